Background: an optimization exercise with open tools, aiming at small area and a short achievable clock period. Do not read the settings as production practice.
Where RTL was checked, it was by simulation tests only, not by an equivalence proof against the original.
Runs are listed by start time; runs that overlapped did not see each other's results, and the first one shown may already differ from the original design.
The series may have gaps, and a smaller design here may also do less where the tests do not look.
For runs 5 and 6, only the layout was checked, not whether the RTL still works.
No activity file was given, so power comes from the tool's default toggle rates.

==> design/flow/design.v <==
module framer_o(
    input mclk,  
    input wclk, 
    input [23:0] chan1,
    input [23:0] chan2,
    input [23:0] chan3,
    input [23:0] chan4,
    input [23:0] chan5,
    input [23:0] chan6,
    input [23:0] chan7,
    input [23:0] chan8,
    input [3:0] user,
    output reg adat
);
reg out;
reg [8:0] bclk;
reg [10:0] xbit;
reg plr;
always @( posedge mclk ) 
begin
    if (plr != wclk && wclk)
        bclk <= 0;  
    else
        bclk <= bclk + 1;
    plr <= wclk;
end
always @( negedge mclk ) 
begin
    case (bclk) 
8'h00: out <= 1;
8'h01: out <= chan1[0];
8'h02: out <= chan1[1];
8'h03: out <= chan1[2];
8'h04: out <= chan1[3];
8'h05: out <= 1;
8'h06: out <= chan1[4];
8'h07: out <= chan1[5];
8'h08: out <= chan1[6];
8'h09: out <= chan1[7];
8'h0a: out <= 1;
8'h0b: out <= chan1[8];
8'h0c: out <= chan1[9];
8'h0d: out <= chan1[10];
8'h0e: out <= chan1[11];
8'h0f: out <= 1;
8'h10: out <= chan1[12];
8'h11: out <= chan1[13];
8'h12: out <= chan1[14];
8'h13: out <= chan1[15];
8'h14: out <= 1;
8'h15: out <= chan1[16];
8'h16: out <= chan1[17];
8'h17: out <= chan1[18];
8'h18: out <= chan1[19];
8'h19: out <= 1;
8'h1a: out <= chan1[20];
8'h1b: out <= chan1[21];
8'h1c: out <= chan1[22];
8'h1d: out <= chan1[23];
8'h1e: out <= 1;
8'h1f: out <= chan2[0];
8'h20: out <= chan2[1];
8'h21: out <= chan2[2];
8'h22: out <= chan2[3];
8'h23: out <= 1;
8'h24: out <= chan2[4];
8'h25: out <= chan2[5];
8'h26: out <= chan2[6];
8'h27: out <= chan2[7];
8'h28: out <= 1;
8'h29: out <= chan2[8];
8'h2a: out <= chan2[9];
8'h2b: out <= chan2[10];
8'h2c: out <= chan2[11];
8'h2d: out <= 1;
8'h2e: out <= chan2[12];
8'h2f: out <= chan2[13];
8'h30: out <= chan2[14];
8'h31: out <= chan2[15];
8'h32: out <= 1;
8'h33: out <= chan2[16];
8'h34: out <= chan2[17];
8'h35: out <= chan2[18];
8'h36: out <= chan2[19];
8'h37: out <= 1;
8'h38: out <= chan2[20];
8'h39: out <= chan2[21];
8'h3a: out <= chan2[22];
8'h3b: out <= chan2[23];
8'h3c: out <= 1;
8'h3d: out <= chan3[0];
8'h3e: out <= chan3[1];
8'h3f: out <= chan3[2];
8'h40: out <= chan3[3];
8'h41: out <= 1;
8'h42: out <= chan3[4];
8'h43: out <= chan3[5];
8'h44: out <= chan3[6];
8'h45: out <= chan3[7];
8'h46: out <= 1;
8'h47: out <= chan3[8];
8'h48: out <= chan3[9];
8'h49: out <= chan3[10];
8'h4a: out <= chan3[11];
8'h4b: out <= 1;
8'h4c: out <= chan3[12];
8'h4d: out <= chan3[13];
8'h4e: out <= chan3[14];
8'h4f: out <= chan3[15];
8'h50: out <= 1;
8'h51: out <= chan3[16];
8'h52: out <= chan3[17];
8'h53: out <= chan3[18];
8'h54: out <= chan3[19];
8'h55: out <= 1;
8'h56: out <= chan3[20];
8'h57: out <= chan3[21];
8'h58: out <= chan3[22];
8'h59: out <= chan3[23];
8'h5a: out <= 1;
8'h5b: out <= chan4[0];
8'h5c: out <= chan4[1];
8'h5d: out <= chan4[2];
8'h5e: out <= chan4[3];
8'h5f: out <= 1;
8'h60: out <= chan4[4];
8'h61: out <= chan4[5];
8'h62: out <= chan4[6];
8'h63: out <= chan4[7];
8'h64: out <= 1;
8'h65: out <= chan4[8];
8'h66: out <= chan4[9];
8'h67: out <= chan4[10];
8'h68: out <= chan4[11];
8'h69: out <= 1;
8'h6a: out <= chan4[12];
8'h6b: out <= chan4[13];
8'h6c: out <= chan4[14];
8'h6d: out <= chan4[15];
8'h6e: out <= 1;
8'h6f: out <= chan4[16];
8'h70: out <= chan4[17];
8'h71: out <= chan4[18];
8'h72: out <= chan4[19];
8'h73: out <= 1;
8'h74: out <= chan4[20];
8'h75: out <= chan4[21];
8'h76: out <= chan4[22];
8'h77: out <= chan4[23];
8'h78: out <= 1;
8'h79: out <= chan5[0];
8'h7a: out <= chan5[1];
8'h7b: out <= chan5[2];
8'h7c: out <= chan5[3];
8'h7d: out <= 1;
8'h7e: out <= chan5[4];
8'h7f: out <= chan5[5];
8'h80: out <= chan5[6];
8'h81: out <= chan5[7];
8'h82: out <= 1;
8'h83: out <= chan5[8];
8'h84: out <= chan5[9];
8'h85: out <= chan5[10];
8'h86: out <= chan5[11];
8'h87: out <= 1;
8'h88: out <= chan5[12];
8'h89: out <= chan5[13];
8'h8a: out <= chan5[14];
8'h8b: out <= chan5[15];
8'h8c: out <= 1;
8'h8d: out <= chan5[16];
8'h8e: out <= chan5[17];
8'h8f: out <= chan5[18];
8'h90: out <= chan5[19];
8'h91: out <= 1;
8'h92: out <= chan5[20];
8'h93: out <= chan5[21];
8'h94: out <= chan5[22];
8'h95: out <= chan5[23];
8'h96: out <= 1;
8'h97: out <= chan6[0];
8'h98: out <= chan6[1];
8'h99: out <= chan6[2];
8'h9a: out <= chan6[3];
8'h9b: out <= 1;
8'h9c: out <= chan6[4];
8'h9d: out <= chan6[5];
8'h9e: out <= chan6[6];
8'h9f: out <= chan6[7];
8'ha0: out <= 1;
8'ha1: out <= chan6[8];
8'ha2: out <= chan6[9];
8'ha3: out <= chan6[10];
8'ha4: out <= chan6[11];
8'ha5: out <= 1;
8'ha6: out <= chan6[12];
8'ha7: out <= chan6[13];
8'ha8: out <= chan6[14];
8'ha9: out <= chan6[15];
8'haa: out <= 1;
8'hab: out <= chan6[16];
8'hac: out <= chan6[17];
8'had: out <= chan6[18];
8'hae: out <= chan6[19];
8'haf: out <= 1;
8'hb0: out <= chan6[20];
8'hb1: out <= chan6[21];
8'hb2: out <= chan6[22];
8'hb3: out <= chan6[23];
8'hb4: out <= 1;
8'hb5: out <= chan7[0];
8'hb6: out <= chan7[1];
8'hb7: out <= chan7[2];
8'hb8: out <= chan7[3];
8'hb9: out <= 1;
8'hba: out <= chan7[4];
8'hbb: out <= chan7[5];
8'hbc: out <= chan7[6];
8'hbd: out <= chan7[7];
8'hbe: out <= 1;
8'hbf: out <= chan7[8];
8'hc0: out <= chan7[9];
8'hc1: out <= chan7[10];
8'hc2: out <= chan7[11];
8'hc3: out <= 1;
8'hc4: out <= chan7[12];
8'hc5: out <= chan7[13];
8'hc6: out <= chan7[14];
8'hc7: out <= chan7[15];
8'hc8: out <= 1;
8'hc9: out <= chan7[16];
8'hca: out <= chan7[17];
8'hcb: out <= chan7[18];
8'hcc: out <= chan7[19];
8'hcd: out <= 1;
8'hce: out <= chan7[20];
8'hcf: out <= chan7[21];
8'hd0: out <= chan7[22];
8'hd1: out <= chan7[23];
8'hd2: out <= 1;
8'hd3: out <= chan8[0];
8'hd4: out <= chan8[1];
8'hd5: out <= chan8[2];
8'hd6: out <= chan8[3];
8'hd7: out <= 1;
8'hd8: out <= chan8[4];
8'hd9: out <= chan8[5];
8'hda: out <= chan8[6];
8'hdb: out <= chan8[7];
8'hdc: out <= 1;
8'hdd: out <= chan8[8];
8'hde: out <= chan8[9];
8'hdf: out <= chan8[10];
8'he0: out <= chan8[11];
8'he1: out <= 1;
8'he2: out <= chan8[12];
8'he3: out <= chan8[13];
8'he4: out <= chan8[14];
8'he5: out <= chan8[15];
8'he6: out <= 1;
8'he7: out <= chan8[16];
8'he8: out <= chan8[17];
8'he9: out <= chan8[18];
8'hea: out <= chan8[19];
8'heb: out <= 1;
8'hec: out <= chan8[20];
8'hed: out <= chan8[21];
8'hee: out <= chan8[22];
8'hef: out <= chan8[23];
8'hf0: out <= 1;
8'hf1: out <= 0;
8'hf2: out <= 0;
8'hf3: out <= 0;
8'hf4: out <= 0;
8'hf5: out <= 0;
8'hf6: out <= 0;
8'hf7: out <= 0;
8'hf8: out <= 0;
8'hf9: out <= 0;
8'hfa: out <= 0;
8'hfb: out <= 1;
8'hfc: out <= user[0];
8'hfd: out <= user[1];
8'hfe: out <= user[2];
8'hff: out <= user[3];
    endcase
end
always @( posedge mclk )
begin
    if(out)
        adat <= ~adat;
end
endmodule
==> design/flow/run.sh <==
#!/bin/bash
# synth_recipe.tcl (not shown) runs the flow's synth.tcl, then flattens the netlist and writes it again
# the make line also repeats each setting of config.mk as NAME=value (left out here)
make -C /OpenROAD-flow-scripts/flow DESIGN_CONFIG=/design/flow/config.mk WORK_HOME=/design/flow/orfs CLKGATE_MAP_FILE= SYNTH_SCRIPT=/design/flow/synth_recipe.tcl finish
==> design/flow/config.mk <==
export PLATFORM = sky130hd
export DESIGN_NAME = framer_o
export DESIGN_NICKNAME = framer_o
export VERILOG_FILES = /design/flow/design.v
export SDC_FILE = /design/flow/constraint.sdc
export NUM_CORES = 4
export LEC_CHECK = 0
export CAP_MARGIN = 20
export CORE_MARGIN = 2
export CORE_UTILIZATION = 40
export PLACE_DENSITY = 0.6
export SETUP_SLACK_MARGIN = 0.2
export SLEW_MARGIN = 20
==> design/flow/constraint.sdc <==
create_clock -name core_clock -period 6.0 [get_ports {mclk}]
set_input_delay 1.2000 -clock core_clock [delete_from_list [all_inputs] [get_ports {mclk}]]
set_output_delay 1.2000 -clock core_clock [all_outputs]
set_load 0.01 [all_outputs]
==> results by group, run 1 <==
Outcome
  • Status: finished clean

Finish
  • Share of cells above drive strength 1: 18.2%
  • Area grow syn2layout: 73.5%
  • Layout Cells excl Fill: 818
  • Util after Layout: 71.1%
  • # diodes: 0
  • Cell area after layout: 0.00617 mm2
  • Final nets: 914

Yosys
  • Unique masters post-synth: 86
  • Mapped Area: 0.00356 mm2
  • Register area share after synthesis: 7.32%
  • Ys async rst share: 0%
  • Main synth FF type: dfxtp_1
  • Post-Synthesis Cells: 505
  • Syn nets: 708
  • Synth warn: 1
  • Number of synthesized flops with an enable pin: 2
  • Avg Inst Size Synth: 7.04 um2
  • Flops & latches, synth: 12

Critical path
  • CP Buf/Inv Count: 1
  • Worst path required time: 3.05 ns
  • Delay-heaviest family, CP: simple AND/OR/NAND/NOR gates
  • Critical path peak fanout: 1
  • Worst Setup End Kind: flop
  • CP startpoint kind: input pin
  • Worst-path cell chain: clkdlybuf4s50_1 > a22oi_1 > o32ai_1 > nor4_1 > nor4bb_2 > and4bb_2 > a32oi_1
  • Slowest stage delay, CP: 0.40 ns
  • Critical Path Slowest Stage Cell: clkdlybuf4s50_1
  • CP Class: input pin to flop
  • Worst path arrival time: 2.84 ns

Clock network
  • Num CTS Buffers: 3
  • Buffer depth of the longest clock path: 2
  • CTS Root Cell: clkbuf_8
  • Clk sinks: 12
  • Hold buffers post-CTS: 0
  • CTS tree: done
  • Worst-Skew Late Latency: 0.31 ns
  • H-tree levels: 1
  • Clock transition at the registers of the reported paths: 0.07 ns

Detailed routing
  • Via count: 5,871
  • ANT nets after route: 0
  • Starting DRT DRC Count: 768
  • Remaining DRCs: 0
  • Total wire length: 22,800 um
  • Via-to-Cell Ratio: 7.18
  • Total iterations of the first detailed-routing run: 14
  • Avg WL per Cell: 27.9 um

Pwr
  • Maximum VDD drop: 0.315 mV
  • Leakage power: 2.35 nW
  • PD cells: 206 mW/mm2

Timing
  • Fin Hold WS: 0.457 ns
  • # setup viols final: 0
  • Final Skew: 0.0698 ns
  • Final Hold Vio Count: 0
  • Setup ws final: 0.211 ns
  • Slew Limit Fails: 0
  • Worst-Margin Slew: 0.698 ns
  • Worst slew margin relative to its limit: 53.4%
  • Unrepaired setup endpoints after global routing: no

Global routing
  • Global route overflow: 0
  • Initial antenna violation count: 0
  • First-pass GRT wire length: 33,300 um
  • All-Layer GR Usage: 44.3%
  • Vias in the first global route: 5,644
  • Largest net degree at the start of global routing: 51

Worst hold path
  • Class of the worst hold path: flop to flop

Floorplan
  • Die H: 98.3 um
  • Initial Utilization: 41.0%
  • I/O Pins: 199
  • Core area: 0.00868 mm2
  • # rows: 34
  • Die X-Extent: 98.3 um
  • Die area: 0.00966 mm2

Placement
  • Inst Count DP: 812
  • Pre-CTS WS: -0.316 ns
  • Area after DPL: 0.00583 mm2
  • Placer Congestion: 1.09
  • Post-DP HPWL: 17,200 um
  • Port Buffer Count: 198

Job
  • Max-cap check violation count: 0
==> cell families (layout without fill, tap and decap cells) <==
group           Yosys count  after routing  share of synthesized area, %
flops                    12             12                          7.32
compound gates          211            211                          44.8
simple gates            194            194                          31.9
mux                       8              8                          2.32
buf+inv                  68            273                          10.2
xor+xnor                  7              7                          1.72
fa+ha+maj                 5              5                          1.76
==> repair_timing <==
item | 4_1_cts | 5_1_grt
endpoints found under the setup margin | 2 | 2
buffers inserted | 0 | 2
endpoints found under the hold margin | 0 | 0
resized for setup | 28 | 66
pin swaps | 31 | 35
==> where the power goes <==
| group | total, mW | internal (mW) | leakage [nW] | switching [mW] |
|---|---|---|---|---|
| combinational | 1.05 | 0.462 | 2.22 | 0.588 |
| sequential | 0.128 | 0.107 | 0.104 | 0.0213 |
| clock | 0.0911 | 0.0480 | 0.0281 | 0.0431 |
==> registers in the layout, indices dropped and copies added (netlist names) <==
name and flops:
adat 1, out 1, plr 1, bclk 9
==> per-stage QoR <==
step	total power, mW	TNS, ns
floorplan	0.674	0
global placement	1.06	-0.241
detailed placement	1.06	-0.316
CTS	1.17	0
global route	1.31	0
finish	1.27	0
==> placed cells by master, fill, tap and decap left out, types with 4 or more instances in the layout <==
cell | synthesis | routed
a221oi_2 | 0 | 6
a22o_1 | 23 | 23
a32oi_1 | 4 | 4
inv_1 | 11 | 11
nor2b_1 | 9 | 9
o22ai_1 | 9 | 8
nor3_1 | 8 | 8
a222oi_1 | 5 | 5
a211oi_1 | 4 | 4
buf_4 | 6 | 55
nand4_1 | 12 | 12
nor4_1 | 9 | 8
and3b_2 | 0 | 4
a31oi_1 | 6 | 6
nor2_1 | 37 | 36
o211ai_1 | 6 | 6
dlymetal6s2s_1 | 0 | 19
dfxtp_2 | 0 | 5
nor3b_4 | 1 | 4
nand3_1 | 23 | 22
dfxtp_1 | 10 | 4
buf_12 | 0 | 4
o2111ai_1 | 8 | 7
dlygate4sd2_1 | 0 | 12
a21oi_1 | 24 | 24
xor2_1 | 5 | 5
and3_1 | 8 | 5
o21ai_0 | 17 | 16
nand2b_1 | 7 | 7
a22oi_1 | 48 | 40
o221ai_1 | 5 | 5
and3b_1 | 8 | 4
nand2_1 | 38 | 38
a221oi_1 | 10 | 4
ha_1 | 5 | 4
mux2i_1 | 6 | 6
clkdlybuf4s50_1 | 0 | 164
a22oi_2 | 0 | 8
o32ai_1 | 4 | 4
==> synthesized netlist by cell type, types with 9 or more instances <==
cell type / instances / area [um2]
nor2_1: 37 / 139
nor4_1: 9 / 56.3
a22o_1: 23 / 201
o22ai_1: 9 / 56.3
nand3_1: 23 / 115
dfxtp_1: 10 / 200
a22oi_1: 48 / 360
nand2_1: 38 / 143
inv_1: 11 / 41.3
a221oi_1: 10 / 87.6
clkbuf_1: 13 / 48.8
o21ai_0: 17 / 85.1
buf_2: 25 / 125
nor2b_1: 9 / 56.3
nand4_1: 12 / 75.1
a21oi_1: 24 / 120
==> path summary, 6_finish.rpt <==
check,from,endpoint,slack [ns],cells after the start
worst max register to register,bclk[5]$_SDFF_PP0_,out$_DFFE_NP_,0.28,7
worst min register to register,bclk[0]$_SDFF_PP0_,bclk[0]$_SDFF_PP0_,0.46,1
worst max-delay path,chan4[19],out$_DFFE_NP_,0.21,7
worst min-delay path,bclk[0]$_SDFF_PP0_,bclk[0]$_SDFF_PP0_,0.46,1
==> final cells by class <==
| type | instances | area, um2 |
|---|---|---|
| inverter | 11 | 41.3 |
| tap | 108 | 135 |
| timing repair buffer | 257 | 2510 |
| multi-input combinational | 425 | 3170 |
| fill | 705 | 2510 |
| sequential | 12 | 270 |
| clock buffer | 4 | 45.0 |
| clock inverter | 1 | 3.75 |
==> layer usage <==
layer / vias up / global-route usage (%) / share of wire [%]
met5: - / 0 / 0
met4: 0 / 22.2 / 6.1
met3: 137 / 11.1 / 13
met2: 547 / 71.3 / 45
met1: 2741 / 54.8 / 36
li1: 2446 / - / -
==> run 2, diff against run 1 <==
==> design/flow/design.v (replaced) <==
module framer_o(
    input mclk,  
    input wclk,
    input [23:0] chan1,
    input [23:0] chan2,
    input [23:0] chan3,
    input [23:0] chan4,
    input [23:0] chan5,
    input [23:0] chan6,
    input [23:0] chan7,
    input [23:0] chan8,
    input [3:0] user,
    output reg adat
);
reg       t;
reg [2:0] j;
reg [4:0] m;
reg       plr;
reg [7:0] pn;
wire fs = wclk & ~plr;
wire [23:0] a;
wire [7:0]  b;
adat_dec dec (.t(t), .j(j), .m(m), .a(a), .b(b));
wire [23:0] ch [0:7];
assign ch[0] = chan1; assign ch[1] = chan2; assign ch[2] = chan3; assign ch[3] = chan4;
assign ch[4] = chan5; assign ch[5] = chan6; assign ch[6] = chan7; assign ch[7] = chan8;
wire [7:0] pnd;
genvar c;
generate
    for (c = 0; c < 8; c = c + 1) begin : g_ch
        adat_chsel sel (.d(ch[c]), .a(a), .b(b[c]), .yn(pnd[c]));
    end
endgenerate
wire cb;
adat_const cst (.t(t), .j(j), .m(m), .user(user), .y(cb));
wire [8:0] qn;
adat_inc inc (.q({t, j, m}), .qn(qn));
always @(posedge mclk) begin
    plr <= wclk;
    pn <= pnd;
    {t, j, m} <= fs ? 9'd1 : qn;
    if (cb | ~&pn)
        adat <= ~adat;
end
endmodule
module adat_dec (
    input t,
    input [2:0] j,
    input [4:0] m,
    output [23:0] a,
    output [7:0] b
);
genvar i;
generate
    for (i = 0; i < 24; i = i + 1) begin : g_a
        assign a[i] = (m == (i / 4) * 5 + (i % 4) + 1);
    end
    for (i = 0; i < 8; i = i + 1) begin : g_b
        assign b[i] = ~t & (j == i);
    end
endgenerate
endmodule
module adat_chsel (
    input [23:0] d,
    input [23:0] a,
    input b,
    output yn
);
wire [7:0] y;
wire [1:0] o;
genvar i;
generate
    for (i = 0; i < 8; i = i + 1) begin : g_aoi
        adat_aoi222 u (.a0(d[3*i]), .s0(a[3*i]), .a1(d[3*i+1]), .s1(a[3*i+1]),
                       .a2(d[3*i+2]), .s2(a[3*i+2]), .y(y[i]));
    end
endgenerate
adat_nand4 n0 (.a(y[3:0]), .y(o[0]));
adat_nand4 n1 (.a(y[7:4]), .y(o[1]));
adat_oai21 f (.a(o), .b(b), .y(yn));
endmodule
module adat_aoi222 (
    input a0, s0, a1, s1, a2, s2,
    output y
);
assign y = ~((a0 & s0) | (a1 & s1) | (a2 & s2));
endmodule
module adat_nand4 (
    input [3:0] a,
    output y
);
assign y = ~&a;
endmodule
module adat_oai21 (
    input [1:0] a,
    input b,
    output y
);
assign y = ~((a[0] | a[1]) & b);
endmodule
module adat_const (
    input t,
    input [2:0] j,
    input [4:0] m,
    input [3:0] user,
    output reg y
);
always @* begin
    if (t)
        y = user[3];                                    
    else if (m == 5'd0)
        y = (j == 3'd0) ? user[3] : 1'b0;               
    else if (m < 5'd30)
        y = (m == 5'd1) || (m == 5'd6) || (m == 5'd11) ||
            (m == 5'd16) || (m == 5'd21) || (m == 5'd26);  
    else if (m == 5'd30)
        y = (j == 3'd6) ? 1'b1 : (j == 3'd7) ? user[1] : 1'b0;  
    else
        y = (j == 3'd0) ? 1'b1 : (j == 3'd6) ? user[0] :
            (j == 3'd7) ? user[2] : 1'b0;               
end
endmodule
module adat_inc (
    input [8:0] q,
    output reg [8:0] qn
);
wire       t = q[8];
wire [2:0] j = q[7:5];
wire [4:0] m = q[4:0];
always @* begin
    qn = {t, j, m + 5'd1};
    if (t)
        qn = q + 9'd1;
    else if (m == 5'd29)
        qn = {1'b0, j + 3'd1, (j == 3'd7) ? 5'd30 : 5'd0};
    else if (m == 5'd31)
        qn = {j == 3'd7, j + 3'd1, (j == 3'd7) ? 5'd0 : 5'd30};
end
endmodule
--- a/design/flow/config.mk
+++ b/design/flow/config.mk
@@ -11,3 +11,4 @@
 export PLACE_DENSITY = 0.6
 export SETUP_SLACK_MARGIN = 0.2
 export SLEW_MARGIN = 20
+export SYNTH_HIERARCHICAL = 1
==> run 2 against run 1 <==
Against the previous run: still clean on timing, DRC and antenna; design area decreased by 34%; routed wire length decreased by 50%; combinational power decreased by 62%; via count decreased by 43%; core utilization increased by 15 points; first-iteration DRC count decreased by 20%; sequential share of layout area increased by 5.1 points; power decreased by 46%; sequential power increased by 52%; final cell count decreased by 39%; largest cell class is now non-clock buffers; highest routed layer unchanged.
==> results by group, run 2 <==
Placement
  • Post-DP HPWL: 9290 um (-46%)
  • Port Buffer Count: 198 (unchanged)
  • Placer Congestion: 0.939 (-14%)

Clock network
  • Clock transition at the registers of the reported paths: 0.07 ns (about the same)
  • Hold buffers post-CTS: 0 (unchanged)
  • Num CTS Buffers: 3 (unchanged)
  • Clk sinks: 19 (+7)
  • CTS Root Cell: clkbuf_8
  • Buffer depth of the longest clock path: 2 (unchanged)
  • CTS tree: done
  • H-tree levels: 1 (unchanged)
  • Post-CTS setup buffers: 0 (unchanged)
  • PostCTS Resize Cnt: 0 (-100%)
  • Worst-Skew Late Latency: 0.26 ns (-0.05 ns)

Floorplan
  • Die H: 74.6 um (-24%)
  • Core area: 0.00475 mm2 (-45%)
  • # rows: 25 (-26%)
  • Die area: 0.00557 mm2 (-42%)
  • I/O Pins: 199 (unchanged)
  • Initial Utilization: 42.0% (+1.0 points)
  • Die X-Extent: 74.6 um (-24%)

Critical path
  • Worst-path cell chain: clkdlybuf4s50_1 > mux2_1 > a31oi_1 > a211o_1 > a32oi_1 > or4b_1
  • Worst path required time: 6.01 ns (+2.96 ns)
  • Slowest stage delay, CP: 0.54 ns (+0.14 ns)
  • CP startpoint kind: input pin
  • Worst path arrival time: 2.84 ns (about the same)
  • Critical Path Slowest Stage Cell: or4b_1
  • Worst Setup End Kind: flop
  • Critical Path Start: user[0]
  • Critical path peak fanout: 1 (unchanged)
  • Launch point of the worst reg-to-reg path: m[2]$_SDFF_PP0_
  • CP Class: input pin to flop

Finish
  • Most common cell after layout, fill and taps aside: clkdlybuf4s50_1
  • Number of flip-flops under the largest register name: 8 (-1)
  • # diodes: 0 (unchanged)
  • Most frequent cells in the layout: clkdlybuf4s50_1 (198), a222oi_1 (64), nor2_1 (30)
  • Area grow syn2layout: 106%
  • Share of cells above drive strength 1: 3.45% (-15 points)
  • Util after Layout: 86.3% (+15 points)
  • Fill cells: 275 (-61%)
  • Reg with most FFs: pn
  • Final nets: 639 (-30%)

Yosys
  • Register area share after synthesis: 19.6% (+12 points)
  • Ys async rst share: 0% (unchanged)
  • Avg Inst Size Synth: 8.53 um2 (+21%)
  • Largest area contributor in the netlist: a222oi_1
  • Mux cell area share after synthesis: 2.57% (+0.25 points)
  • Post-synth top cells: a222oi_1 (64), nor2_1 (30), nand4_1 (19), dfxtp_1 (18), nand2b_1 (10)
  • Synth warn: 9 (+8)
  • Area fraction in compound gates after synthesis: 39.7% (-5.0 points)
  • Post-Synth XOR/XNOR Area: 2.19% (+0.47 points)
  • Largest family of logic cells by synthesized area: compound AO/OA/AOI/OAI gates
  • Flops & latches, synth: 19 (+7)
  • Unique masters post-synth: 45 (-48%)
  • Adder-Cell Fraction of Synth Area: 3.13% (+1.4 points)
  • Top cells by area, synth: a222oi_1 (32%), dfxtp_1 (18%), nand4_1 (6.0%), nor2_1 (5.6%), ha_1 (3.1%)
  • Number of synthesized flops with an enable pin: 1 (-1)
  • Mapped Area: 0.00200 mm2 (-44%)
  • Synth top area share: 32.1% (+22 points)
  • Syn nets: 437 (-38%)
  • Top-count cell post-synth: a222oi_1
  • Simple-gate area share of the yosys netlist: 32.0% (+0.12 points)
  • Post-Synthesis Cells: 234 (-54%)
  • Main synth FF type: dfxtp_1

Global routing
  • Vias in the first global route: 3,455 (-39%)
  • All-Layer GR Usage: 38.7% (-5.5 points)
  • Largest net degree at the start of global routing: 22 (-57%)
  • Initial antenna violation count: 0 (unchanged)
  • First-pass GRT wire length: 16,200 um (-51%)
  • Global route overflow: 0 (unchanged)

Pwr
  • PD cells: 168 mW/mm2 (-19%)
  • Leakage power: 1.46 nW (-38%)
  • Maximum VDD drop: 0.101 mV (-68%)

Timing
  • Final Skew: 0.000501 ns (-0.0693 ns)
  • Peak Freq: 353 MHz
  • Unrepaired setup endpoints after global routing: no
  • Final min period: 2.83 ns
  • Worst slew margin relative to its limit: 42.0% (-11 points)
  • Final worst-path cycle share: 47.2%
  • Setup TNS: 0 ns (unchanged)
  • Final Hold Vio Count: 0 (unchanged)
  • Worst-Margin Slew: 0.867 ns (+0.169 ns)
  • Slew Limit Fails: 0 (unchanged)
  • # setup viols final: 0 (unchanged)

Detailed routing
  • Avg WL per Cell: 22.7 um (-19%)
  • ANT nets after route: 0 (unchanged)
  • Via-to-Cell Ratio: 6.66 (-7.3%)
  • Total iterations of the first detailed-routing run: 8 (-6)
  • Starting DRT DRC Count: 614 (-20%)
  • Total wire length: 11,400 um (-50%)
  • Remaining DRCs: 0 (unchanged)
  • Via count: 3,341 (-43%)

Worst hold path
  • Min-delay src: adat$_DFFE_PP_
  • Class of the worst hold path: flop to flop

Outcome
  • Status: finished clean

Job
  • Max-cap check violation count: 0 (unchanged)
[run 2: changes by cell type in the layout (fill, tap and decap cells not counted), moves of 12 or more]
cell,before,now
a22oi_1,40,0
buf_4,55,0
nand2_1,38,4
dlygate4sd2_1,12,0
dlymetal6s2s_1,19,0
a22o_1,23,0
clkdlybuf4s50_1,164,198
o21ai_0,16,3
nand3_1,22,5
dfxtp_1,4,18
a222oi_1,5,64
a21oi_1,24,3
[run 2: metrics by stage]
stage / setup WS [ns] / total power, mW / cell area [um2] / hold slack [ns] / instances
detailed placement: 2.91 / 0.584 / 4060 / 0.545 / 498
global route: 3.11 / 0.723 / 4100 / 0.566 / 502
CTS: 3.17 / 0.672 / 4100 / 0.560 / 502
finish: 3.17 / 0.688 / 4100 / 0.563 / 502
global placement: 2.94 / 0.566 / 4060 / 0.531 / 498
floorplan: 3.39 / 0.377 / 2000 / 0.538 / 234
[run 2: per-module statistics from Yosys, one instance, submodules excluded, a selection]
module / copies in the design / cells inside / area, um2 / flip-flops and latches
framer_o: 1 / 33 / 478 / 19
adat_inc: 1 / 44 / 348 / 0
adat_dec: 1 / 49 / 239 / 0
adat_const: 1 / 20 / 150 / 0
adat_aoi222: 64 / 1 / 10.0 / 0
adat_nand4: 16 / 1 / 6.26 / 0
adat_oai21: 8 / 1 / 5.00 / 0
[run 2: critical path: cells and delay by family]
| family | cells | cell delay (ns) |
|---|---|---|
| muxes | 1 | 0.29 |
| buffers and inverters | 1 | 0.41 |
| AOI/OAI and AO/OA | 3 | 0.40 |
| and+or+nand+nor | 1 | 0.54 |
[run 2: cell families (layout without fill, tap and decap cells)]
logic type,Yosys count,in the layout
AO/OA/AOI/OAI,87,87
adder cells (fa/ha/maj),5,5
multiplexers,5,5
flip-flops,19,19
XOR/XNOR,5,5
AND/OR/NAND/NOR,109,109
buffers and inverters,4,205
[run 2: power breakdown]
group / total, mW / internal, mW / switching [mW]
Sequential: 0.195 / 0.147 / 0.0484
Clock: 0.0903 / 0.0472 / 0.0430
Combinational: 0.402 / 0.230 / 0.173
Total: 0.688 / 0.424 / 0.264
[run 2: worst paths after layout]
kind,endpoint,slack (ns),depth (start not counted)
setup reg to reg,pn[2]$_DFF_P_,3.49,5
hold / removal,adat$_DFFE_PP_,0.56,1
hold reg to reg,adat$_DFFE_PP_,0.56,1
setup / recovery,adat$_DFFE_PP_,3.17,6
[run 2: area by class of cell]
| cell class | instances | area, um2 | share of cell area [%] |
|---|---|---|---|
| Tap cell | 67 | 83.8 | 2.04 |
| Multi-Input combinational cell | 211 | 1590 | 38.8 |
| Timing Repair Buffer | 198 | 1980 | 48.3 |
| Inverter | 3 | 11.3 | 0.274 |
| Clock buffer | 4 | 45.0 | 1.10 |
| Sequential cell | 19 | 390 | 9.52 |
[run 2: layer usage]
metal | global-route usage [%] | routed length [um] | vias to the layer above
met3 | 11.5 | 1250 | 63
met4 | 23.2 | 642 | 0
li1 | - | - | 1481
met2 | 71.3 | 5890 | 277
met5 | 0 | 0 | -
met1 | 38.1 | 3610 | 1520
==> run 3, diff against run 2 <==
--- a/design/flow/config.mk
+++ b/design/flow/config.mk
@@ -9,6 +9,6 @@
 export CORE_MARGIN = 2
 export CORE_UTILIZATION = 40
 export PLACE_DENSITY = 0.6
-export SETUP_SLACK_MARGIN = 0.2
+export SETUP_SLACK_MARGIN = 4.0
 export SLEW_MARGIN = 20
 export SYNTH_HIERARCHICAL = 1
==> run 3 against run 2 <==
Against the previous run: area after synthesis stayed put; worst setup slack better by 0.43 ns; hold slack worse by 0.021 ns.
==> results by group, run 3 <==
Detailed routing
  • Total wire length: 12,200 um (+7.1%)
  • Via-to-Cell Ratio: 7.00 (+5.1%)
  • Starting DRT DRC Count: 752 (+22%)
  • Remaining DRCs: 0 (unchanged)
  • ANT nets after route: 0 (unchanged)
  • Via count: 3,526 (+5.5%)
  • Avg WL per Cell: 24.2 um (+6.6%)
  • Total iterations of the first detailed-routing run: 9 (+1)

Pwr
  • Final Power: 693 uW (+0.80%)
  • Maximum VDD drop: 0.116 mV (+15%)
  • Leakage power: 1.72 nW (+18%)
  • PD cells: 173 mW/mm2 (+3.3%)

Timing
  • Setup TNS: 0 ns (unchanged)
  • Final min period: 2.41 ns (-0.425 ns)
  • Final Hold Vio Count: 0 (unchanged)
  • Unrepaired setup endpoints after global routing: yes
  • Fin Hold WS: 0.542 ns (-0.0211 ns)
  • # setup viols final: 0 (unchanged)
  • Final Skew: 0.00407 ns (+0.00357 ns)
  • Worst slew margin relative to its limit: 54.5% (+12 points)
  • Slew Limit Fails: 0 (unchanged)
  • Peak Freq: 415 MHz (+18%)
  • Worst-Margin Slew: 0.680 ns (-0.187 ns)
  • Final worst-path cycle share: 40.1% (-7.1 points)

Global routing
  • First-pass GRT wire length: 16,700 um (+2.8%)
  • Global route overflow: 0 (unchanged)
  • Largest net degree at the start of global routing: 22 (unchanged)
  • Vias in the first global route: 3,431 (-0.69%)
  • All-Layer GR Usage: 39.4% (+0.69 points)
  • Initial antenna violation count: 0 (unchanged)

Yosys
  • Syn nets: 437 (unchanged)
  • Main synth FF type: dfxtp_1
  • Post-Synthesis Cells: 234 (unchanged)
  • Flops & latches, synth: 19 (unchanged)
  • Number of synthesized flops with an enable pin: 1 (unchanged)
  • Synth warn: 9 (unchanged)
  • Synth top area share: 32.1% (unchanged)
  • Register area share after synthesis: 19.6% (unchanged)
  • Top-count cell post-synth: a222oi_1
  • Ys async rst share: 0% (unchanged)
  • Largest area contributor in the netlist: a222oi_1
  • Mapped Area: 0.00200 mm2 (unchanged)
  • Top cells by area, synth: a222oi_1 (32%), dfxtp_1 (18%), nand4_1 (6.0%), nor2_1 (5.6%), ha_1 (3.1%)
  • Unique masters post-synth: 45 (unchanged)
  • Post-synth top cells: a222oi_1 (64), nor2_1 (30), nand4_1 (19), dfxtp_1 (18), nand2b_1 (10)
  • Avg Inst Size Synth: 8.53 um2 (unchanged)

Floorplan
  • Die H: 74.6 um (unchanged)
  • I/O Pins: 199 (unchanged)
  • Initial Utilization: 42.0% (unchanged)
  • Die area: 0.00557 mm2 (unchanged)
  • Core area: 0.00475 mm2 (unchanged)
  • # rows: 25 (unchanged)
  • Die X-Extent: 74.6 um (unchanged)

Clock network
  • Clock transition at the registers of the reported paths: 0.07 ns (about the same)
  • Post-CTS setup buffers: 0 (unchanged)
  • CTS Root Cell: clkbuf_8
  • CTS tree: done
  • H-tree levels: 1 (unchanged)
  • Clk sinks: 19 (unchanged)
  • Worst-Skew Late Latency: 0.26 ns (about the same)
  • Buffer depth of the longest clock path: 2 (unchanged)
  • Num CTS Buffers: 3 (unchanged)

Placement
  • Placer Congestion: 0.905 (-3.7%)
  • Port Buffer Count: 198 (unchanged)
  • Post-DP HPWL: 9030 um (-2.8%)
  • Area after DPL: 0.00406 mm2 (about the same)

Finish
  • Share of cells above drive strength 1: 17.7% (+14 points)
  • Reg with most FFs: pn
  • Most common cell after layout, fill and taps aside: dlygate4sd2_1
  • Most frequent cells in the layout: dlygate4sd2_1 (115), a222oi_1 (64), clkdlybuf4s15_1 (31)
  • Cell area after layout: 0.00400 mm2 (-2.4%)
  • Number of flip-flops under the largest register name: 8 (unchanged)
  • Final nets: 639 (unchanged)
  • Fill cells: 308 (+12%)
  • Util after Layout: 84.2% (-2.1 points)
  • Area grow syn2layout: 101%

Critical path
  • Critical path peak fanout: 1 (unchanged)
  • CP startpoint kind: input pin
  • Worst path arrival time: 2.42 ns (-0.42 ns)
  • Worst path required time: 6.01 ns (about the same)
  • CP Class: input pin to flop
  • Worst Setup End Kind: flop

Outcome
  • Status: finished clean

Job
  • Max-cap check violation count: 0 (unchanged)

Worst hold path
  • Class of the worst hold path: flop to flop
[run 3: changes by cell type in the layout (fill, tap and decap cells not counted), moves of 10 or more]
cell	previous run	this run
nor2_4	0	10
clkdlybuf4s15_1	0	31
clkdlybuf4s50_1	198	15
nor2_1	30	13
clkbuf_2	0	23
dlygate4sd2_1	0	115
[run 3: cell families (layout without fill, tap and decap cells)]
| logic type | count (synthesis) | in the layout | share of synthesized area [%] |
|---|---|---|---|
| AO/OA/AOI/OAI | 87 | 87 | 39.7 |
| XOR/XNOR | 5 | 5 | 2.19 |
| adder cells (fa/ha/maj) | 5 | 5 | 3.13 |
| buffers and inverters | 4 | 205 | 0.752 |
| flip-flops | 19 | 19 | 19.6 |
| multiplexers | 5 | 5 | 2.57 |
| other | 0 | 2 | 0 |
| AND/OR/NAND/NOR | 109 | 109 | 32.0 |
[run 3: timing repair]
action,CTS,global route
gates resized for setup,226,96
hold endpoints to repair,0,0
pin swaps,92,57
hold buffers,0,0
endpoints found under the setup margin,13,16
[run 3: worst paths after layout]
check,start,to,slack (ns),depth (start not counted)
setup / recovery,user[0],adat$_DFFE_PP_,3.59,6
hold / removal,adat$_DFFE_PP_,adat$_DFFE_PP_,0.54,1
setup reg to reg,j[2]$_SDFF_PP0_,adat$_DFFE_PP_,3.95,5
hold reg to reg,adat$_DFFE_PP_,adat$_DFFE_PP_,0.54,1
[run 3: final cells by class]
class / instances / area [um2] / share of cell area, %
Multi-Input combinational cell: 211 / 1730 / 43.2
Timing Repair Buffer: 198 / 1720 / 43.1
Sequential cell: 19 / 404 / 10.1
Tap cell: 67 / 83.8 / 2.09
Clock buffer: 4 / 45.0 / 1.13
Inverter: 3 / 11.3 / 0.281
Antenna cell: 2 / 5.00 / 0.125
[run 3: layer usage]
| layer | vias to the layer above | wire (um) | part of all wire [%] | track usage [%] |
|---|---|---|---|---|
| met5 | - | 0 | 0 | 0 |
| met4 | 0 | 679 | 5.6 | 17.3 |
| met3 | 83 | 1390 | 11 | 8.84 |
| met2 | 348 | 6180 | 51 | 73.0 |
| met1 | 1608 | 3950 | 32 | 42.9 |
| li1 | 1487 | - | - | - |
[run 3: where the power goes]
part           internal, mW  switching, mW  total, mW
registers             0.150         0.0489      0.199
logic                 0.196          0.204      0.400
clock network        0.0474         0.0463     0.0937
total                 0.394          0.300      0.693
[run 3: critical path: stages]
cell	delay, ns
buf_6	0.09
mux2_4	0.27
a31oi_4	0.13
a211o_1	0.15
a32oi_1	0.10
or4b_1	0.48
[run 3: modules after synthesis, one instance, submodules excluded, excerpt]
module | cells inside | copies in the design | flops+latches | area (um2)
adat_aoi222 | 1 | 64 | 0 | 10.0
adat_const | 20 | 1 | 0 | 150
adat_dec | 49 | 1 | 0 | 239
adat_inc | 44 | 1 | 0 | 348
adat_nand4 | 1 | 16 | 0 | 6.26
adat_oai21 | 1 | 8 | 0 | 5.00
framer_o | 33 | 1 | 19 | 478
[run 3: per-stage QoR]
step,setup slack (ns),std cells
3_3_place_gp,3.05,498
3_5_place_dp,3.01,498
4_1_cts,3.55,502
6_report,3.59,504
2_1_floorplan,3.50,234
5_1_grt,3.56,502
==> run 4, diff against run 3 <==
==> design/flow/flow/run.sh (new file) <==
#!/bin/bash
# The standard layout, with plain buf_1 cells as the port buffers
set -euo pipefail
bash standard.sh "BUFFER_PORTS_ARGS=-buffer_cell sky130_fd_sc_hd__buf_1" finish > standard_flow.log 2>&1
==> design/flow/standard.sh (new file) <==
#!/bin/bash
# synth_recipe.tcl (not shown) runs the flow's synth.tcl, then flattens the netlist and writes it again
# the make line also repeats each setting of config.mk as NAME=value (left out here)
make -C /OpenROAD-flow-scripts/flow DESIGN_CONFIG=/design/flow/config.mk WORK_HOME=/design/flow/orfs CLKGATE_MAP_FILE= SYNTH_SCRIPT=/design/flow/synth_recipe.tcl "${@:-finish}"
--- a/design/flow/config.mk
+++ b/design/flow/config.mk
@@ -9,6 +9,6 @@
 export CORE_MARGIN = 2
 export CORE_UTILIZATION = 40
 export PLACE_DENSITY = 0.6
-export SETUP_SLACK_MARGIN = 4.0
+export SETUP_SLACK_MARGIN = 0.2
 export SLEW_MARGIN = 20
 export SYNTH_HIERARCHICAL = 1
removed: design/flow/run.sh
==> run 4 against run 3 <==
Against the previous run: clock skew is 0.0024 ns higher; final cell count shrank 0.40%; synthesized cell count stayed put; combinational power shrank 25%; power fell by 16%; clock-buffer cell count did not move; design area is 28% lower.
==> results by group, run 4 <==
Outcome
  • Status: finished clean

Finish
  • Area grow syn2layout: 43.5%
  • Most common cell after layout, fill and taps aside: buf_1
  • Final nets: 639 (unchanged)
  • Util after Layout: 60.2% (-24 points)
  • Share of cells above drive strength 1: 3.45% (-14 points)
  • Reg with most FFs: pn
  • # diodes: 0 (-2)
  • Most frequent cells in the layout: buf_1 (198), a222oi_1 (64), nor2_1 (30)
  • Number of flip-flops under the largest register name: 8 (unchanged)
  • Layout Cells excl Fill: 502 (-0.40%)
  • Cell area after layout: 0.00286 mm2 (-28%)

Yosys
  • Synth top area share: 32.1% (unchanged)
  • Largest family of logic cells by synthesized area: compound AO/OA/AOI/OAI gates
  • Ys async rst share: 0% (unchanged)
  • Flops & latches, synth: 19 (unchanged)
  • Register area share after synthesis: 19.6% (unchanged)
  • Avg Inst Size Synth: 8.53 um2 (unchanged)
  • Top cells by area, synth: a222oi_1 (32%), dfxtp_1 (18%), nand4_1 (6.0%), nor2_1 (5.6%), ha_1 (3.1%)
  • Mux cell area share after synthesis: 2.57% (unchanged)
  • Number of synthesized flops with an enable pin: 1 (unchanged)
  • Largest area contributor in the netlist: a222oi_1
  • Mapped Area: 0.00200 mm2 (unchanged)
  • Adder-Cell Fraction of Synth Area: 3.13% (unchanged)
  • Syn nets: 437 (unchanged)
  • Simple-gate area share of the yosys netlist: 32.0% (unchanged)
  • Post-Synthesis Cells: 234 (unchanged)
  • Top-count cell post-synth: a222oi_1
  • Post-synth top cells: a222oi_1 (64), nor2_1 (30), nand4_1 (19), dfxtp_1 (18), nand2b_1 (10)
  • Area fraction in compound gates after synthesis: 39.7% (unchanged)
  • Main synth FF type: dfxtp_1
  • Unique masters post-synth: 45 (unchanged)
  • Post-Synth XOR/XNOR Area: 2.19% (unchanged)
  • Synth warn: 9 (unchanged)

Detailed routing
  • Total iterations of the first detailed-routing run: 11 (+2)
  • Via count: 3,192 (-9.5%)
  • Total wire length: 9590 um (-21%)
  • ANT nets after route: 0 (unchanged)
  • Remaining DRCs: 0 (unchanged)
  • Via-to-Cell Ratio: 6.36 (-9.1%)
  • Avg WL per Cell: 19.1 um (-21%)
  • Starting DRT DRC Count: 517 (-31%)

Pwr
  • Leakage power: 0.916 nW (-47%)
  • Comb power frac: 51.5% (-6.2 points)
  • Switching power total: 246 uW (-18%)
  • Maximum VDD drop: 0.128 mV (+11%)
  • Int Pwr: 337 uW (-15%)
  • Sw frac: 42.3% (-0.94 points)
  • Sequential power share: 32.7% (+4.0 points)
  • Final Power: 583 uW (-16%)
  • Clock Power Share: 15.8% (+2.3 points)
  • PD cells: 204 mW/mm2 (+17%)

Clock network
  • Clock transition at the registers of the reported paths: 0.07 ns (about the same)
  • Clk sinks: 19 (unchanged)
  • PostCTS Resize Cnt: 0 (-100%)
  • CTS Root Cell: clkbuf_8
  • Buffer depth of the longest clock path: 2 (unchanged)
  • CTS tree: done
  • H-tree levels: 1 (unchanged)
  • Worst-Skew Late Latency: 0.26 ns (about the same)
  • Hold buffers post-CTS: 0 (unchanged)
  • Post-CTS setup buffers: 0 (unchanged)
  • Num CTS Buffers: 3 (unchanged)

Global routing
  • Initial antenna violation count: 0 (unchanged)
  • All-Layer GR Usage: 32.2% (-7.2 points)
  • Largest net degree at the start of global routing: 22 (unchanged)
  • Global route overflow: 0 (unchanged)
  • Vias in the first global route: 2,762 (-19%)
  • First-pass GRT wire length: 13,600 um (-19%)

Timing
  • Worst-Margin Slew: 0.689 ns (+0.00936 ns)
  • Final Skew: 0.00648 ns (+0.00241 ns)
  • Unrepaired setup endpoints after global routing: no
  • Slew Limit Fails: 0 (unchanged)
  • Final Hold Vio Count: 0 (unchanged)
  • Fin Hold WS: 0.544 ns (+0.00212 ns)
  • Setup ws final: 3.54 ns (-0.0506 ns)
  • Peak Freq: 407 MHz (-2.1%)
  • Setup TNS: 0 ns (unchanged)
  • Final worst-path cycle share: 41.0% (+0.84 points)
  • # setup viols final: 0 (unchanged)
  • Worst slew margin relative to its limit: 53.9% (-0.63 points)
  • Final min period: 2.46 ns (+0.0506 ns)

Job
  • Max-cap check violation count: 0 (unchanged)

Floorplan
  • Die H: 74.6 um (unchanged)
  • # rows: 25 (unchanged)
  • Die area: 0.00557 mm2 (unchanged)
  • Die X-Extent: 74.6 um (unchanged)
  • I/O Pins: 199 (unchanged)
  • Initial Utilization: 42.0% (unchanged)
  • Core area: 0.00475 mm2 (unchanged)

Worst hold path
  • Hold EP: adat$_DFFE_PP_
  • Class of the worst hold path: flop to flop
  • Min-delay src: adat$_DFFE_PP_
  • WHS Path Cells: 1 (unchanged)

Critical path
  • CP startpoint kind: input pin
  • Reg-to-reg slack, setup: 3.65 ns (-0.30 ns)
  • Launch point of the worst reg-to-reg path: m[0]$_SDFF_PP1_
  • RR Endpoint: pn[0]$_DFF_P_
  • Worst path arrival time: 2.47 ns (+0.05 ns)
  • Worst path required time: 6.01 ns (about the same)
  • CP Class: input pin to flop
  • Reg2Reg Depth: 5 (unchanged)
  • Critical path peak fanout: 1 (unchanged)
  • Worst Setup End Kind: flop

Placement
  • Area after DPL: 0.00282 mm2 (-31%)
  • Pre-CTS WS: 3.27 ns (+0.266 ns)
  • Port Buffer Count: 198 (unchanged)
  • Post-DP HPWL: 7820 um (-13%)
  • Placer Congestion: 0.924 (+2.2%)
  • Inst Count DP: 498 (unchanged)
-- run 4: kinds of logic (layout without fill, tap and decap cells) --
family,Yosys count,count (layout)
AND/OR/NAND/NOR,109,109
AO/OA/AOI/OAI,87,87
flip-flops,19,19
adder cells (fa/ha/maj),5,5
XOR/XNOR,5,5
multiplexers,5,5
buffers and inverters,4,205
-- run 4: Yosys stat by module, one instance, submodules excluded, a selection --
module | cell area (um2) | flip-flops and latches | cells inside | times used
framer_o | 478 | 19 | 33 | 1
adat_const | 150 | 0 | 20 | 1
adat_oai21 | 5.00 | 0 | 1 | 8
adat_aoi222 | 10.0 | 0 | 1 | 64
adat_dec | 239 | 0 | 49 | 1
adat_inc | 348 | 0 | 44 | 1
adat_nand4 | 6.26 | 0 | 1 | 16
-- run 4: critical path: stages --
cell and delay, ns:
buf_1 0.07, mux2_1 0.28, a31oi_1 0.17, a211o_1 0.14, a32oi_1 0.08, or4b_1 0.53
-- run 4: worst max-delay path by stage --
| stage | from | endpoint | slack (ns) | cells past startpoint |
|---|---|---|---|---|
| final | user[2] | adat$_DFFE_PP_ | 3.54 | 6 |
| after global routing | user[2] | adat$_DFFE_PP_ | 3.47 | 6 |
| after CTS | user[2] | adat$_DFFE_PP_ | 3.54 | 6 |
| after detailed placement | user[2] | adat$_DFFE_PP_ | 3.27 | 6 |
| after global placement | user[2] | adat$_DFFE_PP_ | 3.28 | 6 |
| after floorplan | user[2] | adat$_DFFE_PP_ | 3.39 | 5 |
-- run 4: final cells by class --
class                   count  area [um2]
clock buffers               4        45.0
flip-flops and latches     19         390
inverters                   3        11.3
repair buffers            198         743
fillers                   496        1890
multi-input cells         211        1590
well taps                  67        83.8
-- run 4: layer usage --
layer  vias up  global-route usage [%]  wire length (um)
met4         0                    14.7               387
met5         -                       0                 0
met2       236                    54.6              4760
met3        32                    2.81               778
li1       1481                       -                 -
met1      1443                    41.6              3670
-- run 4: power groups by stage --
| stage | Clock, mW | Sequential, mW | Combinational, mW |
|---|---|---|---|
| finish | 0.0919 | 0.191 | 0.300 |
| detailed placement | 0 | 0.192 | 0.293 |
| global placement | 0 | 0.191 | 0.290 |
| CTS | 0.0917 | 0.189 | 0.295 |
| floorplan | 0 | 0.181 | 0.196 |
| global route | 0.0978 | 0.197 | 0.328 |
==> run 5, diff against run 4 <==
==> design/flow/design.v (replaced) <==
module framer_o(
    input mclk,  
    input wclk,
    input [23:0] chan1,
    input [23:0] chan2,
    input [23:0] chan3,
    input [23:0] chan4,
    input [23:0] chan5,
    input [23:0] chan6,
    input [23:0] chan7,
    input [23:0] chan8,
    input [3:0] user,
    output reg adat
);
reg [6:0] G;
reg [2:0] r;
reg plr;
reg [5:0] pn;
wire [5:0] pnd;
wire fs = wclk & ~plr;
wire [191:0] data = {chan8, chan7, chan6, chan5, chan4, chan3, chan2, chan1};
wire [31:0] a;    
wire [5:0]  b;    
adat_dec dec (.G(G), .r(r), .a(a), .b(b));
wire y0_0;
adat_aoi222 u0_0 (.a0(data[0]), .s0(a[0]), .a1(data[1]), .s1(a[1]), .a2(data[2]), .s2(a[2]), .y(y0_0));
wire y0_1;
adat_aoi222 u0_1 (.a0(data[3]), .s0(a[3]), .a1(data[4]), .s1(a[4]), .a2(data[5]), .s2(a[5]), .y(y0_1));
wire y0_2;
adat_aoi222 u0_2 (.a0(data[6]), .s0(a[6]), .a1(data[7]), .s1(a[7]), .a2(data[8]), .s2(a[8]), .y(y0_2));
wire y0_3;
adat_aoi222 u0_3 (.a0(data[9]), .s0(a[9]), .a1(data[10]), .s1(a[10]), .a2(data[11]), .s2(a[11]), .y(y0_3));
wire y0_4;
adat_aoi222 u0_4 (.a0(data[12]), .s0(a[12]), .a1(data[13]), .s1(a[13]), .a2(data[14]), .s2(a[14]), .y(y0_4));
wire y0_5;
adat_aoi222 u0_5 (.a0(data[15]), .s0(a[15]), .a1(data[16]), .s1(a[16]), .a2(data[17]), .s2(a[17]), .y(y0_5));
wire y0_6;
adat_aoi222 u0_6 (.a0(data[18]), .s0(a[18]), .a1(data[19]), .s1(a[19]), .a2(data[20]), .s2(a[20]), .y(y0_6));
wire y0_7;
adat_aoi222 u0_7 (.a0(data[21]), .s0(a[21]), .a1(data[22]), .s1(a[22]), .a2(data[23]), .s2(a[23]), .y(y0_7));
wire y0_8;
adat_aoi222 u0_8 (.a0(data[24]), .s0(a[24]), .a1(data[25]), .s1(a[25]), .a2(data[26]), .s2(a[26]), .y(y0_8));
wire y0_9;
adat_aoi222 u0_9 (.a0(data[27]), .s0(a[27]), .a1(data[28]), .s1(a[28]), .a2(data[29]), .s2(a[29]), .y(y0_9));
wire y0_10;
adat_aoi22 u0_10 (.a0(data[30]), .s0(a[30]), .a1(data[31]), .s1(a[31]), .y(y0_10));
wire o0_0;
adat_nand4 n0_0 (.a({y0_0, y0_1, y0_2, y0_3}), .y(o0_0));
wire o0_1;
adat_nand4 n0_1 (.a({y0_4, y0_5, y0_6, y0_7}), .y(o0_1));
wire o0_2;
adat_nand3 n0_2 (.a({y0_8, y0_9, y0_10}), .y(o0_2));
adat_oai31 f0 (.a({o0_0, o0_1, o0_2}), .b(b[0]), .y(pnd[0]));
wire y1_0;
adat_aoi222 u1_0 (.a0(data[32]), .s0(a[0]), .a1(data[33]), .s1(a[1]), .a2(data[34]), .s2(a[2]), .y(y1_0));
wire y1_1;
adat_aoi222 u1_1 (.a0(data[35]), .s0(a[3]), .a1(data[36]), .s1(a[4]), .a2(data[37]), .s2(a[5]), .y(y1_1));
wire y1_2;
adat_aoi222 u1_2 (.a0(data[38]), .s0(a[6]), .a1(data[39]), .s1(a[7]), .a2(data[40]), .s2(a[8]), .y(y1_2));
wire y1_3;
adat_aoi222 u1_3 (.a0(data[41]), .s0(a[9]), .a1(data[42]), .s1(a[10]), .a2(data[43]), .s2(a[11]), .y(y1_3));
wire y1_4;
adat_aoi222 u1_4 (.a0(data[44]), .s0(a[12]), .a1(data[45]), .s1(a[13]), .a2(data[46]), .s2(a[14]), .y(y1_4));
wire y1_5;
adat_aoi222 u1_5 (.a0(data[47]), .s0(a[15]), .a1(data[48]), .s1(a[16]), .a2(data[49]), .s2(a[17]), .y(y1_5));
wire y1_6;
adat_aoi222 u1_6 (.a0(data[50]), .s0(a[18]), .a1(data[51]), .s1(a[19]), .a2(data[52]), .s2(a[20]), .y(y1_6));
wire y1_7;
adat_aoi222 u1_7 (.a0(data[53]), .s0(a[21]), .a1(data[54]), .s1(a[22]), .a2(data[55]), .s2(a[23]), .y(y1_7));
wire y1_8;
adat_aoi222 u1_8 (.a0(data[56]), .s0(a[24]), .a1(data[57]), .s1(a[25]), .a2(data[58]), .s2(a[26]), .y(y1_8));
wire y1_9;
adat_aoi222 u1_9 (.a0(data[59]), .s0(a[27]), .a1(data[60]), .s1(a[28]), .a2(data[61]), .s2(a[29]), .y(y1_9));
wire y1_10;
adat_aoi22 u1_10 (.a0(data[62]), .s0(a[30]), .a1(data[63]), .s1(a[31]), .y(y1_10));
wire o1_0;
adat_nand4 n1_0 (.a({y1_0, y1_1, y1_2, y1_3}), .y(o1_0));
wire o1_1;
adat_nand4 n1_1 (.a({y1_4, y1_5, y1_6, y1_7}), .y(o1_1));
wire o1_2;
adat_nand3 n1_2 (.a({y1_8, y1_9, y1_10}), .y(o1_2));
adat_oai31 f1 (.a({o1_0, o1_1, o1_2}), .b(b[1]), .y(pnd[1]));
wire y2_0;
adat_aoi222 u2_0 (.a0(data[64]), .s0(a[0]), .a1(data[65]), .s1(a[1]), .a2(data[66]), .s2(a[2]), .y(y2_0));
wire y2_1;
adat_aoi222 u2_1 (.a0(data[67]), .s0(a[3]), .a1(data[68]), .s1(a[4]), .a2(data[69]), .s2(a[5]), .y(y2_1));
wire y2_2;
adat_aoi222 u2_2 (.a0(data[70]), .s0(a[6]), .a1(data[71]), .s1(a[7]), .a2(data[72]), .s2(a[8]), .y(y2_2));
wire y2_3;
adat_aoi222 u2_3 (.a0(data[73]), .s0(a[9]), .a1(data[74]), .s1(a[10]), .a2(data[75]), .s2(a[11]), .y(y2_3));
wire y2_4;
adat_aoi222 u2_4 (.a0(data[76]), .s0(a[12]), .a1(data[77]), .s1(a[13]), .a2(data[78]), .s2(a[14]), .y(y2_4));
wire y2_5;
adat_aoi222 u2_5 (.a0(data[79]), .s0(a[15]), .a1(data[80]), .s1(a[16]), .a2(data[81]), .s2(a[17]), .y(y2_5));
wire y2_6;
adat_aoi222 u2_6 (.a0(data[82]), .s0(a[18]), .a1(data[83]), .s1(a[19]), .a2(data[84]), .s2(a[20]), .y(y2_6));
wire y2_7;
adat_aoi222 u2_7 (.a0(data[85]), .s0(a[21]), .a1(data[86]), .s1(a[22]), .a2(data[87]), .s2(a[23]), .y(y2_7));
wire y2_8;
adat_aoi222 u2_8 (.a0(data[88]), .s0(a[24]), .a1(data[89]), .s1(a[25]), .a2(data[90]), .s2(a[26]), .y(y2_8));
wire y2_9;
adat_aoi222 u2_9 (.a0(data[91]), .s0(a[27]), .a1(data[92]), .s1(a[28]), .a2(data[93]), .s2(a[29]), .y(y2_9));
wire y2_10;
adat_aoi22 u2_10 (.a0(data[94]), .s0(a[30]), .a1(data[95]), .s1(a[31]), .y(y2_10));
wire o2_0;
adat_nand4 n2_0 (.a({y2_0, y2_1, y2_2, y2_3}), .y(o2_0));
wire o2_1;
adat_nand4 n2_1 (.a({y2_4, y2_5, y2_6, y2_7}), .y(o2_1));
wire o2_2;
adat_nand3 n2_2 (.a({y2_8, y2_9, y2_10}), .y(o2_2));
adat_oai31 f2 (.a({o2_0, o2_1, o2_2}), .b(b[2]), .y(pnd[2]));
wire y3_0;
adat_aoi222 u3_0 (.a0(data[96]), .s0(a[0]), .a1(data[97]), .s1(a[1]), .a2(data[98]), .s2(a[2]), .y(y3_0));
wire y3_1;
adat_aoi222 u3_1 (.a0(data[99]), .s0(a[3]), .a1(data[100]), .s1(a[4]), .a2(data[101]), .s2(a[5]), .y(y3_1));
wire y3_2;
adat_aoi222 u3_2 (.a0(data[102]), .s0(a[6]), .a1(data[103]), .s1(a[7]), .a2(data[104]), .s2(a[8]), .y(y3_2));
wire y3_3;
adat_aoi222 u3_3 (.a0(data[105]), .s0(a[9]), .a1(data[106]), .s1(a[10]), .a2(data[107]), .s2(a[11]), .y(y3_3));
wire y3_4;
adat_aoi222 u3_4 (.a0(data[108]), .s0(a[12]), .a1(data[109]), .s1(a[13]), .a2(data[110]), .s2(a[14]), .y(y3_4));
wire y3_5;
adat_aoi222 u3_5 (.a0(data[111]), .s0(a[15]), .a1(data[112]), .s1(a[16]), .a2(data[113]), .s2(a[17]), .y(y3_5));
wire y3_6;
adat_aoi222 u3_6 (.a0(data[114]), .s0(a[18]), .a1(data[115]), .s1(a[19]), .a2(data[116]), .s2(a[20]), .y(y3_6));
wire y3_7;
adat_aoi222 u3_7 (.a0(data[117]), .s0(a[21]), .a1(data[118]), .s1(a[22]), .a2(data[119]), .s2(a[23]), .y(y3_7));
wire y3_8;
adat_aoi222 u3_8 (.a0(data[120]), .s0(a[24]), .a1(data[121]), .s1(a[25]), .a2(data[122]), .s2(a[26]), .y(y3_8));
wire y3_9;
adat_aoi222 u3_9 (.a0(data[123]), .s0(a[27]), .a1(data[124]), .s1(a[28]), .a2(data[125]), .s2(a[29]), .y(y3_9));
wire y3_10;
adat_aoi22 u3_10 (.a0(data[126]), .s0(a[30]), .a1(data[127]), .s1(a[31]), .y(y3_10));
wire o3_0;
adat_nand4 n3_0 (.a({y3_0, y3_1, y3_2, y3_3}), .y(o3_0));
wire o3_1;
adat_nand4 n3_1 (.a({y3_4, y3_5, y3_6, y3_7}), .y(o3_1));
wire o3_2;
adat_nand3 n3_2 (.a({y3_8, y3_9, y3_10}), .y(o3_2));
adat_oai31 f3 (.a({o3_0, o3_1, o3_2}), .b(b[3]), .y(pnd[3]));
wire y4_0;
adat_aoi222 u4_0 (.a0(data[128]), .s0(a[0]), .a1(data[129]), .s1(a[1]), .a2(data[130]), .s2(a[2]), .y(y4_0));
wire y4_1;
adat_aoi222 u4_1 (.a0(data[131]), .s0(a[3]), .a1(data[132]), .s1(a[4]), .a2(data[133]), .s2(a[5]), .y(y4_1));
wire y4_2;
adat_aoi222 u4_2 (.a0(data[134]), .s0(a[6]), .a1(data[135]), .s1(a[7]), .a2(data[136]), .s2(a[8]), .y(y4_2));
wire y4_3;
adat_aoi222 u4_3 (.a0(data[137]), .s0(a[9]), .a1(data[138]), .s1(a[10]), .a2(data[139]), .s2(a[11]), .y(y4_3));
wire y4_4;
adat_aoi222 u4_4 (.a0(data[140]), .s0(a[12]), .a1(data[141]), .s1(a[13]), .a2(data[142]), .s2(a[14]), .y(y4_4));
wire y4_5;
adat_aoi222 u4_5 (.a0(data[143]), .s0(a[15]), .a1(data[144]), .s1(a[16]), .a2(data[145]), .s2(a[17]), .y(y4_5));
wire y4_6;
adat_aoi222 u4_6 (.a0(data[146]), .s0(a[18]), .a1(data[147]), .s1(a[19]), .a2(data[148]), .s2(a[20]), .y(y4_6));
wire y4_7;
adat_aoi222 u4_7 (.a0(data[149]), .s0(a[21]), .a1(data[150]), .s1(a[22]), .a2(data[151]), .s2(a[23]), .y(y4_7));
wire y4_8;
adat_aoi222 u4_8 (.a0(data[152]), .s0(a[24]), .a1(data[153]), .s1(a[25]), .a2(data[154]), .s2(a[26]), .y(y4_8));
wire y4_9;
adat_aoi222 u4_9 (.a0(data[155]), .s0(a[27]), .a1(data[156]), .s1(a[28]), .a2(data[157]), .s2(a[29]), .y(y4_9));
wire y4_10;
adat_aoi22 u4_10 (.a0(data[158]), .s0(a[30]), .a1(data[159]), .s1(a[31]), .y(y4_10));
wire o4_0;
adat_nand4 n4_0 (.a({y4_0, y4_1, y4_2, y4_3}), .y(o4_0));
wire o4_1;
adat_nand4 n4_1 (.a({y4_4, y4_5, y4_6, y4_7}), .y(o4_1));
wire o4_2;
adat_nand3 n4_2 (.a({y4_8, y4_9, y4_10}), .y(o4_2));
adat_oai31 f4 (.a({o4_0, o4_1, o4_2}), .b(b[4]), .y(pnd[4]));
wire y5_0;
adat_aoi222 u5_0 (.a0(data[160]), .s0(a[0]), .a1(data[161]), .s1(a[1]), .a2(data[162]), .s2(a[2]), .y(y5_0));
wire y5_1;
adat_aoi222 u5_1 (.a0(data[163]), .s0(a[3]), .a1(data[164]), .s1(a[4]), .a2(data[165]), .s2(a[5]), .y(y5_1));
wire y5_2;
adat_aoi222 u5_2 (.a0(data[166]), .s0(a[6]), .a1(data[167]), .s1(a[7]), .a2(data[168]), .s2(a[8]), .y(y5_2));
wire y5_3;
adat_aoi222 u5_3 (.a0(data[169]), .s0(a[9]), .a1(data[170]), .s1(a[10]), .a2(data[171]), .s2(a[11]), .y(y5_3));
wire y5_4;
adat_aoi222 u5_4 (.a0(data[172]), .s0(a[12]), .a1(data[173]), .s1(a[13]), .a2(data[174]), .s2(a[14]), .y(y5_4));
wire y5_5;
adat_aoi222 u5_5 (.a0(data[175]), .s0(a[15]), .a1(data[176]), .s1(a[16]), .a2(data[177]), .s2(a[17]), .y(y5_5));
wire y5_6;
adat_aoi222 u5_6 (.a0(data[178]), .s0(a[18]), .a1(data[179]), .s1(a[19]), .a2(data[180]), .s2(a[20]), .y(y5_6));
wire y5_7;
adat_aoi222 u5_7 (.a0(data[181]), .s0(a[21]), .a1(data[182]), .s1(a[22]), .a2(data[183]), .s2(a[23]), .y(y5_7));
wire y5_8;
adat_aoi222 u5_8 (.a0(data[184]), .s0(a[24]), .a1(data[185]), .s1(a[25]), .a2(data[186]), .s2(a[26]), .y(y5_8));
wire y5_9;
adat_aoi222 u5_9 (.a0(data[187]), .s0(a[27]), .a1(data[188]), .s1(a[28]), .a2(data[189]), .s2(a[29]), .y(y5_9));
wire y5_10;
adat_aoi22 u5_10 (.a0(data[190]), .s0(a[30]), .a1(data[191]), .s1(a[31]), .y(y5_10));
wire o5_0;
adat_nand4 n5_0 (.a({y5_0, y5_1, y5_2, y5_3}), .y(o5_0));
wire o5_1;
adat_nand4 n5_1 (.a({y5_4, y5_5, y5_6, y5_7}), .y(o5_1));
wire o5_2;
adat_nand3 n5_2 (.a({y5_8, y5_9, y5_10}), .y(o5_2));
adat_oai31 f5 (.a({o5_0, o5_1, o5_2}), .b(b[5]), .y(pnd[5]));
wire cb;
adat_const cst (.G(G), .r(r), .user(user), .y(cb));
wire [6:0] Gn;
wire [2:0] rn;
adat_next nx (.G(G), .r(r), .fs(fs), .Gn(Gn), .rn(rn));
always @(posedge mclk) begin
    plr <= wclk;
    pn <= pnd;
    G <= Gn;
    r <= rn;
    adat <= adat ^ (cb | ~&pn);
end
endmodule
module adat_dec (
    input [6:0] G,
    input [2:0] r,
    output [31:0] a,
    output [5:0] b
);
wire [3:0] rsn;
adat_nand2b d_r1 (.an(r[1]), .b(r[0]), .y(rsn[0]));    
adat_nand2b d_r2 (.an(r[2]), .b(r[1]), .y(rsn[1]));    
adat_nand2 d_r3 (.a(r[2]), .b(r[0]), .y(rsn[2]));      
adat_nand2b d_r4 (.an(r[0]), .b(r[2]), .y(rsn[3]));    
wire [2:0] gi;
adat_inv i_g0 (.a(G[0]), .y(gi[0]));
adat_inv i_g1 (.a(G[1]), .y(gi[1]));
adat_inv i_g2 (.a(G[2]), .y(gi[2]));
wire [7:0] gln;
genvar i;
generate
    for (i = 0; i < 8; i = i + 1) begin : g_gl
        adat_nand3 d_gl (.a({i[2] ? G[2] : gi[2], i[1] ? G[1] : gi[1], i[0] ? G[0] : gi[0]}), .y(gln[i]));
    end
    for (i = 0; i < 32; i = i + 1) begin : g_a
        adat_nor2 d_a (.a(rsn[i % 4]), .b(gln[i / 4]), .y(a[i]));
    end
    for (i = 0; i < 6; i = i + 1) begin : g_b
        assign b[i] = (G[6:3] == i);
    end
endgenerate
endmodule
module adat_inv (input a, output y);
assign y = ~a;
endmodule
module adat_nand2 (input a, b, output y);
assign y = ~(a & b);
endmodule
module adat_nand2b (input an, b, output y);
assign y = ~(~an & b);
endmodule
module adat_nor2 (input a, b, output y);
assign y = ~(a | b);
endmodule
module adat_const (
    input [6:0] G,
    input [2:0] r,
    input [3:0] user,
    output y
);
wire r0 = ~r[2] & ~r[0];
wire r1 = r[0] & ~r[1];
wire r2 = r[1] & ~r[2];
wire r3 = r[2] & r[0];
wire r4 = r[2] & ~r[0];
wire g50 = (G == 7'd50);
wire g51 = (G == 7'd51);
assign y = (r1 & (G <= 7'd48)) | (r2 & g50) | (r3 & g50 & user[0]) |
           (r4 & g50 & user[1]) | (r0 & g51 & user[2]) |
           (user[3] & ((G >= 7'd52) | (g51 & ~r0) | ((G == 7'd0) & r0)));
endmodule
module adat_next (
    input [6:0] G,
    input [2:0] r,
    input fs,
    output [6:0] Gn,
    output [2:0] rn
);
wire wrap = G[6] & G[5] & G[2] & G[1] & r[0] & ~r[1];
wire clr = fs | wrap;
wire e = r[2] & ~r[0];
assign Gn = clr ? 7'd0 : G + {6'd0, e};
assign rn = fs ? 3'b001 : wrap ? 3'b000 : {r[1] & r[0], r[0], ~r[2]};
endmodule
module adat_aoi222 (input a0, s0, a1, s1, a2, s2, output y);
assign y = ~((a0 & s0) | (a1 & s1) | (a2 & s2));
endmodule
module adat_aoi22 (input a0, s0, a1, s1, output y);
assign y = ~((a0 & s0) | (a1 & s1));
endmodule
module adat_nand4 (input [3:0] a, output y);
assign y = ~&a;
endmodule
module adat_nand3 (input [2:0] a, output y);
assign y = ~&a;
endmodule
module adat_oai31 (input [2:0] a, input b, output y);
assign y = ~((|a) & b);
endmodule
--- a/design/flow/config.mk
+++ b/design/flow/config.mk
@@ -9,6 +9,6 @@
 export CORE_MARGIN = 2
 export CORE_UTILIZATION = 40
 export PLACE_DENSITY = 0.6
-export SETUP_SLACK_MARGIN = 0.2
+export SETUP_SLACK_MARGIN = 4.1
 export SLEW_MARGIN = 20
 export SYNTH_HIERARCHICAL = 1
==> run 5 against run 4 <==
Against the previous run: clock-buffer cell count is the same; critical path depth grew 2; non-clock buffer count is the same; register-to-register slack gained 0.43 ns; critical endpoint is now adat$_DFF_P_; design area shrank 6.3%; sequential power shrank about 20%; maximum frequency grew 3.2%; final cell count shrank 6.8%; first-iteration DRC count grew 12%; highest routed layer unchanged; worst setup slack gained 0.075 ns; area after synthesis shrank 9.8%; routed wire length shrank 11%.
==> results by group, run 5 <==
Critical path
  • Worst path arrival time: 2.53 ns (+0.06 ns)
  • CP startpoint kind: input pin
  • RR Endpoint: pn[5]$_DFF_P_
  • Critical Path Start: user[1]
  • CP Class: input pin to flop
  • Worst Setup End Kind: flop
  • Slowest stage delay, CP: 0.35 ns (-0.18 ns)
  • Critical Path Slowest Stage Cell: a221o_1
  • Reg2Reg Depth: 6 (+1)
  • Launch point of the worst reg-to-reg path: G[2]$_DFF_P_
  • Worst path required time: 6.15 ns (+0.14 ns)
  • Reg-to-reg slack, setup: 4.08 ns (+0.43 ns)
  • Worst-path cell chain: buf_1 > mux2_4 > mux2i_1 > nand2_1 > a221o_1 > and4b_1 > nand4_1 > xor2_1
  • Critical path peak fanout: 1 (unchanged)

Finish
  • Reg with most FFs: G
  • Final nets: 617 (-3.4%)
  • Layout Cells excl Fill: 468 (-6.8%)
  • # diodes: 0 (unchanged)
  • Most frequent cells in the layout: buf_1 (197), a222oi_1 (60), nor2_1 (42)
  • Most common cell after layout, fill and taps aside: buf_1
  • Multi-input gate area: 0.00143 mm2 (-10%)
  • Reg area: 367 um2 (-6.1%)
  • Share of cells above drive strength 1: 7.21% (+3.8 points)
  • Number of flip-flops under the largest register name: 7 (-1)
  • Area grow syn2layout: 49.1%
  • Fill cells: 436 (-12%)

Detailed routing
  • Starting DRT DRC Count: 579 (+12%)
  • Remaining DRCs: 0 (unchanged)
  • Via count: 2,981 (-6.6%)
  • Via-to-Cell Ratio: 6.37 (+0.17%)
  • ANT nets after route: 0 (unchanged)
  • Total wire length: 8580 um (-11%)
  • Total iterations of the first detailed-routing run: 8 (-3)
  • Avg WL per Cell: 18.3 um (-4.1%)

Pwr
  • Comb power frac: 41.5% (-10 points)
  • Sw frac: 36.8% (-5.4 points)
  • Switching power total: 159 uW (-36%)
  • Clock Power Share: 22.9% (+7.1 points)
  • Maximum VDD drop: 0.0838 mV (-35%)
  • PD cells: 160 mW/mm2 (-21%)
  • Sequential power share: 35.7% (+3.0 points)
  • Leakage power: 0.817 nW (-11%)
  • Int Pwr: 272 uW (-19%)

Clock network
  • CTS Root Cell: clkbuf_8
  • CTS tree: done
  • Clock transition at the registers of the reported paths: 0.07 ns (about the same)
  • Num CTS Buffers: 3 (unchanged)
  • Clk sinks: 18 (-1)
  • Buffer depth of the longest clock path: 2 (unchanged)
  • H-tree levels: 1 (unchanged)
  • Post-CTS setup buffers: 0 (unchanged)
  • Worst-Skew Late Latency: 0.25 ns (about the same)

Yosys
  • Avg Inst Size Synth: 8.41 um2 (-1.4%)
  • Unique masters post-synth: 33 (-27%)
  • Post-synth top cells: a222oi_1 (60), nor2_1 (42), dfxtp_1 (18), nand3_1 (16), nand4_1 (13)
  • Ys async rst share: 0% (unchanged)
  • Post-Synthesis Cells: 214 (-8.5%)
  • Mapped Area: 0.00180 mm2 (-9.8%)
  • Top cells by area, synth: a222oi_1 (33%), dfxtp_1 (20%), nor2_1 (8.8%), nand4_1 (4.5%), nand3_1 (4.5%)
  • Flops & latches, synth: 18 (-1)
  • Synth top area share: 33.4% (+1.3 points)
  • Main synth FF type: dfxtp_1
  • Synth warn: 7 (-2)
  • Syn nets: 414 (-5.3%)
  • Top-count cell post-synth: a222oi_1
  • Number of synthesized flops with an enable pin: 0 (-1)
  • Largest area contributor in the netlist: a222oi_1
  • Register area share after synthesis: 20.0% (+0.47 points)

Timing
  • Setup TNS: 0 ns (unchanged)
  • # setup viols final: 0 (unchanged)
  • Worst slew margin relative to its limit: 64.0% (+10 points)
  • Final Hold Vio Count: 0 (unchanged)
  • Peak Freq: 420 MHz (+3.2%)
  • Worst-Margin Slew: 0.538 ns (-0.151 ns)
  • Final Skew: 0.00554 ns (-0.000942 ns)
  • Final worst-path cycle share: 39.7% (-1.3 points)
  • Slew Limit Fails: 0 (unchanged)
  • Setup ws final: 3.62 ns (+0.0752 ns)
  • Final min period: 2.38 ns (-0.0752 ns)
  • Unrepaired setup endpoints after global routing: yes

Worst hold path
  • WHS Path Cells: 1 (unchanged)
  • Class of the worst hold path: flop to flop
  • Min-delay src: adat$_DFF_P_
  • Hold EP: adat$_DFF_P_

Placement
  • Port Buffer Count: 198 (unchanged)
  • Placer Congestion: 0.913 (-1.3%)
  • Post-DP HPWL: 7100 um (-9.3%)
  • Pre-CTS WS: 3.33 ns (+0.0541 ns)
  • Inst Count DP: 464 (-6.8%)

Floorplan
  • I/O Pins: 199 (unchanged)
  • Die X-Extent: 71.1 um (-4.8%)
  • # rows: 24 (-4.0%)
  • Die area: 0.00505 mm2 (-9.3%)
  • Core area: 0.00435 mm2 (-8.4%)
  • Initial Utilization: 41.3% (-0.65 points)
  • Die H: 71.1 um (-4.8%)

Global routing
  • First-pass GRT wire length: 12,900 um (-5.3%)
  • Vias in the first global route: 2,700 (-2.2%)
  • Initial antenna violation count: 0 (unchanged)
  • Largest net degree at the start of global routing: 13 (-41%)
  • Global route overflow: 0 (unchanged)
  • All-Layer GR Usage: 31.8% (-0.42 points)

Outcome
  • Status: finished clean

Job
  • Max-cap check violation count: 0 (unchanged)
-- run 5: final cells by class --
type / instances / area share, %
inverters: 7 / 0.979
flip-flops and latches: 18 / 13.7
clock buffers: 4 / 2.05
repair buffers: 198 / 27.8
well taps: 52 / 2.43
multi-input cells: 189 / 53.1
-- run 5: worst max path at each step --
stage,endpoint,cells after the start
2_1_floorplan,adat$_DFF_P_,7
3_5_place_dp,adat$_DFF_P_,8
3_3_place_gp,adat$_DFF_P_,8
4_1_cts,adat$_DFF_P_,8
6_report,adat$_DFF_P_,8
5_1_grt,adat$_DFF_P_,8
-- run 5: critical path, delay by kind of cell --
family	cells	cell delay [ns]
compound gates	1	0.35
xor+xnor	1	0.15
buf+inv	1	0.07
mux	2	0.38
simple gates	3	0.39
-- run 5: logic make-up (layout without fill, tap and decap cells) --
kind of cell | after synthesis | after routing | synth area share, %
and+or+nand+nor | 99 | 99 | 28.2
AOI/OAI and AO/OA | 82 | 82 | 45.8
DFF | 18 | 18 | 20.0
buffers and inverters | 7 | 209 | 1.46
xor gates and xnor gates | 4 | 4 | 1.95
adders and majority gates | 2 | 2 | 1.39
muxes | 2 | 2 | 1.18
-- run 5: repair_timing --
| item | 4_1_cts | 5_1_grt |
|---|---|---|
| pin swaps | 0 | 20 |
| hold buffers | 0 | 0 |
| setup endpoints to repair | 8 | 9 |
| gates resized for setup | 3 | 8 |
-- run 5: power groups by stage --
stage               Clock [mW]  Combinational, mW  Sequential, mW
global placement             0              0.171           0.154
detailed placement           0              0.173           0.154
finish                  0.0986              0.178           0.153
CTS                     0.0994              0.174           0.152
floorplan                    0             0.0920           0.150
global route             0.105              0.196           0.156
-- run 5: metal layers --
layer,vias to the layer above,routed length [um],global-route usage [%]
li1,1395,-,-
met3,18,657,3.42
met2,177,4220,52.4
met1,1391,3540,44.0
met4,0,163,8.81
met5,-,0,0
-- run 5: modules after synthesis, one instance, submodules excluded, excerpt --
module / flops+latches / times used / area, um2 / cells inside
adat_const: 0 / 1 / 115 / 17
adat_nor2: 0 / 32 / 3.75 / 1
adat_next: 0 / 1 / 185 / 32
adat_dec: 0 / 1 / 57.6 / 6
adat_nand2b: 0 / 3 / 6.26 / 1
adat_inv: 0 / 3 / 3.75 / 1
adat_nand2: 0 / 1 / 3.75 / 1
adat_aoi22: 0 / 6 / 12.5 / 1
adat_oai31: 0 / 6 / 12.5 / 1
adat_nand4: 0 / 12 / 6.26 / 1
adat_aoi222: 0 / 60 / 10.0 / 1
framer_o: 18 / 1 / 392 / 22
-- run 5: metrics by stage --
step	hold slack (ns)	total power, mW	instance area, um2	util [%]
after floorplan	0.468	0.242	1800	-
after global placement	0.474	0.325	2610	59.9
after detailed placement	0.479	0.326	2610	59.9
after CTS	0.490	0.425	2670	61.2
after global routing	0.520	0.457	2680	61.6
final	0.477	0.431	2680	61.6
==> run 6, diff against run 5 <==
--- a/design/flow/config.mk
+++ b/design/flow/config.mk
@@ -9,6 +9,6 @@
 export CORE_MARGIN = 2
 export CORE_UTILIZATION = 40
 export PLACE_DENSITY = 0.6
-export SETUP_SLACK_MARGIN = 4.1
+export SETUP_SLACK_MARGIN = 3.8
 export SLEW_MARGIN = 20
 export SYNTH_HIERARCHICAL = 1
==> run 6 against run 5 <==
Against the previous run: global-route usage grew 0.57 points; power decreased by 0.66%; largest power group unchanged; largest cell class unchanged; still clean on timing, DRC and antenna; combinational power is essentially flat.
==> results by group, run 6 <==
Outcome
  • Status: finished clean

Detailed routing
  • Total wire length: 8550 um (-0.29%)
  • Starting DRT DRC Count: 545 (-5.9%)
  • Avg WL per Cell: 18.3 um (-0.29%)
  • Total iterations of the first detailed-routing run: 11 (+3)
  • Via-to-Cell Ratio: 6.33 (-0.57%)
  • Via count: 2,964 (-0.57%)
  • Remaining DRCs: 0 (unchanged)
  • ANT nets after route: 0 (unchanged)

Yosys
  • Flops & latches, synth: 18 (unchanged)
  • Avg Inst Size Synth: 8.41 um2 (unchanged)
  • Top-count cell post-synth: a222oi_1
  • Main synth FF type: dfxtp_1
  • Post-synth top cells: a222oi_1 (60), nor2_1 (42), dfxtp_1 (18), nand3_1 (16), nand4_1 (13)
  • Syn nets: 414 (unchanged)
  • Ys async rst share: 0% (unchanged)
  • Synth warn: 7 (unchanged)
  • Unique masters post-synth: 33 (unchanged)
  • Synth top area share: 33.4% (unchanged)
  • Post-Synthesis Cells: 214 (unchanged)
  • Largest area contributor in the netlist: a222oi_1
  • Register area share after synthesis: 20.0% (unchanged)
  • Top cells by area, synth: a222oi_1 (33%), dfxtp_1 (20%), nor2_1 (8.8%), nand4_1 (4.5%), nand3_1 (4.5%)
  • Number of synthesized flops with an enable pin: 0 (unchanged)
  • Mapped Area: 0.00180 mm2 (unchanged)

Finish
  • Most frequent cells in the layout: buf_1 (198), a222oi_1 (60), nor2_1 (42)
  • Final nets: 617 (unchanged)
  • Reg with most FFs: G
  • Area grow syn2layout: 48.4%
  • Share of cells above drive strength 1: 5.29% (-1.9 points)
  • Most common cell after layout, fill and taps aside: buf_1
  • Number of flip-flops under the largest register name: 7 (unchanged)
  • # diodes: 0 (unchanged)
  • Layout Cells excl Fill: 468 (unchanged)

Job
  • Max-cap check violation count: 0 (unchanged)

Critical path
  • CP startpoint kind: input pin
  • Worst Setup End Kind: flop
  • Worst path required time: 6.14 ns (about the same)
  • CP Class: input pin to flop
  • Worst path arrival time: 2.57 ns (+0.04 ns)
  • Critical path peak fanout: 1 (unchanged)

Timing
  • Final min period: 2.43 ns (+0.0482 ns)
  • Final worst-path cycle share: 40.5% (+0.80 points)
  • Final Skew: 0.00489 ns (-0.000654 ns)
  • Unrepaired setup endpoints after global routing: yes
  • Slew Limit Fails: 0 (unchanged)
  • Worst slew margin relative to its limit: 61.0% (-3.0 points)
  • Final Hold Vio Count: 0 (unchanged)
  • # setup viols final: 0 (unchanged)
  • Setup TNS: 0 ns (unchanged)
  • Peak Freq: 411 MHz (-2.0%)
  • Worst-Margin Slew: 0.583 ns (+0.0453 ns)

Global routing
  • All-Layer GR Usage: 32.4% (+0.57 points)
  • Largest net degree at the start of global routing: 13 (unchanged)
  • Initial antenna violation count: 0 (unchanged)
  • Vias in the first global route: 2,783 (+3.1%)
  • Global route overflow: 0 (unchanged)
  • First-pass GRT wire length: 13,100 um (+1.5%)

Pwr
  • Leakage power: 0.812 nW (-0.67%)
  • Comb power frac: 41.4% (about the same)
  • Int Pwr: 268 uW (-1.3%)
  • Sequential power share: 35.8% (about the same)
  • Switching power total: 159 uW (+0.48%)
  • PD cells: 160 mW/mm2 (-0.19%)
  • Maximum VDD drop: 0.0942 mV (+12%)
  • Sw frac: 37.2% (+0.42 points)
  • Clock Power Share: 22.8% (about the same)

Clock network
  • Num CTS Buffers: 3 (unchanged)
  • Hold buffers post-CTS: 0 (unchanged)
  • CTS tree: done
  • H-tree levels: 1 (unchanged)
  • Worst-Skew Late Latency: 0.25 ns (about the same)
  • Clk sinks: 18 (unchanged)
  • Clock transition at the registers of the reported paths: 0.06 ns (about the same)
  • CTS Root Cell: clkbuf_8
  • Buffer depth of the longest clock path: 2 (unchanged)

Floorplan
  • Die X-Extent: 71.1 um (unchanged)
  • Die H: 71.1 um (unchanged)
  • Core area: 0.00435 mm2 (unchanged)
  • # rows: 24 (unchanged)
  • Initial Utilization: 41.3% (unchanged)
  • Die area: 0.00505 mm2 (unchanged)
  • I/O Pins: 199 (unchanged)

Placement
  • Post-DP HPWL: 7070 um (-0.34%)
  • Placer Congestion: 0.894 (-2.0%)
  • Inst Count DP: 464 (unchanged)
  • Port Buffer Count: 198 (unchanged)

Worst hold path
  • Class of the worst hold path: flop to flop
[run 6: cell count changes in the layout (fill, tap and decap cells not counted), moves of 3 or more]
cell / previous run / this run
dfxtp_1: 13 / 17
nand2b_1: 1 / 4
nand2b_2: 3 / 0
dfxtp_2: 5 / 1
[run 6: critical path, stage by stage]
cell     delay (ns)
buf_1          0.07
mux2_1         0.28
mux2i_1        0.12
nand2_1        0.06
a221o_1        0.33
and4b_1        0.25
nand4_1        0.10
xor2_1         0.16
[run 6: path summary, 6_finish.rpt]
| kind | to | slack [ns] | depth (start not counted) | start |
|---|---|---|---|---|
| setup / recovery | adat$_DFF_P_ | 3.57 | 8 | user[0] |
| hold / removal | adat$_DFF_P_ | 0.49 | 1 | adat$_DFF_P_ |
| setup reg to reg | pn[0]$_DFF_P_ | 3.91 | 5 | r[0]$_DFF_P_ |
| hold reg to reg | adat$_DFF_P_ | 0.49 | 1 | adat$_DFF_P_ |
[run 6: area by class of cell]
type,instances,area (um2)
sequential,18,362
inverter,7,26.3
timing repair buffer,198,743
multi-input combinational,189,1420
clock buffer,4,55.1
fill,421,1680
tap,52,65.1
[run 6: cell families (layout without fill, tap and decap cells)]
kind of cell             count (synthesis)  after routing  share of synthesized area [%]
adder cells (fa/ha/maj)                  2              2                           1.39
buffers and inverters                    7            209                           1.46
flip-flops                              18             18                           20.0
AND/OR/NAND/NOR                         99             99                           28.2
XOR/XNOR                                 4              4                           1.95
multiplexers                             2              2                           1.18
AO/OA/AOI/OAI                           82             82                           45.8
[run 6: per-stage QoR]
| step | area, um2 | hold slack, ns | utilization (%) | setup slack, ns | total power [mW] |
|---|---|---|---|---|---|
| 5_1_grt | 2670 | 0.511 | 61.3 | 3.45 | 0.455 |
| 3_3_place_gp | 2610 | 0.477 | 59.9 | 3.35 | 0.325 |
| 2_1_floorplan | 1800 | 0.468 | - | 3.48 | 0.240 |
| 3_5_place_dp | 2610 | 0.484 | 59.9 | 3.32 | 0.327 |
| 4_1_cts | 2660 | 0.501 | 61.1 | 3.57 | 0.425 |
| 6_report | 2670 | 0.487 | 61.3 | 3.57 | 0.428 |
[run 6: metal layers]
metal | GRT usage (%) | vias to the layer above | wire length, um
met2 | 53.9 | 189 | 4190
met5 | 0 | - | 0
li1 | - | 1394 | -
met1 | 42.6 | 1366 | 3320
met3 | 5.84 | 15 | 911
met4 | 9.64 | 0 | 129
[run 6: repair_timing]
action / in CTS / in global routing
buffers inserted: 0 / 0
setup endpoints to repair: 1 / 5
gates resized for setup: 0 / 3
[run 6: power by group through the flow]
stage | clock (mW) | sequential [mW] | combinational (mW)
6_report | 0.0976 | 0.153 | 0.177
5_1_grt | 0.105 | 0.155 | 0.194
4_1_cts | 0.0992 | 0.152 | 0.174
3_5_place_dp | 0 | 0.155 | 0.172
3_3_place_gp | 0 | 0.155 | 0.170
2_1_floorplan | 0 | 0.150 | 0.0902
[run 6: modules after synthesis, one instance, submodules excluded, a selection]
module       cells  times used  flip-flops and latches
adat_aoi22       1           6                       0
adat_aoi222      1          60                       0
adat_const      17           1                       0
adat_dec         6           1                       0
adat_inv         1           3                       0
adat_nand2       1           1                       0
adat_nand2b      1           3                       0
adat_nand3       1          14                       0
adat_nand4       1          12                       0
adat_next       32           1                       0
adat_nor2        1          32                       0
adat_oai31       1           6                       0
==> run 7, diff against run 6 <==
--- a/design/flow/design.v
+++ b/design/flow/design.v
@@ -196,8 +196,15 @@
 wire o5_2;
 adat_nand3 n5_2 (.a({y5_8, y5_9, y5_10}), .y(o5_2));
 adat_oai31 f5 (.a({o5_0, o5_1, o5_2}), .b(b[5]), .y(pnd[5]));
-wire cb;
-adat_const cst (.G(G), .r(r), .user(user), .y(cb));
+wire [3:0] us;
+wire k;
+adat_const cst (.G(G), .r(r), .us(us), .k(k));
+wire yu, yk, p1, p2, cur;
+adat_aoi222 c_u (.a0(user[0]), .s0(us[0]), .a1(user[1]), .s1(us[1]), .a2(user[2]), .s2(us[2]), .y(yu));
+adat_aoi21 c_k (.a0(user[3]), .s0(us[3]), .b(k), .y(yk));
+adat_and4 c_p1 (.a(pn[3:0]), .y(p1));
+adat_and3 c_p2 (.a({yk, pn[5:4]}), .y(p2));
+adat_nand3 c_b (.a({yu, p1, p2}), .y(cur));
 wire [6:0] Gn;
 wire [2:0] rn;
 adat_next nx (.G(G), .r(r), .fs(fs), .Gn(Gn), .rn(rn));
@@ -206,7 +213,7 @@
     pn <= pnd;
     G <= Gn;
     r <= rn;
-    adat <= adat ^ (cb | ~&pn);
+    adat <= adat ^ cur;
 end
 endmodule
 module adat_dec (
@@ -253,8 +260,8 @@
 module adat_const (
     input [6:0] G,
     input [2:0] r,
-    input [3:0] user,
-    output y
+    output [3:0] us,
+    output k
 );
 wire r0 = ~r[2] & ~r[0];
 wire r1 = r[0] & ~r[1];
@@ -263,9 +270,20 @@
 wire r4 = r[2] & ~r[0];
 wire g50 = (G == 7'd50);
 wire g51 = (G == 7'd51);
-assign y = (r1 & (G <= 7'd48)) | (r2 & g50) | (r3 & g50 & user[0]) |
-           (r4 & g50 & user[1]) | (r0 & g51 & user[2]) |
-           (user[3] & ((G >= 7'd52) | (g51 & ~r0) | ((G == 7'd0) & r0)));
+assign k = (r1 & (G <= 7'd48)) | (r2 & g50);
+assign us[0] = r3 & g50;
+assign us[1] = r4 & g50;
+assign us[2] = r0 & g51;
+assign us[3] = (G >= 7'd52) | (g51 & ~r0) | ((G == 7'd0) & r0);
+endmodule
+module adat_aoi21 (input a0, s0, b, output y);
+assign y = ~((a0 & s0) | b);
+endmodule
+module adat_and4 (input [3:0] a, output y);
+assign y = &a;
+endmodule
+module adat_and3 (input [2:0] a, output y);
+assign y = &a;
 endmodule
 module adat_next (
     input [6:0] G,
--- a/design/flow/config.mk
+++ b/design/flow/config.mk
@@ -9,6 +9,6 @@
 export CORE_MARGIN = 2
 export CORE_UTILIZATION = 40
 export PLACE_DENSITY = 0.6
-export SETUP_SLACK_MARGIN = 3.8
+export SETUP_SLACK_MARGIN = 4.1
 export SLEW_MARGIN = 20
 export SYNTH_HIERARCHICAL = 1
==> run 7 against run 6 <==
Against the previous run: still clean on timing, DRC and antenna; area after synthesis increased by 2.3%; power up 4.5%; sequential power about the same; maximum frequency grew 19%; first-iteration DRC count up 8.4%; final cell count rose by 1.5%; critical endpoint is now pn[5]$_DFF_P_; highest routed layer unchanged.
==> results by group, run 7 <==
Outcome
  • Status: finished clean

Finish
  • Number of flip-flops under the largest register name: 7 (unchanged)
  • Final nets: 624 (+1.1%)
  • # diodes: 0 (unchanged)
  • Layout Cells excl Fill: 475 (+1.5%)
  • Most frequent cells in the layout: buf_1 (196), a222oi_1 (61), nor2_1 (41)
  • Reg with most FFs: G
  • Most common cell after layout, fill and taps aside: buf_1
  • Cell area after layout: 0.00276 mm2 (+3.2%)
  • Share of cells above drive strength 1: 8.98% (+3.7 points)
  • Util after Layout: 62.8% (+1.5 points)
  • Area grow syn2layout: 49.7%
  • Fill cells: 413 (-1.9%)

Placement
  • Placer Congestion: 0.936 (+4.7%)
  • Post-DP HPWL: 7130 um (+0.76%)
  • Inst Count DP: 470 (+1.3%)
  • Pre-CTS WS: 3.71 ns (+0.389 ns)
  • Port Buffer Count: 198 (unchanged)
  • Area after DPL: 0.00265 mm2 (+1.6%)

Yosys
  • Number of synthesized flops with an enable pin: 0 (unchanged)
  • Unique masters post-synth: 34 (+3.0%)
  • Main synth FF type: dfxtp_1
  • Synth warn: 7 (unchanged)
  • Mapped Area: 0.00184 mm2 (+2.3%)
  • Avg Inst Size Synth: 8.37 um2 (-0.50%)
  • Synth top area share: 33.2% (-0.20 points)
  • Flops & latches, synth: 18 (unchanged)
  • Top cells by area, synth: a222oi_1 (33%), dfxtp_1 (20%), nor2_1 (8.4%), nand3_1 (4.9%), a22oi_2 (4.1%)
  • Ys async rst share: 0% (unchanged)
  • Syn nets: 420 (+1.4%)
  • Largest area contributor in the netlist: a222oi_1
  • Register area share after synthesis: 19.6% (-0.45 points)
  • Top-count cell post-synth: a222oi_1
  • Post-synth top cells: a222oi_1 (61), nor2_1 (41), dfxtp_1 (18), nand3_1 (18), nand4_1 (12)
  • Post-Synthesis Cells: 220 (+2.8%)

Detailed routing
  • Metal2 WL: 4310 um (+2.8%)
  • Via count: 3,005 (+1.4%)
  • Top layer in use: met4
  • Starting DRT DRC Count: 591 (+8.4%)
  • Metal1 wirelength: 3390 um (+2.1%)
  • Avg WL per Cell: 18.3 um (about the same)
  • Met3 wire length: 833 um (-8.6%)
  • ANT nets after route: 0 (unchanged)
  • Remaining DRCs: 0 (unchanged)
  • Total iterations of the first detailed-routing run: 11 (unchanged)
  • Via-to-Cell Ratio: 6.33 (-0.11%)
  • Total wire length: 8690 um (+1.6%)

Timing
  • Worst-Margin Slew: 0.575 ns (-0.00756 ns)
  • # setup viols final: 0 (unchanged)
  • Final Skew: 0.00251 ns (-0.00238 ns)
  • Final min period: 2.04 ns (-0.393 ns)
  • Fin Hold WS: 0.521 ns (+0.0331 ns)
  • Final Hold Vio Count: 0 (unchanged)
  • Peak Freq: 490 MHz (+19%)
  • Worst slew margin relative to its limit: 61.5% (+0.51 points)
  • Setup TNS: 0 ns (unchanged)
  • Slew Limit Fails: 0 (unchanged)
  • Setup ws final: 3.96 ns (+0.393 ns)
  • Unrepaired setup endpoints after global routing: yes
  • Final worst-path cycle share: 34.0% (-6.5 points)

Critical path
  • Worst Setup End Kind: flop
  • Worst path required time: 6.18 ns (+0.04 ns)
  • CP startpoint kind: input pin
  • Worst path arrival time: 2.22 ns (-0.35 ns)
  • Critical Path Slowest Stage Cell: a222oi_1
  • Worst-path cell chain: buf_1 > a222oi_1 > nand4_1 > o31ai_2
  • CP Class: input pin to flop
  • Slowest stage delay, CP: 0.54 ns (+0.21 ns)
  • CP Buf/Inv Count: 1 (unchanged)
  • Delay-heaviest family, CP: compound AO/OA/AOI/OAI gates
  • Critical path peak fanout: 1 (unchanged)

Clock network
  • Hold buffers post-CTS: 0 (unchanged)
  • Num CTS Buffers: 3 (unchanged)
  • CTS Root Cell: clkbuf_8
  • Clock transition at the registers of the reported paths: 0.07 ns (about the same)
  • CTS tree: done
  • Buffer depth of the longest clock path: 2 (unchanged)
  • Clk sinks: 18 (unchanged)
  • H-tree levels: 1 (unchanged)
  • Worst-Skew Late Latency: 0.26 ns (about the same)

Global routing
  • First-pass GRT wire length: 13,000 um (-0.47%)
  • Vias in the first global route: 2,763 (-0.72%)
  • Global route overflow: 0 (unchanged)
  • All-Layer GR Usage: 31.5% (-0.87 points)
  • Largest net degree at the start of global routing: 14 (+1)
  • Initial antenna violation count: 0 (unchanged)

Floorplan
  • Die H: 71.8 um (+1.1%)
  • Initial Utilization: 42.0% (+0.66 points)
  • Die X-Extent: 71.8 um (+1.1%)
  • Core area: 0.00438 mm2 (+0.69%)
  • # rows: 24 (unchanged)
  • Die area: 0.00516 mm2 (+2.2%)
  • I/O Pins: 199 (unchanged)

Job
  • Max-cap check violation count: 0 (unchanged)

Pwr
  • Final Power: 447 uW (+4.5%)
  • Leakage power: 0.845 nW (+4.1%)
  • Maximum VDD drop: 0.0965 mV (+2.4%)
  • PD cells: 162 mW/mm2 (+1.3%)

Worst hold path
  • Class of the worst hold path: flop to flop
-- run 7: cell types whose count changed in the layout (fill, tap and decap cells not counted), sizes merged, moves of 2 or more --
cell / before / now
inv: 7 / 9
o21ai: 4 / 6
nand3: 16 / 18
nor3: 1 / 3
-- run 7: kinds of logic (layout without fill, tap and decap cells) --
kind of cell	count (synthesis)	in the layout	share of synthesized area, %
AOI/OAI and AO/OA	84	84	45.3
xor gates and xnor gates	4	4	1.90
adders and majority gates	2	2	1.36
buffers and inverters	9	212	1.84
DFF	18	18	19.6
and+or+nand+nor	103	103	30.0
-- run 7: final cells by class --
cell class / instances / area (um2) / share of cell area, %
multi-input cells: 193 / 1460 / 53.1
repair buffers: 199 / 766 / 27.8
flip-flops and latches: 18 / 372 / 13.5
well taps: 52 / 65.1 / 2.36
clock buffers: 4 / 55.1 / 2.00
inverters: 9 / 33.8 / 1.23
-- run 7: metal layers --
layer  vias to the layer above  track usage [%]
li1                       1421                -
met1                      1365             40.5
met2                       199             54.0
met3                        20             6.47
met4                         0             7.34
met5                         -                0
-- run 7: worst min-delay path, cell delays in order (launching register included) --
cell     delay, ns
dfxtp_2       0.34
buf_4         0.10
xor2_1        0.05
-- run 7: final timing paths --
kind / startpoint / to / slack (ns) / depth (start not counted)
setup / recovery: chan7[16] / pn[5]$_DFF_P_ / 3.96 / 4
hold / removal: adat$_DFF_P_ / adat$_DFF_P_ / 0.52 / 2
hold reg to reg: adat$_DFF_P_ / adat$_DFF_P_ / 0.52 / 2
setup reg to reg: G[0]$_DFF_P_ / pn[4]$_DFF_P_ / 4.03 / 6
-- run 7: modules after synthesis, one instance, submodules excluded, excerpt --
module / flip-flops and latches / cells inside / cell area [um2] / times used
adat_and3: 0 / 1 / 6.26 / 1
adat_dec: 0 / 6 / 57.6 / 1
adat_nand2b: 0 / 1 / 6.26 / 3
adat_nand2: 0 / 1 / 3.75 / 1
adat_nand4: 0 / 1 / 6.26 / 12
adat_nor2: 0 / 1 / 3.75 / 32
adat_aoi21: 0 / 1 / 8.76 / 1
adat_const: 0 / 20 / 134 / 1
adat_aoi222: 0 / 1 / 10.0 / 61
framer_o: 18 / 20 / 375 / 1
-- run 7: report_power, final --
part / internal [mW] / total [mW] / switching (mW)
registers: 0.135 / 0.155 / 0.0200
clock network: 0.0584 / 0.100 / 0.0421
logic: 0.0889 / 0.192 / 0.103
total: 0.282 / 0.447 / 0.165
-- run 7: repair_timing --
action	in CTS	in global routing
gates resized for setup	11	6
hold endpoints to repair	0	0
gates cloned	0	0
setup buffers	1	0
pin swaps	16	11
endpoints found under the setup margin	7	8
==> run 8, diff against run 7 <==
--- a/design/flow/config.mk
+++ b/design/flow/config.mk
@@ -7,8 +7,8 @@
 export LEC_CHECK = 0
 export CAP_MARGIN = 20
 export CORE_MARGIN = 2
-export CORE_UTILIZATION = 40
-export PLACE_DENSITY = 0.6
-export SETUP_SLACK_MARGIN = 4.1
+export CORE_UTILIZATION = 48
+export PLACE_DENSITY = 0.7
+export SETUP_SLACK_MARGIN = 4.2
 export SLEW_MARGIN = 20
 export SYNTH_HIERARCHICAL = 1
==> run 8 against run 7 <==
Against the previous run: non-clock buffer count did not move; combinational power barely moved; hold slack improved by 0.0069 ns; design area fell by 0.45%; critical path depth did not move; critical path type unchanged; critical endpoint is now pn[3]$_DFF_P_.
==> results by group, run 8 <==
Detailed routing
  • Via count: 3,137 (+4.4%)
  • Remaining DRCs: 0 (unchanged)
  • Total wire length: 8930 um (+2.8%)
  • Avg WL per Cell: 19.0 um (+3.6%)
  • ANT nets after route: 0 (unchanged)
  • Total iterations of the first detailed-routing run: 11 (unchanged)
  • Via-to-Cell Ratio: 6.66 (+5.3%)
  • Starting DRT DRC Count: 710 (+20%)

Timing
  • Setup TNS: 0 ns (unchanged)
  • Peak Freq: 490 MHz (-0.18%)
  • Slew Limit Fails: 0 (unchanged)
  • Setup ws final: 3.96 ns (-0.00367 ns)
  • Worst slew margin relative to its limit: 60.1% (-1.4 points)
  • Final min period: 2.04 ns (+0.00367 ns)
  • Worst-Margin Slew: 0.596 ns (+0.0209 ns)
  • Final Hold Vio Count: 0 (unchanged)
  • Unrepaired setup endpoints after global routing: yes
  • Final Skew: 0.000839 ns (-0.00167 ns)
  • Final worst-path cycle share: 34.0% (+0.061 points)
  • # setup viols final: 0 (unchanged)

Finish
  • Final nets: 624 (unchanged)
  • Most common cell after layout, fill and taps aside: buf_1
  • # diodes: 0 (unchanged)
  • Most frequent cells in the layout: buf_1 (197), a222oi_1 (61), nor2_1 (41)
  • Reg with most FFs: G
  • Number of flip-flops under the largest register name: 7 (unchanged)
  • Share of cells above drive strength 1: 8.98% (unchanged)
  • Area grow syn2layout: 49.0%

Clock network
  • Buffer depth of the longest clock path: 2 (unchanged)
  • H-tree levels: 1 (unchanged)
  • Worst-Skew Late Latency: 0.26 ns (about the same)
  • Hold buffers post-CTS: 0 (unchanged)
  • CTS Root Cell: clkbuf_8
  • Clock transition at the registers of the reported paths: 0.07 ns (about the same)
  • Clk sinks: 18 (unchanged)
  • CTS tree: done
  • Num CTS Buffers: 3 (unchanged)

Floorplan
  • Core area: 0.00366 mm2 (-16%)
  • Die X-Extent: 65.9 um (-8.2%)
  • Initial Utilization: 50.3% (+8.3 points)
  • Die area: 0.00435 mm2 (-16%)
  • Die H: 65.9 um (-8.2%)
  • I/O Pins: 199 (unchanged)
  • # rows: 22 (-8.3%)

Pwr
  • Leakage power: 0.842 nW (-0.34%)
  • PD cells: 161 mW/mm2 (-0.71%)
  • Final Power: 442 uW (-1.2%)
  • Maximum VDD drop: 0.0796 mV (-17%)

Yosys
  • Avg Inst Size Synth: 8.37 um2 (unchanged)
  • Synth warn: 7 (unchanged)
  • Top-count cell post-synth: a222oi_1
  • Top cells by area, synth: a222oi_1 (33%), dfxtp_1 (20%), nor2_1 (8.4%), nand3_1 (4.9%), a22oi_2 (4.1%)
  • Main synth FF type: dfxtp_1
  • Unique masters post-synth: 34 (unchanged)
  • Number of synthesized flops with an enable pin: 0 (unchanged)
  • Syn nets: 420 (unchanged)
  • Ys async rst share: 0% (unchanged)
  • Register area share after synthesis: 19.6% (unchanged)
  • Largest area contributor in the netlist: a222oi_1
  • Flops & latches, synth: 18 (unchanged)
  • Mapped Area: 0.00184 mm2 (unchanged)
  • Synth top area share: 33.2% (unchanged)
  • Post-synth top cells: a222oi_1 (61), nor2_1 (41), dfxtp_1 (18), nand3_1 (18), nand4_1 (12)
  • Post-Synthesis Cells: 220 (unchanged)

Placement
  • Placer Congestion: 0.996 (+6.4%)
  • Post-DP HPWL: 7290 um (+2.3%)
  • Pre-CTS WS: 3.72 ns (+0.0101 ns)
  • Port Buffer Count: 198 (unchanged)

Global routing
  • Vias in the first global route: 2,724 (-1.4%)
  • Largest net degree at the start of global routing: 14 (unchanged)
  • All-Layer GR Usage: 38.9% (+7.4 points)
  • Initial antenna violation count: 0 (unchanged)
  • Global route overflow: 0 (unchanged)
  • First-pass GRT wire length: 12,900 um (-0.85%)

Outcome
  • Status: finished clean

Critical path
  • Worst path required time: 6.18 ns (about the same)
  • Worst Setup End Kind: flop
  • Reg2Reg Depth: 6 (unchanged)
  • Critical path peak fanout: 1 (unchanged)
  • Stages on worst setup path: 4 (unchanged)
  • Critical Path Slowest Stage Cell: a222oi_1
  • Delay-heaviest family, CP: compound AO/OA/AOI/OAI gates
  • Worst path arrival time: 2.22 ns (about the same)
  • Worst-path cell chain: buf_1 > a222oi_1 > nand4_1 > o31ai_2
  • CP startpoint kind: input pin
  • Slowest stage delay, CP: 0.47 ns (-0.07 ns)
  • CP Buf/Inv Count: 1 (unchanged)
  • CP Class: input pin to flop

Job
  • Max-cap check violation count: 0 (unchanged)

Worst hold path
  • Class of the worst hold path: flop to flop
  • WHS Path Cells: 2 (unchanged)
==> run 8: cell count changes in the layout (fill, tap and decap cells not counted) <==
cell	before	now
dfxtp_2	6	7
dfxtp_4	1	2
nand3_1	17	18
dfxtp_1	11	9
nand3_2	1	0
buf_6	2	1
buf_1	196	197
==> run 8: cell families (layout without fill, tap and decap cells) <==
kind of cell / Yosys count / after routing / share of synthesized area (%)
AOI/OAI and AO/OA: 84 / 84 / 45.3
adders and majority gates: 2 / 2 / 1.36
DFF: 18 / 18 / 19.6
and+or+nand+nor: 103 / 103 / 30.0
buffers and inverters: 9 / 212 / 1.84
xor gates and xnor gates: 4 / 4 / 1.90
==> run 8: worst paths after layout <==
check                    start       endpoint  slack (ns)
setup reg to reg  G[0]$_DFF_P_  pn[0]$_DFF_P_        4.02
setup / recovery     chan5[15]  pn[3]$_DFF_P_        3.96
hold reg to reg   adat$_DFF_P_   adat$_DFF_P_        0.53
hold / removal    adat$_DFF_P_   adat$_DFF_P_        0.53
==> run 8: layout make-up <==
type                            instances  area (um2)
Fill cell                             304         918
Clock buffer                            4        55.1
Timing Repair Buffer                  199         758
Multi-Input combinational cell        193        1460
Sequential cell                        18         377
Inverter                                9        33.8
Tap cell                               48        60.1
==> run 8: through the flow <==
stage	utilization, %	hold WS [ns]	instance area [um2]	instances
floorplan	-	0.496	1840	220
global placement	72.2	0.441	2640	466
detailed placement	72.2	0.453	2640	466
CTS	74.5	0.527	2730	471
global route	74.9	0.551	2740	471
finish	74.9	0.527	2740	471
==> run 8: tightest hold or removal path, stage by stage, from the launching register on <==
cell and delay [ns]:
dfxtp_2 0.34, buf_4 0.10, xor2_1 0.05
==> run 8: layer usage <==
layer	up-vias	GRT usage (%)	routed length [um]
met5	-	0	0
met4	0	13.0	200
met3	28	10.1	1330
met2	282	61.4	4130
met1	1408	51.2	3270
li1	1419	-	-
==> run 8: per-module statistics from Yosys (local to each module, per instance), excerpt <==
module | times used | cells | flip-flops and latches
adat_and3 | 1 | 1 | 0
adat_aoi21 | 1 | 1 | 0
adat_aoi22 | 6 | 1 | 0
adat_const | 1 | 20 | 0
adat_nand2 | 1 | 1 | 0
adat_nand2b | 3 | 1 | 0
adat_nand3 | 15 | 1 | 0
adat_nand4 | 12 | 1 | 0
adat_next | 1 | 32 | 0
adat_nor2 | 32 | 1 | 0
framer_o | 1 | 20 | 18
==> run 8: power by group <==
group | total [mW] | leakage, nW | switching [mW] | internal (mW)
clock | 0.0991 | 0.0288 | 0.0407 | 0.0584
combinational | 0.190 | 0.662 | 0.102 | 0.0873
sequential | 0.153 | 0.151 | 0.0185 | 0.134
total | 0.442 | 0.842 | 0.162 | 0.280
==> run 8: repair_timing <==
item | CTS | global route
pin swaps | 17 | 12
hold endpoints to repair | 0 | 0
gates resized for setup | 10 | 7
setup endpoints to repair | 8 | 9
setup buffers | 1 | 0
==> run 9, diff against run 8 <==
==> design/flow/design.v (replaced) <==
module framer_o(
    input mclk,  
    input wclk,
    input [23:0] chan1,
    input [23:0] chan2,
    input [23:0] chan3,
    input [23:0] chan4,
    input [23:0] chan5,
    input [23:0] chan6,
    input [23:0] chan7,
    input [23:0] chan8,
    input [3:0] user,
    output reg adat
);
reg [4:0] c;
reg [2:0] h;
reg [2:0] r;
reg plr;
reg [7:0] pn;
wire [7:0] pnd;
wire fs = wclk & ~plr;
wire [23:0] a;    
wire [7:0]  b;    
adat_dec dec (.c(c), .h(h), .r(r), .a(a), .b(b));
wire y0_0;
adat_aoi222 u0_0 (.a0(chan1[0]), .s0(a[0]), .a1(chan1[1]), .s1(a[1]), .a2(chan1[2]), .s2(a[2]), .y(y0_0));
wire y0_1;
adat_aoi222 u0_1 (.a0(chan1[3]), .s0(a[3]), .a1(chan1[4]), .s1(a[4]), .a2(chan1[5]), .s2(a[5]), .y(y0_1));
wire y0_2;
adat_aoi222 u0_2 (.a0(chan1[6]), .s0(a[6]), .a1(chan1[7]), .s1(a[7]), .a2(chan1[8]), .s2(a[8]), .y(y0_2));
wire y0_3;
adat_aoi222 u0_3 (.a0(chan1[9]), .s0(a[9]), .a1(chan1[10]), .s1(a[10]), .a2(chan1[11]), .s2(a[11]), .y(y0_3));
wire y0_4;
adat_aoi222 u0_4 (.a0(chan1[12]), .s0(a[12]), .a1(chan1[13]), .s1(a[13]), .a2(chan1[14]), .s2(a[14]), .y(y0_4));
wire y0_5;
adat_aoi222 u0_5 (.a0(chan1[15]), .s0(a[15]), .a1(chan1[16]), .s1(a[16]), .a2(chan1[17]), .s2(a[17]), .y(y0_5));
wire y0_6;
adat_aoi222 u0_6 (.a0(chan1[18]), .s0(a[18]), .a1(chan1[19]), .s1(a[19]), .a2(chan1[20]), .s2(a[20]), .y(y0_6));
wire y0_7;
adat_aoi222 u0_7 (.a0(chan1[21]), .s0(a[21]), .a1(chan1[22]), .s1(a[22]), .a2(chan1[23]), .s2(a[23]), .y(y0_7));
wire o0_0, o0_1;
adat_nand4 n0_0 (.a({y0_0, y0_1, y0_2, y0_3}), .y(o0_0));
adat_nand4 n0_1 (.a({y0_4, y0_5, y0_6, y0_7}), .y(o0_1));
adat_oai21 f0 (.a({o0_1, o0_0}), .b(b[0]), .y(pnd[0]));
wire y1_0;
adat_aoi222 u1_0 (.a0(chan2[0]), .s0(a[0]), .a1(chan2[1]), .s1(a[1]), .a2(chan2[2]), .s2(a[2]), .y(y1_0));
wire y1_1;
adat_aoi222 u1_1 (.a0(chan2[3]), .s0(a[3]), .a1(chan2[4]), .s1(a[4]), .a2(chan2[5]), .s2(a[5]), .y(y1_1));
wire y1_2;
adat_aoi222 u1_2 (.a0(chan2[6]), .s0(a[6]), .a1(chan2[7]), .s1(a[7]), .a2(chan2[8]), .s2(a[8]), .y(y1_2));
wire y1_3;
adat_aoi222 u1_3 (.a0(chan2[9]), .s0(a[9]), .a1(chan2[10]), .s1(a[10]), .a2(chan2[11]), .s2(a[11]), .y(y1_3));
wire y1_4;
adat_aoi222 u1_4 (.a0(chan2[12]), .s0(a[12]), .a1(chan2[13]), .s1(a[13]), .a2(chan2[14]), .s2(a[14]), .y(y1_4));
wire y1_5;
adat_aoi222 u1_5 (.a0(chan2[15]), .s0(a[15]), .a1(chan2[16]), .s1(a[16]), .a2(chan2[17]), .s2(a[17]), .y(y1_5));
wire y1_6;
adat_aoi222 u1_6 (.a0(chan2[18]), .s0(a[18]), .a1(chan2[19]), .s1(a[19]), .a2(chan2[20]), .s2(a[20]), .y(y1_6));
wire y1_7;
adat_aoi222 u1_7 (.a0(chan2[21]), .s0(a[21]), .a1(chan2[22]), .s1(a[22]), .a2(chan2[23]), .s2(a[23]), .y(y1_7));
wire o1_0, o1_1;
adat_nand4 n1_0 (.a({y1_0, y1_1, y1_2, y1_3}), .y(o1_0));
adat_nand4 n1_1 (.a({y1_4, y1_5, y1_6, y1_7}), .y(o1_1));
adat_oai21 f1 (.a({o1_1, o1_0}), .b(b[1]), .y(pnd[1]));
wire y2_0;
adat_aoi222 u2_0 (.a0(chan3[0]), .s0(a[0]), .a1(chan3[1]), .s1(a[1]), .a2(chan3[2]), .s2(a[2]), .y(y2_0));
wire y2_1;
adat_aoi222 u2_1 (.a0(chan3[3]), .s0(a[3]), .a1(chan3[4]), .s1(a[4]), .a2(chan3[5]), .s2(a[5]), .y(y2_1));
wire y2_2;
adat_aoi222 u2_2 (.a0(chan3[6]), .s0(a[6]), .a1(chan3[7]), .s1(a[7]), .a2(chan3[8]), .s2(a[8]), .y(y2_2));
wire y2_3;
adat_aoi222 u2_3 (.a0(chan3[9]), .s0(a[9]), .a1(chan3[10]), .s1(a[10]), .a2(chan3[11]), .s2(a[11]), .y(y2_3));
wire y2_4;
adat_aoi222 u2_4 (.a0(chan3[12]), .s0(a[12]), .a1(chan3[13]), .s1(a[13]), .a2(chan3[14]), .s2(a[14]), .y(y2_4));
wire y2_5;
adat_aoi222 u2_5 (.a0(chan3[15]), .s0(a[15]), .a1(chan3[16]), .s1(a[16]), .a2(chan3[17]), .s2(a[17]), .y(y2_5));
wire y2_6;
adat_aoi222 u2_6 (.a0(chan3[18]), .s0(a[18]), .a1(chan3[19]), .s1(a[19]), .a2(chan3[20]), .s2(a[20]), .y(y2_6));
wire y2_7;
adat_aoi222 u2_7 (.a0(chan3[21]), .s0(a[21]), .a1(chan3[22]), .s1(a[22]), .a2(chan3[23]), .s2(a[23]), .y(y2_7));
wire o2_0, o2_1;
adat_nand4 n2_0 (.a({y2_0, y2_1, y2_2, y2_3}), .y(o2_0));
adat_nand4 n2_1 (.a({y2_4, y2_5, y2_6, y2_7}), .y(o2_1));
adat_oai21 f2 (.a({o2_1, o2_0}), .b(b[2]), .y(pnd[2]));
wire y3_0;
adat_aoi222 u3_0 (.a0(chan4[0]), .s0(a[0]), .a1(chan4[1]), .s1(a[1]), .a2(chan4[2]), .s2(a[2]), .y(y3_0));
wire y3_1;
adat_aoi222 u3_1 (.a0(chan4[3]), .s0(a[3]), .a1(chan4[4]), .s1(a[4]), .a2(chan4[5]), .s2(a[5]), .y(y3_1));
wire y3_2;
adat_aoi222 u3_2 (.a0(chan4[6]), .s0(a[6]), .a1(chan4[7]), .s1(a[7]), .a2(chan4[8]), .s2(a[8]), .y(y3_2));
wire y3_3;
adat_aoi222 u3_3 (.a0(chan4[9]), .s0(a[9]), .a1(chan4[10]), .s1(a[10]), .a2(chan4[11]), .s2(a[11]), .y(y3_3));
wire y3_4;
adat_aoi222 u3_4 (.a0(chan4[12]), .s0(a[12]), .a1(chan4[13]), .s1(a[13]), .a2(chan4[14]), .s2(a[14]), .y(y3_4));
wire y3_5;
adat_aoi222 u3_5 (.a0(chan4[15]), .s0(a[15]), .a1(chan4[16]), .s1(a[16]), .a2(chan4[17]), .s2(a[17]), .y(y3_5));
wire y3_6;
adat_aoi222 u3_6 (.a0(chan4[18]), .s0(a[18]), .a1(chan4[19]), .s1(a[19]), .a2(chan4[20]), .s2(a[20]), .y(y3_6));
wire y3_7;
adat_aoi222 u3_7 (.a0(chan4[21]), .s0(a[21]), .a1(chan4[22]), .s1(a[22]), .a2(chan4[23]), .s2(a[23]), .y(y3_7));
wire o3_0, o3_1;
adat_nand4 n3_0 (.a({y3_0, y3_1, y3_2, y3_3}), .y(o3_0));
adat_nand4 n3_1 (.a({y3_4, y3_5, y3_6, y3_7}), .y(o3_1));
adat_oai21 f3 (.a({o3_1, o3_0}), .b(b[3]), .y(pnd[3]));
wire y4_0;
adat_aoi222 u4_0 (.a0(chan5[0]), .s0(a[0]), .a1(chan5[1]), .s1(a[1]), .a2(chan5[2]), .s2(a[2]), .y(y4_0));
wire y4_1;
adat_aoi222 u4_1 (.a0(chan5[3]), .s0(a[3]), .a1(chan5[4]), .s1(a[4]), .a2(chan5[5]), .s2(a[5]), .y(y4_1));
wire y4_2;
adat_aoi222 u4_2 (.a0(chan5[6]), .s0(a[6]), .a1(chan5[7]), .s1(a[7]), .a2(chan5[8]), .s2(a[8]), .y(y4_2));
wire y4_3;
adat_aoi222 u4_3 (.a0(chan5[9]), .s0(a[9]), .a1(chan5[10]), .s1(a[10]), .a2(chan5[11]), .s2(a[11]), .y(y4_3));
wire y4_4;
adat_aoi222 u4_4 (.a0(chan5[12]), .s0(a[12]), .a1(chan5[13]), .s1(a[13]), .a2(chan5[14]), .s2(a[14]), .y(y4_4));
wire y4_5;
adat_aoi222 u4_5 (.a0(chan5[15]), .s0(a[15]), .a1(chan5[16]), .s1(a[16]), .a2(chan5[17]), .s2(a[17]), .y(y4_5));
wire y4_6;
adat_aoi222 u4_6 (.a0(chan5[18]), .s0(a[18]), .a1(chan5[19]), .s1(a[19]), .a2(chan5[20]), .s2(a[20]), .y(y4_6));
wire y4_7;
adat_aoi222 u4_7 (.a0(chan5[21]), .s0(a[21]), .a1(chan5[22]), .s1(a[22]), .a2(chan5[23]), .s2(a[23]), .y(y4_7));
wire o4_0, o4_1;
adat_nand4 n4_0 (.a({y4_0, y4_1, y4_2, y4_3}), .y(o4_0));
adat_nand4 n4_1 (.a({y4_4, y4_5, y4_6, y4_7}), .y(o4_1));
adat_oai21 f4 (.a({o4_1, o4_0}), .b(b[4]), .y(pnd[4]));
wire y5_0;
adat_aoi222 u5_0 (.a0(chan6[0]), .s0(a[0]), .a1(chan6[1]), .s1(a[1]), .a2(chan6[2]), .s2(a[2]), .y(y5_0));
wire y5_1;
adat_aoi222 u5_1 (.a0(chan6[3]), .s0(a[3]), .a1(chan6[4]), .s1(a[4]), .a2(chan6[5]), .s2(a[5]), .y(y5_1));
wire y5_2;
adat_aoi222 u5_2 (.a0(chan6[6]), .s0(a[6]), .a1(chan6[7]), .s1(a[7]), .a2(chan6[8]), .s2(a[8]), .y(y5_2));
wire y5_3;
adat_aoi222 u5_3 (.a0(chan6[9]), .s0(a[9]), .a1(chan6[10]), .s1(a[10]), .a2(chan6[11]), .s2(a[11]), .y(y5_3));
wire y5_4;
adat_aoi222 u5_4 (.a0(chan6[12]), .s0(a[12]), .a1(chan6[13]), .s1(a[13]), .a2(chan6[14]), .s2(a[14]), .y(y5_4));
wire y5_5;
adat_aoi222 u5_5 (.a0(chan6[15]), .s0(a[15]), .a1(chan6[16]), .s1(a[16]), .a2(chan6[17]), .s2(a[17]), .y(y5_5));
wire y5_6;
adat_aoi222 u5_6 (.a0(chan6[18]), .s0(a[18]), .a1(chan6[19]), .s1(a[19]), .a2(chan6[20]), .s2(a[20]), .y(y5_6));
wire y5_7;
adat_aoi222 u5_7 (.a0(chan6[21]), .s0(a[21]), .a1(chan6[22]), .s1(a[22]), .a2(chan6[23]), .s2(a[23]), .y(y5_7));
wire o5_0, o5_1;
adat_nand4 n5_0 (.a({y5_0, y5_1, y5_2, y5_3}), .y(o5_0));
adat_nand4 n5_1 (.a({y5_4, y5_5, y5_6, y5_7}), .y(o5_1));
adat_oai21 f5 (.a({o5_1, o5_0}), .b(b[5]), .y(pnd[5]));
wire y6_0;
adat_aoi222 u6_0 (.a0(chan7[0]), .s0(a[0]), .a1(chan7[1]), .s1(a[1]), .a2(chan7[2]), .s2(a[2]), .y(y6_0));
wire y6_1;
adat_aoi222 u6_1 (.a0(chan7[3]), .s0(a[3]), .a1(chan7[4]), .s1(a[4]), .a2(chan7[5]), .s2(a[5]), .y(y6_1));
wire y6_2;
adat_aoi222 u6_2 (.a0(chan7[6]), .s0(a[6]), .a1(chan7[7]), .s1(a[7]), .a2(chan7[8]), .s2(a[8]), .y(y6_2));
wire y6_3;
adat_aoi222 u6_3 (.a0(chan7[9]), .s0(a[9]), .a1(chan7[10]), .s1(a[10]), .a2(chan7[11]), .s2(a[11]), .y(y6_3));
wire y6_4;
adat_aoi222 u6_4 (.a0(chan7[12]), .s0(a[12]), .a1(chan7[13]), .s1(a[13]), .a2(chan7[14]), .s2(a[14]), .y(y6_4));
wire y6_5;
adat_aoi222 u6_5 (.a0(chan7[15]), .s0(a[15]), .a1(chan7[16]), .s1(a[16]), .a2(chan7[17]), .s2(a[17]), .y(y6_5));
wire y6_6;
adat_aoi222 u6_6 (.a0(chan7[18]), .s0(a[18]), .a1(chan7[19]), .s1(a[19]), .a2(chan7[20]), .s2(a[20]), .y(y6_6));
wire y6_7;
adat_aoi222 u6_7 (.a0(chan7[21]), .s0(a[21]), .a1(chan7[22]), .s1(a[22]), .a2(chan7[23]), .s2(a[23]), .y(y6_7));
wire o6_0, o6_1;
adat_nand4 n6_0 (.a({y6_0, y6_1, y6_2, y6_3}), .y(o6_0));
adat_nand4 n6_1 (.a({y6_4, y6_5, y6_6, y6_7}), .y(o6_1));
adat_oai21 f6 (.a({o6_1, o6_0}), .b(b[6]), .y(pnd[6]));
wire y7_0;
adat_aoi222 u7_0 (.a0(chan8[0]), .s0(a[0]), .a1(chan8[1]), .s1(a[1]), .a2(chan8[2]), .s2(a[2]), .y(y7_0));
wire y7_1;
adat_aoi222 u7_1 (.a0(chan8[3]), .s0(a[3]), .a1(chan8[4]), .s1(a[4]), .a2(chan8[5]), .s2(a[5]), .y(y7_1));
wire y7_2;
adat_aoi222 u7_2 (.a0(chan8[6]), .s0(a[6]), .a1(chan8[7]), .s1(a[7]), .a2(chan8[8]), .s2(a[8]), .y(y7_2));
wire y7_3;
adat_aoi222 u7_3 (.a0(chan8[9]), .s0(a[9]), .a1(chan8[10]), .s1(a[10]), .a2(chan8[11]), .s2(a[11]), .y(y7_3));
wire y7_4;
adat_aoi222 u7_4 (.a0(chan8[12]), .s0(a[12]), .a1(chan8[13]), .s1(a[13]), .a2(chan8[14]), .s2(a[14]), .y(y7_4));
wire y7_5;
adat_aoi222 u7_5 (.a0(chan8[15]), .s0(a[15]), .a1(chan8[16]), .s1(a[16]), .a2(chan8[17]), .s2(a[17]), .y(y7_5));
wire y7_6;
adat_aoi222 u7_6 (.a0(chan8[18]), .s0(a[18]), .a1(chan8[19]), .s1(a[19]), .a2(chan8[20]), .s2(a[20]), .y(y7_6));
wire y7_7;
adat_aoi222 u7_7 (.a0(chan8[21]), .s0(a[21]), .a1(chan8[22]), .s1(a[22]), .a2(chan8[23]), .s2(a[23]), .y(y7_7));
wire o7_0, o7_1;
adat_nand4 n7_0 (.a({y7_0, y7_1, y7_2, y7_3}), .y(o7_0));
adat_nand4 n7_1 (.a({y7_4, y7_5, y7_6, y7_7}), .y(o7_1));
adat_oai21 f7 (.a({o7_1, o7_0}), .b(b[7]), .y(pnd[7]));
wire [3:0] us;
wire k;
adat_const cst (.c(c), .h(h), .r(r), .us(us), .k(k));
wire yu, yk, p1, p2, cur;
adat_aoi222 c_u (.a0(user[0]), .s0(us[0]), .a1(user[1]), .s1(us[1]), .a2(user[2]), .s2(us[2]), .y(yu));
adat_aoi21 c_k (.a0(user[3]), .s0(us[3]), .b(k), .y(yk));
adat_and4 c_p1 (.a(pn[3:0]), .y(p1));
adat_and4 c_p2 (.a(pn[7:4]), .y(p2));
adat_nand4 c_b (.a({yu, yk, p1, p2}), .y(cur));
wire [4:0] cn;
wire [2:0] hn, rn;
adat_next nx (.c(c), .h(h), .r(r), .fs(fs), .cn(cn), .hn(hn), .rn(rn));
always @(posedge mclk) begin
    plr <= wclk;
    pn <= pnd;
    c <= cn;
    h <= hn;
    r <= rn;
    adat <= adat ^ cur;
end
endmodule
module adat_dec (
    input [4:0] c,
    input [2:0] h,
    input [2:0] r,
    output [23:0] a,
    output [7:0] b
);
wire [3:0] rsn;
adat_nand2b d_r1 (.an(r[1]), .b(r[0]), .y(rsn[0]));    
adat_nand2b d_r2 (.an(r[2]), .b(r[1]), .y(rsn[1]));    
adat_nand2 d_r3 (.a(r[2]), .b(r[0]), .y(rsn[2]));      
adat_nand2b d_r4 (.an(r[0]), .b(r[2]), .y(rsn[3]));    
wire [5:0] hsn;
adat_or2 d_h0 (.a(h[2]), .b(h[0]), .y(hsn[0]));        
adat_nand2b d_h1 (.an(h[1]), .b(h[0]), .y(hsn[1]));    
adat_nand2b d_h2 (.an(h[2]), .b(h[1]), .y(hsn[2]));    
adat_nand2 d_h3 (.a(h[2]), .b(h[0]), .y(hsn[3]));      
adat_nand2b d_h4 (.an(h[0]), .b(h[1]), .y(hsn[4]));    
adat_nand2b d_h5 (.an(h[1]), .b(h[2]), .y(hsn[5]));    
genvar i;
generate
    for (i = 0; i < 24; i = i + 1) begin : g_a
        adat_nor2 d_a (.a(rsn[i % 4]), .b(hsn[i / 4]), .y(a[i]));
    end
    for (i = 0; i < 8; i = i + 1) begin : g_b
        assign b[i] = (c == i);
    end
endgenerate
endmodule
module adat_const (
    input [4:0] c,
    input [2:0] h,
    input [2:0] r,
    output [3:0] us,
    output k
);
wire r0 = ~r[2] & ~r[0];
wire r1 = r[0] & ~r[1];
wire r2 = r[1] & ~r[2];
wire r3 = r[2] & r[0];
wire r4 = r[2] & ~r[0];
wire h0 = ~h[2] & ~h[0];
wire h2 = h[1] & ~h[2];
wire h3 = h[2] & h[0];
wire c8 = (c == 5'd8);
wire c9up = c[4] | (c[3] & |c[2:0]);
assign k = (r1 & ((c < 5'd8) | (c8 & h0))) | (r2 & c8 & h2);
assign us[0] = r3 & c8 & h2;
assign us[1] = r4 & c8 & h2;
assign us[2] = r0 & c8 & h3;
assign us[3] = c9up | ((c == 5'd0) & r0 & h0) |
               (c8 & h[2] & (~r0 | ~h[0]));
endmodule
module adat_next (
    input [4:0] c,
    input [2:0] h,
    input [2:0] r,
    input fs,
    output [4:0] cn,
    output [2:0] hn,
    output [2:0] rn
);
wire wrap = c[4] & c[0] & ~h[2] & ~h[0] & r[0] & ~r[1];
wire clr = fs | wrap;
wire er = r[2] & ~r[0];
wire eh = er & h[2] & ~h[1];
assign rn = fs ? 3'b001 : wrap ? 3'b000 : {r[1] & r[0], r[0], ~r[2]};
assign hn = clr ? 3'b000 : er ? {h[1], h[0], ~h[2]} : h;
assign cn = clr ? 5'd0 : c + {4'd0, eh};
endmodule
module adat_aoi222 (input a0, s0, a1, s1, a2, s2, output y);
assign y = ~((a0 & s0) | (a1 & s1) | (a2 & s2));
endmodule
module adat_aoi21 (input a0, s0, b, output y);
assign y = ~((a0 & s0) | b);
endmodule
module adat_and4 (input [3:0] a, output y);
assign y = &a;
endmodule
module adat_nand4 (input [3:0] a, output y);
assign y = ~&a;
endmodule
module adat_oai21 (input [1:0] a, input b, output y);
assign y = ~((|a) & b);
endmodule
module adat_nand2 (input a, b, output y);
assign y = ~(a & b);
endmodule
module adat_nand2b (input an, b, output y);
assign y = ~(~an & b);
endmodule
module adat_or2 (input a, b, output y);
assign y = a | b;
endmodule
module adat_nor2 (input a, b, output y);
assign y = ~(a | b);
endmodule
--- a/design/flow/config.mk
+++ b/design/flow/config.mk
@@ -7,8 +7,8 @@
 export LEC_CHECK = 0
 export CAP_MARGIN = 20
 export CORE_MARGIN = 2
-export CORE_UTILIZATION = 48
-export PLACE_DENSITY = 0.7
-export SETUP_SLACK_MARGIN = 4.2
+export CORE_UTILIZATION = 40
+export PLACE_DENSITY = 0.6
+export SETUP_SLACK_MARGIN = 4.1
 export SLEW_MARGIN = 20
 export SYNTH_HIERARCHICAL = 1
==> run 9 against run 8 <==
Against the previous run: die area rose by 18%; sequential cell count rose by 3; largest power group unchanged; via count fell by 2.9%; combinational power barely moved; synthesized cell count fell by 3.2%; worst setup slack improved by 0.076 ns.
==> results by group, run 9 <==
Outcome
  • Status: finished clean

Floorplan
  • Die H: 71.7 um (+8.8%)
  • Die area: 0.00514 mm2 (+18%)
  • Core area: 0.00438 mm2 (+20%)
  • # rows: 24 (+9.1%)
  • Die X-Extent: 71.7 um (+8.8%)
  • Initial Utilization: 41.8% (-8.4 points)
  • I/O Pins: 199 (unchanged)

Yosys
  • Ys async rst share: 0% (unchanged)
  • Top-count cell post-synth: a222oi_1
  • Mapped Area: 0.00183 mm2 (-0.34%)
  • Post-Synthesis Cells: 213 (-3.2%)
  • Synth top area share: 35.5% (+2.3 points)
  • Main synth FF type: dfxtp_1
  • Largest area contributor in the netlist: a222oi_1
  • Synth warn: 7 (unchanged)
  • Avg Inst Size Synth: 8.61 um2 (+2.9%)
  • Flops & latches, synth: 21 (+3)
  • Top cells by area, synth: a222oi_1 (35%), dfxtp_1 (23%), nor2_1 (8.4%), nand4_1 (5.8%), nand2b_1 (3.4%)
  • Number of synthesized flops with an enable pin: 0 (unchanged)
  • Unique masters post-synth: 36 (+5.9%)
  • Post-synth top cells: a222oi_1 (65), nor2_1 (41), dfxtp_1 (21), nand4_1 (17), nand2b_1 (10)
  • Syn nets: 413 (-1.7%)
  • Register area share after synthesis: 22.9% (+3.3 points)

Critical path
  • Worst path arrival time: 2.16 ns (-0.06 ns)
  • CP Class: input pin to flop
  • Worst Setup End Kind: flop
  • Worst path required time: 6.19 ns (about the same)
  • CP startpoint kind: input pin
  • Critical path peak fanout: 1 (unchanged)

Worst hold path
  • Class of the worst hold path: flop to flop

Detailed routing
  • Via-to-Cell Ratio: 6.52 (-2.1%)
  • Met3 wire length: 1030 um (-23%)
  • Avg WL per Cell: 19.8 um (+4.6%)
  • Metal2 WL: 4480 um (+8.6%)
  • Top layer in use: met4
  • Total wire length: 9260 um (+3.8%)
  • Total iterations of the first detailed-routing run: 9 (-2)
  • Via count: 3,046 (-2.9%)
  • ANT nets after route: 0 (unchanged)
  • Remaining DRCs: 0 (unchanged)
  • Starting DRT DRC Count: 522 (-26%)
  • Metal1 wirelength: 3640 um (+11%)

Placement
  • Post-DP HPWL: 7490 um (+2.7%)
  • Area after DPL: 0.00263 mm2 (-0.47%)
  • Port Buffer Count: 198 (unchanged)
  • Placer Congestion: 0.900 (-9.7%)

Pwr
  • PD cells: 165 mW/mm2 (+2.7%)
  • Leakage power: 0.872 nW (+3.6%)
  • Maximum VDD drop: 0.0975 mV (+22%)

Finish
  • Util after Layout: 62.2% (-13 points)
  • Cell area after layout: 0.00273 mm2 (-0.50%)
  • Area grow syn2layout: 48.8%
  • Final nets: 616 (-1.3%)
  • Most common cell after layout, fill and taps aside: buf_1
  • # diodes: 0 (unchanged)
  • Share of cells above drive strength 1: 7.95% (-1.0 points)
  • Reg with most FFs: pn
  • Most frequent cells in the layout: buf_1 (197), a222oi_1 (65), nor2_1 (32)
  • Fill cells: 444 (+46%)
  • Number of flip-flops under the largest register name: 8 (+1)

Timing
  • Setup TNS: 0 ns (unchanged)
  • Slew Limit Fails: 0 (unchanged)
  • Final worst-path cycle share: 32.8% (-1.3 points)
  • Unrepaired setup endpoints after global routing: yes
  • Peak Freq: 508 MHz (+3.8%)
  • # setup viols final: 0 (unchanged)
  • Final min period: 1.97 ns (-0.0756 ns)
  • Fin Hold WS: 0.529 ns (+0.00121 ns)
  • Worst-Margin Slew: 0.631 ns (+0.0345 ns)
  • Final Skew: 0.000436 ns (-0.000403 ns)
  • Final Hold Vio Count: 0 (unchanged)
  • Worst slew margin relative to its limit: 57.8% (-2.3 points)

Global routing
  • Initial antenna violation count: 0 (unchanged)
  • Largest net degree at the start of global routing: 13 (-1)
  • All-Layer GR Usage: 34.4% (-4.5 points)
  • Global route overflow: 0 (unchanged)
  • First-pass GRT wire length: 14,000 um (+8.9%)
  • Vias in the first global route: 2,904 (+6.6%)

Clock network
  • Hold buffers post-CTS: 0 (unchanged)
  • H-tree levels: 1 (unchanged)
  • CTS Root Cell: clkbuf_8
  • Num CTS Buffers: 3 (unchanged)
  • Worst-Skew Late Latency: 0.25 ns (about the same)
  • Buffer depth of the longest clock path: 2 (unchanged)
  • Clock transition at the registers of the reported paths: 0.08 ns (about the same)
  • CTS tree: done
  • Clk sinks: 21 (+3)

Job
  • Max-cap check violation count: 0 (unchanged)
## run 9: changes by cell type after synthesis, sizes merged, moves of 4 or more
cell and change:
nor3b +4, a222oi +4, inv -4, nand4 +5, nand3 -15, a22oi -6, o31ai -6, nand2b +7
## run 9: area by class of cell
cell class / instances / area [um2] / area share (%)
Inverter: 5 / 18.8 / 0.688
Sequential cell: 21 / 427 / 15.6
Clock buffer: 3 / 41.3 / 1.51
Multi-Input combinational cell: 186 / 1410 / 51.8
Tap cell: 52 / 65.1 / 2.38
Timing Repair Buffer: 199 / 758 / 27.8
Clock inverter: 1 / 5.00 / 0.183
## run 9: per-stage QoR
step | power (mW) | std cells | setup slack, ns
2_1_floorplan | 0.258 | 213 | 4.10
6_report | 0.451 | 467 | 4.03
3_3_place_gp | 0.339 | 462 | 3.81
5_1_grt | 0.476 | 467 | 4.03
3_5_place_dp | 0.341 | 462 | 3.80
4_1_cts | 0.444 | 467 | 4.09
## run 9: per-module statistics from Yosys (local to each module, per instance), excerpt
module	cells	copies in the design	area (um2)
adat_dec	13	1	81.3
adat_const	18	1	135
adat_aoi222	1	65	10.0
adat_and4	1	2	8.76
adat_aoi21	1	1	8.76
adat_nor2	1	24	3.75
adat_nand2b	1	7	6.26
framer_o	23	1	435
## run 9: worst max-delay path: stages
cell,delay (ns)
buf_1,0.07
a222oi_1,0.55
nand4_1,0.19
o21ai_1,0.15
## run 9: path summary, 6_finish.rpt
kind / startpoint / endpoint / slack [ns] / cells past startpoint
worst min-delay path: adat$_DFF_P_ / adat$_DFF_P_ / 0.53 / 2
worst max register to register: r[2]$_DFF_P_ / pn[5]$_DFF_P_ / 4.08 / 5
worst max-delay path: chan6[9] / pn[5]$_DFF_P_ / 4.03 / 4
worst min register to register: adat$_DFF_P_ / adat$_DFF_P_ / 0.53 / 2
## run 9: where the power goes
group | total, mW | switching (mW) | internal, mW
registers | 0.173 | 0.0193 | 0.154
clock network | 0.0910 | 0.0449 | 0.0462
logic | 0.188 | 0.0993 | 0.0883
total | 0.451 | 0.163 | 0.288
## run 9: repair_timing
action	in CTS	in global routing
setup buffers	1	0
gates resized for setup	8	11
pin swaps	2	3
endpoints found under the hold margin	0	0
endpoints found under the setup margin	9	9
## run 9: logic make-up after synthesis
logic type / share of synthesized area [%]
XOR/XNOR: 1.91
buffers and inverters: 1.64
adder cells (fa/ha/maj): 1.36
AO/OA/AOI/OAI: 40.9
AND/OR/NAND/NOR: 30.2
multiplexers: 1.09
flip-flops: 22.9
## run 9: per-layer routing
metal / up-vias / GRT usage (%)
met4: 0 / 6.50
met5: - / 0
met1: 1442 / 45.1
met3: 8 / 4.64
met2: 203 / 60.6
li1: 1393 / -
==> run 10, diff against run 9 <==
--- a/design/flow/config.mk
+++ b/design/flow/config.mk
@@ -9,6 +9,6 @@
 export CORE_MARGIN = 2
 export CORE_UTILIZATION = 40
 export PLACE_DENSITY = 0.6
-export SETUP_SLACK_MARGIN = 4.1
+export SETUP_SLACK_MARGIN = 4.25
 export SLEW_MARGIN = 20
 export SYNTH_HIERARCHICAL = 1
==> run 10 against run 9 <==
Against the previous run: non-clock buffer count unchanged; clock skew grew 0.0037 ns; core utilization up 0.37 points; register-to-register slack better by 0.04 ns; clock power grew 2.9%; synthesized cell count unchanged; critical path type unchanged; critical endpoint is now pn[0]$_DFF_P_; largest power group unchanged.
==> results by group, run 10 <==
Global routing
  • First-pass GRT wire length: 13,300 um (-5.2%)
  • Initial antenna violation count: 0 (unchanged)
  • All-Layer GR Usage: 32.9% (-1.5 points)
  • Largest net degree at the start of global routing: 13 (unchanged)
  • Global route overflow: 0 (unchanged)
  • Vias in the first global route: 2,727 (-6.1%)

Critical path
  • CP Class: input pin to flop
  • Launch point of the worst reg-to-reg path: h[1]$_DFF_P_
  • Worst Setup End Kind: flop
  • CP startpoint kind: input pin
  • Critical path peak fanout: 1 (unchanged)
  • Reg-to-reg slack, setup: 4.12 ns (+0.04 ns)
  • Worst path arrival time: 2.15 ns (about the same)
  • Reg2Reg Depth: 5 (unchanged)
  • Worst path required time: 6.20 ns (about the same)
  • RR Endpoint: pn[0]$_DFF_P_

Yosys
  • Ys async rst share: 0% (unchanged)
  • Synth top area share: 35.5% (unchanged)
  • Largest area contributor in the netlist: a222oi_1
  • Top-count cell post-synth: a222oi_1
  • Mapped Area: 0.00183 mm2 (unchanged)
  • Flops & latches, synth: 21 (unchanged)
  • Register area share after synthesis: 22.9% (unchanged)
  • Synth warn: 7 (unchanged)
  • Post-Synthesis Cells: 213 (unchanged)
  • Syn nets: 413 (unchanged)
  • Avg Inst Size Synth: 8.61 um2 (unchanged)
  • Top cells by area, synth: a222oi_1 (35%), dfxtp_1 (23%), nor2_1 (8.4%), nand4_1 (5.8%), nand2b_1 (3.4%)
  • Unique masters post-synth: 36 (unchanged)
  • Number of synthesized flops with an enable pin: 0 (unchanged)
  • Main synth FF type: dfxtp_1
  • Post-synth top cells: a222oi_1 (65), nor2_1 (41), dfxtp_1 (21), nand4_1 (17), nand2b_1 (10)

Timing
  • Final Hold Vio Count: 0 (unchanged)
  • Worst slew margin relative to its limit: 60.1% (+2.3 points)
  • Worst-Margin Slew: 0.596 ns (-0.0346 ns)
  • Final min period: 1.96 ns (-0.0121 ns)
  • # setup viols final: 0 (unchanged)
  • Final Skew: 0.00411 ns (+0.00368 ns)
  • Slew Limit Fails: 0 (unchanged)
  • Final worst-path cycle share: 32.6% (-0.20 points)
  • Setup TNS: 0 ns (unchanged)
  • Peak Freq: 511 MHz (+0.62%)
  • Unrepaired setup endpoints after global routing: yes

Finish
  • # diodes: 0 (unchanged)
  • Reg with most FFs: pn
  • Share of cells above drive strength 1: 9.16% (+1.2 points)
  • Number of flip-flops under the largest register name: 8 (unchanged)
  • Most common cell after layout, fill and taps aside: buf_1
  • Final nets: 616 (unchanged)
  • Fill cells: 422 (-5.0%)
  • Area grow syn2layout: 49.7%
  • Util after Layout: 62.6% (+0.37 points)
  • Most frequent cells in the layout: buf_1 (197), a222oi_1 (65), nor2_1 (30)

Pwr
  • PD cells: 165 mW/mm2 (-0.18%)
  • Leakage power: 0.862 nW (-1.2%)
  • Final Power: 453 uW (+0.42%)
  • Maximum VDD drop: 0.0856 mV (-12%)

Detailed routing
  • Starting DRT DRC Count: 525 (+0.57%)
  • Avg WL per Cell: 19.0 um (-4.2%)
  • ANT nets after route: 0 (unchanged)
  • Remaining DRCs: 0 (unchanged)
  • Total wire length: 8880 um (-4.2%)
  • Total iterations of the first detailed-routing run: 7 (-2)
  • Via count: 3,012 (-1.1%)
  • Via-to-Cell Ratio: 6.45 (-1.1%)

Clock network
  • Clock transition at the registers of the reported paths: 0.08 ns (about the same)
  • Num CTS Buffers: 3 (unchanged)
  • Hold buffers post-CTS: 0 (unchanged)
  • CTS Root Cell: clkbuf_8
  • Worst-Skew Late Latency: 0.26 ns (about the same)
  • H-tree levels: 1 (unchanged)
  • Buffer depth of the longest clock path: 2 (unchanged)
  • Clk sinks: 21 (unchanged)
  • CTS tree: done

Outcome
  • Status: finished clean

Worst hold path
  • Hold EP: adat$_DFF_P_
  • Class of the worst hold path: flop to flop
  • Min-delay src: adat$_DFF_P_
  • WHS Path Cells: 2 (unchanged)

Floorplan
  • Initial Utilization: 41.8% (unchanged)
  • Die area: 0.00514 mm2 (unchanged)
  • # rows: 24 (unchanged)
  • Core area: 0.00438 mm2 (unchanged)
  • Die H: 71.7 um (unchanged)
  • I/O Pins: 199 (unchanged)
  • Die X-Extent: 71.7 um (unchanged)

Job
  • Max-cap check violation count: 0 (unchanged)

Placement
  • Post-DP HPWL: 7250 um (-3.2%)
  • Placer Congestion: 0.970 (+7.8%)
  • Port Buffer Count: 198 (unchanged)
[run 10: cell types whose count changed in the layout (fill, tap and decap cells not counted)]
cell      before  now
nand2b_1       7    6
a21o_1         1    0
a21o_2         0    1
nand2b_2       3    4
nor3b_2        1    2
dfxtp_4        0    1
nor3b_1        3    2
nor2_1        32   30
dfxtp_2        5    4
nor2_2         9   11
[run 10: routing by layer]
metal | vias up | track usage, % | share of wire [%]
li1 | 1395 | - | -
met1 | 1377 | 43.3 | 40
met2 | 215 | 55.6 | 47
met3 | 25 | 4.36 | 9.8
met4 | 0 | 10.9 | 3.0
met5 | - | 0 | 0
[run 10: repair_timing]
action	in CTS	in global routing
pin swaps	1	8
resized for setup	10	15
setup buffers	1	0
endpoints found under the setup margin	11	19
[run 10: cells by family after synthesis]
family                   count (synthesis)  synth area share, %
buffers and inverters                    6                 1.64
XOR/XNOR                                 4                 1.91
adder cells (fa/ha/maj)                  2                 1.36
AND/OR/NAND/NOR                         97                 30.2
AO/OA/AOI/OAI                           81                 40.9
flip-flops                              21                 22.9
multiplexers                             2                 1.09
[run 10: modules after synthesis (local to each module, per instance), a selection]
module,cells,copies in the design
adat_and4,1,2
adat_aoi21,1,1
adat_nand2,1,2
adat_nand2b,1,7
adat_nand4,1,17
adat_next,32,1
adat_nor2,1,24
adat_or2,1,1
framer_o,23,1
[run 10: area by class of cell]
| type | instances | area (um2) | area share, % |
|---|---|---|---|
| Tap cell | 52 | 65.1 | 2.37 |
| Clock inverter | 1 | 5.00 | 0.182 |
| Inverter | 5 | 18.8 | 0.684 |
| Multi-Input combinational cell | 186 | 1430 | 52.0 |
| Sequential cell | 21 | 429 | 15.6 |
| Timing Repair Buffer | 199 | 758 | 27.6 |
| Clock buffer | 3 | 41.3 | 1.50 |
[run 10: critical path, stage by stage]
cell and delay, ns:
buf_1 0.07, a222oi_1 0.56, nand4_1 0.18, o21ai_1 0.14
[run 10: through the flow]
stage / instances / area, um2 / hold slack (ns) / setup WS [ns]
2_1_floorplan: 213 / 1830 / 0.496 / 4.12
3_3_place_gp: 462 / 2630 / 0.441 / 3.84
3_5_place_dp: 462 / 2630 / 0.445 / 3.82
4_1_cts: 467 / 2710 / 0.527 / 4.10
5_1_grt: 467 / 2750 / 0.537 / 4.03
6_report: 467 / 2750 / 0.525 / 4.04
[run 10: how the worst max path moves through the flow]
stage / start / endpoint / slack (ns) / depth (start not counted)
4_1_cts: adat$_DFF_P_ / adat / 4.10 / 1
2_1_floorplan: user[0] / adat$_DFF_P_ / 4.12 / 3
3_5_place_dp: chan4[6] / pn[3]$_DFF_P_ / 3.82 / 4
6_report: chan1[6] / pn[0]$_DFF_P_ / 4.04 / 4
3_3_place_gp: chan4[6] / pn[3]$_DFF_P_ / 3.84 / 4
5_1_grt: chan1[6] / pn[0]$_DFF_P_ / 4.03 / 4
[run 10: power breakdown]
group | switching (mW) | internal (mW)
Clock | 0.0472 | 0.0463
Combinational | 0.0983 | 0.0895
Sequential | 0.0185 | 0.154
Total | 0.164 | 0.289
==> run 11, diff against run 10 <==
--- a/design/flow/config.mk
+++ b/design/flow/config.mk
@@ -8,7 +8,7 @@
 export CAP_MARGIN = 20
 export CORE_MARGIN = 2
 export CORE_UTILIZATION = 40
-export PLACE_DENSITY = 0.6
-export SETUP_SLACK_MARGIN = 4.25
+export PLACE_DENSITY = 0.5
+export SETUP_SLACK_MARGIN = 4.1
 export SLEW_MARGIN = 20
 export SYNTH_HIERARCHICAL = 1
==> run 11 against run 10 <==
Against the previous run: still clean; final cell count down 0.21%; area after synthesis unchanged; maximum frequency up 1.1%; clock-buffer cell count unchanged; design area down 1.2%; sequential share of layout area up 0.14 points; routed wire length up 6.5%; critical path depth unchanged; die area unchanged; via count up 3.6%; critical endpoint is now pn[4]$_DFF_P_; largest cell class unchanged; largest power group unchanged; highest routed layer unchanged.
==> results by group, run 11 <==
Outcome
  • Status: finished clean

Critical path
  • CP startpoint kind: input pin
  • CP Class: input pin to flop
  • Worst path arrival time: 2.13 ns (-0.02 ns)
  • Critical path peak fanout: 1 (unchanged)
  • Critical Path Slowest Stage Cell: a222oi_1
  • Reg2Reg Depth: 5 (unchanged)
  • Launch point of the worst reg-to-reg path: r[2]$_DFF_P_
  • CP Buf/Inv Count: 1 (unchanged)
  • Worst-path cell chain: buf_1 > a222oi_1 > nand4_1 > o21ai_1
  • Worst path required time: 6.20 ns (about the same)
  • Delay-heaviest family, CP: compound AO/OA/AOI/OAI gates
  • Worst Setup End Kind: flop
  • Reg-to-reg slack, setup: 4.09 ns (-0.03 ns)
  • Slowest stage delay, CP: 0.51 ns (-0.05 ns)
  • RR Endpoint: pn[6]$_DFF_P_

Clock network
  • Worst-Skew Late Latency: 0.26 ns (about the same)
  • Hold buffers post-CTS: 0 (unchanged)
  • Post-CTS setup buffers: 0 (-1)
  • H-tree levels: 1 (unchanged)
  • Clock transition at the registers of the reported paths: 0.08 ns (about the same)
  • CTS tree: done
  • CTS Root Cell: clkbuf_8
  • Clk sinks: 21 (unchanged)
  • Num CTS Buffers: 3 (unchanged)
  • Buffer depth of the longest clock path: 2 (unchanged)

Finish
  • # diodes: 0 (unchanged)
  • Most common cell after layout, fill and taps aside: buf_1
  • Most frequent cells in the layout: buf_1 (197), a222oi_1 (65), nor2_1 (34)
  • Final nets: 615 (-0.16%)
  • Util after Layout: 61.9% (-0.74 points)
  • Share of cells above drive strength 1: 7.00% (-2.2 points)
  • Number of flip-flops under the largest register name: 8 (unchanged)
  • Area grow syn2layout: 47.9%
  • Reg with most FFs: pn

Yosys
  • Mux cell area share after synthesis: 1.09% (unchanged)
  • Simple-gate area share of the yosys netlist: 30.2% (unchanged)
  • Adder-Cell Fraction of Synth Area: 1.36% (unchanged)
  • Syn nets: 413 (unchanged)
  • Avg Inst Size Synth: 8.61 um2 (unchanged)
  • Post-Synth XOR/XNOR Area: 1.91% (unchanged)
  • Main synth FF type: dfxtp_1
  • Largest area contributor in the netlist: a222oi_1
  • Area fraction in compound gates after synthesis: 40.9% (unchanged)
  • Flops & latches, synth: 21 (unchanged)
  • Mapped Area: 0.00183 mm2 (unchanged)
  • Post-Synthesis Cells: 213 (unchanged)
  • Largest family of logic cells by synthesized area: compound AO/OA/AOI/OAI gates
  • Top cells by area, synth: a222oi_1 (35%), dfxtp_1 (23%), nor2_1 (8.4%), nand4_1 (5.8%), nand2b_1 (3.4%)
  • Register area share after synthesis: 22.9% (unchanged)
  • Top-count cell post-synth: a222oi_1
  • Synth warn: 7 (unchanged)
  • Unique masters post-synth: 36 (unchanged)
  • Synth top area share: 35.5% (unchanged)
  • Post-synth top cells: a222oi_1 (65), nor2_1 (41), dfxtp_1 (21), nand4_1 (17), nand2b_1 (10)
  • Ys async rst share: 0% (unchanged)
  • Number of synthesized flops with an enable pin: 0 (unchanged)

Detailed routing
  • ANT nets after route: 0 (unchanged)
  • Total wire length: 9460 um (+6.5%)
  • Via-to-Cell Ratio: 6.70 (+3.8%)
  • Remaining DRCs: 0 (unchanged)
  • Total iterations of the first detailed-routing run: 10 (+3)
  • Starting DRT DRC Count: 617 (+18%)
  • Via count: 3,120 (+3.6%)
  • Avg WL per Cell: 20.3 um (+6.8%)

Global routing
  • Global route overflow: 0 (unchanged)
  • Initial antenna violation count: 0 (unchanged)
  • Largest net degree at the start of global routing: 13 (unchanged)
  • Vias in the first global route: 2,840 (+4.1%)
  • First-pass GRT wire length: 14,100 um (+5.9%)
  • All-Layer GR Usage: 34.6% (+1.7 points)

Timing
  • Worst slew margin relative to its limit: 58.9% (-1.2 points)
  • Final worst-path cycle share: 32.2% (-0.36 points)
  • Final Skew: 0.00502 ns (+0.000908 ns)
  • Worst-Margin Slew: 0.615 ns (+0.0184 ns)
  • Final Hold Vio Count: 0 (unchanged)
  • Slew Limit Fails: 0 (unchanged)
  • Fin Hold WS: 0.441 ns (-0.0847 ns)
  • Final min period: 1.93 ns (-0.0217 ns)
  • Peak Freq: 517 MHz (+1.1%)
  • Unrepaired setup endpoints after global routing: yes
  • # setup viols final: 0 (unchanged)
  • Setup TNS: 0 ns (unchanged)

Floorplan
  • Die H: 71.7 um (unchanged)
  • I/O Pins: 199 (unchanged)
  • Die area: 0.00514 mm2 (unchanged)
  • Initial Utilization: 41.8% (unchanged)
  • # rows: 24 (unchanged)
  • Core area: 0.00438 mm2 (unchanged)
  • Die X-Extent: 71.7 um (unchanged)

Pwr
  • PD cells: 167 mW/mm2 (+1.1%)
  • Final Power: 453 uW (about the same)
  • Leakage power: 0.867 nW (+0.61%)
  • Maximum VDD drop: 0.0956 mV (+12%)

Placement
  • Post-DP HPWL: 7780 um (+7.3%)
  • Port Buffer Count: 198 (unchanged)
  • Placer Congestion: 0.933 (-3.8%)

Worst hold path
  • Hold EP: adat$_DFF_P_
  • Class of the worst hold path: flop to flop
  • WHS Path Cells: 1 (-1)
  • Min-delay src: adat$_DFF_P_

Job
  • Max-cap check violation count: 0 (unchanged)
## run 11: changes by cell type in the layout (fill, tap and decap cells not counted), moves of 2 or more
cell,change
nor2_2,-4
dfxtp_2,+2
nor2_1,+4
nand2b_1,+3
nand2b_2,-3
## run 11: worst register-to-register path: cells and delay by family (launching register included)
family             cells  cell delay (ns)
AOI/OAI and AO/OA      2             0.60
and+or+nand+nor        3             0.78
DFF                    1             0.45
## run 11: worst max path at each step
stage | start | endpoint | slack (ns) | cells past startpoint
2_1_floorplan | user[0] | adat$_DFF_P_ | 4.10 | 3
3_3_place_gp | chan7[0] | pn[6]$_DFF_P_ | 3.77 | 4
3_5_place_dp | chan8[0] | pn[7]$_DFF_P_ | 3.86 | 4
4_1_cts | adat$_DFF_P_ | adat | 4.07 | 1
5_1_grt | chan8[2] | pn[7]$_DFF_P_ | 4.06 | 4
6_report | chan5[12] | pn[4]$_DFF_P_ | 4.07 | 4
## run 11: stage by stage
step,worst slack [ns],area (um2),std cells
final,4.07,2710,466
after global placement,3.77,2630,462
after detailed placement,3.86,2630,462
after floorplan,4.10,1830,213
after global routing,4.06,2710,466
after CTS,4.07,2700,466
## run 11: routing by layer
layer  part of all wire (%)  vias to the layer above  global-route usage (%)
met4                    2.6                        0                    8.81
li1                       -                     1388                       -
met1                     40                     1455                    47.6
met3                     11                       28                    8.44
met2                     46                      249                    54.3
met5                      0                        -                       0
## run 11: final cells by class
| class | count | area (um2) |
|---|---|---|
| repair buffers | 198 | 751 |
| multi-input cells | 186 | 1400 |
| flip-flops and latches | 21 | 428 |
| fillers | 418 | 1670 |
| clock inverters | 1 | 5.00 |
| clock buffers | 3 | 41.3 |
| inverters | 5 | 18.8 |
| well taps | 52 | 65.1 |
## run 11: report_power, final
group / total, mW / switching, mW / internal (mW)
clock network: 0.0954 / 0.0491 / 0.0463
registers: 0.173 / 0.0195 / 0.154
logic: 0.184 / 0.100 / 0.0838
total: 0.453 / 0.169 / 0.284
## run 11: cells by family after synthesis
| family | after synthesis |
|---|---|
| flip-flops | 21 |
| multiplexers | 2 |
| XOR/XNOR | 4 |
| AND/OR/NAND/NOR | 97 |
| AO/OA/AOI/OAI | 81 |
| buffers and inverters | 6 |
| adder cells (fa/ha/maj) | 2 |
## run 11: timing repair
item,4_1_cts,5_1_grt
pin swaps,0,5
gates cloned,0,0
gates resized for setup,9,7
endpoints found under the setup margin,7,10
## run 11: per-module statistics from Yosys, one instance, submodules excluded, excerpt
module / flip-flops and latches / cells inside / area [um2]
adat_dec: 0 / 13 / 81.3
framer_o: 21 / 23 / 435
adat_or2: 0 / 1 / 6.26
adat_nand2b: 0 / 1 / 6.26
adat_nand2: 0 / 1 / 3.75
adat_aoi222: 0 / 1 / 10.0
adat_aoi21: 0 / 1 / 8.76
adat_next: 0 / 32 / 211
adat_oai21: 0 / 1 / 5.00
==> run 12, diff against run 11 <==
==> design/flow/config.mk (replaced) <==
export PLATFORM = sky130hd
export DESIGN_NAME = framer_o
export DESIGN_NICKNAME = framer_o
export VERILOG_FILES = /design/flow/design.v
export SDC_FILE = /design/flow/constraint.sdc
export NUM_CORES = 4
export LEC_CHECK = 0
export CAP_MARGIN = 0
export CORE_MARGIN = 2
export CORE_UTILIZATION = 40
export PLACE_DENSITY = 0.6
export SETUP_SLACK_MARGIN = 4.1
export SLEW_MARGIN = 0
export SYNTH_HIERARCHICAL = 1
==> run 12 against run 11 <==
Against the previous run: worst setup slack got worse by 0.034 ns; register-to-register slack about the same; clock-buffer cell count stayed put; global-route usage decreased by 0.20 points; core utilization increased by 0.37 points; combinational power rose by 2%; maximum frequency shrank 1.7%; sequential power about the same; synthesized cell count unchanged; final cell count is 0.21% higher; sequential share of layout area shrank 0.14 points; power fell by 0.34%.
==> results by group, run 12 <==
Pwr
  • Switching power total: 163 uW (-3.3%)
  • Comb power frac: 41.6% (+0.9 points)
  • PD cells: 165 mW/mm2 (-0.93%)
  • Sw frac: 36.2% (-1.1 points)
  • Leakage power: 0.872 nW (+0.56%)
  • Int Pwr: 288 uW (+1.4%)
  • Maximum VDD drop: 0.0975 mV (+2.1%)
  • Clock Power Share: 20.2% (-0.9 points)
  • Sequential power share: 38.3% (about the same)

Placement
  • Placer Congestion: 0.900 (-3.6%)
  • Port Buffer Count: 198 (unchanged)
  • Post-DP HPWL: 7490 um (-3.7%)

Detailed routing
  • Avg WL per Cell: 19.8 um (-2.2%)
  • Total iterations of the first detailed-routing run: 9 (-1)
  • Via-to-Cell Ratio: 6.52 (-2.6%)
  • Total wire length: 9260 um (-2.0%)
  • Via count: 3,046 (-2.4%)
  • ANT nets after route: 0 (unchanged)
  • Remaining DRCs: 0 (unchanged)
  • Starting DRT DRC Count: 522 (-15%)

Finish
  • Reg with most FFs: pn
  • Fill cells: 444 (+6.2%)
  • Number of flip-flops under the largest register name: 8 (unchanged)
  • Multi-input gate area: 0.00141 mm2 (+0.71%)
  • Most frequent cells in the layout: buf_1 (197), a222oi_1 (65), nor2_1 (32)
  • Final nets: 616 (+0.16%)
  • Area grow syn2layout: 48.8%
  • Reg area: 427 um2 (-0.29%)
  • # diodes: 0 (unchanged)
  • Most common cell after layout, fill and taps aside: buf_1
  • Share of cells above drive strength 1: 7.95% (+0.95 points)

Yosys
  • Synth top area share: 35.5% (unchanged)
  • Mux cell area share after synthesis: 1.09% (unchanged)
  • Synth warn: 7 (unchanged)
  • Post-Synthesis Cells: 213 (unchanged)
  • Flops & latches, synth: 21 (unchanged)
  • Unique masters post-synth: 36 (unchanged)
  • Largest area contributor in the netlist: a222oi_1
  • Register area share after synthesis: 22.9% (unchanged)
  • Simple-gate area share of the yosys netlist: 30.2% (unchanged)
  • Adder-Cell Fraction of Synth Area: 1.36% (unchanged)
  • Avg Inst Size Synth: 8.61 um2 (unchanged)
  • Main synth FF type: dfxtp_1
  • Largest family of logic cells by synthesized area: compound AO/OA/AOI/OAI gates
  • Post-synth top cells: a222oi_1 (65), nor2_1 (41), dfxtp_1 (21), nand4_1 (17), nand2b_1 (10)
  • Area fraction in compound gates after synthesis: 40.9% (unchanged)
  • Post-Synth XOR/XNOR Area: 1.91% (unchanged)
  • Number of synthesized flops with an enable pin: 0 (unchanged)
  • Top cells by area, synth: a222oi_1 (35%), dfxtp_1 (23%), nor2_1 (8.4%), nand4_1 (5.8%), nand2b_1 (3.4%)
  • Mapped Area: 0.00183 mm2 (unchanged)
  • Ys async rst share: 0% (unchanged)
  • Top-count cell post-synth: a222oi_1
  • Syn nets: 413 (unchanged)

Critical path
  • Slowest stage delay, CP: 0.55 ns (+0.04 ns)
  • Critical Path Start: chan6[9]
  • Reg2Reg Depth: 5 (unchanged)
  • Critical path peak fanout: 1 (unchanged)
  • RR Endpoint: pn[5]$_DFF_P_
  • Reg-to-reg slack, setup: 4.08 ns (about the same)
  • CP startpoint kind: input pin
  • Launch point of the worst reg-to-reg path: r[2]$_DFF_P_
  • Worst Setup End Kind: flop
  • Critical Path Slowest Stage Cell: a222oi_1
  • CP Buf/Inv Count: 1 (unchanged)
  • Worst-path cell chain: buf_1 > a222oi_1 > nand4_1 > o21ai_1
  • Worst path required time: 6.19 ns (about the same)
  • Delay-heaviest family, CP: compound AO/OA/AOI/OAI gates
  • Worst path arrival time: 2.16 ns (+0.03 ns)
  • CP Class: input pin to flop

Timing
  • Peak Freq: 508 MHz (-1.7%)
  • Worst slew margin relative to its limit: 57.8% (-1.1 points)
  • Worst-Margin Slew: 0.631 ns (+0.0162 ns)
  • Unrepaired setup endpoints after global routing: yes
  • Final worst-path cycle share: 32.8% (+0.56 points)
  • Final Hold Vio Count: 0 (unchanged)
  • Fin Hold WS: 0.529 ns (+0.0881 ns)
  • # setup viols final: 0 (unchanged)
  • Final min period: 1.97 ns (+0.0338 ns)
  • Final Skew: 0.000436 ns (-0.00459 ns)
  • Setup TNS: 0 ns (unchanged)
  • Slew Limit Fails: 0 (unchanged)

Outcome
  • Status: finished clean

Worst hold path
  • Hold EP: adat$_DFF_P_
  • Min-delay src: adat$_DFF_P_
  • WHS Path Cells: 2 (+1)
  • Class of the worst hold path: flop to flop

Clock network
  • CTS tree: done
  • Buffer depth of the longest clock path: 2 (unchanged)
  • Clk sinks: 21 (unchanged)
  • Worst-Skew Late Latency: 0.25 ns (about the same)
  • Num CTS Buffers: 3 (unchanged)
  • CTS Root Cell: clkbuf_8
  • H-tree levels: 1 (unchanged)
  • Clock transition at the registers of the reported paths: 0.08 ns (about the same)

Floorplan
  • Initial Utilization: 41.8% (unchanged)
  • Die area: 0.00514 mm2 (unchanged)
  • Die H: 71.7 um (unchanged)
  • I/O Pins: 199 (unchanged)
  • # rows: 24 (unchanged)
  • Die X-Extent: 71.7 um (unchanged)
  • Core area: 0.00438 mm2 (unchanged)

Job
  • Max-cap check violation count: 0 (unchanged)

Global routing
  • Global route overflow: 0 (unchanged)
  • Largest net degree at the start of global routing: 13 (unchanged)
  • Vias in the first global route: 2,904 (+2.3%)
  • First-pass GRT wire length: 14,000 um (-0.39%)
  • All-Layer GR Usage: 34.4% (-0.20 points)
  • Initial antenna violation count: 0 (unchanged)
==> run 12: cell types whose count changed in the layout (fill, tap and decap cells not counted), sizes merged <==
| cell | before | now |
|---|---|---|
| buf | 198 | 199 |
==> run 12: metal layers <==
metal,track usage (%),up-vias,wire length (um)
met3,4.64,8,1030
met2,60.6,203,4480
li1,-,1393,-
met1,45.1,1442,3640
met5,0,-,0
met4,6.50,0,114
==> run 12: cell type report <==
cell class / instances / area share, %
Timing Repair Buffer: 199 / 27.8
Tap cell: 52 / 2.38
Multi-Input combinational cell: 186 / 51.8
Clock buffer: 3 / 1.51
Clock inverter: 1 / 0.183
Inverter: 5 / 0.688
Sequential cell: 21 / 15.6
==> run 12: stage by stage <==
step / total power, mW / worst slack (ns) / cells / util [%] / instance area, um2
after floorplan: 0.258 / 4.10 / 213 / - / 1830
after global placement: 0.339 / 3.81 / 462 / 60.0 / 2630
after detailed placement: 0.341 / 3.80 / 462 / 60.0 / 2630
after CTS: 0.444 / 4.09 / 467 / 61.7 / 2700
after global routing: 0.476 / 4.03 / 467 / 62.2 / 2730
final: 0.451 / 4.03 / 467 / 62.2 / 2730
==> run 12: what timing repair did <==
| item | in CTS | in global routing |
|---|---|---|
| buffers inserted | 1 | 0 |
| hold buffers | 0 | 0 |
| endpoints found under the setup margin | 9 | 9 |
| pin swaps | 2 | 3 |
| gates resized for setup | 8 | 11 |
==> run 12: worst max path at each step <==
stage,end,cells after the start,slack [ns]
finish,pn[5]$_DFF_P_,4,4.03
global route,pn[0]$_DFF_P_,4,4.03
CTS,pn[5]$_DFF_P_,4,4.09
detailed placement,pn[5]$_DFF_P_,4,3.80
global placement,pn[0]$_DFF_P_,4,3.81
floorplan,adat$_DFF_P_,3,4.10
==> run 12: power by group through the flow <==
| stage | Combinational, mW | Clock (mW) | Sequential (mW) |
|---|---|---|---|
| 3_5_place_dp | 0.169 | 0 | 0.173 |
| 5_1_grt | 0.204 | 0.0982 | 0.174 |
| 6_report | 0.188 | 0.0910 | 0.173 |
| 3_3_place_gp | 0.167 | 0 | 0.172 |
| 4_1_cts | 0.181 | 0.0926 | 0.171 |
| 2_1_floorplan | 0.0886 | 0 | 0.169 |
==> run 12: cells by family after synthesis <==
kind of cell | count (synthesis)
AND/OR/NAND/NOR | 97
AO/OA/AOI/OAI | 81
flip-flops | 21
buffers and inverters | 6
XOR/XNOR | 4
multiplexers | 2
adder cells (fa/ha/maj) | 2
==> run 12: modules after synthesis (local to each module, per instance), a selection <==
module,copies in the design,flops+latches,area [um2],cells
adat_nor2,24,0,3.75,1
adat_or2,1,0,6.26,1
adat_nand4,17,0,6.26,1
framer_o,1,21,435,23
adat_next,1,0,211,32
adat_aoi222,65,0,10.0,1
adat_oai21,8,0,5.00,1
adat_nand2,2,0,3.75,1
adat_nand2b,7,0,6.26,1
==> run 12: worst register-to-register path, cell delays in order (launching register included) <==
cell,delay (ns)
dfxtp_2,0.47
nand2b_2,0.28
nor2_1,0.17
a222oi_1,0.62
nand4_1,0.19
o21ai_1,0.15
==> run 13, diff against run 12 <==
==> design/flow/flow/run.sh (replaced) <==
#!/bin/bash
# The standard layout, with plain buf_1 cells as the port buffers and no
# dummy loads in the clock tree
set -euo pipefail
bash standard.sh "BUFFER_PORTS_ARGS=-buffer_cell sky130_fd_sc_hd__buf_1" \
  "CTS_ARGS=-sink_clustering_enable -repair_clock_nets -dont_use_dummy_load" \
  finish > standard_flow.log 2>&1
--- a/design/flow/config.mk
+++ b/design/flow/config.mk
@@ -5,10 +5,10 @@
 export SDC_FILE = /design/flow/constraint.sdc
 export NUM_CORES = 4
 export LEC_CHECK = 0
-export CAP_MARGIN = 0
+export CAP_MARGIN = 20
 export CORE_MARGIN = 2
 export CORE_UTILIZATION = 40
 export PLACE_DENSITY = 0.6
 export SETUP_SLACK_MARGIN = 4.1
-export SLEW_MARGIN = 0
+export SLEW_MARGIN = 20
 export SYNTH_HIERARCHICAL = 1
==> run 13 against run 12 <==
Against the previous run: combinational power barely moved; clock skew up 0.010 ns; area after synthesis unchanged; sequential power is essentially flat; design area shrank 0.18%; routed wire length is 0.12% higher; worst setup slack worse by 0.0058 ns; hold slack better by 0.0011 ns; via count increased by 0.59%; clock power shrank 3.0%; first-iteration DRC count is 3.8% higher; critical endpoint unchanged; largest power group unchanged; highest routed layer unchanged.
==> results by group, run 13 <==
Outcome
  • Status: finished clean

Detailed routing
  • Total iterations of the first detailed-routing run: 9 (unchanged)
  • Via-to-Cell Ratio: 6.58 (+0.81%)
  • Starting DRT DRC Count: 542 (+3.8%)
  • Total wire length: 9270 um (+0.12%)
  • Via count: 3,064 (+0.59%)
  • Avg WL per Cell: 19.9 um (+0.33%)
  • Remaining DRCs: 0 (unchanged)
  • ANT nets after route: 0 (unchanged)

Timing
  • Peak Freq: 507 MHz (-0.29%)
  • # setup viols final: 0 (unchanged)
  • Slew Limit Fails: 0 (unchanged)
  • Worst slew margin relative to its limit: 58.0% (+0.26 points)
  • Final Skew: 0.0106 ns (+0.0102 ns)
  • Worst-Margin Slew: 0.627 ns (-0.00391 ns)
  • Setup ws final: 4.03 ns (-0.00577 ns)
  • Fin Hold WS: 0.530 ns (+0.00113 ns)
  • Final worst-path cycle share: 32.9% (+0.096 points)
  • Unrepaired setup endpoints after global routing: yes
  • Final min period: 1.97 ns (+0.00577 ns)
  • Setup TNS: 0 ns (unchanged)
  • Final Hold Vio Count: 0 (unchanged)

Placement
  • Pre-CTS WS: 3.80 ns (unchanged)
  • Port Buffer Count: 198 (unchanged)
  • Placer Congestion: 0.900 (unchanged)
  • Post-DP HPWL: 7490 um (unchanged)
  • Inst Count DP: 462 (unchanged)
  • Area after DPL: 0.00263 mm2 (unchanged)

Yosys
  • Register area share after synthesis: 22.9% (unchanged)
  • Unique masters post-synth: 36 (unchanged)
  • Largest area contributor in the netlist: a222oi_1
  • Ys async rst share: 0% (unchanged)
  • Synth top area share: 35.5% (unchanged)
  • Synth warn: 7 (unchanged)
  • Mapped Area: 0.00183 mm2 (unchanged)
  • Post-synth top cells: a222oi_1 (65), nor2_1 (41), dfxtp_1 (21), nand4_1 (17), nand2b_1 (10)
  • Post-Synthesis Cells: 213 (unchanged)
  • Top cells by area, synth: a222oi_1 (35%), dfxtp_1 (23%), nor2_1 (8.4%), nand4_1 (5.8%), nand2b_1 (3.4%)
  • Top-count cell post-synth: a222oi_1
  • Syn nets: 413 (unchanged)
  • Main synth FF type: dfxtp_1
  • Flops & latches, synth: 21 (unchanged)
  • Avg Inst Size Synth: 8.61 um2 (unchanged)
  • Number of synthesized flops with an enable pin: 0 (unchanged)

Worst hold path
  • Class of the worst hold path: flop to flop
  • WHS Path Cells: 2 (unchanged)
  • Min-delay src: adat$_DFF_P_
  • Hold EP: adat$_DFF_P_

Global routing
  • Initial antenna violation count: 0 (unchanged)
  • Met1 GRT Util: 45.5% (+0.35 points)
  • First-pass GRT wire length: 14,000 um (-0.34%)
  • Met2 GRT Util: 60.3% (-0.31 points)
  • All-Layer GR Usage: 34.3% (-0.11 points)
  • GRT met3 Usage: 3.94% (-0.70 points)
  • Vias in the first global route: 2,889 (-0.52%)
  • Largest net degree at the start of global routing: 13 (unchanged)
  • Busiest grt layer: met2
  • Global route overflow: 0 (unchanged)

Finish
  • Share of cells above drive strength 1: 7.73% (-0.22 points)
  • Layout Cells excl Fill: 466 (-0.21%)
  • Most frequent cells in the layout: buf_1 (197), a222oi_1 (65), nor2_1 (32)
  • Area grow syn2layout: 48.5%
  • # diodes: 0 (unchanged)
  • Final nets: 616 (unchanged)
  • Number of flip-flops under the largest register name: 8 (unchanged)
  • Most common cell after layout, fill and taps aside: buf_1
  • Reg with most FFs: pn
  • Cell area after layout: 0.00272 mm2 (-0.18%)
  • Util after Layout: 62.1% (-0.11 points)

Floorplan
  • Core area: 0.00438 mm2 (unchanged)
  • I/O Pins: 199 (unchanged)
  • Die X-Extent: 71.7 um (unchanged)
  • # rows: 24 (unchanged)
  • Die area: 0.00514 mm2 (unchanged)
  • Die H: 71.7 um (unchanged)
  • Initial Utilization: 41.8% (unchanged)

Pwr
  • Clock Power Share: 19.7% (-0.5 points)
  • Sw frac: 36.2% (-0.039 points)
  • Final Power: 449 uW (-0.54%)
  • Comb power frac: 41.8% (+0.2 points)
  • Maximum VDD drop: 0.101 mV (+3.1%)
  • Switching power total: 162 uW (-0.65%)
  • Int Pwr: 287 uW (-0.48%)
  • PD cells: 165 mW/mm2 (-0.36%)
  • Leakage power: 0.868 nW (-0.45%)
  • Sequential power share: 38.5% (+0.2 points)

Job
  • Max-cap check violation count: 0 (unchanged)

Critical path
  • Critical path peak fanout: 1 (unchanged)
  • Launch point of the worst reg-to-reg path: r[2]$_DFF_P_
  • Worst path arrival time: 2.17 ns (about the same)
  • CP Buf/Inv Count: 1 (unchanged)
  • Reg2Reg Depth: 5 (unchanged)
  • Delay-heaviest family, CP: compound AO/OA/AOI/OAI gates
  • Worst-path cell chain: buf_1 > a222oi_1 > nand4_1 > o21ai_1
  • CP Class: input pin to flop
  • Slowest stage delay, CP: 0.57 ns (+0.02 ns)
  • Worst Setup End Kind: flop
  • Worst path required time: 6.20 ns (about the same)
  • CP startpoint kind: input pin
  • RR Endpoint: pn[5]$_DFF_P_
  • Reg-to-reg slack, setup: 4.06 ns (-0.02 ns)
  • Stages on worst setup path: 4 (unchanged)
  • Critical Path Slowest Stage Cell: a222oi_1

Clock network
  • CTS tree: done
  • Hold buffers post-CTS: 0 (unchanged)
  • Worst-Skew Late Latency: 0.26 ns (about the same)
  • Buffer depth of the longest clock path: 2 (unchanged)
  • Clock transition at the registers of the reported paths: 0.08 ns (about the same)
  • CTS Root Cell: clkbuf_8
  • Num CTS Buffers: 3 (unchanged)
  • Clk sinks: 21 (unchanged)
  • H-tree levels: 1 (unchanged)
## run 13: cell counts after synthesis
No cell type changed its count.
## run 13: final cells by class
type | count | area, um2
fill | 444 | 1660
multi-input combinational | 186 | 1410
timing repair buffer | 199 | 758
sequential | 21 | 427
tap | 52 | 65.1
clock buffer | 3 | 41.3
inverter | 5 | 18.8
## run 13: cells by family after synthesis
family	after synthesis	synth area share, %
compound gates	81	40.9
xor+xnor	4	1.91
fa+ha+maj	2	1.36
buf+inv	6	1.64
flops	21	22.9
mux	2	1.09
simple gates	97	30.2
## run 13: layer usage
metal	routed length, um	vias to the layer above
li1	-	1389
met1	3680	1442
met2	4430	221
met3	1030	12
met4	131	0
met5	0	-
## run 13: timing repair
action                     4_1_cts  5_1_grt
setup endpoints to repair        9        9
resized for setup                8       11
cloned                           0        0
pin swaps                        2        3
buffers inserted                 1        0
## run 13: worst max path at each step
stage,endpoint,slack (ns),startpoint
finish,pn[5]$_DFF_P_,4.03,chan6[9]
global route,pn[0]$_DFF_P_,4.02,chan1[15]
CTS,pn[5]$_DFF_P_,4.09,chan6[9]
detailed placement,pn[5]$_DFF_P_,3.80,chan6[9]
global placement,pn[0]$_DFF_P_,3.81,chan1[15]
floorplan,adat$_DFF_P_,4.10,user[0]
## run 13: worst min-delay path, cell delays in order, from the launching register on
cell and delay, ns:
dfxtp_2 0.34, buf_4 0.11, xor2_1 0.05
## run 13: modules after synthesis (local to each module, per instance), excerpt
| module | flops+latches | area (um2) | cells |
|---|---|---|---|
| adat_const | 0 | 135 | 18 |
| adat_dec | 0 | 81.3 | 13 |
| framer_o | 21 | 435 | 23 |
| adat_oai21 | 0 | 5.00 | 1 |
| adat_nand2 | 0 | 3.75 | 1 |
| adat_next | 0 | 211 | 32 |
| adat_aoi21 | 0 | 8.76 | 1 |
| adat_aoi222 | 0 | 10.0 | 1 |
## run 13: power groups by stage
| stage | Clock [mW] | Combinational, mW | Sequential [mW] |
|---|---|---|---|
| 2_1_floorplan | 0 | 0.0886 | 0.169 |
| 3_3_place_gp | 0 | 0.167 | 0.172 |
| 3_5_place_dp | 0 | 0.169 | 0.173 |
| 4_1_cts | 0.0877 | 0.181 | 0.171 |
| 5_1_grt | 0.0931 | 0.204 | 0.174 |
| 6_report | 0.0883 | 0.188 | 0.173 |
==> run 14, diff against run 13 <==
==> design/flow/flow/run.sh (replaced) <==
#!/bin/bash
# The standard layout, with plain buf_1 cells as the port buffers
set -euo pipefail
bash standard.sh "BUFFER_PORTS_ARGS=-buffer_cell sky130_fd_sc_hd__buf_1" finish > standard_flow.log 2>&1
--- a/design/flow/config.mk
+++ b/design/flow/config.mk
@@ -8,7 +8,7 @@
 export CAP_MARGIN = 20
 export CORE_MARGIN = 2
 export CORE_UTILIZATION = 40
-export PLACE_DENSITY = 0.6
+export PLACE_DENSITY = 0.75
 export SETUP_SLACK_MARGIN = 4.1
 export SLEW_MARGIN = 20
 export SYNTH_HIERARCHICAL = 1
==> run 14 against run 13 <==
Against the previous run: largest cell class unchanged; critical endpoint is now pn[0]$_DFF_P_; register-to-register slack gained 0.03 ns; hold slack lost 0.0029 ns; sequential power is essentially flat; still clean on timing, DRC and antenna.
==> results by group, run 14 <==
Finish
  • Layout Cells excl Fill: 467 (+0.21%)
  • # diodes: 0 (unchanged)
  • Area grow syn2layout: 49.0%
  • Share of cells above drive strength 1: 8.43% (+0.70 points)
  • Most common cell after layout, fill and taps aside: buf_1
  • Most frequent cells in the layout: buf_1 (197), a222oi_1 (65), nor2_1 (30)
  • Util after Layout: 62.4% (+0.23 points)
  • Number of flip-flops under the largest register name: 8 (unchanged)
  • Final nets: 616 (unchanged)
  • Reg with most FFs: pn

Critical path
  • Worst Setup End Kind: flop
  • Worst path arrival time: 2.18 ns (about the same)
  • Worst-path cell chain: buf_1 > a222oi_1 > nand4_1 > o21ai_1
  • Critical Path Slowest Stage Cell: a222oi_1
  • CP startpoint kind: input pin
  • Slowest stage delay, CP: 0.60 ns (+0.03 ns)
  • Critical path peak fanout: 1 (unchanged)
  • CP Class: input pin to flop
  • Worst path required time: 6.20 ns (about the same)

Timing
  • Setup TNS: 0 ns (unchanged)
  • Peak Freq: 506 MHz (-0.13%)
  • Setup ws final: 4.02 ns (-0.00253 ns)
  • Final min period: 1.98 ns (+0.00253 ns)
  • Fin Hold WS: 0.527 ns (-0.00287 ns)
  • # setup viols final: 0 (unchanged)
  • Unrepaired setup endpoints after global routing: yes
  • Worst-Margin Slew: 0.645 ns (+0.0181 ns)
  • Worst slew margin relative to its limit: 57.0% (-1.1 points)
  • Final worst-path cycle share: 32.9% (+0.042 points)
  • Final Hold Vio Count: 0 (unchanged)
  • Slew Limit Fails: 0 (unchanged)
  • Final Skew: 0.00183 ns (-0.00877 ns)

Job
  • Max-cap check violation count: 0 (unchanged)

Worst hold path
  • Class of the worst hold path: flop to flop

Pwr
  • Maximum VDD drop: 0.0788 mV (-22%)
  • PD cells: 167 mW/mm2 (+1.5%)
  • Leakage power: 0.871 nW (+0.34%)

Detailed routing
  • Total wire length: 9450 um (+1.9%)
  • Via-to-Cell Ratio: 6.73 (+2.4%)
  • Starting DRT DRC Count: 701 (+29%)
  • Remaining DRCs: 0 (unchanged)
  • Via count: 3,143 (+2.6%)
  • ANT nets after route: 0 (unchanged)
  • Total iterations of the first detailed-routing run: 10 (+1)
  • Avg WL per Cell: 20.2 um (+1.7%)

Yosys
  • Synth top area share: 35.5% (unchanged)
  • Number of synthesized flops with an enable pin: 0 (unchanged)
  • Post-synth top cells: a222oi_1 (65), nor2_1 (41), dfxtp_1 (21), nand4_1 (17), nand2b_1 (10)
  • Top-count cell post-synth: a222oi_1
  • Largest area contributor in the netlist: a222oi_1
  • Post-Synthesis Cells: 213 (unchanged)
  • Unique masters post-synth: 36 (unchanged)
  • Avg Inst Size Synth: 8.61 um2 (unchanged)
  • Register area share after synthesis: 22.9% (unchanged)
  • Syn nets: 413 (unchanged)
  • Mapped Area: 0.00183 mm2 (unchanged)
  • Flops & latches, synth: 21 (unchanged)
  • Main synth FF type: dfxtp_1
  • Ys async rst share: 0% (unchanged)
  • Top cells by area, synth: a222oi_1 (35%), dfxtp_1 (23%), nor2_1 (8.4%), nand4_1 (5.8%), nand2b_1 (3.4%)
  • Synth warn: 7 (unchanged)

Clock network
  • Worst-Skew Late Latency: 0.27 ns (about the same)
  • Clock transition at the registers of the reported paths: 0.08 ns (about the same)
  • Buffer depth of the longest clock path: 2 (unchanged)
  • H-tree levels: 1 (unchanged)
  • Clk sinks: 21 (unchanged)
  • CTS tree: done
  • Num CTS Buffers: 3 (unchanged)
  • CTS Root Cell: clkbuf_8

Outcome
  • Status: finished clean

Floorplan
  • Die H: 71.7 um (unchanged)
  • Die area: 0.00514 mm2 (unchanged)
  • Core area: 0.00438 mm2 (unchanged)
  • Die X-Extent: 71.7 um (unchanged)
  • I/O Pins: 199 (unchanged)
  • Initial Utilization: 41.8% (unchanged)
  • # rows: 24 (unchanged)

Placement
  • Inst Count DP: 462 (unchanged)
  • Placer Congestion: 0.942 (+4.7%)
  • Port Buffer Count: 198 (unchanged)
  • Post-DP HPWL: 7600 um (+1.5%)
  • Pre-CTS WS: 3.84 ns (+0.0349 ns)

Global routing
  • Vias in the first global route: 2,874 (-0.52%)
  • Initial antenna violation count: 0 (unchanged)
  • First-pass GRT wire length: 13,900 um (-0.44%)
  • Global route overflow: 0 (unchanged)
  • All-Layer GR Usage: 35.0% (+0.67 points)
  • Largest net degree at the start of global routing: 13 (unchanged)
==> run 14: cell count changes in the layout (fill, tap and decap cells not counted), sizes merged <==
cell	previous run	this run
clkinv	0	1
==> run 14: routing by layer <==
layer	wire, um	global-route usage (%)	vias to the layer above
li1	-	-	1393
met1	3630	46.0	1420
met2	4220	57.1	286
met5	0	0	-
met3	1320	6.61	44
met4	288	12.6	0
==> run 14: path summary, 6_finish.rpt <==
check                from       endpoint  slack [ns]  cells past startpoint
min          adat$_DFF_P_   adat$_DFF_P_        0.53                      2
max reg2reg  r[2]$_DFF_P_  pn[0]$_DFF_P_        4.09                      5
max             chan1[15]  pn[0]$_DFF_P_        4.02                      4
min reg2reg  adat$_DFF_P_   adat$_DFF_P_        0.53                      2
==> run 14: final cells by class <==
| cell class | count | area [um2] |
|---|---|---|
| Fill cell | 428 | 1650 |
| Multi-Input combinational cell | 186 | 1420 |
| Timing Repair Buffer | 199 | 758 |
| Sequential cell | 21 | 427 |
| Tap cell | 52 | 65.1 |
| Clock buffer | 3 | 41.3 |
| Inverter | 5 | 18.8 |
| Clock inverter | 1 | 5.00 |
==> run 14: power breakdown <==
group | switching, mW | total (mW) | internal (mW)
clock | 0.0484 | 0.0949 | 0.0464
combinational | 0.102 | 0.190 | 0.0886
sequential | 0.0188 | 0.172 | 0.153
==> run 14: through the flow <==
step / cell area, um2 / total power, mW
floorplan: 1830 / 0.258
global placement: 2630 / 0.341
detailed placement: 2630 / 0.343
CTS: 2700 / 0.447
global route: 2730 / 0.479
finish: 2730 / 0.458
==> run 14: kinds of logic after synthesis <==
kind of cell,count (synthesis),synth area share [%]
simple gates,97,30.2
xor+xnor,4,1.91
compound gates,81,40.9
fa+ha+maj,2,1.36
mux,2,1.09
flops,21,22.9
buf+inv,6,1.64
==> run 14: per-module statistics from Yosys (local to each module, per instance), excerpt <==
module | cells inside | cell area (um2) | flip-flops and latches | times used
framer_o | 23 | 435 | 21 | 1
adat_const | 18 | 135 | 0 | 1
adat_dec | 13 | 81.3 | 0 | 1
adat_aoi222 | 1 | 10.0 | 0 | 65
adat_nand2b | 1 | 6.26 | 0 | 7
adat_nor2 | 1 | 3.75 | 0 | 24
==> run 14: critical path: cells and delay by family <==
kind	cells	cell delay, ns
buf+inv	1	0.08
simple gates	1	0.15
compound gates	2	0.75
==> run 14: what timing repair did <==
action | in CTS | in global routing
gates resized for setup | 6 | 15
pin swaps | 1 | 10
gates cloned | 0 | 0
buffers inserted | 1 | 0
endpoints found under the setup margin | 9 | 9
hold buffers | 0 | 0
==> run 15, diff against run 14 <==
--- a/design/flow/config.mk
+++ b/design/flow/config.mk
@@ -7,8 +7,8 @@
 export LEC_CHECK = 0
 export CAP_MARGIN = 20
 export CORE_MARGIN = 2
-export CORE_UTILIZATION = 40
-export PLACE_DENSITY = 0.75
+export CORE_UTILIZATION = 44
+export PLACE_DENSITY = 0.65
 export SETUP_SLACK_MARGIN = 4.1
 export SLEW_MARGIN = 20
 export SYNTH_HIERARCHICAL = 1
==> run 15 against run 14 <==
Against the previous run: still clean; highest routed layer unchanged; power is 1.1% lower; design area is 0.64% lower; maximum frequency fell by 5.4%.
==> results by group, run 15 <==
Detailed routing
  • Remaining DRCs: 0 (unchanged)
  • Starting DRT DRC Count: 563 (-20%)
  • Via count: 3,044 (-3.1%)
  • Total iterations of the first detailed-routing run: 10 (unchanged)
  • Avg WL per Cell: 19.8 um (-2.3%)
  • Via-to-Cell Ratio: 6.55 (-2.7%)
  • Total wire length: 9200 um (-2.7%)
  • ANT nets after route: 0 (unchanged)

Critical path
  • Worst path required time: 6.20 ns (about the same)
  • CP Buf/Inv Count: 1 (unchanged)
  • Slowest stage delay, CP: 0.60 ns (about the same)
  • Worst path arrival time: 2.28 ns (+0.10 ns)
  • Launch point of the worst reg-to-reg path: r[2]$_DFF_P_
  • Worst-path cell chain: buf_1 > a222oi_1 > nand4_1 > o21ai_1
  • Reg-to-reg slack, setup: 3.94 ns (-0.15 ns)
  • CP startpoint kind: input pin
  • Reg2Reg Depth: 5 (unchanged)
  • CP Class: input pin to flop
  • Critical path peak fanout: 1 (unchanged)
  • Delay-heaviest family, CP: compound AO/OA/AOI/OAI gates
  • Critical Path Slowest Stage Cell: a222oi_1
  • RR Endpoint: pn[5]$_DFF_P_
  • Worst Setup End Kind: flop

Yosys
  • Top cells by area, synth: a222oi_1 (35%), dfxtp_1 (23%), nor2_1 (8.4%), nand4_1 (5.8%), nand2b_1 (3.4%)
  • Post-Synthesis Cells: 213 (unchanged)
  • Main synth FF type: dfxtp_1
  • Ys async rst share: 0% (unchanged)
  • Flops & latches, synth: 21 (unchanged)
  • Unique masters post-synth: 36 (unchanged)
  • Post-synth top cells: a222oi_1 (65), nor2_1 (41), dfxtp_1 (21), nand4_1 (17), nand2b_1 (10)
  • Mapped Area: 0.00183 mm2 (unchanged)
  • Synth warn: 7 (unchanged)
  • Number of synthesized flops with an enable pin: 0 (unchanged)
  • Synth top area share: 35.5% (unchanged)
  • Largest area contributor in the netlist: a222oi_1
  • Register area share after synthesis: 22.9% (unchanged)
  • Syn nets: 413 (unchanged)
  • Avg Inst Size Synth: 8.61 um2 (unchanged)
  • Top-count cell post-synth: a222oi_1

Clock network
  • Hold buffers post-CTS: 0 (unchanged)
  • Worst-Skew Late Latency: 0.26 ns (about the same)
  • Clk sinks: 21 (unchanged)
  • H-tree levels: 1 (unchanged)
  • Buffer depth of the longest clock path: 2 (unchanged)
  • Num CTS Buffers: 3 (unchanged)
  • Clock transition at the registers of the reported paths: 0.08 ns (about the same)
  • CTS tree: done
  • CTS Root Cell: clkbuf_8

Worst hold path
  • Hold EP: adat$_DFF_P_
  • Class of the worst hold path: flop to flop
  • WHS Path Cells: 2 (unchanged)
  • Min-delay src: adat$_DFF_P_

Timing
  • Setup ws final: 3.91 ns (-0.112 ns)
  • Worst slew margin relative to its limit: 57.2% (+0.17 points)
  • # setup viols final: 0 (unchanged)
  • Final worst-path cycle share: 34.8% (+1.9 points)
  • Unrepaired setup endpoints after global routing: yes
  • Final min period: 2.09 ns (+0.112 ns)
  • Final Skew: 0.00495 ns (+0.00312 ns)
  • Slew Limit Fails: 0 (unchanged)
  • Setup TNS: 0 ns (unchanged)
  • Peak Freq: 479 MHz (-5.4%)
  • Worst-Margin Slew: 0.640 ns (-0.00490 ns)
  • Final Hold Vio Count: 0 (unchanged)

Outcome
  • Status: finished clean

Global routing
  • Largest net degree at the start of global routing: 13 (unchanged)
  • Global route overflow: 0 (unchanged)
  • First-pass GRT wire length: 12,800 um (-8.0%)
  • All-Layer GR Usage: 36.5% (+1.5 points)
  • Initial antenna violation count: 0 (unchanged)
  • Vias in the first global route: 2,746 (-4.5%)

Finish
  • Util after Layout: 67.9% (+5.6 points)
  • Reg with most FFs: pn
  • Area grow syn2layout: 48.1%
  • Share of cells above drive strength 1: 6.99% (-1.4 points)
  • Final nets: 616 (unchanged)
  • Number of flip-flops under the largest register name: 8 (unchanged)
  • Most frequent cells in the layout: buf_1 (197), a222oi_1 (65), nor2_1 (35)
  • Most common cell after layout, fill and taps aside: buf_1
  • # diodes: 0 (unchanged)

Pwr
  • Sw frac: 36.5% (-0.47 points)
  • Int Pwr: 287 uW (-0.41%)
  • Leakage power: 0.873 nW (+0.22%)
  • Comb power frac: 40.8% (-0.8 points)
  • Clock Power Share: 21.1% (+0.4 points)
  • Maximum VDD drop: 0.0944 mV (+20%)
  • Sequential power share: 38.1% (+0.5 points)
  • Switching power total: 165 uW (-2.4%)
  • PD cells: 167 mW/mm2 (-0.51%)

Floorplan
  • I/O Pins: 199 (unchanged)
  • Die H: 68.6 um (-4.4%)
  • Initial Utilization: 45.9% (+4.0 points)
  • Die area: 0.00470 mm2 (-8.6%)
  • Die X-Extent: 68.6 um (-4.4%)
  • # rows: 23 (-4.2%)
  • Core area: 0.00400 mm2 (-8.8%)

Job
  • Max-cap check violation count: 0 (unchanged)

Placement
  • Pre-CTS WS: 3.78 ns (-0.0605 ns)
  • Port Buffer Count: 198 (unchanged)
  • Placer Congestion: 0.946 (+0.46%)
  • Post-DP HPWL: 7420 um (-2.4%)
run 15: what timing repair did:
item,CTS,global route
endpoints found under the setup margin,8,9
pin swaps,5,5
buffers inserted,1,0
resized for setup,7,8
gates cloned,0,0
run 15: worst max path at each step:
stage | start | depth (start not counted) | slack (ns) | to
after floorplan | user[0] | 3 | 4.10 | adat$_DFF_P_
after global placement | chan8[18] | 4 | 3.77 | pn[7]$_DFF_P_
after detailed placement | chan8[18] | 4 | 3.78 | pn[7]$_DFF_P_
after CTS | chan6[15] | 4 | 4.05 | pn[5]$_DFF_P_
after global routing | chan6[15] | 4 | 3.96 | pn[5]$_DFF_P_
final | chan6[15] | 4 | 3.91 | pn[5]$_DFF_P_
run 15: power groups by stage:
stage	logic, mW	registers (mW)	clock network (mW)
finish	0.185	0.172	0.0953
floorplan	0.0886	0.169	0
global route	0.200	0.175	0.0988
detailed placement	0.166	0.172	0
CTS	0.178	0.171	0.0941
global placement	0.165	0.172	0
run 15: stage by stage:
step	hold WS (ns)	total power, mW	std cells	instance area (um2)
after floorplan	0.496	0.258	213	1830
after detailed placement	0.441	0.339	460	2630
after global placement	0.441	0.337	460	2630
final	0.524	0.452	465	2720
after CTS	0.526	0.443	465	2700
after global routing	0.561	0.473	465	2720
run 15: area by class of cell:
cell class / count / area (um2)
clock buffers: 3 / 41.3
clock inverters: 1 / 5.00
fillers: 375 / 1280
inverters: 5 / 18.8
multi-input cells: 186 / 1400
flip-flops and latches: 21 / 427
well taps: 50 / 62.6
repair buffers: 199 / 758
run 15: cell families (layout without fill, tap and decap cells):
| logic type | count (synthesis) | after routing | synth area share, % |
|---|---|---|---|
| AOI/OAI and AO/OA | 81 | 81 | 40.9 |
| adders and majority gates | 2 | 2 | 1.36 |
| and+or+nand+nor | 97 | 97 | 30.2 |
| DFF | 21 | 21 | 22.9 |
| buffers and inverters | 6 | 208 | 1.64 |
| xor gates and xnor gates | 4 | 4 | 1.91 |
| muxes | 2 | 2 | 1.09 |
run 15: worst register-to-register path, delay by kind of cell, from the launching register on:
family / cells / cell delay [ns]
and+or+nand+nor: 3 / 0.79
DFF: 1 / 0.46
AOI/OAI and AO/OA: 2 / 0.76
run 15: modules after synthesis (local to each module, per instance), a selection:
module	area, um2	copies in the design	cells inside	flip-flops and latches
adat_nand4	6.26	17	1	0
adat_aoi222	10.0	65	1	0
framer_o	435	1	23	21
adat_aoi21	8.76	1	1	0
adat_nand2b	6.26	7	1	0
adat_or2	6.26	1	1	0
adat_and4	8.76	2	1	0
adat_next	211	1	32	0
adat_const	135	1	18	0
adat_oai21	5.00	8	1	0
run 15: per-layer routing:
| layer | global-route usage [%] | up-vias | part of all wire [%] |
|---|---|---|---|
| li1 | - | 1390 | - |
| met1 | 43.4 | 1397 | 38 |
| met2 | 63.7 | 229 | 49 |
| met3 | 6.33 | 28 | 10 |
| met4 | 16.3 | 0 | 2.9 |
| met5 | 0 | - | 0 |
==> run 16, diff against run 15 <==
==> design/flow/flow/run.sh (replaced) <==
#!/bin/bash
# The standard layout, with plain buf_1 cells as the port buffers and
# each channel's input pins kept together (flow/io.tcl)
set -euo pipefail
bash standard.sh "BUFFER_PORTS_ARGS=-buffer_cell sky130_fd_sc_hd__buf_1" \
  "IO_CONSTRAINTS=$PWD/flow/io.tcl" \
  finish > standard_flow.log 2>&1
==> design/flow/flow/io.tcl (new file) <==
# Keep each channel's input pins together, in bit order, so that each
# channel's selection logic can sit next to its pins.
set_io_pin_constraint -group -order -pin_names {chan1\[0\] chan1\[1\] chan1\[2\] chan1\[3\] chan1\[4\] chan1\[5\] chan1\[6\] chan1\[7\] chan1\[8\] chan1\[9\] chan1\[10\] chan1\[11\] chan1\[12\] chan1\[13\] chan1\[14\] chan1\[15\] chan1\[16\] chan1\[17\] chan1\[18\] chan1\[19\] chan1\[20\] chan1\[21\] chan1\[22\] chan1\[23\]}
set_io_pin_constraint -group -order -pin_names {chan2\[0\] chan2\[1\] chan2\[2\] chan2\[3\] chan2\[4\] chan2\[5\] chan2\[6\] chan2\[7\] chan2\[8\] chan2\[9\] chan2\[10\] chan2\[11\] chan2\[12\] chan2\[13\] chan2\[14\] chan2\[15\] chan2\[16\] chan2\[17\] chan2\[18\] chan2\[19\] chan2\[20\] chan2\[21\] chan2\[22\] chan2\[23\]}
set_io_pin_constraint -group -order -pin_names {chan3\[0\] chan3\[1\] chan3\[2\] chan3\[3\] chan3\[4\] chan3\[5\] chan3\[6\] chan3\[7\] chan3\[8\] chan3\[9\] chan3\[10\] chan3\[11\] chan3\[12\] chan3\[13\] chan3\[14\] chan3\[15\] chan3\[16\] chan3\[17\] chan3\[18\] chan3\[19\] chan3\[20\] chan3\[21\] chan3\[22\] chan3\[23\]}
set_io_pin_constraint -group -order -pin_names {chan4\[0\] chan4\[1\] chan4\[2\] chan4\[3\] chan4\[4\] chan4\[5\] chan4\[6\] chan4\[7\] chan4\[8\] chan4\[9\] chan4\[10\] chan4\[11\] chan4\[12\] chan4\[13\] chan4\[14\] chan4\[15\] chan4\[16\] chan4\[17\] chan4\[18\] chan4\[19\] chan4\[20\] chan4\[21\] chan4\[22\] chan4\[23\]}
set_io_pin_constraint -group -order -pin_names {chan5\[0\] chan5\[1\] chan5\[2\] chan5\[3\] chan5\[4\] chan5\[5\] chan5\[6\] chan5\[7\] chan5\[8\] chan5\[9\] chan5\[10\] chan5\[11\] chan5\[12\] chan5\[13\] chan5\[14\] chan5\[15\] chan5\[16\] chan5\[17\] chan5\[18\] chan5\[19\] chan5\[20\] chan5\[21\] chan5\[22\] chan5\[23\]}
set_io_pin_constraint -group -order -pin_names {chan6\[0\] chan6\[1\] chan6\[2\] chan6\[3\] chan6\[4\] chan6\[5\] chan6\[6\] chan6\[7\] chan6\[8\] chan6\[9\] chan6\[10\] chan6\[11\] chan6\[12\] chan6\[13\] chan6\[14\] chan6\[15\] chan6\[16\] chan6\[17\] chan6\[18\] chan6\[19\] chan6\[20\] chan6\[21\] chan6\[22\] chan6\[23\]}
set_io_pin_constraint -group -order -pin_names {chan7\[0\] chan7\[1\] chan7\[2\] chan7\[3\] chan7\[4\] chan7\[5\] chan7\[6\] chan7\[7\] chan7\[8\] chan7\[9\] chan7\[10\] chan7\[11\] chan7\[12\] chan7\[13\] chan7\[14\] chan7\[15\] chan7\[16\] chan7\[17\] chan7\[18\] chan7\[19\] chan7\[20\] chan7\[21\] chan7\[22\] chan7\[23\]}
set_io_pin_constraint -group -order -pin_names {chan8\[0\] chan8\[1\] chan8\[2\] chan8\[3\] chan8\[4\] chan8\[5\] chan8\[6\] chan8\[7\] chan8\[8\] chan8\[9\] chan8\[10\] chan8\[11\] chan8\[12\] chan8\[13\] chan8\[14\] chan8\[15\] chan8\[16\] chan8\[17\] chan8\[18\] chan8\[19\] chan8\[20\] chan8\[21\] chan8\[22\] chan8\[23\]}
--- a/design/flow/config.mk
+++ b/design/flow/config.mk
@@ -7,8 +7,8 @@
 export LEC_CHECK = 0
 export CAP_MARGIN = 20
 export CORE_MARGIN = 2
-export CORE_UTILIZATION = 44
-export PLACE_DENSITY = 0.65
+export CORE_UTILIZATION = 40
+export PLACE_DENSITY = 0.6
 export SETUP_SLACK_MARGIN = 4.1
 export SLEW_MARGIN = 20
 export SYNTH_HIERARCHICAL = 1
==> run 16 against run 15 <==
Against the previous run: the flow now stops in floorplan (2_1_floorplan); synthesized cell count did not move; area after synthesis did not move.
==> results by group, run 16 <==
Floorplan
  • # rows: 24 (+4.3%)
  • Die X-Extent: 71.7 um (+4.6%)
  • Die H: 71.7 um (+4.6%)
  • Initial Utilization: 41.8% (-4.0 points)

Yosys
  • Syn nets: 413 (unchanged)
  • Number of synthesized flops with an enable pin: 0 (unchanged)
  • Synth warn: 7 (unchanged)
  • Mapped Area: 0.00183 mm2 (unchanged)
  • Largest area contributor in the netlist: a222oi_1
  • Top-count cell post-synth: a222oi_1
  • Avg Inst Size Synth: 8.61 um2 (unchanged)
  • Register area share after synthesis: 22.9% (unchanged)
  • Unique masters post-synth: 36 (unchanged)
  • Main synth FF type: dfxtp_1
  • Post-Synthesis Cells: 213 (unchanged)
  • Ys async rst share: 0% (unchanged)
  • Post-synth top cells: a222oi_1 (65), nor2_1 (41), dfxtp_1 (21), nand4_1 (17), nand2b_1 (10)
  • Top cells by area, synth: a222oi_1 (35%), dfxtp_1 (23%), nor2_1 (8.4%), nand4_1 (5.8%), nand2b_1 (3.4%)
  • Flops & latches, synth: 21 (unchanged)
  • Synth top area share: 35.5% (unchanged)

Outcome
  • Stage reached: floorplan (2_1_floorplan)
  • Status: aborted with a tool error
  • Run Error: [ERROR PPL-0061] Pins {chan1\[0\] chan1\[1\] chan1\[2\] chan1\[3\] chan1\[4\] chan1\[5\] chan1\[6\] chan1\[7\] chan1\[8\] chan1\[9\] chan1\[10\] chan1\[11\] chan1\[12\...
## run 16: per-module statistics from Yosys (local to each module, per instance)
module / area, um2 / copies in the design / flip-flops and latches / cells
framer_o: 435 / 1 / 21 / 23
adat_next: 211 / 1 / 0 / 32
adat_const: 135 / 1 / 0 / 18
adat_dec: 81.3 / 1 / 0 / 13
adat_aoi222: 10.0 / 65 / 0 / 1
adat_and4: 8.76 / 2 / 0 / 1
adat_aoi21: 8.76 / 1 / 0 / 1
adat_nand2b: 6.26 / 7 / 0 / 1
adat_nand4: 6.26 / 17 / 0 / 1
adat_or2: 6.26 / 1 / 0 / 1
adat_oai21: 5.00 / 8 / 0 / 1
adat_nand2: 3.75 / 2 / 0 / 1
adat_nor2: 3.75 / 24 / 0 / 1
## run 16: cells by family after synthesis
kind of cell	count (synthesis)	share of synthesized area (%)
AND/OR/NAND/NOR	97	30.2
AO/OA/AOI/OAI	81	40.9
flip-flops	21	22.9
buffers and inverters	6	1.64
XOR/XNOR	4	1.91
multiplexers	2	1.09
adder cells (fa/ha/maj)	2	1.36
==> run 17, diff against run 16 <==
==> design/flow/flow/io.tcl (replaced) <==
# Keep each channel's input pins together, in bit order, so that each
# channel's selection logic can sit next to its pins.
for {set c 1} {$c <= 8} {incr c} {
  set names {}
  for {set i 0} {$i < 24} {incr i} {
    lappend names "chan${c}\[$i\]"
  }
  set_io_pin_constraint -group -order -pin_names $names
}
==> run 17 against run 16 <==
Against the previous run: now clean on timing, DRC and antenna; area after synthesis unchanged; synthesized cell count unchanged.
==> results by group, run 17 <==
Clock network
  • Num CTS Buffers: 3
  • H-tree levels: 1
  • Clk sinks: 21
  • Clock transition at the registers of the reported paths: 0.09 ns
  • CTS Root Cell: clkbuf_8
  • Hold buffers post-CTS: 0
  • CTS tree: done
  • Buffer depth of the longest clock path: 2
  • Worst-Skew Late Latency: 0.28 ns

Finish
  • Area grow syn2layout: 54.8%
  • Most frequent cells in the layout: buf_1 (197), a222oi_1 (65), nand4_1 (17), nor2_1 (17), dfxtp_1 (16)
  • Multi-input gate area: 0.00152 mm2
  • # diodes: 0
  • Reg with most FFs: pn
  • Most common cell after layout, fill and taps aside: buf_1
  • Share of cells above drive strength 1: 12.0%
  • Fill cells: 418
  • Final nets: 616
  • Reg area: 427 um2
  • Number of flip-flops under the largest register name: 8

Yosys
  • Number of synthesized flops with an enable pin: 0 (unchanged)
  • Main synth FF type: dfxtp_1
  • Ys async rst share: 0% (unchanged)
  • Top cells by area, synth: a222oi_1 (35%), dfxtp_1 (23%), nor2_1 (8.4%), nand4_1 (5.8%), nand2b_1 (3.4%)
  • Synth warn: 7 (unchanged)
  • Top-count cell post-synth: a222oi_1
  • Avg Inst Size Synth: 8.61 um2 (unchanged)
  • Register area share after synthesis: 22.9% (unchanged)
  • Post-Synthesis Cells: 213 (unchanged)
  • Synth top area share: 35.5% (unchanged)
  • Largest area contributor in the netlist: a222oi_1
  • Unique masters post-synth: 36 (unchanged)
  • Syn nets: 413 (unchanged)
  • Flops & latches, synth: 21 (unchanged)
  • Mapped Area: 0.00183 mm2 (unchanged)
  • Post-synth top cells: a222oi_1 (65), nor2_1 (41), dfxtp_1 (21), nand4_1 (17), nand2b_1 (10)

Detailed routing
  • Via-to-Cell Ratio: 6.85
  • Total iterations of the first detailed-routing run: 10
  • Starting DRT DRC Count: 715
  • Via count: 3,197
  • Avg WL per Cell: 22.7 um
  • Remaining DRCs: 0
  • Total wire length: 10,600 um
  • ANT nets after route: 0

Floorplan
  • Die area: 0.00514 mm2
  • Initial Utilization: 41.8% (unchanged)
  • Die X-Extent: 71.7 um (unchanged)
  • I/O Pins: 199
  • Die H: 71.7 um (unchanged)
  • Core area: 0.00438 mm2
  • # rows: 24 (unchanged)

Global routing
  • Global route overflow: 0
  • Vias in the first global route: 2,933
  • Initial antenna violation count: 0
  • Largest net degree at the start of global routing: 14
  • First-pass GRT wire length: 15,300 um
  • All-Layer GR Usage: 39.1%

Critical path
  • Worst path arrival time: 0.72 ns
  • Critical Path Slowest Stage Cell: dfxtp_2
  • RR Endpoint: pn[4]$_DFF_P_
  • Launch point of the worst reg-to-reg path: r[1]$_DFF_P_
  • Worst path required time: 4.80 ns
  • CP startpoint kind: flop
  • Delay-heaviest family, CP: flip-flops
  • Worst-path cell chain: buf_6
  • Slowest stage delay, CP: 0.33 ns
  • Reg2Reg Depth: 5
  • CP Buf/Inv Count: 1
  • CP Class: flop to output port
  • Critical path peak fanout: 2
  • Reg-to-reg slack, setup: 4.15 ns
  • Worst Setup End Kind: output port

Timing
  • Final worst-path cycle share: 31.9%
  • Unrepaired setup endpoints after global routing: yes
  • # setup viols final: 0
  • Final Hold Vio Count: 0
  • Worst slew margin relative to its limit: 59.4%
  • Final min period: 1.92 ns
  • Slew Limit Fails: 0
  • Peak Freq: 522 MHz
  • Final Skew: 0.00369 ns
  • Setup TNS: 0 ns
  • Worst-Margin Slew: 0.609 ns

Job
  • Max-cap check violation count: 0

Pwr
  • Leakage power: 0.871 nW
  • Final Power: 492 uW
  • Switching power total: 199 uW
  • Clock Power Share: 21.1%
  • Int Pwr: 293 uW
  • Sequential power share: 35.2%
  • Maximum VDD drop: 0.0913 mV
  • PD cells: 173 mW/mm2
  • Sw frac: 40.5%
  • Comb power frac: 43.8%

Worst hold path
  • WHS Path Cells: 2
  • Min-delay src: adat$_DFF_P_
  • Hold EP: adat$_DFF_P_
  • Class of the worst hold path: flop to flop

Placement
  • Post-DP HPWL: 7420 um
  • Port Buffer Count: 198
  • Placer Congestion: 0.911

Outcome
  • Status: finished clean
## run 17: cell counts after synthesis
Identical to the previous run, type by type.
## run 17: metrics by stage
| step | cells | hold slack, ns | instance area [um2] | utilization, % | setup slack, ns |
|---|---|---|---|---|---|
| floorplan | 213 | 0.496 | 1830 | - | 4.10 |
| global placement | 462 | 0.444 | 2630 | 60.0 | 3.95 |
| detailed placement | 462 | 0.451 | 2630 | 60.0 | 3.95 |
| CTS | 467 | 0.527 | 2750 | 62.8 | 4.09 |
| global route | 467 | 0.555 | 2840 | 64.8 | 4.07 |
| finish | 467 | 0.531 | 2840 | 64.8 | 4.08 |
## run 17: cell type report
cell class	instances	area share, %
clock inverter	1	0.264
multi-input combinational	186	53.6
timing repair buffer	199	26.7
tap	52	2.29
inverter	5	0.661
sequential	21	15.0
clock buffer	3	1.45
## run 17: what timing repair did
action	4_1_cts	5_1_grt
endpoints found under the setup margin	9	11
buffers inserted	1	0
hold endpoints to repair	0	0
gates resized for setup	25	24
## run 17: worst max-delay path by stage
stage,start,endpoint,slack [ns],cells after the start
2_1_floorplan,user[0],adat$_DFF_P_,4.10,3
3_3_place_gp,wclk,h[1]$_DFF_P_,3.95,4
3_5_place_dp,wclk,h[1]$_DFF_P_,3.95,4
4_1_cts,adat$_DFF_P_,adat,4.09,1
5_1_grt,adat$_DFF_P_,adat,4.07,1
6_report,adat$_DFF_P_,adat,4.08,1
## run 17: modules after synthesis, one instance, submodules excluded, a selection
module,cells,cell area (um2)
adat_next,32,211
adat_oai21,1,5.00
adat_dec,13,81.3
adat_and4,1,8.76
adat_nand4,1,6.26
adat_aoi222,1,10.0
adat_nor2,1,3.75
## run 17: logic make-up after synthesis
family | after synthesis | share of synthesized area, %
DFF | 21 | 22.9
adders and majority gates | 2 | 1.36
and+or+nand+nor | 97 | 30.2
muxes | 2 | 1.09
buffers and inverters | 6 | 1.64
xor gates and xnor gates | 4 | 1.91
AOI/OAI and AO/OA | 81 | 40.9
## run 17: metal layers
| layer | vias up | track usage, % | routed length (um) |
|---|---|---|---|
| li1 | 1397 | - | - |
| met1 | 1438 | 52.5 | 3800 |
| met2 | 320 | 61.1 | 4680 |
| met3 | 42 | 12.1 | 1770 |
| met4 | 0 | 10.1 | 344 |
| met5 | - | 0 | 0 |
## run 17: power by group through the flow
stage          Sequential, mW  Clock (mW)  Combinational [mW]
6_report                0.173       0.104               0.215
5_1_grt                 0.174       0.111               0.227
4_1_cts                 0.170       0.104               0.193
3_5_place_dp            0.172           0               0.174
3_3_place_gp            0.172           0               0.174
2_1_floorplan           0.169           0              0.0886
==> run 18, diff against run 17 <==
--- a/design/flow/config.mk
+++ b/design/flow/config.mk
@@ -9,6 +9,6 @@
 export CORE_MARGIN = 2
 export CORE_UTILIZATION = 40
 export PLACE_DENSITY = 0.6
-export SETUP_SLACK_MARGIN = 4.1
+export SETUP_SLACK_MARGIN = 3.95
 export SLEW_MARGIN = 20
 export SYNTH_HIERARCHICAL = 1
==> run 18 against run 17 <==
Against the previous run: critical path depth did not move; sequential power barely moved; power fell by 7.7%; die area did not move; largest cell class unchanged; routed wire length fell by 3.8%.
==> results by group, run 18 <==
Global routing
  • Vias in the first global route: 2,914 (-0.65%)
  • All-Layer GR Usage: 37.5% (-1.6 points)
  • Initial antenna violation count: 0 (unchanged)
  • Largest net degree at the start of global routing: 13 (-1)
  • Global route overflow: 0 (unchanged)
  • First-pass GRT wire length: 14,500 um (-5.0%)

Clock network
  • H-tree levels: 1 (unchanged)
  • CTS Root Cell: clkbuf_8
  • Post-CTS setup buffers: 0 (-1)
  • Clk sinks: 21 (unchanged)
  • Buffer depth of the longest clock path: 2 (unchanged)
  • Hold buffers post-CTS: 0 (unchanged)
  • Num CTS Buffers: 3 (unchanged)
  • Clock transition at the registers of the reported paths: 0.08 ns (about the same)
  • PostCTS Resize Cnt: 1 (-96%)
  • CTS tree: done
  • Worst-Skew Late Latency: 0.28 ns (about the same)

Timing
  • Peak Freq: 503 MHz (-3.6%)
  • Slew Limit Fails: 0 (unchanged)
  • Final Skew: 0.00511 ns (+0.00142 ns)
  • Worst slew margin relative to its limit: 46.3% (-13 points)
  • Setup ws final: 4.01 ns (-0.0708 ns)
  • Final Hold Vio Count: 0 (unchanged)
  • Setup TNS: 0 ns (unchanged)
  • # setup viols final: 0 (unchanged)
  • Final worst-path cycle share: 33.1% (+1.2 points)
  • Final min period: 1.99 ns (+0.0708 ns)
  • Fin Hold WS: 0.464 ns (-0.0670 ns)
  • Unrepaired setup endpoints after global routing: no
  • Worst-Margin Slew: 0.803 ns (+0.194 ns)

Pwr
  • Final Power: 454 uW (-7.7%)
  • Leakage power: 0.859 nW (-1.4%)
  • Maximum VDD drop: 0.0876 mV (-4.0%)
  • PD cells: 166 mW/mm2 (-4.4%)

Detailed routing
  • Remaining DRCs: 0 (unchanged)
  • Total iterations of the first detailed-routing run: 9 (-1)
  • Via-to-Cell Ratio: 6.78 (-0.98%)
  • ANT nets after route: 0 (unchanged)
  • Total wire length: 10,200 um (-3.8%)
  • Avg WL per Cell: 21.9 um (-3.6%)
  • Starting DRT DRC Count: 764 (+6.9%)
  • Via count: 3,159 (-1.2%)

Finish
  • Cell area after layout: 0.00274 mm2 (-3.4%)
  • Layout Cells excl Fill: 466 (-0.21%)
  • Most common cell after layout, fill and taps aside: buf_1
  • Number of flip-flops under the largest register name: 8 (unchanged)
  • # diodes: 0 (unchanged)
  • Reg area: 422 um2 (-1.2%)
  • Multi-input gate area: 0.00145 mm2 (-4.9%)
  • Util after Layout: 62.5% (-2.2 points)
  • Area grow syn2layout: 49.5%
  • Reg with most FFs: pn
  • Share of cells above drive strength 1: 9.18% (-2.9 points)
  • Final nets: 615 (-0.16%)
  • Most frequent cells in the layout: buf_1 (198), a222oi_1 (65), nor2_2 (22)
  • Fill cells: 452 (+8.1%)

Critical path
  • Critical path peak fanout: 2 (unchanged)
  • Worst path required time: 4.80 ns (about the same)
  • Slowest stage delay, CP: 0.36 ns (+0.03 ns)
  • CP Class: flop to output port
  • Worst-path cell chain: buf_1
  • Critical Path Slowest Stage Cell: dfxtp_1
  • CP startpoint kind: flop
  • CP Buf/Inv Count: 1 (unchanged)
  • Worst path arrival time: 0.79 ns (+0.07 ns)
  • Delay-heaviest family, CP: flip-flops
  • Worst Setup End Kind: output port

Placement
  • Inst Count DP: 462 (unchanged)
  • Pre-CTS WS: 3.95 ns (-0.000850 ns)
  • Post-DP HPWL: 7170 um (-3.4%)
  • Port Buffer Count: 198 (unchanged)
  • Area after DPL: 0.00263 mm2 (unchanged)
  • Placer Congestion: 0.939 (+3.1%)

Outcome
  • Status: finished clean

Floorplan
  • Initial Utilization: 41.8% (unchanged)
  • Core area: 0.00438 mm2 (unchanged)
  • Die X-Extent: 71.7 um (unchanged)
  • Die area: 0.00514 mm2 (unchanged)
  • Die H: 71.7 um (unchanged)
  • # rows: 24 (unchanged)
  • I/O Pins: 199 (unchanged)

Yosys
  • Post-Synthesis Cells: 213 (unchanged)
  • Top cells by area, synth: a222oi_1 (35%), dfxtp_1 (23%), nor2_1 (8.4%), nand4_1 (5.8%), nand2b_1 (3.4%)
  • Largest area contributor in the netlist: a222oi_1
  • Avg Inst Size Synth: 8.61 um2 (unchanged)
  • Flops & latches, synth: 21 (unchanged)
  • Synth warn: 7 (unchanged)
  • Syn nets: 413 (unchanged)
  • Post-synth top cells: a222oi_1 (65), nor2_1 (41), dfxtp_1 (21), nand4_1 (17), nand2b_1 (10)
  • Register area share after synthesis: 22.9% (unchanged)
  • Main synth FF type: dfxtp_1
  • Number of synthesized flops with an enable pin: 0 (unchanged)
  • Unique masters post-synth: 36 (unchanged)
  • Mapped Area: 0.00183 mm2 (unchanged)
  • Top-count cell post-synth: a222oi_1
  • Ys async rst share: 0% (unchanged)
  • Synth top area share: 35.5% (unchanged)

Worst hold path
  • Class of the worst hold path: flop to flop

Job
  • Max-cap check violation count: 0 (unchanged)
run 18: cell counts after synthesis:
No cell type changed its count.
run 18: report_power, final:
part	switching, mW	internal [mW]
registers	0.0179	0.152
logic	0.103	0.0793
clock network	0.0547	0.0466
run 18: layout make-up:
class / instances / share of cell area, %
multi-input combinational: 186 / 52.8
timing repair buffer: 198 / 27.1
sequential: 21 / 15.4
tap: 52 / 2.37
clock buffer: 3 / 1.51
inverter: 5 / 0.685
clock inverter: 1 / 0.183
run 18: modules after synthesis, one instance, submodules excluded, a selection:
module / flip-flops and latches / cells inside / cell area (um2)
framer_o: 21 / 23 / 435
adat_const: 0 / 18 / 135
adat_dec: 0 / 13 / 81.3
adat_aoi222: 0 / 1 / 10.0
adat_and4: 0 / 1 / 8.76
adat_aoi21: 0 / 1 / 8.76
adat_nand4: 0 / 1 / 6.26
adat_nand2b: 0 / 1 / 6.26
adat_oai21: 0 / 1 / 5.00
adat_nor2: 0 / 1 / 3.75
adat_nand2: 0 / 1 / 3.75
run 18: worst paths after layout:
path	cells past startpoint	from	slack [ns]	to
max reg2reg	5	r[2]$_DFF_P_	4.03	pn[0]$_DFF_P_
min reg2reg	1	adat$_DFF_P_	0.46	adat$_DFF_P_
min	1	adat$_DFF_P_	0.46	adat$_DFF_P_
max	1	adat$_DFF_P_	4.01	adat
run 18: cells by family (layout without fill, tap and decap cells):
| group | Yosys count | after routing | synth area share (%) |
|---|---|---|---|
| compound gates | 81 | 81 | 40.9 |
| simple gates | 97 | 97 | 30.2 |
| xor+xnor | 4 | 4 | 1.91 |
| mux | 2 | 2 | 1.09 |
| buf+inv | 6 | 207 | 1.64 |
| flops | 21 | 21 | 22.9 |
| fa+ha+maj | 2 | 2 | 1.36 |
run 18: per-layer routing:
layer | track usage [%] | up-vias | routed length, um
met1 | 49.7 | 1457 | 3700
met4 | 17.2 | 0 | 395
met3 | 8.86 | 40 | 1460
li1 | - | 1388 | -
met5 | 0 | - | 0
met2 | 57.5 | 274 | 4630
==> run 19, diff against run 18 <==
==> design/flow/flow/io.tcl (replaced) <==
# Keep each group of 12 input pins that one NAND4 of the selection logic
# collects together, in bit order.
for {set c 1} {$c <= 8} {incr c} {
  for {set g 0} {$g < 2} {incr g} {
    set names {}
    for {set i [expr {12 * $g}]} {$i < [expr {12 * $g + 12}]} {incr i} {
      lappend names "chan${c}\[$i\]"
    }
    set_io_pin_constraint -group -order -pin_names $names
  }
}
--- a/design/flow/config.mk
+++ b/design/flow/config.mk
@@ -9,6 +9,6 @@
 export CORE_MARGIN = 2
 export CORE_UTILIZATION = 40
 export PLACE_DENSITY = 0.6
-export SETUP_SLACK_MARGIN = 3.95
+export SETUP_SLACK_MARGIN = 4.1
 export SLEW_MARGIN = 20
 export SYNTH_HIERARCHICAL = 1
==> run 19 against run 18 <==
Against the previous run: routed wire length shrank 15%; clock power shrank 11%; first-iteration DRC count shrank 41%; worst setup slack gained 0.094 ns; hold slack gained 0.060 ns; via count shrank 3.6%; clock skew shrank 0.0010 ns; critical endpoint unchanged; sequential power is essentially flat; core utilization grew 0.49 points.
==> results by group, run 19 <==
Yosys
  • Number of synthesized flops with an enable pin: 0 (unchanged)
  • Post-synth top cells: a222oi_1 (65), nor2_1 (41), dfxtp_1 (21), nand4_1 (17), nand2b_1 (10)
  • Top cells by area, synth: a222oi_1 (35%), dfxtp_1 (23%), nor2_1 (8.4%), nand4_1 (5.8%), nand2b_1 (3.4%)
  • Syn nets: 413 (unchanged)
  • Flops & latches, synth: 21 (unchanged)
  • Synth warn: 7 (unchanged)
  • Ys async rst share: 0% (unchanged)
  • Mapped Area: 0.00183 mm2 (unchanged)
  • Post-Synthesis Cells: 213 (unchanged)
  • Top-count cell post-synth: a222oi_1
  • Register area share after synthesis: 22.9% (unchanged)
  • Largest area contributor in the netlist: a222oi_1
  • Avg Inst Size Synth: 8.61 um2 (unchanged)
  • Synth top area share: 35.5% (unchanged)
  • Main synth FF type: dfxtp_1
  • Unique masters post-synth: 36 (unchanged)

Critical path
  • CP Buf/Inv Count: 1 (unchanged)
  • Critical path peak fanout: 2 (unchanged)
  • Stages on worst setup path: 1 (unchanged)
  • Slowest stage delay, CP: 0.33 ns (-0.03 ns)
  • Delay-heaviest family, CP: flip-flops
  • CP Class: flop to output port
  • Reg2Reg Depth: 5 (unchanged)
  • Critical Path Start: adat$_DFF_P_
  • Critical Path Slowest Stage Cell: dfxtp_2
  • Worst path required time: 4.80 ns (about the same)
  • CP startpoint kind: flop
  • Launch point of the worst reg-to-reg path: h[2]$_DFF_P_
  • Worst path arrival time: 0.69 ns (-0.10 ns)
  • Worst Setup End Kind: output port
  • Worst-path cell chain: buf_6

Timing
  • Slew Limit Fails: 0 (unchanged)
  • # setup viols final: 0 (unchanged)
  • Final Hold Vio Count: 0 (unchanged)
  • Setup TNS: 0 ns (unchanged)
  • Worst-Margin Slew: 0.637 ns (-0.166 ns)
  • Final worst-path cycle share: 31.5% (-1.6 points)
  • Worst slew margin relative to its limit: 57.4% (+11 points)
  • Final min period: 1.89 ns (-0.0937 ns)
  • Unrepaired setup endpoints after global routing: yes
  • Final Skew: 0.00410 ns (-0.00102 ns)
  • Peak Freq: 528 MHz (+4.9%)

Clock network
  • Clock transition at the registers of the reported paths: 0.07 ns (about the same)
  • Buffer depth of the longest clock path: 2 (unchanged)
  • Worst-Skew Late Latency: 0.25 ns (-0.03 ns)
  • Hold buffers post-CTS: 0 (unchanged)
  • Num CTS Buffers: 3 (unchanged)
  • H-tree levels: 1 (unchanged)
  • Clk sinks: 21 (unchanged)
  • CTS Root Cell: clkbuf_8
  • CTS tree: done

Global routing
  • First-pass GRT wire length: 13,100 um (-9.8%)
  • Global route overflow: 0 (unchanged)
  • Busiest grt layer: met2
  • Vias in the first global route: 2,842 (-2.5%)
  • All-Layer GR Usage: 31.7% (-5.8 points)
  • GRT met3 Usage: 3.23% (-5.6 points)
  • Initial antenna violation count: 0 (unchanged)
  • Largest net degree at the start of global routing: 13 (unchanged)
  • Met2 GRT Util: 56.0% (-1.5 points)
  • Met1 GRT Util: 39.5% (-10 points)

Worst hold path
  • WHS Path Cells: 2 (+1)
  • Class of the worst hold path: flop to flop
  • Min-delay src: adat$_DFF_P_

Pwr
  • Maximum VDD drop: 0.0881 mV (+0.57%)
  • PD cells: 164 mW/mm2 (-0.90%)
  • Leakage power: 0.868 nW (+1.0%)
  • Final Power: 453 uW (-0.14%)

Floorplan
  • Initial Utilization: 41.8% (unchanged)
  • Core area: 0.00438 mm2 (unchanged)
  • Die X-Extent: 71.7 um (unchanged)
  • Die H: 71.7 um (unchanged)
  • # rows: 24 (unchanged)
  • I/O Pins: 199 (unchanged)
  • Die area: 0.00514 mm2 (unchanged)

Detailed routing
  • Via-to-Cell Ratio: 6.52 (-3.8%)
  • Total wire length: 8610 um (-15%)
  • ANT nets after route: 0 (unchanged)
  • Via count: 3,046 (-3.6%)
  • Remaining DRCs: 0 (unchanged)
  • Starting DRT DRC Count: 450 (-41%)
  • Avg WL per Cell: 18.4 um (-16%)
  • Total iterations of the first detailed-routing run: 13 (+4)

Outcome
  • Status: finished clean

Finish
  • # diodes: 0 (unchanged)
  • Number of flip-flops under the largest register name: 8 (unchanged)
  • Fill cells: 443 (-2.0%)
  • Reg with most FFs: pn
  • Share of cells above drive strength 1: 11.1% (+1.9 points)
  • Layout Cells excl Fill: 467 (+0.21%)
  • Most common cell after layout, fill and taps aside: buf_1
  • Final nets: 616 (+0.16%)
  • Cell area after layout: 0.00276 mm2 (+0.78%)
  • Most frequent cells in the layout: buf_1 (197), a222oi_1 (65), nor2_2 (23)
  • Area grow syn2layout: 50.6%

Job
  • Max-cap check violation count: 0 (unchanged)

Placement
  • Post-DP HPWL: 6590 um (-8.1%)
  • Area after DPL: 0.00263 mm2 (unchanged)
  • Placer Congestion: 0.901 (-4.1%)
  • Port Buffer Count: 198 (unchanged)
  • Inst Count DP: 462 (unchanged)
-- run 19: cell counts after synthesis --
Identical to the previous run, type by type.
-- run 19: kinds of logic (layout without fill, tap and decap cells) --
kind of cell | after synthesis | in the layout | synth area share (%)
XOR/XNOR | 4 | 4 | 1.91
AO/OA/AOI/OAI | 81 | 81 | 40.9
AND/OR/NAND/NOR | 97 | 97 | 30.2
buffers and inverters | 6 | 208 | 1.64
flip-flops | 21 | 21 | 22.9
adder cells (fa/ha/maj) | 2 | 2 | 1.36
multiplexers | 2 | 2 | 1.09
-- run 19: routing by layer --
metal / share of wire, % / wire length [um]
met1: 38 / 3290
met2: 50 / 4290
met3: 10 / 891
met4: 1.6 / 136
met5: 0 / 0
-- run 19: final timing paths --
| check | to | slack (ns) |
|---|---|---|
| max | adat | 4.11 |
| min | adat$_DFF_P_ | 0.52 |
| max reg2reg | pn[1]$_DFF_P_ | 4.22 |
| min reg2reg | adat$_DFF_P_ | 0.52 |
-- run 19: worst min-delay path, delay by kind of cell, from the launching register on --
family	cells	cell delay [ns]
xor gates and xnor gates	1	0.05
buffers and inverters	1	0.10
DFF	1	0.34
-- run 19: Yosys stat by module, one instance, submodules excluded, excerpt --
module	flip-flops and latches	times used	cell area, um2	cells inside
adat_next	0	1	211	32
adat_nand2b	0	7	6.26	1
adat_aoi222	0	65	10.0	1
adat_and4	0	2	8.76	1
adat_oai21	0	8	5.00	1
adat_nor2	0	24	3.75	1
adat_nand2	0	2	3.75	1
adat_const	0	1	135	18
adat_nand4	0	17	6.26	1
framer_o	21	1	435	23
adat_or2	0	1	6.26	1
-- run 19: per-stage QoR --
step           worst slack [ns]  hold WS [ns]  utilization [%]
6_report                   4.11         0.524             63.0
5_1_grt                    4.09         0.532             63.0
4_1_cts                    4.07         0.526             62.5
3_5_place_dp               3.91         0.445             60.0
3_3_place_gp               3.89         0.443             60.0
2_1_floorplan              4.10         0.496                -
-- run 19: repair_timing --
action | CTS | global route
endpoints found under the hold margin | 0 | 0
setup buffers | 1 | 0
endpoints found under the setup margin | 9 | 10
pin swaps | 0 | 2
resized for setup | 22 | 11
-- run 19: area by class of cell --
cell class | instances | area (um2) | share of cell area, %
multi-input combinational | 186 | 1450 | 52.4
inverter | 5 | 18.8 | 0.679
sequential | 21 | 427 | 15.4
timing repair buffer | 199 | 758 | 27.4
tap | 52 | 65.1 | 2.36
clock buffer | 4 | 45.0 | 1.63
-- run 19: where the power goes --
group | switching, mW | internal, mW
combinational | 0.101 | 0.0897
clock | 0.0430 | 0.0472
sequential | 0.0187 | 0.153
==> run 20, diff against run 19 <==
==> design/flow/flow/io.tcl (replaced) <==
# Keep the three input pins that each AOI222 of the selection logic reads
# together, in bit order.
for {set c 1} {$c <= 8} {incr c} {
  for {set g 0} {$g < 8} {incr g} {
    set names {}
    for {set i [expr {3 * $g}]} {$i < [expr {3 * $g + 3}]} {incr i} {
      lappend names "chan${c}\[$i\]"
    }
    set_io_pin_constraint -group -order -pin_names $names
  }
}
==> run 20 against run 19 <==
Against the previous run: design area shrank 1.2%; largest power group unchanged; still clean on timing, DRC and antenna; maximum frequency shrank 7.6%; largest cell class unchanged; via count grew 1.1%.
==> results by group, run 20 <==
Outcome
  • Status: finished clean

Finish
  • Fill cells: 433 (-2.3%)
  • # diodes: 0 (unchanged)
  • Number of flip-flops under the largest register name: 8 (unchanged)
  • Most common cell after layout, fill and taps aside: buf_1
  • Most frequent cells in the layout: buf_1 (197), a222oi_1 (65), nor2_1 (31)
  • Share of cells above drive strength 1: 7.95% (-3.1 points)
  • Reg with most FFs: pn
  • Area grow syn2layout: 48.8%
  • Final nets: 616 (unchanged)

Timing
  • Setup TNS: 0 ns (unchanged)
  • Worst slew margin relative to its limit: 51.0% (-6.4 points)
  • # setup viols final: 0 (unchanged)
  • Worst-Margin Slew: 0.732 ns (+0.0954 ns)
  • Final Hold Vio Count: 0 (unchanged)
  • Final worst-path cycle share: 34.2% (+2.6 points)
  • Peak Freq: 488 MHz (-7.6%)
  • Setup ws final: 3.95 ns (-0.156 ns)
  • Final Skew: 0.00255 ns (-0.00155 ns)
  • Unrepaired setup endpoints after global routing: yes
  • Final min period: 2.05 ns (+0.156 ns)
  • Slew Limit Fails: 0 (unchanged)

Detailed routing
  • Via-to-Cell Ratio: 6.59 (+1.1%)
  • Starting DRT DRC Count: 605 (+34%)
  • Total wire length: 8960 um (+4.0%)
  • ANT nets after route: 0 (unchanged)
  • Total iterations of the first detailed-routing run: 14 (+1)
  • Via count: 3,079 (+1.1%)
  • Remaining DRCs: 0 (unchanged)
  • Avg WL per Cell: 19.2 um (+4.0%)

Yosys
  • Top cells by area, synth: a222oi_1 (35%), dfxtp_1 (23%), nor2_1 (8.4%), nand4_1 (5.8%), nand2b_1 (3.4%)
  • Register area share after synthesis: 22.9% (unchanged)
  • Top-count cell post-synth: a222oi_1
  • Avg Inst Size Synth: 8.61 um2 (unchanged)
  • Synth top area share: 35.5% (unchanged)
  • Ys async rst share: 0% (unchanged)
  • Unique masters post-synth: 36 (unchanged)
  • Post-Synthesis Cells: 213 (unchanged)
  • Post-synth top cells: a222oi_1 (65), nor2_1 (41), dfxtp_1 (21), nand4_1 (17), nand2b_1 (10)
  • Main synth FF type: dfxtp_1
  • Number of synthesized flops with an enable pin: 0 (unchanged)
  • Flops & latches, synth: 21 (unchanged)
  • Syn nets: 413 (unchanged)
  • Largest area contributor in the netlist: a222oi_1
  • Mapped Area: 0.00183 mm2 (unchanged)
  • Synth warn: 7 (unchanged)

Critical path
  • Critical path peak fanout: 1 (-1)
  • Reg-to-reg slack, setup: 4.01 ns (-0.21 ns)
  • Reg2Reg Depth: 5 (unchanged)
  • Worst path required time: 6.20 ns (+1.40 ns)
  • Worst path arrival time: 2.25 ns (+1.56 ns)
  • RR Endpoint: pn[7]$_DFF_P_
  • CP startpoint kind: input pin
  • Launch point of the worst reg-to-reg path: r[0]$_DFF_P_
  • Worst Setup End Kind: flop
  • CP Class: input pin to flop

Global routing
  • Global route overflow: 0 (unchanged)
  • All-Layer GR Usage: 32.7% (+0.96 points)
  • First-pass GRT wire length: 13,100 um (+0.21%)
  • Vias in the first global route: 2,791 (-1.8%)
  • Largest net degree at the start of global routing: 13 (unchanged)
  • Initial antenna violation count: 0 (unchanged)

Clock network
  • Clk sinks: 21 (unchanged)
  • CTS tree: done
  • Worst-Skew Late Latency: 0.26 ns (about the same)
  • Clock transition at the registers of the reported paths: 0.07 ns (about the same)
  • H-tree levels: 1 (unchanged)
  • Num CTS Buffers: 3 (unchanged)
  • CTS Root Cell: clkbuf_8
  • Hold buffers post-CTS: 0 (unchanged)
  • Buffer depth of the longest clock path: 2 (unchanged)

Floorplan
  • Die H: 71.7 um (unchanged)
  • I/O Pins: 199 (unchanged)
  • Core area: 0.00438 mm2 (unchanged)
  • Die X-Extent: 71.7 um (unchanged)
  • Die area: 0.00514 mm2 (unchanged)
  • Initial Utilization: 41.8% (unchanged)
  • # rows: 24 (unchanged)

Placement
  • Post-DP HPWL: 7290 um (+11%)
  • Pre-CTS WS: 3.71 ns (-0.197 ns)
  • Placer Congestion: 0.962 (+6.7%)
  • Port Buffer Count: 198 (unchanged)

Pwr
  • PD cells: 167 mW/mm2 (+1.5%)
  • Maximum VDD drop: 0.0989 mV (+12%)
  • Leakage power: 0.870 nW (+0.22%)
  • Final Power: 455 uW (+0.35%)

Worst hold path
  • Min-delay src: adat$_DFF_P_
  • Hold EP: adat$_DFF_P_
  • WHS Path Cells: 2 (unchanged)
  • Class of the worst hold path: flop to flop

Job
  • Max-cap check violation count: 0 (unchanged)
-- run 20: cell counts after synthesis --
No cell type changed its count.
-- run 20: cell type report --
type	instances	area, um2	area share, %
Tap cell	52	65.1	2.38
Inverter	5	18.8	0.687
Timing Repair Buffer	199	758	27.8
Multi-Input combinational cell	186	1420	51.9
Sequential cell	21	427	15.6
Clock buffer	4	45.0	1.65
-- run 20: worst max path at each step --
stage | start | cells past startpoint | slack (ns) | end
after CTS | chan8[9] | 4 | 4.00 | pn[7]$_DFF_P_
after detailed placement | chan8[9] | 4 | 3.71 | pn[7]$_DFF_P_
final | chan8[9] | 4 | 3.95 | pn[7]$_DFF_P_
after global placement | chan8[9] | 4 | 3.71 | pn[7]$_DFF_P_
after floorplan | user[0] | 3 | 4.10 | adat$_DFF_P_
after global routing | chan8[9] | 4 | 3.92 | pn[7]$_DFF_P_
-- run 20: worst max-delay path: stages --
cell      delay [ns]
buf_1           0.07
a222oi_1        0.66
nand4_1         0.18
o21ai_1         0.13
-- run 20: per-stage QoR --
stage,area (um2),std cells,hold slack (ns),utilization (%)
floorplan,1830,213,0.496,-
global placement,2630,462,0.442,60.0
detailed placement,2630,462,0.451,60.0
CTS,2700,467,0.525,61.6
global route,2730,467,0.556,62.3
finish,2730,467,0.543,62.3
-- run 20: what timing repair did --
item                       CTS  global route
pin swaps                    4             4
resized for setup            7            13
setup endpoints to repair    9             9
buffers inserted             1             0
-- run 20: cell families after synthesis --
| kind of cell | synth area share (%) |
|---|---|
| simple gates | 30.2 |
| fa+ha+maj | 1.36 |
| compound gates | 40.9 |
| xor+xnor | 1.91 |
| flops | 22.9 |
| mux | 1.09 |
| buf+inv | 1.64 |
-- run 20: routing by layer --
| layer | up-vias | GRT usage [%] | share of wire, % |
|---|---|---|---|
| met1 | 1425 | 39.7 | 37 |
| met2 | 245 | 57.0 | 47 |
| li1 | 1392 | - | - |
| met3 | 17 | 8.02 | 13 |
| met4 | 0 | 9.85 | 2.1 |
| met5 | - | 0 | 0 |
-- run 20: modules after synthesis (local to each module, per instance), excerpt --
module | cells | times used | flops+latches
adat_oai21 | 1 | 8 | 0
adat_next | 32 | 1 | 0
framer_o | 23 | 1 | 21
adat_nand2 | 1 | 2 | 0
adat_and4 | 1 | 2 | 0
adat_nor2 | 1 | 24 | 0
adat_const | 18 | 1 | 0
adat_aoi222 | 1 | 65 | 0
adat_nand2b | 1 | 7 | 0
adat_or2 | 1 | 1 | 0
-- run 20: power by group --
part / total [mW] / switching, mW / leakage (nW) / internal [mW]
registers: 0.172 / 0.0181 / 0.173 / 0.154
logic: 0.191 / 0.102 / 0.674 / 0.0890
clock network: 0.0920 / 0.0447 / 0.0228 / 0.0474
total: 0.455 / 0.165 / 0.870 / 0.290
==> run 21, diff against run 20 <==
==> design/flow/flow/run.sh (replaced) <==
#!/bin/bash
# The standard layout, with plain buf_1 cells as the port buffers, each
# group of 12 channel input pins kept together (flow/io.tcl) and no dummy
# loads in the clock tree
set -euo pipefail
bash standard.sh "BUFFER_PORTS_ARGS=-buffer_cell sky130_fd_sc_hd__buf_1" \
  "IO_CONSTRAINTS=$PWD/flow/io.tcl" \
  "CTS_ARGS=-sink_clustering_enable -repair_clock_nets -dont_use_dummy_load" \
  finish > standard_flow.log 2>&1
==> design/flow/flow/io.tcl (replaced) <==
# Keep each group of 12 input pins that one NAND4 of the selection logic
# collects together, in bit order.
for {set c 1} {$c <= 8} {incr c} {
  for {set g 0} {$g < 2} {incr g} {
    set names {}
    for {set i [expr {12 * $g}]} {$i < [expr {12 * $g + 12}]} {incr i} {
      lappend names "chan${c}\[$i\]"
    }
    set_io_pin_constraint -group -order -pin_names $names
  }
}
==> run 21 against run 20 <==
Against the previous run: clock power decreased by 6.5%; power fell by 2.5%; worst setup slack gained 0.15 ns; critical endpoint is now pn[1]$_DFF_P_; largest power group unchanged.
==> results by group, run 21 <==
Outcome
  • Status: finished clean

Yosys
  • Largest area contributor in the netlist: a222oi_1
  • Ys async rst share: 0% (unchanged)
  • Top-count cell post-synth: a222oi_1
  • Register area share after synthesis: 22.9% (unchanged)
  • Synth warn: 7 (unchanged)
  • Unique masters post-synth: 36 (unchanged)
  • Mapped Area: 0.00183 mm2 (unchanged)
  • Post-synth top cells: a222oi_1 (65), nor2_1 (41), dfxtp_1 (21), nand4_1 (17), nand2b_1 (10)
  • Post-Synthesis Cells: 213 (unchanged)
  • Synth top area share: 35.5% (unchanged)
  • Avg Inst Size Synth: 8.61 um2 (unchanged)
  • Syn nets: 413 (unchanged)
  • Flops & latches, synth: 21 (unchanged)
  • Main synth FF type: dfxtp_1
  • Number of synthesized flops with an enable pin: 0 (unchanged)
  • Top cells by area, synth: a222oi_1 (35%), dfxtp_1 (23%), nor2_1 (8.4%), nand4_1 (5.8%), nand2b_1 (3.4%)

Timing
  • Setup TNS: 0 ns (unchanged)
  • Peak Freq: 527 MHz (+8.1%)
  • Worst-Margin Slew: 0.673 ns (-0.0592 ns)
  • Slew Limit Fails: 0 (unchanged)
  • Final Skew: 0.00470 ns (+0.00215 ns)
  • Final worst-path cycle share: 31.6% (-2.6 points)
  • Final Hold Vio Count: 0 (unchanged)
  • Unrepaired setup endpoints after global routing: yes
  • Setup ws final: 4.10 ns (+0.153 ns)
  • Final min period: 1.90 ns (-0.153 ns)
  • # setup viols final: 0 (unchanged)
  • Worst slew margin relative to its limit: 55.0% (+4.0 points)

Clock network
  • Clock transition at the registers of the reported paths: 0.07 ns (about the same)
  • CTS tree: done
  • H-tree levels: 1 (unchanged)
  • Buffer depth of the longest clock path: 2 (unchanged)
  • Num CTS Buffers: 3 (unchanged)
  • Post-CTS setup buffers: 0 (-1)
  • Worst-Skew Late Latency: 0.26 ns (about the same)
  • Clk sinks: 21 (unchanged)
  • CTS Root Cell: clkbuf_8

Floorplan
  • Core area: 0.00438 mm2 (unchanged)
  • Die area: 0.00514 mm2 (unchanged)
  • Initial Utilization: 41.8% (unchanged)
  • Die X-Extent: 71.7 um (unchanged)
  • Die H: 71.7 um (unchanged)
  • I/O Pins: 199 (unchanged)
  • # rows: 24 (unchanged)

Worst hold path
  • Hold EP: adat$_DFF_P_
  • Class of the worst hold path: flop to flop
  • Min-delay src: adat$_DFF_P_
  • WHS Path Cells: 1 (-1)

Pwr
  • PD cells: 162 mW/mm2 (-3.0%)
  • Maximum VDD drop: 0.0892 mV (-9.8%)
  • Leakage power: 0.862 nW (-0.85%)

Detailed routing
  • Via-to-Cell Ratio: 6.50 (-1.4%)
  • Via count: 3,023 (-1.8%)
  • Total wire length: 8660 um (-3.3%)
  • Starting DRT DRC Count: 520 (-14%)
  • Remaining DRCs: 0 (unchanged)
  • ANT nets after route: 0 (unchanged)
  • Total iterations of the first detailed-routing run: 9 (-5)
  • Avg WL per Cell: 18.6 um (-2.9%)

Global routing
  • Initial antenna violation count: 0 (unchanged)
  • Vias in the first global route: 2,846 (+2.0%)
  • First-pass GRT wire length: 13,100 um (-0.37%)
  • All-Layer GR Usage: 31.7% (-0.99 points)
  • Global route overflow: 0 (unchanged)
  • Largest net degree at the start of global routing: 13 (unchanged)

Critical path
  • CP Class: input pin to flop
  • CP startpoint kind: input pin
  • Critical path peak fanout: 1 (unchanged)
  • Worst path required time: 6.19 ns (about the same)
  • RR Endpoint: pn[1]$_DFF_P_
  • Worst path arrival time: 2.09 ns (-0.16 ns)
  • Reg-to-reg slack, setup: 4.18 ns (+0.17 ns)
  • Launch point of the worst reg-to-reg path: h[2]$_DFF_P_
  • Worst Setup End Kind: flop
  • Reg2Reg Depth: 5 (unchanged)

Placement
  • Post-DP HPWL: 6590 um (-9.7%)
  • Pre-CTS WS: 3.91 ns (+0.197 ns)
  • Inst Count DP: 462 (unchanged)
  • Port Buffer Count: 198 (unchanged)
  • Placer Congestion: 0.901 (-6.3%)

Finish
  • Most common cell after layout, fill and taps aside: buf_1
  • Share of cells above drive strength 1: 10.4% (+2.5 points)
  • Most frequent cells in the layout: buf_1 (197), a222oi_1 (65), nor2_2 (21)
  • Final nets: 615 (-0.16%)
  • Reg with most FFs: pn
  • Layout Cells excl Fill: 465 (-0.43%)
  • # diodes: 0 (unchanged)
  • Number of flip-flops under the largest register name: 8 (unchanged)
  • Area grow syn2layout: 49.7%

Job
  • Max-cap check violation count: 0 (unchanged)
## run 21: cells by family after synthesis
family | synth area share [%]
buffers and inverters | 1.64
and+or+nand+nor | 30.2
AOI/OAI and AO/OA | 40.9
DFF | 22.9
muxes | 1.09
xor gates and xnor gates | 1.91
adders and majority gates | 1.36
## run 21: stage by stage
| step | utilization, % | power (mW) | hold WS (ns) | cell area (um2) |
|---|---|---|---|---|
| final | 62.6 | 0.444 | 0.442 | 2750 |
| after global routing | 62.6 | 0.470 | 0.456 | 2750 |
| after CTS | 62.2 | 0.438 | 0.443 | 2730 |
| after detailed placement | 60.0 | 0.339 | 0.445 | 2630 |
| after global placement | 60.0 | 0.339 | 0.443 | 2630 |
| after floorplan | - | 0.258 | 0.496 | 1830 |
## run 21: worst max path at each step
stage	startpoint	endpoint	slack, ns
after detailed placement	chan2[9]	pn[1]$_DFF_P_	3.91
after global placement	chan2[9]	pn[1]$_DFF_P_	3.89
final	chan2[9]	pn[1]$_DFF_P_	4.10
after global routing	adat$_DFF_P_	adat	4.09
after floorplan	user[0]	adat$_DFF_P_	4.10
after CTS	adat$_DFF_P_	adat	4.10
## run 21: per-module statistics from Yosys, one instance, submodules excluded
module       cells  times used
adat_oai21       1           8
adat_aoi222      1          65
adat_next       32           1
adat_or2         1           1
adat_aoi21       1           1
adat_nand4       1          17
framer_o        23           1
adat_and4        1           2
adat_nand2b      1           7
adat_nand2       1           2
adat_nor2        1          24
adat_const      18           1
adat_dec        13           1
## run 21: worst max-delay path, cell delays in order
cell and delay, ns:
buf_1 0.07, a222oi_1 0.40, nand4_1 0.25, o21ai_1 0.17
## run 21: power breakdown
part	internal [mW]	switching [mW]	leakage [nW]
registers	0.154	0.0192	0.173
clock network	0.0447	0.0413	0.0216
logic	0.0855	0.0995	0.668
total	0.284	0.160	0.862
## run 21: timing repair
| item | in CTS | in global routing |
|---|---|---|
| endpoints found under the hold margin | 0 | 0 |
| setup endpoints to repair | 9 | 10 |
| pin swaps | 0 | 2 |
| hold buffers | 0 | 0 |
| resized for setup | 23 | 8 |
## run 21: layout make-up
type	count	area, um2
clock buffers	3	41.3
fillers	437	1640
inverters	5	18.8
multi-input cells	186	1440
flip-flops and latches	21	427
well taps	52	65.1
repair buffers	198	751
## run 21: routing by layer
| layer | vias up | global-route usage, % | routed length, um |
|---|---|---|---|
| met3 | 17 | 3.23 | 924 |
| met5 | - | 0 | 0 |
| met1 | 1382 | 39.1 | 3320 |
| li1 | 1387 | - | - |
| met2 | 237 | 56.2 | 4300 |
| met4 | 0 | 12.8 | 121 |

==> port drivers added, routing unchanged <==
How much do the figures lean on ideal ports? The routed layouts below were timed once more, with nothing changed but the port constraints.
Step 1, drivers: a clkbuf_16 drives mclk and a buf_2 each remaining input, both assumed.
Step 2 also shifts input and output timing later by t, the mid clock arrival at the registers, as if the neighbouring blocks saw the same clock.
Slacks: ideal / step 1 / step 2; pairs: ideal / step 1.
run	t, ns	setup WS [ns]	slew at the worst register clock pin (ns)	worst slew at a driven data input, ns
run 2	0.280	3.166 / 3.162 / 2.882	0.07 / 0.07	0.08
run 3	0.285	3.592 / 3.579 / 3.294	0.08 / 0.08	0.08
run 4	0.283	3.541 / 3.547 / 3.263	0.08 / 0.08	0.06
run 5	0.278	3.616 / 3.622 / 3.345	0.07 / 0.07	0.04
run 6	0.278	3.568 / 3.575 / 3.297	0.07 / 0.07	0.04
run 7	0.280	3.961 / 3.963 / 3.683	0.07 / 0.07	0.05
run 8	0.279	3.957 / 3.956 / 3.678	0.07 / 0.07	0.06
run 9	0.277	4.033 / 4.036 / 3.759	0.08 / 0.08	0.07
run 10	0.287	4.045 / 4.050 / 3.763	0.08 / 0.08	0.06
run 11	0.287	4.067 / 4.062 / 3.786	0.08 / 0.08	0.05
run 12	0.277	4.033 / 4.036 / 3.759	0.08 / 0.08	0.07
run 13	0.279	4.027 / 4.030 / 3.751	0.08 / 0.08	0.07
run 14	0.293	4.024 / 4.031 / 3.738	0.08 / 0.08	0.06
run 15	0.284	3.912 / 3.915 / 3.631	0.08 / 0.08	0.07
run 17	0.299	4.084 / 4.059 / 3.929	0.09 / 0.09	0.05
run 18	0.304	4.014 / 3.985 / 3.892	0.09 / 0.09	0.05
run 19	0.277	4.107 / 4.082 / 3.849	0.07 / 0.07	0.05
run 20	0.285	3.951 / 3.946 / 3.661	0.07 / 0.07	0.04
run 21	0.279	4.104 / 4.081 / 3.831	0.07 / 0.07	0.05
After both steps setup and hold are still met in every run listed. The setup slack of run 3, which loses most, moves by -0.013 ns with the drivers and by -0.298 ns with both steps.
